Context: an optimization exercise on an open-source flow, tuned for small area. The choices shown serve that exercise and are no tape-out recipe. At most, simulation tests tie the RTL to the original design; equivalence was not proved. The runs stand in the order in which they began. Some may have run side by side, so a run need not build on the results above it, and the first need not be the original design. The series may have gaps, and a smaller design here may also do less where the tests do not look. Function not checked in runs 2, 6, 14 and 19: the RTL went through the layout flow alone. Power and IR drop assume default switching activity.

==> flow/config.mk <==
export PLATFORM = sky130hd
export DESIGN_NAME = riscvCpu
export DESIGN_NICKNAME = riscvCpu
export VERILOG_FILES = /design/flow/design.v
export SDC_FILE = /design/flow/constraint.sdc
export NUM_CORES = 4
export LEC_CHECK = 0
export CAP_MARGIN = 20
export CORE_MARGIN = 2
export CORE_UTILIZATION = 40
export SLEW_MARGIN = 20
==> flow/constraint.sdc <==
create_clock -name core_clock -period 9.0 [get_ports {clk}]
set_input_delay 1.8000 -clock core_clock [delete_from_list [all_inputs] [get_ports {clk}]]
set_output_delay 1.8000 -clock core_clock [all_outputs]
set_load 0.01 [all_outputs]
==> flow/design.v <==
module IFU #(parameter PC_WIDTH = 32, INS_WIDTH = 32) (
  input resetn,
  input clk,
  input logic stall, w_stall,
  input logic doBranch,
  input logic [PC_WIDTH-1:0] branchAdr,
  input logic [INS_WIDTH-1:0] Instr,
  output logic [PC_WIDTH-1:0] PC, PC1CK,
  output logic InstrRd,
  output logic [INS_WIDTH-1:0] IR
);
  always @(posedge clk or negedge resetn) begin
    if(~resetn)
      PC1CK <= 0;
    else if (doBranch)
      PC1CK <= branchAdr;
    else if (w_stall)
      PC1CK <= PC1CK;
    else
      PC1CK <= PC1CK+(PC_WIDTH/8);
  end
  always @(posedge clk) PC <= PC1CK;
  always @(posedge clk) begin
    IR <= Instr;
    InstrRd <= ~stall;
  end
endmodule
module IDU  #(parameter REG_WIDTH = 32, INS_WIDTH = 32, IMMFULLWIDTH = 19, TOTAL_REGS=32, PC_WIDTH = 32)(
  input logic resetn,
  input logic clk,
  input logic [INS_WIDTH-1:0] IR,
  input logic [REG_WIDTH-1:0] rs1_data,
  input logic [REG_WIDTH-1:0] rs2_data,
  input logic [PC_WIDTH-1:0] PC,
  output logic [5-1:0] rs1_adr,
  output logic [5-1:0] rs2_adr,
  output logic [5-1:0] idu_rs1_adr,
  output logic [5-1:0] idu_rs2_adr,
  output logic [5-1:0] idu_rd_adr,
  output logic [REG_WIDTH-1:0] rs1,
  output logic [REG_WIDTH-1:0] rs2,
  output logic [2:0] funct3,
  output logic [6:0] funct7,
  output logic [6:0] opcode,
  output logic [31:0] immVal,
  output logic [PC_WIDTH-1:0] idu_PC
);
  wire [6:0] w_opcode = IR[6:0];
  assign rs1_adr = IR[19:15];
  assign rs2_adr = IR[24:20];
  always @(posedge clk or negedge resetn) begin
    if (~resetn) begin
      rs1 <= 0;
      rs2 <= 0;
      idu_rs1_adr <= 0;
      idu_rs2_adr <= 0;
      opcode <= 0;
      funct7 <= 0;
      funct3 <= 0;
      idu_rd_adr <= 0;
      idu_PC <= 0;
    end else begin
      rs1 <= rs1_data;
      rs2 <= rs2_data;  
      idu_rs1_adr <= rs1_adr;
      idu_rs2_adr <= rs2_adr;
      opcode <= w_opcode;
      funct7 <= IR[31:25];
      funct3 <= IR[14:12];
      idu_rd_adr <= IR[11:7];
      idu_PC <= PC;
    end
  end
  wire [31:0] imm_I = { {21{IR[31]}}, IR[30:25], IR[24:20] };
  wire [31:0] imm_S = { {21{IR[31]}}, IR[30:25], IR[11:8], IR[7] };
  wire [31:0] imm_B = { {20{IR[31]}}, IR[7],IR[30:25] ,IR[11:8], 1'b0 };
  wire [31:0] imm_U = { IR[31:12], 12'b0 };
  wire [31:0] imm_J = { {12{IR[31]}}, IR[19:12], IR[20], IR[30:25], IR[24:21], 1'b0 };
  wire [31:0] imm_C = { 27'b0, IR[19:15] };
  always @(posedge clk) begin
      case (w_opcode)
            7'h13 : immVal <= imm_I;
            7'h23 : immVal <= imm_S;
            7'h03 : immVal <= imm_I;
            7'h37 : immVal <= imm_U;
            7'h63 : immVal <= imm_B;
            7'h17 : immVal <= imm_U;
            7'h6F : immVal <= imm_J;
            7'h67 : immVal <= imm_I;
            7'h73 : immVal <= imm_C;
            default          : immVal <= 0;
        endcase
    end
endmodule
module EXU #( parameter REG_WIDTH = 32, PC_WIDTH = 32) (
  input logic resetn,
  input logic clk,
  input logic [5-1:0] idu_rd_adr,
  input logic [REG_WIDTH-1:0] opd1,
  input logic [REG_WIDTH-1:0] opd2,
  input logic [2:0] funct3,
  input logic [6:0] funct7,
  input logic [6:0] opcode,
  input logic [REG_WIDTH-1:0] immVal,
  input logic [PC_WIDTH-1:0] idu_PC,
  input logic [PC_WIDTH-1:0] lsu_PC,
  output logic [6:0] ex_opcode,
  output logic [REG_WIDTH-1:0] ex_rs1,
  output logic [REG_WIDTH-1:0] ex_rs2,
  output logic [REG_WIDTH-1:0] ex_immVal,
  output logic [REG_WIDTH-1:0] rslt,
  output logic [4:0] ex_rd_adr,
  output logic doBranch,
  output logic [PC_WIDTH-1:0] branchAdr,
  output logic [PC_WIDTH-1:0] mem_adr,
  output logic [REG_WIDTH-1:0] mem_wdata,
  output logic mem_we,
  output logic [PC_WIDTH-1:0] ex_PC
);
  wire [31:0] w_in2 = (opcode ==7'h13) ? immVal : (opcode == 7'h17) ? ex_PC + immVal: opd2;
  wire [31:0] w_in1 = opd1;
  wire signed [31:0] ws_in1 = w_in1;
  wire signed [31:0] ws_in2 = w_in2;
  wire [4:0] w_shamt = w_in2[4:0];
  logic branchTkn;
  logic [REG_WIDTH-1:0] w_rslt;
  always @(posedge clk or negedge resetn) begin
    if (~resetn) begin
      branchAdr <=0; 
      doBranch <= 0;
    end else begin
      branchAdr <= (opcode==7'h67) ? opd1 + immVal : (opcode == 7'h6F) ? lsu_PC   + immVal : ex_PC + immVal;
      doBranch  <= (opcode==7'h6F || opcode==7'h67) ? 1 :
      (opcode==7'h63) ? branchTkn : 0;
    end
  end
  always @(posedge clk or negedge resetn) begin
    if (!resetn)
      rslt<=0;
    else if ((opcode == 7'h33) || (opcode == 7'h13) || (opcode == 7'h17) || (opcode ==  7'h67) )
      rslt <= w_rslt;
    else if (opcode == 7'h37) 
      rslt <= immVal;
    else 
      rslt <=0;
  end
  always @(posedge clk or negedge resetn) begin
    if (!resetn) begin
      ex_opcode <= 0;
      ex_rs1 <= 0;
      ex_rs2 <= 0;
      ex_immVal <= 0;
      ex_rd_adr <= 0;
      ex_PC <= 0;
    end else begin
      ex_opcode <= opcode;
      ex_rs1 <= opd1;
      ex_rs2 <= opd2;
      ex_immVal <= immVal;
      ex_rd_adr <= idu_rd_adr;
      ex_PC <= idu_PC;
    end
  end
  always@(*) begin
    if (opcode == 7'h17) w_rslt = w_in1 + w_in2;
    else if (opcode == 7'h67) w_rslt = idu_PC;
    else
        case (funct3)
          3'h0 : w_rslt = (funct7 && (opcode == 7'h33)) ? w_in1 - w_in2 : w_in1 + w_in2;
            3'h1 : w_rslt = w_in1 << w_shamt;
            3'h2 : w_rslt = {31'b0, w_in1 < w_in2};
            3'h3 : w_rslt = {31'b0, w_in1 < w_in2};
            3'h4 : w_rslt = w_in1 ^ w_in2;
            3'h5 : begin
               if(funct7[5]) w_rslt = w_in1 >>> w_shamt;
               else          w_rslt = w_in1   >> w_shamt;
             end
            3'h6 : w_rslt = w_in1 | w_in2;
            3'h7 : w_rslt = w_in1 & w_in2;
            default        : begin
                w_rslt = 0;
            end
        endcase
  end
  always@(*) begin
        case(funct3)
            3'h0 : branchTkn = w_in1 == w_in2;
            3'h1 : branchTkn = w_in1 != w_in2;
            3'h4 : branchTkn = ws_in1 < ws_in2;
            3'h5 : branchTkn = ws_in1 >= ws_in2;
            3'h6 : branchTkn = w_in1 < w_in2;
            3'h7 : branchTkn = w_in1 >= w_in2;
            default        : branchTkn = 0;
        endcase
  end
  assign mem_we = (opcode == 7'h23);
  assign mem_wdata = (opcode == 7'h23)? opd2:0;
  assign mem_adr = (opcode == 7'h23 || opcode == 7'h03)? (opd1 + immVal):0;
endmodule
module LSU #(parameter REG_WIDTH = 32, PC_WIDTH = 32) (
  input logic clk,
  input logic resetn,
  input logic [REG_WIDTH-1:0] rslt,
  input logic [6:0] ex_opcode,
  input logic [REG_WIDTH-1:0] mem_rdata,
  input logic [REG_WIDTH-1:0] ex_rs1,
  input logic [REG_WIDTH-1:0] ex_immVal,
  input logic [REG_WIDTH-1:0] ex_rs2,
  input logic [4:0] ex_rd_adr,
  input logic [PC_WIDTH-1:0] ex_PC,
  output logic [REG_WIDTH-1:0] lsu_data,
  output logic [4:0] lsu_rd_adr,
  output logic [REG_WIDTH-1:0] lsu_rslt,
  output logic [6:0] lsu_opcode,
  output logic [PC_WIDTH-1:0] lsu_PC
);
  always @(posedge clk) lsu_data <= (ex_opcode == 7'h03)? mem_rdata: lsu_data;
  always @(posedge clk) lsu_rslt <= rslt;
  always @(posedge clk) lsu_opcode <= ex_opcode;
  always @(posedge clk) lsu_rd_adr <= ex_rd_adr;
  always @(posedge clk) lsu_PC <= ex_PC;
endmodule
module RUU #(parameter REG_WIDTH = 32, PC_WIDTH = 32) (
  input logic clk,
  input logic [REG_WIDTH-1:0] lsu_data,
  input logic [REG_WIDTH-1:0] lsu_rslt,
  input logic [6:0] lsu_opcode,
  input logic [PC_WIDTH-1:0] lsu_PC,
  output logic [REG_WIDTH-1:0] ruu_rdata,
  output logic ruu_rwe
);
  assign ruu_rdata = (lsu_opcode == 7'h03) ? lsu_data : ((lsu_opcode == 7'h6F) || (lsu_opcode == 7'h6F)) ? (lsu_PC + 4) : lsu_rslt;
  assign ruu_rwe = (lsu_opcode==7'h03) ? 1 :
    (lsu_opcode==7'h37) ? 1 :
    (lsu_opcode==7'h17) ? 1 :
    (lsu_opcode==7'h6F) ? 1 :
    (lsu_opcode==7'h67) ? 1 :
    (lsu_opcode==7'h33) ? 1 :
    (lsu_opcode==7'h13) ? 1 : 0;
endmodule
module riscvCpu #(parameter PC_WIDTH = 32, INS_WIDTH = 32, REG_WIDTH = 32, IMMFULLWIDTH = 19, REG_ADDR_WIDTH = 5, TOTAL_REGS = 32) (
  input logic resetn,
  input logic clk,
  input logic [REG_WIDTH-1:0] regRdData1,
  input logic [REG_WIDTH-1:0] regRdData2,
  input logic [REG_WIDTH-1:0] memrdData,
  input logic [INS_WIDTH-1:0] InstrData,
  output logic [REG_ADDR_WIDTH-1:0] regWrAdr,
  output logic [REG_ADDR_WIDTH-1:0] regRdAdr1,
  output logic [REG_ADDR_WIDTH-1:0] regRdAdr2,
  output logic regWE,
  output logic [REG_WIDTH-1:0] regWrData,
  output logic [PC_WIDTH-1:0] memAdr,
  output logic [REG_WIDTH-1:0] memwrData,
  output logic memWE,
  output logic [PC_WIDTH-1:0] InstrAdr
);
  logic [PC_WIDTH-1:0] branchAdr;
  logic [INS_WIDTH-1:0] Instr;
  logic stall;
  logic doBranch;
  logic [PC_WIDTH-1:0] PC, PC1CK;
  logic [INS_WIDTH-1:0] IR;
  logic InstrRd;
  logic [REG_WIDTH-1:0] rs1, rs2, rs1_data, rs2_data, opd1, opd2;
  logic [REG_ADDR_WIDTH-1:0] rs1_adr, rs2_adr, idu_rd_adr;
  logic [REG_ADDR_WIDTH-1:0] idu_rs1_adr, idu_rs2_adr;
  logic [2:0] funct3;
  logic [6:0] funct7;
  logic [6:0] opcode;
  logic [31:0] immVal;	
  logic [PC_WIDTH-1:0] idu_PC;
  logic [31:0] rslt;
  logic [PC_WIDTH-1:0] mem_adr;
  logic [REG_WIDTH-1:0] mem_wdata;
  logic [REG_WIDTH-1:0] mem_rdata;
  logic mem_we;
  logic [REG_WIDTH-1:0] lsu_data;
  logic [6:0] ex_opcode;
  logic [REG_WIDTH-1:0] ex_rs1;
  logic [REG_WIDTH-1:0] ex_rs2;
  logic [4:0] ex_rd_adr;
  logic [REG_WIDTH-1:0] ex_immVal;
  logic [PC_WIDTH-1:0] ex_PC;
  logic [REG_WIDTH-1:0] ruu_rdata;
  logic [REG_WIDTH-1:0] lsu_rslt;
  logic [4:0] lsu_rd_adr;
  logic [6:0] lsu_opcode;
  logic [PC_WIDTH-1:0] lsu_PC;
  logic ruu_rwe;
  logic w_stall;
  IFU ifu (.*);
  IDU idu (.*);
  EXU exu (.*);
  LSU lsu (.*);
  RUU ruu (.*);
  always @(*)
    w_stall = resetn && ( (Instr[6:0] == 7'h63) || (IR[6:0] == 7'h63) || (opcode == 7'h63) || (ex_opcode == 7'h63) 
                         || (Instr[6:0] == 7'h6F) || (IR[6:0] == 7'h6F) || (opcode == 7'h6F) || (ex_opcode == 7'h6F)
                         || (Instr[6:0] == 7'h67) || (IR[6:0] == 7'h67) || (opcode == 7'h67) || (ex_opcode == 7'h67) );
  always @(posedge clk) stall <= w_stall;
  assign InstrAdr = PC1CK;
  always @(posedge clk) begin
    if (~w_stall) Instr <= InstrData;
    else Instr <= 7'h13 ;
  end
  assign mem_rdata = memrdData;
  assign memwrData = mem_wdata;
  assign memWE = mem_we;
  assign memAdr = mem_adr;
  assign regWrData = ruu_rdata;
  assign regWE = ruu_rwe && (lsu_rd_adr != 0);
  assign regWrAdr = lsu_rd_adr;
  assign regRdAdr1 = rs1_adr;
  assign regRdAdr2 = rs2_adr;
  always @(*) rs1_data = ((lsu_rd_adr == rs1_adr) && (lsu_rd_adr !=0)) ? ruu_rdata: regRdData1;
  always @(*) if ( (ex_rd_adr == idu_rs1_adr)  && (ex_rd_adr != 0)) opd1 = rslt;
  else if ((lsu_rd_adr == idu_rs1_adr) && (lsu_rd_adr !=0)) opd1 = lsu_rslt;
  else opd1 = rs1;
  always @(*) rs2_data = ((lsu_rd_adr == rs2_adr) && (lsu_rd_adr !=0)) ? ruu_rdata: regRdData2;
  always @(*) if ( (ex_rd_adr == idu_rs2_adr)  && (ex_rd_adr != 0)) opd2 = rslt;
  else if ( (lsu_rd_adr == idu_rs2_adr) && (lsu_rd_adr != 0)) opd2 = lsu_rslt;
  else opd2 = rs2;
endmodule
==> flow/run.sh <==
#!/bin/bash
# synth_recipe.tcl (not shown) runs the flow's synth.tcl, then flattens the netlist and writes it again
# the make line also repeats each setting of config.mk as NAME=value (left out here)
make -C /OpenROAD-flow-scripts/flow DESIGN_CONFIG=/design/flow/config.mk WORK_HOME=/design/flow/orfs CLKGATE_MAP_FILE= SYNTH_SCRIPT=/design/flow/synth_recipe.tcl finish
==> impl_metrics.py, run 1 <==
metrics = {
    "status": {
        "status": "complete, no violations",
    },
    "pwr": {
        "internal_power_mw": 4.83,
        "pwr-share-clk": 0.313,
        "power_density_nw_per_um2": 200,
        "p_seq_frac": 0.365,
        "comb_power_share": 0.322,
        "p_switching_mw": 2.87,
        "swShare": 0.373,
        "vdd_drop_max_v": 0.000164,
        "p_leak_nw": 16.2,
    },
    "sta": {
        "slew_viol_final": 0,
        "period_needed_ps": 8670,
        "tns_ps": 0,
        "worstMarginPinSlew_ps": 1310,
        "min_period_over_period": 0.963,
        "rsz0062_at_grt": "false",
        "hold_viol": 0,
        "relSlewSlack": 0.118,
        "fin_skew_ps": 30.4,
        "setup_viol": 0,
        "timing.hold.ws_ps": 324,
        "fmax_mhz": 115,
        "setup_slack_ps": 334,
    },
    "clock_network": {
        "clk_path_buf_depth": 3,
        "htree_num_levels": 2,
        "post_cts_buffers": 0,
        "clk_latency_ps": 640,
        "clk_pin_slew_ps": 70,
        "cts_tree": "yes",
        "clock-sinks": 505,
        "cts_buffers": 54,
        "cts_root_buf": "clkbuf_16",
    },
    "synth": {
        "syn_area_per_cell_um2": 8.83,
        "synth_top_cell_by_area": "dfrtp_1",
        "yosysWarnings": 5,
        "synth_mux_area_frac": 0.0807,
        "synth_cell_types": 96,
        "synth_fa_ha_area_frac": 0.0770,
        "netlist_area_um2": 32500,
        "synthCells": 3680,
        "yosys.area_share.simple": 0.156,
        "synth_edf_count": 32,
        "synth_xor_area_frac": 0.0585,
        "ys_ff_latch": 505,
        "synth_top_area_share": 0.207,
        "synth_area_leaders": "dfrtp_1 21%, dfxtp_1 13%, ha_1 7.4%",
        "ys_async_sr_fraction": 0.533,
        "synth_common_cells": "301 x nand2_1, 301 x nor2_1, 269 x dfrtp_1, 263 x a21oi_1, 235 x o21ai_0",
        "ys.flop_type": "dfrtp_1",
        "synth_compound_area_frac": 0.221,
        "synth.yosys.seq_area_share": 0.362,
        "synth_top_family_by_area": "compound AO/OA/AOI/OAI gates",
        "synthesis.nets": 4007,
    },
    "floorplanning": {
        "dieArea_um2": 83500,
        "die_y_um": 289,
        "num_io_pins": 275,
        "core_area_um2": 80500,
        "rows": 104,
        "die-width_um": 289,
        "initial_core_util": 0.403,
    },
    "cells_and_area": {
        "layout-drive-gt1-share": 0.0931,
        "syn_to_final_growth_pct": 18.5,
        "finalNetCount": 4221,
    },
    "setup_path": {
        "r2r_slack_ps": 2130,
        "critPathKind": "flop to output port",
        "cp_max_fo": 13,
        "critPathCaptureType": "output port",
        "timing.critical_path.required_ps": 7200,
        "reg2reg_depth": 22,
        "startpoint_type": "flop",
        "worstReg2RegEnd": "exu.rslt[24]",
        "worstPathArrival_ps": 6870,
        "r2r-start": "idu.immVal[0]",
    },
    "placement": {
        "place_ws_ps": 1250,
        "gp_congestion": 1.05,
        "dpl.hpwl_mm": 122,
        "portBuffers": 274,
    },
    "global_route": {
        "grt_pass1_wl_mm": 218,
        "grt_pass1_vias": 29473,
        "grtUsageTotal": 0.362,
        "antenna_found_initial": 15,
        "grt_remaining_overflow": 0,
        "grt_start_max_net_pins": 150,
    },
    "routing": {
        "avgRoutedWirePerCell_um": 31.0,
        "drtIter0Drc": 4102,
        "drc_errors": 0,
        "finalWirelength_mm": 155,
        "vias": 31281,
        "drtPass1Iterations": 6,
        "vias_per_cell": 6.25,
        "ant_nets": 0,
    },
    "worst_hold_path": {
        "worst_hold_path.endpoint": "ifu.IR[24]",
        "hp-start": "Instr[24]",
        "min_path_cells": 0,
        "hold_class": "flop to flop",
    },
    "job": {
        "drv_cap": 0,
    },
}
==> per-stage QoR <==
| step | utilization | power, mW | cells | area, um2 |
|---|---|---|---|---|
| finish | 0.478 | 7.71 | 5001 | 38500 |
| global route | 0.478 | 7.96 | 5000 | 38500 |
| floorplan | - | 4.18 | 3680 | 32500 |
| global placement | 0.454 | 5.23 | 4896 | 36500 |
| detailed placement | 0.454 | 5.21 | 4896 | 36500 |
| CTS | 0.478 | 7.63 | 4998 | 38500 |
==> state kept, by name (all words and copies together), names as in the netlist, 32 cells and up <==
| name | cells |
|---|---|
| Instr | 32 |
| exu.branchAdr | 32 |
| exu.ex_PC | 32 |
| exu.rslt | 32 |
| idu.idu_PC | 32 |
| idu.immVal | 32 |
| idu.rs1 | 32 |
| idu.rs2 | 32 |
| ifu.IR | 32 |
| ifu.PC1CK | 32 |
| ifu.PC | 32 |
| lsu.lsu_PC | 32 |
| lsu.lsu_data | 32 |
| lsu.lsu_rslt | 32 |
==> worst max-delay path, stage by stage, from the launching register on <==
cell and delay [ps]:
dfrtp_1 450, xnor2_1 190, nand3_1 440, or2_2 610, a31oi_1 910, ha_1 470
a2111oi_0 590, a211oi_1 310, o2111a_1 320, o21ai_0 450, a31oi_1 150, o41ai_1 410
xor2_1 190, nor2_1 170, clkdlybuf4s50_1 560
==> what timing repair did <==
| item | 4_1_cts | 5_1_grt |
|---|---|---|
| gates resized for setup | 0 | 2 |
| setup endpoints to repair | 0 | 1 |
| hold buffers | 0 | 0 |
==> final cells by class <==
type                            instances  area, um2
Fill cell                            7763      42000
Multi-Input combinational cell       2820      19400
Sequential cell                       505      11800
Timing Repair Buffer                  367       3460
Clock buffer                           71       1520
Tap cell                             1060       1330
Inverter                              146        553
Clock inverter                         31        428
Antenna cell                            1       2.50
==> per-layer routing <==
metal,global-route usage,vias up,routed length [um]
li1,-,13783,-
met1,0.486,15261,63600
met2,0.556,1879,66800
met3,0.104,350,18300
met4,0.129,8,6410
met5,0,-,56
==> cell usage in the layout, fill, tap and decap left out, types with 57 or more instances in the layout <==
cell type,n
ha_1,192
dfxtp_1,204
nand2_1,301
clkbuf_16,57
a21oi_1,263
and2_1,69
clkdlybuf4s50_1,273
a21o_1,75
mux2_2,79
nand3_1,93
xnor2_1,149
xor2_1,68
buf_4,91
nor2_1,294
inv_1,138
nor3_1,64
o21ai_0,232
dfrtp_1,268
mux2i_1,147
==> power groups by stage <==
| stage | registers (mW) | logic [mW] | clock network (mW) |
|---|---|---|---|
| final | 2.81 | 2.48 | 2.41 |
| after global routing | 2.83 | 2.60 | 2.53 |
| after CTS | 2.80 | 2.39 | 2.44 |
| after detailed placement | 2.84 | 2.37 | 0 |
| after global placement | 2.84 | 2.38 | 0 |
| after floorplan | 2.69 | 1.49 | 0 |
==> how the worst max path moves through the flow <==
stage                           start         end  slack, ps
floorplan           lsu.lsu_rd_adr[2]  memAdr[30]       2490
global placement     exu.ex_rd_adr[1]  memAdr[30]       1290
detailed placement  lsu.lsu_rd_adr[2]  memAdr[30]       1250
CTS                 lsu.lsu_rd_adr[2]  memAdr[30]        390
global route         exu.ex_rd_adr[1]  memAdr[30]         50
finish               exu.ex_rd_adr[0]  memAdr[30]        330
==> cells by family (layout without fill, tap and decap cells) <==
| logic type | after synthesis | in the layout |
|---|---|---|
| DFF | 505 | 505 |
| and+or+nand+nor | 1070 | 1070 |
| buffers and inverters | 355 | 615 |
| muxes | 241 | 241 |
| other | 0 | 1 |
| AOI/OAI and AO/OA | 1095 | 1095 |
| xor gates and xnor gates | 217 | 217 |
| adders and majority gates | 197 | 197 |
==> run 2: changes to the inputs <==
==> flow/design.v (replaced) <==
module riscvCpu #(parameter PC_WIDTH = 32, INS_WIDTH = 32, REG_WIDTH = 32, IMMFULLWIDTH = 19, REG_ADDR_WIDTH = 5, TOTAL_REGS = 32) (
  input logic resetn,
  input logic clk,
  input logic [REG_WIDTH-1:0] regRdData1,
  input logic [REG_WIDTH-1:0] regRdData2,
  input logic [REG_WIDTH-1:0] memrdData,
  input logic [INS_WIDTH-1:0] InstrData,
  output logic [REG_ADDR_WIDTH-1:0] regWrAdr,
  output logic [REG_ADDR_WIDTH-1:0] regRdAdr1,
  output logic [REG_ADDR_WIDTH-1:0] regRdAdr2,
  output logic regWE,
  output logic [REG_WIDTH-1:0] regWrData,
  output logic [PC_WIDTH-1:0] memAdr,
  output logic [REG_WIDTH-1:0] memwrData,
  output logic memWE,
  output logic [PC_WIDTH-1:0] InstrAdr
);
  function automatic logic is_ctrl(input logic [6:0] op);
    is_ctrl = (op == 7'h63) || (op == 7'h6F) || (op == 7'h67);
  endfunction
  logic [31:0] pc;             
  logic [31:0] instr;          
  logic [31:0] ir;             
  logic [31:0] e_rs1, e_rs2;   
  logic [6:0]  e_op;
  logic [4:0]  e_rd, e_ra1, e_ra2;
  logic [2:0]  e_f3;
  logic [6:0]  e_f7;
  logic [31:0] m_res;          
  logic [31:0] badr;           
  logic        dobr;
  logic        m_ctrl, m_load, m_wr, m_fwd;
  logic [4:0]  m_rd;
  logic [31:0] w_val;          
  logic        w_wr, w_fwd;
  logic [4:0]  w_rd;
  logic        f0, f1, f2, f3;   
  logic        g1, g2, g3, g4;   
  logic w_stall;
  always_comb
    w_stall = resetn && (is_ctrl(instr[6:0]) || is_ctrl(ir[6:0]) || is_ctrl(e_op) || m_ctrl);
  logic [31:0] pc_inc;
  assign pc_inc = pc + 32'd4;
  assign InstrAdr = pc;
  always_ff @(posedge clk or negedge resetn)
    if (!resetn) pc <= 32'd0;
    else if (dobr) pc <= badr;
    else if (!w_stall) pc <= pc_inc;
  always_ff @(posedge clk) begin
    instr <= w_stall ? 32'h00000013 : InstrData;
    ir <= instr;
  end
  always_ff @(posedge clk or negedge resetn)
    if (!resetn) begin
      {f0, f1, f2, f3} <= 4'b0;
      {g1, g2, g3, g4} <= 4'b0;
    end else begin
      f0 <= !dobr && !w_stall;
      f1 <= f0;
      f2 <= f1;
      f3 <= f2;
      g1 <= dobr;
      g2 <= g1;
      g3 <= g2;
      g4 <= g3;
    end
  assign regRdAdr1 = ir[19:15];
  assign regRdAdr2 = ir[24:20];
  logic byp1, byp2;
  logic [31:0] rs1_data, rs2_data;
  assign byp1 = (w_rd == ir[19:15]) && (w_rd != 5'd0);
  assign byp2 = (w_rd == ir[24:20]) && (w_rd != 5'd0);
  assign rs1_data = byp1 ? (w_wr ? w_val : 32'd0) : regRdData1;
  assign rs2_data = byp2 ? (w_wr ? w_val : 32'd0) : regRdData2;
  always_ff @(posedge clk or negedge resetn)
    if (!resetn) begin
      e_op <= 7'd0;
      e_rd <= 5'd0;
    end else begin
      e_op <= ir[6:0];
      e_rd <= ir[11:7];
    end
  always_ff @(posedge clk) begin
    e_rs1 <= rs1_data;
    e_rs2 <= rs2_data;
    e_ra1 <= ir[19:15];
    e_ra2 <= ir[24:20];
    e_f3  <= ir[14:12];
    e_f7  <= ir[31:25];
  end
  logic is_op, is_opi, is_auipc, is_lui, is_jal, is_jalr, is_br, is_ld, is_st;
  assign is_op    = e_op == 7'h33;
  assign is_opi   = e_op == 7'h13;
  assign is_auipc = e_op == 7'h17;
  assign is_lui   = e_op == 7'h37;
  assign is_jal   = e_op == 7'h6F;
  assign is_jalr  = e_op == 7'h67;
  assign is_br    = e_op == 7'h63;
  assign is_ld    = e_op == 7'h03;
  assign is_st    = e_op == 7'h23;
  logic [31:0] imm;
  always_comb begin
    if (is_opi || is_ld || is_jalr) imm = {{21{e_f7[6]}}, e_f7[5:0], e_ra2};
    else if (is_st)                 imm = {{21{e_f7[6]}}, e_f7[5:0], e_rd};
    else if (is_br)                 imm = {{20{e_f7[6]}}, e_rd[0], e_f7[5:0], e_rd[4:1], 1'b0};
    else if (is_lui || is_auipc)    imm = {e_f7, e_ra2, e_ra1, e_f3, 12'b0};
    else if (is_jal)                imm = {{12{e_f7[6]}}, e_ra1, e_f3, e_ra2[0], e_f7[5:0], e_ra2[4:1], 1'b0};
    else                            imm = 32'd0;
  end
  logic mh1, mh2, wh1, wh2;
  logic [31:0] opd1, opd2;
  assign mh1 = (m_rd == e_ra1) && (m_rd != 5'd0);
  assign mh2 = (m_rd == e_ra2) && (m_rd != 5'd0);
  assign wh1 = (w_rd == e_ra1) && (w_rd != 5'd0);
  assign wh2 = (w_rd == e_ra2) && (w_rd != 5'd0);
  assign opd1 = mh1 ? (m_fwd ? m_res : 32'd0) : wh1 ? (w_fwd ? w_val : 32'd0) : e_rs1;
  assign opd2 = mh2 ? (m_fwd ? m_res : 32'd0) : wh2 ? (w_fwd ? w_val : 32'd0) : e_rs2;
  logic [2:0]  n_adv;
  logic [31:0] pc_back, base, tgt;
  assign n_adv   = {2'b0, f0} + {2'b0, f1} + {2'b0, f2} + {2'b0, is_jal & f3};
  assign pc_back = pc - {27'd0, n_adv, 2'b00};
  always_comb begin
    if (is_jalr || is_ld || is_st)             base = opd1;
    else if (is_auipc || is_br || (is_jal && !g4)) base = pc_back;
    else if (is_jal)                           base = badr;
    else                                       base = 32'd0;
  end
  assign tgt = base + imm;
  assign memWE     = is_st;
  assign memwrData = opd2;
  assign memAdr    = (is_ld || is_st) ? tgt : 32'd0;
  logic        sub;
  logic [31:0] ain, bin, bx, sum;
  logic        cout, ult, eq, slt_s, btkn;
  assign ain = opd1;
  assign bin = (is_op || is_br) ? opd2 : tgt;
  assign sub = is_br || ((is_op || is_opi) &&
               ((e_f3 == 3'd0) ? (is_op && (e_f7 != 7'd0)) : (e_f3 == 3'd2 || e_f3 == 3'd3)));
  assign bx  = bin ^ {32{sub}};
  assign {cout, sum} = {1'b0, ain} + {1'b0, bx} + {32'd0, sub};
  assign ult   = !cout;
  assign eq    = (ain == bin);
  assign slt_s = (ain[31] ^ bin[31]) ? ain[31] : ult;
  always_comb
    case (e_f3)
      3'd0: btkn = eq;
      3'd1: btkn = !eq;
      3'd4: btkn = slt_s;
      3'd5: btkn = !slt_s;
      3'd6: btkn = ult;
      3'd7: btkn = !ult;
      default: btkn = 1'b0;
    endcase
  logic        left;
  logic [31:0] shin, shout, shres;
  assign left = (e_f3 == 3'd1);
  always_comb
    for (int i = 0; i < 32; i++) shin[i] = left ? ain[31-i] : ain[i];
  assign shout = shin >> bin[4:0];
  always_comb
    for (int i = 0; i < 32; i++) shres[i] = left ? shout[31-i] : shout[i];
  logic [31:0] alu;
  always_comb
    case (e_f3)
      3'd0: alu = sum;
      3'd1: alu = shres;
      3'd2: alu = {31'd0, ult};
      3'd3: alu = {31'd0, ult};
      3'd4: alu = ain ^ bin;
      3'd5: alu = shres;
      3'd6: alu = ain | bin;
      default: alu = ain & bin;
    endcase
  logic [31:0] res;
  always_comb begin
    if (is_auipc)     res = sum;
    else if (is_jalr) res = pc;
    else if (is_jal)  res = pc_inc;
    else if (is_lui)  res = imm;
    else              res = alu;
  end
  logic fwd_next;
  assign fwd_next = is_op || is_opi || is_auipc || is_jalr || is_lui;
  always_ff @(posedge clk) begin
    m_res  <= res;
    m_fwd  <= fwd_next;
    m_load <= is_ld;
    m_wr   <= fwd_next || is_ld || is_jal;
    m_ctrl <= is_br || is_jal || is_jalr;
    m_rd   <= e_rd;
    dobr   <= is_jal || is_jalr || (is_br && btkn);
    if (is_br || is_jal || is_jalr) badr <= tgt;
    else if (dobr)                  badr <= pc;
  end
  always_ff @(posedge clk) begin
    w_val <= m_load ? memrdData : m_res;
    w_wr  <= m_wr;
    w_fwd <= m_fwd;
    w_rd  <= m_rd;
  end
  assign regWE     = w_wr && (w_rd != 5'd0);
  assign regWrAdr  = w_rd;
  assign regWrData = w_val;
endmodule
--- a/flow/config.mk
+++ b/flow/config.mk
@@ -5,6 +5,7 @@
 export SDC_FILE = /design/flow/constraint.sdc
 export NUM_CORES = 4
 export LEC_CHECK = 0
+export ABC_AREA = 1
 export CAP_MARGIN = 20
 export CORE_MARGIN = 2
 export CORE_UTILIZATION = 40
==> impl_metrics.py, run 2 <==
metrics = {
    "status": {
        "status": "complete, no violations",
    },
    "sta": {
        "rsz0062_at_grt": "true",
        "period_needed_ps": 8640,
        "timing.hold.ws_ps": 319,
        "setup_viol": 0,
        "slew_viol_final": 0,
        "worstMarginPinSlew_ps": 1170,
        "min_period_over_period": 0.960,
        "relSlewSlack": 0.210,
        "hold_viol": 0,
        "fin_skew_ps": 46.2,
        "fmax_mhz": 116,
    },
    "routing": {
        "ant_nets": 0,
        "vias_per_cell": 5.67,
        "drtPass1Iterations": 6,
        "drtIter0Drc": 3124,
        "avgRoutedWirePerCell_um": 26.0,
        "finalWirelength_mm": 126,
        "drc_errors": 0,
        "vias": 27387,
    },
    "synth": {
        "synthCells": 3795,
        "synth_common_cells": "1048 x nand2_1, 402 x nand3_1, 365 x inv_1, 324 x nor2_1, 241 x o21ai_0",
        "ys.flop_type": "dfxtp_1",
        "synth_area_leaders": "dfxtp_1 19%, nand2_1 16%, nand3_1 8.2%",
        "syn_area_per_cell_um2": 6.46,
        "synth_top_cell_by_area": "dfxtp_1",
        "ys_ff_latch": 313,
        "synth_edf_count": 32,
        "netlist_area_um2": 24500,
        "yosysWarnings": 1,
        "synthesis.nets": 4063,
        "synth_cell_types": 64,
        "ys_async_sr_fraction": 0.166,
        "synth.yosys.seq_area_share": 0.279,
        "yosysMostFrequentCell": "nand2_1",
        "synth_top_area_share": 0.187,
    },
    "pwr": {
        "vdd_drop_max_v": 0.000162,
        "p_leak_nw": 14.2,
        "finalPower_mw": 5.90,
        "power_density_nw_per_um2": 199,
    },
    "setup_path": {
        "critPathKind": "flop to output port",
        "startpoint_type": "flop",
        "r2r_slack_ps": 420,
        "path_common_cell": "inv_1",
        "cp_max_fo": 3,
        "reg2reg_depth": 45,
        "worstPathArrival_ps": 6840,
        "max_stage_delay_ps": 420,
        "timing.critical_path.required_ps": 7200,
        "critPathCaptureType": "output port",
        "crit_path_top_delay_cell": "fa_1",
        "worstReg2RegEnd": "m_res[13]",
        "r2r-start": "e_op[6]",
    },
    "cells_and_area": {
        "utilization": 0.489,
        "layout-drive-gt1-share": 0.0910,
        "final_cell_mix": "1041 x nand2_1, 396 x nand3_1, 362 x inv_1",
        "finalNetCount": 4281,
        "nFillCells": 6406,
        "syn_to_final_growth_pct": 20.6,
        "mostFrequentLayoutCell": "nand2_1",
    },
    "floorplanning": {
        "dieArea_um2": 63300,
        "die_y_um": 252,
        "die-width_um": 252,
        "core_area_um2": 60500,
        "num_io_pins": 275,
        "rows": 90,
        "initial_core_util": 0.406,
    },
    "placement": {
        "gp_congestion": 1.09,
        "dpl.hpwl_mm": 99.6,
        "portBuffers": 274,
    },
    "job": {
        "drv_cap": 0,
    },
    "worst_hold_path": {
        "min_path_cells": 0,
        "worst_hold_path.endpoint": "ir[22]",
        "hold_class": "flop to flop",
        "hp-start": "instr[22]",
    },
    "global_route": {
        "grt_remaining_overflow": 0,
        "grt_start_max_net_pins": 65,
        "antenna_found_initial": 5,
        "grtUsageTotal": 0.388,
        "grt_pass1_wl_mm": 179,
        "grt_pass1_vias": 25833,
    },
    "clock_network": {
        "htree_num_levels": 2,
        "holdBufCountCts": 0,
        "cts_tree": "yes",
        "cts_root_buf": "clkbuf_16",
        "cts_buffers": 38,
        "clock-sinks": 313,
        "clk_pin_slew_ps": 60,
        "clk_path_buf_depth": 3,
        "clk_latency_ps": 610,
    },
}
-- run 2: changes by cell type after synthesis, sizes merged, moves of 71 or more --
cell | before | now
inv | 142 | 391
dfrtp | 269 | 52
xnor2 | 149 | 38
a21o | 75 | 4
nand3 | 94 | 410
mux2i | 147 | 0
nand2 | 301 | 1067
-- run 2: area by class of cell --
class / count / area [um2] / share of cell area
Sequential cell: 313 / 6850 / 0.231
Clock inverter: 18 / 194 / 0.00655
Antenna cell: 3 / 7.51 / 0.000254
Timing Repair Buffer: 384 / 3560 / 0.120
Clock buffer: 52 / 1060 / 0.0360
Multi-Input combinational cell: 2878 / 15500 / 0.522
Tap cell: 782 / 978 / 0.0331
Inverter: 398 / 1490 / 0.0505
-- run 2: layer usage --
metal,global-route usage,wire [um],up-vias
met5,0,22,-
met4,0.228,8460,4
met3,0.0933,12000,291
met2,0.580,53300,1387
met1,0.509,51900,12820
li1,-,-,12885
-- run 2: what timing repair did --
| item | CTS | global route |
|---|---|---|
| gates resized for setup | 15 | 49 |
| pin swaps | 5 | 17 |
| setup endpoints to repair | 7 | 29 |
| buffers inserted | 2 | 7 |
-- run 2: metrics by stage --
step / area [um2] / TNS [ps] / setup slack, ps / cells
floorplan: 24500 / 0 / 959 / 3795
global placement: 28100 / 0 / 87.5 / 4746
detailed placement: 28100 / 0 / 32.9 / 4746
CTS: 29400 / 0 / 7.06 / 4818
global route: 29600 / -237 / -79.0 / 4825
finish: 29600 / 0 / 363 / 4828
-- run 2: logic make-up after synthesis --
family                     synth area share
muxes                                0.0147
buffers and inverters                 0.102
and+or+nand+nor                       0.341
xor gates and xnor gates             0.0468
AOI/OAI and AO/OA                     0.146
adders and majority gates            0.0716
DFF                                   0.279
-- run 2: how the worst max path moves through the flow --
| stage | to | startpoint | depth (start not counted) |
|---|---|---|---|
| floorplan | m_res[30] | e_op[5] | 57 |
| global placement | memAdr[30] | e_op[4] | 40 |
| detailed placement | memAdr[30] | e_op[4] | 40 |
| CTS | memAdr[31] | e_op[4] | 40 |
| global route | memAdr[28] | e_op[6] | 41 |
| finish | memAdr[28] | e_op[6] | 41 |
-- run 2: critical path, delay by kind of cell, from the launching register on --
family                   cells  cell delay [ps]
AO/OA/AOI/OAI                5              760
adder cells (fa/ha/maj)      5             1630
flip-flops                   1              370
buffers and inverters       10             1000
XOR/XNOR                     1              150
AND/OR/NAND/NOR             20             2320
-- run 2: where the power goes --
group	leakage [nW]	internal (mW)	switching, mW
registers	2.86	1.63	0.336
logic	10.7	0.842	1.50
clock network	0.603	0.879	0.709
==> run 3: changes to the inputs <==
--- a/flow/design.v
+++ b/flow/design.v
@@ -40,7 +40,15 @@
   always_comb
     w_stall = resetn && (is_ctrl(instr[6:0]) || is_ctrl(ir[6:0]) || is_ctrl(e_op) || m_ctrl);
   logic [31:0] pc_inc;
-  assign pc_inc = pc + 32'd4;
+  always_comb begin : inc
+    logic c;
+    c = 1'b1;
+    pc_inc[1:0] = pc[1:0];
+    for (int i = 2; i < 32; i++) begin
+      pc_inc[i] = pc[i] ^ c;
+      c = c & pc[i];
+    end
+  end
   assign InstrAdr = pc;
   always_ff @(posedge clk or negedge resetn)
     if (!resetn) pc <= 32'd0;
@@ -115,31 +123,33 @@
   assign wh2 = (w_rd == e_ra2) && (w_rd != 5'd0);
   assign opd1 = mh1 ? (m_fwd ? m_res : 32'd0) : wh1 ? (w_fwd ? w_val : 32'd0) : e_rs1;
   assign opd2 = mh2 ? (m_fwd ? m_res : 32'd0) : wh2 ? (w_fwd ? w_val : 32'd0) : e_rs2;
-  logic [2:0]  n_adv;
+  logic [1:0]  n_adv;
+  logic [29:0] pcb_hi;
   logic [31:0] pc_back, base, tgt;
-  assign n_adv   = {2'b0, f0} + {2'b0, f1} + {2'b0, f2} + {2'b0, is_jal & f3};
-  assign pc_back = pc - {27'd0, n_adv, 2'b00};
-  always_comb begin
-    if (is_jalr || is_ld || is_st)             base = opd1;
+  assign n_adv = is_jal ? ({1'b0, f2} + {1'b0, f3}) : ({1'b0, f0} + {1'b0, f1} + {1'b0, f2});
+  bk_add #(30) u_back (.a(pc[31:2]), .b({28'hfffffff, ~n_adv}), .cin(1'b1), .s(pcb_hi), .cout(), .p(), .g());
+  assign pc_back = {pcb_hi, pc[1:0]};
+  always_comb begin
+    if (is_jalr || is_ld || is_st)                 base = opd1;
     else if (is_auipc || is_br || (is_jal && !g4)) base = pc_back;
-    else if (is_jal)                           base = badr;
-    else                                       base = 32'd0;
-  end
-  assign tgt = base + imm;
+    else if (is_jal)                               base = badr;
+    else                                           base = 32'd0;
+  end
+  bk_add #(32) u_tgt (.a(base), .b(imm), .cin(1'b0), .s(tgt), .cout(), .p(), .g());
   assign memWE     = is_st;
   assign memwrData = opd2;
   assign memAdr    = (is_ld || is_st) ? tgt : 32'd0;
   logic        sub;
-  logic [31:0] ain, bin, bx, sum;
+  logic [31:0] ain, bin, bx, sum, ap, ag;
   logic        cout, ult, eq, slt_s, btkn;
   assign ain = opd1;
   assign bin = (is_op || is_br) ? opd2 : tgt;
   assign sub = is_br || ((is_op || is_opi) &&
                ((e_f3 == 3'd0) ? (is_op && (e_f7 != 7'd0)) : (e_f3 == 3'd2 || e_f3 == 3'd3)));
   assign bx  = bin ^ {32{sub}};
-  assign {cout, sum} = {1'b0, ain} + {1'b0, bx} + {32'd0, sub};
+  bk_add #(32) u_alu (.a(ain), .b(bx), .cin(sub), .s(sum), .cout(cout), .p(ap), .g(ag));
   assign ult   = !cout;
-  assign eq    = (ain == bin);
+  assign eq    = &ap;
   assign slt_s = (ain[31] ^ bin[31]) ? ain[31] : ult;
   always_comb
     case (e_f3)
@@ -152,11 +162,13 @@
       default: btkn = 1'b0;
     endcase
   logic        left;
+  logic [4:0]  shamt;
   logic [31:0] shin, shout, shres;
-  assign left = (e_f3 == 3'd1);
+  assign left  = (e_f3 == 3'd1);
+  assign shamt = is_op ? opd2[4:0] : e_ra2;
   always_comb
     for (int i = 0; i < 32; i++) shin[i] = left ? ain[31-i] : ain[i];
-  assign shout = shin >> bin[4:0];
+  assign shout = shin >> shamt;
   always_comb
     for (int i = 0; i < 32; i++) shres[i] = left ? shout[31-i] : shout[i];
   logic [31:0] alu;
@@ -166,10 +178,10 @@
       3'd1: alu = shres;
       3'd2: alu = {31'd0, ult};
       3'd3: alu = {31'd0, ult};
-      3'd4: alu = ain ^ bin;
+      3'd4: alu = ap;
       3'd5: alu = shres;
-      3'd6: alu = ain | bin;
-      default: alu = ain & bin;
+      3'd6: alu = ap | ag;
+      default: alu = ag;
     endcase
   logic [31:0] res;
   always_comb begin
@@ -202,3 +214,34 @@
   assign regWrAdr  = w_rd;
   assign regWrData = w_val;
 endmodule
+module bk_add #(parameter W = 32) (
+  input  logic [W-1:0] a,
+  input  logic [W-1:0] b,
+  input  logic         cin,
+  output logic [W-1:0] s,
+  output logic         cout,
+  output logic [W-1:0] p,
+  output logic [W-1:0] g
+);
+  logic [W-1:0] gg, pp;
+  assign p = a ^ b;
+  assign g = a & b;
+  always_comb begin
+    gg = g;
+    pp = p;
+    gg[0] = g[0] | (p[0] & cin);
+    for (int k = 0; (1 << k) < W; k++)
+      for (int i = (2 << k) - 1; i < W; i += (2 << k)) begin
+        gg[i] = gg[i] | (pp[i] & gg[i - (1 << k)]);
+        pp[i] = pp[i] & pp[i - (1 << k)];
+      end
+    for (int k = 4; k >= 0; k--)
+      if ((3 << k) - 1 < W)
+        for (int i = (3 << k) - 1; i < W; i += (2 << k)) begin
+          gg[i] = gg[i] | (pp[i] & gg[i - (1 << k)]);
+          pp[i] = pp[i] & pp[i - (1 << k)];
+        end
+  end
+  assign s = p ^ {gg[W-2:0], cin};
+  assign cout = gg[W-1];
+endmodule
--- a/flow/config.mk
+++ b/flow/config.mk
@@ -5,7 +5,6 @@
 export SDC_FILE = /design/flow/constraint.sdc
 export NUM_CORES = 4
 export LEC_CHECK = 0
-export ABC_AREA = 1
 export CAP_MARGIN = 20
 export CORE_MARGIN = 2
 export CORE_UTILIZATION = 40
==> impl_metrics.py, run 3 <==
metrics = {
    "status": {
        "status": "complete, no violations",
    },
    "synth": {
        "synthCells": 2820,
        "synth_common_cells": "364 x nand2_1, 256 x o21ai_0, 229 x dfxtp_1, 222 x a21oi_1, 195 x nor2_1",
        "synth_compound_area_frac": 0.236,
        "synth_top_family_by_area": "compound AO/OA/AOI/OAI gates",
        "ys_async_sr_fraction": 0.166,
        "yosys.area_share.simple": 0.178,
        "syn_area_per_cell_um2": 8.04,
        "synthesis.nets": 3121,
        "synth_edf_count": 32,
        "ys_ff_latch": 313,
        "synth_cell_types": 91,
        "yosysWarnings": 3,
        "synth_mux_area_frac": 0.0730,
        "yosysMostFrequentCell": "nand2_1",
        "ys.flop_type": "dfxtp_1",
        "synth_xor_area_frac": 0.0444,
        "synth_area_leaders": "dfxtp_1 20%, ha_1 7.6%, nand2_1 6.0%",
        "synth.yosys.seq_area_share": 0.302,
        "synth_top_area_share": 0.202,
        "synth_fa_ha_area_frac": 0.106,
        "netlist_area_um2": 22700,
        "synth_top_cell_by_area": "dfxtp_1",
    },
    "floorplanning": {
        "initial_core_util": 0.403,
        "die-width_um": 242,
        "dieArea_um2": 58600,
        "num_io_pins": 275,
        "rows": 87,
        "core_area_um2": 56300,
        "die_y_um": 242,
    },
    "setup_path": {
        "timing.critical_path.required_ps": 7200,
        "reg2reg_depth": 37,
        "r2r-start": "e_op[5]",
        "worstReg2RegEnd": "m_res[23]",
        "crit_path_top_delay_cell": "dfrtp_1",
        "max_stage_delay_ps": 370,
        "critPathCaptureType": "output port",
        "r2r_slack_ps": 260,
        "worstPathArrival_ps": 7060,
        "cp_max_fo": 3,
        "critPathKind": "flop to output port",
        "path_common_cell": "or3_4",
        "startpoint_type": "flop",
    },
    "global_route": {
        "grt_pass1_vias": 22370,
        "grt_pass1_wl_mm": 153,
        "grt_start_max_net_pins": 66,
        "grt_remaining_overflow": 0,
        "antenna_found_initial": 0,
        "grtUsageTotal": 0.347,
    },
    "worst_hold_path": {
        "min_path_cells": 0,
        "worst_hold_path.endpoint": "ir[27]",
        "hp-start": "instr[27]",
        "hold_class": "flop to flop",
    },
    "clock_network": {
        "clk_latency_ps": 560,
        "clk_path_buf_depth": 3,
        "cts_root_buf": "clkbuf_16",
        "holdBufCountCts": 0,
        "cts_tree": "yes",
        "htree_num_levels": 2,
        "clk_pin_slew_ps": 60,
        "cts_buffers": 38,
        "clock-sinks": 313,
    },
    "pwr": {
        "swShare": 0.368,
        "internal_power_mw": 3.36,
        "p_leak_nw": 11.9,
        "power_density_nw_per_um2": 189,
        "p_switching_mw": 1.96,
        "pwr-share-clk": 0.297,
        "vdd_drop_max_v": 0.000157,
        "p_seq_frac": 0.352,
        "comb_power_share": 0.351,
        "finalPower_mw": 5.32,
    },
    "cells_and_area": {
        "final_area_um2": 28200,
        "mostFrequentLayoutCell": "nand2_1",
        "final_cell_mix": "363 x nand2_1, 267 x clkdlybuf4s50_1, 250 x o21ai_0",
        "syn_to_final_growth_pct": 24.5,
        "nFillCells": 5507,
        "layout-drive-gt1-share": 0.116,
        "finalNetCount": 3393,
    },
    "sta": {
        "fin_skew_ps": 19.3,
        "relSlewSlack": 0.186,
        "fmax_mhz": 113,
        "timing.hold.ws_ps": 314,
        "period_needed_ps": 8860,
        "rsz0062_at_grt": "true",
        "tns_ps": 0,
        "setup_viol": 0,
        "hold_viol": 0,
        "slew_viol_final": 0,
        "min_period_over_period": 0.984,
        "worstMarginPinSlew_ps": 1220,
    },
    "routing": {
        "finalWirelength_mm": 105,
        "drtPass1Iterations": 7,
        "drc_errors": 0,
        "ant_nets": 0,
        "vias_per_cell": 6.05,
        "vias": 23465,
        "avgRoutedWirePerCell_um": 27.1,
        "drtIter0Drc": 2504,
    },
    "job": {
        "drv_cap": 0,
    },
    "placement": {
        "portBuffers": 274,
        "gp_congestion": 1.04,
        "place_area_um2": 26700,
        "dpl.hpwl_mm": 81.4,
    },
}
-- run 3: cell types whose count changed after synthesis, moves of 30 or more --
cell,before,now
a21o_1,4,55
and2_1,1,45
fa_1,4,34
inv_1,365,124
mux2i_1,0,108
nand2_1,1048,364
nand3_1,402,73
nand4_1,42,11
nor2_1,324,195
nor2b_1,0,40
nor3_1,22,59
or3_1,0,33
xnor2_1,38,78
xor2_1,93,37
-- run 3: how the worst max path moves through the flow --
stage | from | endpoint | depth (start not counted)
3_5_place_dp | f0 | memAdr[31] | 27
4_1_cts | f0 | memAdr[31] | 27
6_report | e_op[4] | memAdr[31] | 29
3_3_place_gp | f0 | memAdr[31] | 27
2_1_floorplan | e_op[4] | m_res[30] | 45
5_1_grt | e_op[4] | memAdr[31] | 29
-- run 3: metrics by stage --
step / setup WS (ps) / utilization / cells
4_1_cts: 31.5 / 0.499 / 3871
3_5_place_dp: -3.83 / 0.475 / 3801
3_3_place_gp: 60.5 / 0.475 / 3801
5_1_grt: -101 / 0.502 / 3876
2_1_floorplan: 45.0 / - / 2820
6_report: 145 / 0.502 / 3877
-- run 3: repair_timing --
action                     4_1_cts  5_1_grt
buffers inserted                 2        5
gates cloned                     0        0
setup endpoints to repair        5       17
resized for setup               14       40
pin swaps                        4       14
-- run 3: cells by family after synthesis --
group                    Yosys count
AND/OR/NAND/NOR                  886
multiplexers                     154
AO/OA/AOI/OAI                    844
flip-flops                       313
XOR/XNOR                         115
adder cells (fa/ha/maj)          171
buffers and inverters            337
-- run 3: final cells by class --
type                       instances  area [um2]  share of cell area
multi-input combinational       2170       14700               0.519
sequential                       313        6850               0.242
timing repair buffer             442        4020               0.142
clock buffer                      54        1130              0.0401
tap                              756         946              0.0335
inverter                         127         477              0.0169
clock inverter                    14         148             0.00523
antenna                            1        2.50           0.0000886
-- run 3: worst max-delay path, delay by kind of cell (launching register included) --
kind | cells | cell delay (ps)
DFF | 1 | 370
and+or+nand+nor | 16 | 3650
buffers and inverters | 2 | 320
adders and majority gates | 5 | 1270
AOI/OAI and AO/OA | 4 | 550
xor gates and xnor gates | 2 | 340
-- run 3: power groups by stage --
| stage | combinational, mW | sequential [mW] | clock (mW) |
|---|---|---|---|
| after floorplan | 0.965 | 1.83 | 0 |
| after global placement | 1.78 | 1.88 | 0 |
| final | 1.87 | 1.87 | 1.58 |
| after global routing | 2.00 | 1.89 | 1.67 |
| after detailed placement | 1.79 | 1.89 | 0 |
| after CTS | 1.82 | 1.86 | 1.61 |
-- run 3: per-layer routing --
layer,vias to the layer above,GRT usage,share of wire
li1,10611,-,-
met4,0,0.107,0.033
met3,164,0.0624,0.086
met1,11479,0.502,0.46
met2,1211,0.521,0.43
met5,-,0,0
==> run 4: changes to the inputs <==
==> flow/flow/run.sh (new file) <==
#!/bin/bash
# Own layout flow: the standard ORFS flow (standard.sh, standard synthesis
# unchanged) with two changes to how the layout is made:
#  * the input and output port buffers are the platform's smallest buffer
#    (sky130_fd_sc_hd__buf_1) instead of the delay buffer buffer_ports picks;
#  * clock tree synthesis inserts no dummy loads.
# Each tool's full output is kept in a log file in the folder this runs in.
set -euo pipefail
bash standard.sh \
  "BUFFER_PORTS_ARGS=-buffer_cell sky130_fd_sc_hd__buf_1" \
  "CTS_ARGS=-sink_clustering_enable -repair_clock_nets -dont_use_dummy_load" \
  finish > make_finish.log 2>&1
cp orfs/logs/sky130hd/riscvCpu/base/*.log . 2>/dev/null || true
==> flow/standard.sh (new file) <==
#!/bin/bash
# synth_recipe.tcl (not shown) runs the flow's synth.tcl, then flattens the netlist and writes it again
# the make line also repeats each setting of config.mk as NAME=value (left out here)
make -C /OpenROAD-flow-scripts/flow DESIGN_CONFIG=/design/flow/config.mk WORK_HOME=/design/flow/orfs CLKGATE_MAP_FILE= SYNTH_SCRIPT=/design/flow/synth_recipe.tcl "${@:-finish}"
removed: flow/run.sh
==> impl_metrics.py, run 4 <==
metrics = {
    "status": {
        "status": "complete, no violations",
    },
    "clock_network": {
        "clk_path_buf_depth": 3,
        "cts_root_buf": "clkbuf_16",
        "cts_tree": "yes",
        "cts_buffers": 36,
        "clk_pin_slew_ps": 60,
        "clk_latency_ps": 580,
        "holdBufCountCts": 0,
        "clock-sinks": 313,
        "htree_num_levels": 2,
    },
    "global_route": {
        "grt_pass1_vias": 22072,
        "antenna_found_initial": 4,
        "grtUsageTotal": 0.346,
        "grt_pass1_wl_mm": 152,
        "grt_remaining_overflow": 0,
        "grt_start_max_net_pins": 66,
    },
    "synth": {
        "synth_common_cells": "364 x nand2_1, 256 x o21ai_0, 229 x dfxtp_1, 222 x a21oi_1, 195 x nor2_1",
        "synth_cell_types": 91,
        "synth_top_area_share": 0.202,
        "synth_area_leaders": "dfxtp_1 20%, ha_1 7.6%, nand2_1 6.0%",
        "yosysMostFrequentCell": "nand2_1",
        "synthesis.nets": 3121,
        "yosysWarnings": 3,
        "syn_area_per_cell_um2": 8.04,
        "synthCells": 2820,
        "ys_ff_latch": 313,
        "synth.yosys.seq_area_share": 0.302,
        "synth_top_cell_by_area": "dfxtp_1",
        "ys_async_sr_fraction": 0.166,
        "ys.flop_type": "dfxtp_1",
        "synth_edf_count": 32,
        "netlist_area_um2": 22700,
    },
    "sta": {
        "min_period_over_period": 0.974,
        "period_needed_ps": 8770,
        "worstMarginPinSlew_ps": 1190,
        "fmax_mhz": 114,
        "setup_viol": 0,
        "relSlewSlack": 0.201,
        "hold_viol": 0,
        "fin_skew_ps": 57.6,
        "rsz0062_at_grt": "true",
        "slew_viol_final": 0,
        "setup_slack_ps": 234,
    },
    "setup_path": {
        "r2r_slack_ps": 350,
        "timing.critical_path.required_ps": 7200,
        "cp-startpoint": "f0",
        "critPathKind": "flop to output port",
        "cp_num_buf_inv": 2,
        "worstReg2RegEnd": "m_res[23]",
        "crit_path_top_delay_cell": "fa_1",
        "cp_max_fo": 3,
        "r2r-start": "e_ra1[2]",
        "path_common_cell": "or3_4",
        "max_stage_delay_ps": 540,
        "reg2reg_depth": 37,
        "startpoint_type": "flop",
        "crit_family": "simple AND/OR/NAND/NOR gates",
        "worstPathArrival_ps": 6970,
        "critPathCaptureType": "output port",
    },
    "cells_and_area": {
        "final_cell_mix": "362 x nand2_1, 272 x buf_1, 250 x o21ai_0",
        "utilization": 0.466,
        "final_area_um2": 26200,
        "finalNetCount": 3401,
        "syn_to_final_growth_pct": 15.7,
        "layout-drive-gt1-share": 0.111,
        "nFillCells": 5748,
        "mostFrequentLayoutCell": "nand2_1",
    },
    "routing": {
        "finalWirelength_mm": 105,
        "wl_met2_mm": 44.4,
        "drtIter0Drc": 2402,
        "vias": 23346,
        "wl_met1_mm": 47.4,
        "drtPass1Iterations": 8,
        "drc_errors": 0,
        "ant_nets": 0,
        "dr_wl_met3_mm": 8.94,
        "top_layer_used": "met5",
        "vias_per_cell": 6.06,
        "avgRoutedWirePerCell_um": 27.2,
    },
    "worst_hold_path": {
        "hp-start": "ir[7]",
        "hold_class": "flop to flop",
        "worst_hold_path.endpoint": "e_rd[0]",
        "min_path_cells": 0,
    },
    "placement": {
        "portBuffers": 274,
        "dpl.hpwl_mm": 81.7,
        "place_area_um2": 25100,
        "place_ws_ps": 59.9,
        "gp_congestion": 1.01,
    },
    "floorplanning": {
        "die_y_um": 242,
        "initial_core_util": 0.403,
        "die-width_um": 242,
        "dieArea_um2": 58600,
        "core_area_um2": 56300,
        "num_io_pins": 275,
        "rows": 87,
    },
    "job": {
        "drv_cap": 0,
    },
    "pwr": {
        "vdd_drop_max_v": 0.000145,
        "p_leak_nw": 11.0,
        "power_density_nw_per_um2": 184,
    },
}
## run 4: cell counts after synthesis
Identical to the previous run, type by type.
## run 4: logic make-up after synthesis
family                   share of synthesized area
AO/OA/AOI/OAI                                0.236
XOR/XNOR                                    0.0444
adder cells (fa/ha/maj)                      0.106
buffers and inverters                       0.0606
flip-flops                                   0.302
multiplexers                                0.0730
AND/OR/NAND/NOR                              0.178
## run 4: timing repair
| action | 4_1_cts | 5_1_grt |
|---|---|---|
| gates cloned | 0 | 0 |
| buffers inserted | 3 | 12 |
| hold endpoints to repair | 0 | 0 |
| resized for setup | 8 | 30 |
| setup endpoints to repair | 3 | 16 |
| pin swaps | 3 | 18 |
## run 4: worst register-to-register path, delay by kind of cell (launching register included)
kind | cells | cell delay (ps)
AO/OA/AOI/OAI | 21 | 3960
adder cells (fa/ha/maj) | 5 | 1920
AND/OR/NAND/NOR | 6 | 1280
XOR/XNOR | 4 | 780
flip-flops | 1 | 350
buffers and inverters | 1 | 190
## run 4: metal layers
layer / vias to the layer above / global-route usage
li1: 10584 / -
met1: 11363 / 0.505
met2: 1214 / 0.519
met3: 179 / 0.0506
met4: 6 / 0.121
met5: - / 0
## run 4: how the worst max path moves through the flow
| stage | depth (start not counted) | to | slack [ps] |
|---|---|---|---|
| after floorplan | 45 | m_res[30] | 50 |
| after global placement | 36 | m_res[23] | 170 |
| after detailed placement | 36 | m_res[23] | 60 |
| after CTS | 27 | memAdr[31] | 7 |
| after global routing | 29 | memAdr[31] | -40 |
| final | 27 | memAdr[31] | 230 |
## run 4: area by class of cell
| type | count | area [um2] | share of cell area |
|---|---|---|---|
| Clock buffer | 36 | 901 | 0.0343 |
| Sequential cell | 313 | 6850 | 0.261 |
| Antenna cell | 1 | 2.50 | 0.0000953 |
| Inverter | 127 | 477 | 0.0182 |
| Timing Repair Buffer | 452 | 2410 | 0.0919 |
| Tap cell | 756 | 946 | 0.0360 |
| Multi-Input combinational cell | 2170 | 14700 | 0.558 |
## run 4: metrics by stage
| step | setup TNS, ps | cells | total power [mW] | hold WS (ps) |
|---|---|---|---|---|
| after global placement | 0 | 3803 | 3.49 | 310 |
| after global routing | -70.8 | 3854 | 5.06 | 318 |
| after floorplan | 0 | 2820 | 2.79 | 310 |
| after detailed placement | 0 | 3803 | 3.50 | 312 |
| final | 0 | 3855 | 4.84 | 316 |
| after CTS | 0 | 3842 | 4.79 | 315 |
## run 4: power breakdown
| group | internal, mW | switching [mW] |
|---|---|---|
| combinational | 0.637 | 1.06 |
| clock | 0.701 | 0.568 |
| sequential | 1.62 | 0.256 |
==> run 5: changes to the inputs <==
==> flow/flow/run.sh (replaced) <==
#!/bin/bash
# Own layout flow: the standard ORFS flow (standard.sh, standard synthesis
# unchanged) with two changes to how the layout is made:
#  * the input and output port buffers are the platform's smallest buffer
#    (sky130_fd_sc_hd__buf_1) instead of the delay buffer buffer_ports picks;
#  * clock tree synthesis inserts no dummy loads and builds the tree from
#    sky130_fd_sc_hd__clkbuf_4 buffers.
# Each tool's full output is kept in a log file in the folder this runs in.
set -euo pipefail
bash standard.sh \
  "BUFFER_PORTS_ARGS=-buffer_cell sky130_fd_sc_hd__buf_1" \
  "CTS_ARGS=-sink_clustering_enable -repair_clock_nets -dont_use_dummy_load -buf_list sky130_fd_sc_hd__clkbuf_4" \
  finish > make_finish.log 2>&1
cp orfs/logs/sky130hd/riscvCpu/base/*.log . 2>/dev/null || true
==> impl_metrics.py, run 5 <==
metrics = {
    "global_route": {
        "grt_start_max_net_pins": 66,
        "antenna_found_initial": 1,
        "grt_pass1_vias": 22596,
        "grtUsageTotal": 0.350,
        "grt_pass1_wl_mm": 154,
        "grt_remaining_overflow": 0,
    },
    "setup_path": {
        "crit_family": "simple AND/OR/NAND/NOR gates",
        "critPathCaptureType": "output port",
        "startpoint_type": "flop",
        "critPathKind": "flop to output port",
        "cp_max_fo": 3,
        "worstPathArrival_ps": 7150,
        "r2r-start": "m_rd[1]",
        "r2r_slack_ps": 400,
        "timing.critical_path.required_ps": 7200,
        "path_common_cell": "or3_4",
        "max_stage_delay_ps": 550,
        "reg2reg_depth": 37,
        "cp_num_buf_inv": 3,
        "worstReg2RegEnd": "m_res[30]",
        "cp-startpoint": "f0",
        "crit_path_top_delay_cell": "fa_1",
    },
    "routing": {
        "ant_nets": 0,
        "drtIter0Drc": 2399,
        "vias_per_cell": 6.06,
        "vias": 23696,
        "finalWirelength_mm": 105,
        "avgRoutedWirePerCell_um": 26.9,
        "drc_errors": 0,
        "drtPass1Iterations": 6,
    },
    "cells_and_area": {
        "syn_to_final_growth_pct": 15.3,
        "final_cell_count_no_fill": 3912,
        "final_cell_mix": "363 x nand2_1, 269 x buf_1, 249 x o21ai_0",
        "finalNetCount": 3456,
        "final_area_um2": 26100,
        "layout-drive-gt1-share": 0.134,
        "nFillCells": 5810,
        "mostFrequentLayoutCell": "nand2_1",
    },
    "sta": {
        "fmax_mhz": 112,
        "period_needed_ps": 8950,
        "slew_viol_final": 0,
        "fin_skew_ps": 114,
        "min_period_over_period": 0.994,
        "timing.hold.ws_ps": 305,
        "tns_ps": 0,
        "setup_viol": 0,
        "worstMarginPinSlew_ps": 1200,
        "hold_viol": 0,
        "relSlewSlack": 0.190,
        "rsz0062_at_grt": "true",
    },
    "placement": {
        "place_area_um2": 25100,
        "gp_congestion": 1.01,
        "dpl.hpwl_mm": 81.7,
        "portBuffers": 274,
        "dp.cells": 3803,
    },
    "synth": {
        "synth_cell_types": 91,
        "ys_async_sr_fraction": 0.166,
        "synthCells": 2820,
        "yosysWarnings": 3,
        "ys_ff_latch": 313,
        "synth_common_cells": "364 x nand2_1, 256 x o21ai_0, 229 x dfxtp_1, 222 x a21oi_1, 195 x nor2_1",
        "synth_area_leaders": "dfxtp_1 20%, ha_1 7.6%, nand2_1 6.0%",
        "yosysMostFrequentCell": "nand2_1",
        "syn_area_per_cell_um2": 8.04,
        "synth.yosys.seq_area_share": 0.302,
        "synth_top_area_share": 0.202,
        "synthesis.nets": 3121,
        "synth_edf_count": 32,
        "netlist_area_um2": 22700,
        "ys.flop_type": "dfxtp_1",
        "synth_top_cell_by_area": "dfxtp_1",
    },
    "worst_hold_path": {
        "hold_class": "flop to flop",
        "min_path_cells": 0,
        "hp-start": "instr[16]",
        "worst_hold_path.endpoint": "ir[16]",
    },
    "floorplanning": {
        "die_y_um": 242,
        "dieArea_um2": 58600,
        "initial_core_util": 0.403,
        "rows": 87,
        "die-width_um": 242,
        "num_io_pins": 275,
        "core_area_um2": 56300,
    },
    "clock_network": {
        "cts_buffers": 88,
        "clk_path_buf_depth": 3,
        "clk_latency_ps": 860,
        "clock-sinks": 313,
        "holdBufCountCts": 0,
        "htree_num_levels": 3,
        "cts_tree": "yes",
        "clk_pin_slew_ps": 60,
        "cts_root_buf": "clkbuf_4",
    },
    "status": {
        "status": "complete, no violations",
    },
    "pwr": {
        "p_leak_nw": 11.0,
        "power_density_nw_per_um2": 175,
        "finalPower_mw": 4.58,
        "vdd_drop_max_v": 0.000118,
    },
    "job": {
        "drv_cap": 0,
    },
}
==> run 5: cells by family after synthesis <==
| kind of cell | count (synthesis) | synth area share |
|---|---|---|
| AND/OR/NAND/NOR | 886 | 0.178 |
| AO/OA/AOI/OAI | 844 | 0.236 |
| buffers and inverters | 337 | 0.0606 |
| flip-flops | 313 | 0.302 |
| adder cells (fa/ha/maj) | 171 | 0.106 |
| multiplexers | 154 | 0.0730 |
| XOR/XNOR | 115 | 0.0444 |
==> run 5: worst max-delay path by stage <==
stage	cells after the start	to	slack, ps
3_3_place_gp	36	m_res[23]	170
4_1_cts	26	memAdr[31]	-20
3_5_place_dp	36	m_res[23]	60
6_report	26	memAdr[29]	50
5_1_grt	26	memAdr[31]	-230
2_1_floorplan	45	m_res[30]	50
==> run 5: worst register-to-register path: cells and delay by family (launching register included) <==
| kind | cells | cell delay [ps] |
|---|---|---|
| flip-flops | 1 | 350 |
| buffers and inverters | 5 | 870 |
| AND/OR/NAND/NOR | 9 | 2100 |
| adder cells (fa/ha/maj) | 4 | 1660 |
| XOR/XNOR | 2 | 340 |
| AO/OA/AOI/OAI | 17 | 3200 |
==> run 5: stage by stage <==
| stage | utilization | setup WS, ps |
|---|---|---|
| finish | 0.465 | 50.1 |
| global route | 0.464 | -231 |
| global placement | 0.446 | 166 |
| CTS | 0.460 | -22.7 |
| floorplan | - | 45.0 |
| detailed placement | 0.446 | 59.9 |
==> run 5: area by class of cell <==
cell class / count / area [um2] / share of cell area
antenna: 3 / 7.51 / 0.000287
clock buffer: 88 / 661 / 0.0253
inverter: 127 / 477 / 0.0182
multi-input combinational: 2170 / 14800 / 0.564
sequential: 313 / 6850 / 0.262
tap: 756 / 946 / 0.0362
timing repair buffer: 455 / 2440 / 0.0935
==> run 5: metal layers <==
metal	vias up	share of wire	global-route usage
met5	-	0	0
met4	0	0.039	0.130
met3	202	0.084	0.0566
met2	1239	0.42	0.526
met1	11540	0.45	0.504
li1	10715	-	-
==> run 5: power by group <==
part | leakage (nW) | total (mW) | switching, mW | internal, mW
combinational | 7.72 | 1.70 | 1.06 | 0.643
clock | 0.405 | 1.00 | 0.560 | 0.440
sequential | 2.87 | 1.88 | 0.258 | 1.62
==> run 5: repair_timing <==
action | 4_1_cts | 5_1_grt
pin swaps | 14 | 23
resized for setup | 28 | 40
endpoints found under the setup margin | 5 | 18
setup buffers | 6 | 12
==> run 6: changes to the inputs <==
--- a/flow/design.v
+++ b/flow/design.v
@@ -32,10 +32,12 @@
   logic        m_ctrl, m_load, m_wr, m_fwd;
   logic [4:0]  m_rd;
   logic [31:0] w_val;          
-  logic        w_wr, w_fwd;
+  logic        w_wr;
   logic [4:0]  w_rd;
-  logic        f0, f1, f2, f3;   
-  logic        g1, g2, g3, g4;   
+  logic        f0, f1, f2;     
+  logic        d1, d2, d3;     
+  logic [1:0]  e_n;            
+  logic        e_j;            
   logic w_stall;
   always_comb
     w_stall = resetn && (is_ctrl(instr[6:0]) || is_ctrl(ir[6:0]) || is_ctrl(e_op) || m_ctrl);
@@ -58,28 +60,37 @@
     instr <= w_stall ? 32'h00000013 : InstrData;
     ir <= instr;
   end
-  always_ff @(posedge clk or negedge resetn)
-    if (!resetn) begin
-      {f0, f1, f2, f3} <= 4'b0;
-      {g1, g2, g3, g4} <= 4'b0;
-    end else begin
-      f0 <= !dobr && !w_stall;
-      f1 <= f0;
-      f2 <= f1;
-      f3 <= f2;
-      g1 <= dobr;
-      g2 <= g1;
-      g3 <= g2;
-      g4 <= g3;
-    end
+  logic inc_now, ir_jal;
+  assign inc_now = resetn && !dobr && !w_stall;
+  assign ir_jal  = ir[6:0] == 7'h6F;
+  always_ff @(posedge clk) begin
+    f0 <= inc_now;
+    f1 <= f0;
+    f2 <= f1;
+    d1 <= resetn && dobr;
+    d2 <= d1;
+    d3 <= d2;
+    e_n <= ir_jal ? ({1'b0, f1} + {1'b0, f2}) : ({1'b0, inc_now} + {1'b0, f0} + {1'b0, f1});
+    e_j <= d3;
+  end
   assign regRdAdr1 = ir[19:15];
   assign regRdAdr2 = ir[24:20];
-  logic byp1, byp2;
+  logic [31:0] res, res_fwd, m_fwdv, w_byp;
+  logic        fwd_next;
   logic [31:0] rs1_data, rs2_data;
-  assign byp1 = (w_rd == ir[19:15]) && (w_rd != 5'd0);
-  assign byp2 = (w_rd == ir[24:20]) && (w_rd != 5'd0);
-  assign rs1_data = byp1 ? (w_wr ? w_val : 32'd0) : regRdData1;
-  assign rs2_data = byp2 ? (w_wr ? w_val : 32'd0) : regRdData2;
+  assign res_fwd = fwd_next ? res : 32'd0;
+  assign m_fwdv  = m_fwd ? m_res : 32'd0;
+  assign w_byp   = w_wr ? w_val : 32'd0;
+  always_comb begin
+    if ((e_rd == ir[19:15]) && (e_rd != 5'd0))      rs1_data = res_fwd;
+    else if ((m_rd == ir[19:15]) && (m_rd != 5'd0)) rs1_data = m_fwdv;
+    else if ((w_rd == ir[19:15]) && (w_rd != 5'd0)) rs1_data = w_byp;
+    else                                            rs1_data = regRdData1;
+    if ((e_rd == ir[24:20]) && (e_rd != 5'd0))      rs2_data = res_fwd;
+    else if ((m_rd == ir[24:20]) && (m_rd != 5'd0)) rs2_data = m_fwdv;
+    else if ((w_rd == ir[24:20]) && (w_rd != 5'd0)) rs2_data = w_byp;
+    else                                            rs2_data = regRdData2;
+  end
   always_ff @(posedge clk or negedge resetn)
     if (!resetn) begin
       e_op <= 7'd0;
@@ -115,23 +126,16 @@
     else if (is_jal)                imm = {{12{e_f7[6]}}, e_ra1, e_f3, e_ra2[0], e_f7[5:0], e_ra2[4:1], 1'b0};
     else                            imm = 32'd0;
   end
-  logic mh1, mh2, wh1, wh2;
   logic [31:0] opd1, opd2;
-  assign mh1 = (m_rd == e_ra1) && (m_rd != 5'd0);
-  assign mh2 = (m_rd == e_ra2) && (m_rd != 5'd0);
-  assign wh1 = (w_rd == e_ra1) && (w_rd != 5'd0);
-  assign wh2 = (w_rd == e_ra2) && (w_rd != 5'd0);
-  assign opd1 = mh1 ? (m_fwd ? m_res : 32'd0) : wh1 ? (w_fwd ? w_val : 32'd0) : e_rs1;
-  assign opd2 = mh2 ? (m_fwd ? m_res : 32'd0) : wh2 ? (w_fwd ? w_val : 32'd0) : e_rs2;
-  logic [1:0]  n_adv;
+  assign opd1 = e_rs1;
+  assign opd2 = e_rs2;
   logic [29:0] pcb_hi;
   logic [31:0] pc_back, base, tgt;
-  assign n_adv = is_jal ? ({1'b0, f2} + {1'b0, f3}) : ({1'b0, f0} + {1'b0, f1} + {1'b0, f2});
-  bk_add #(30) u_back (.a(pc[31:2]), .b({28'hfffffff, ~n_adv}), .cin(1'b1), .s(pcb_hi), .cout(), .p(), .g());
+  bk_add #(30) u_back (.a(pc[31:2]), .b({28'hfffffff, ~e_n}), .cin(1'b1), .s(pcb_hi), .cout(), .p(), .g());
   assign pc_back = {pcb_hi, pc[1:0]};
   always_comb begin
     if (is_jalr || is_ld || is_st)                 base = opd1;
-    else if (is_auipc || is_br || (is_jal && !g4)) base = pc_back;
+    else if (is_auipc || is_br || (is_jal && !e_j)) base = pc_back;
     else if (is_jal)                               base = badr;
     else                                           base = 32'd0;
   end
@@ -183,7 +187,6 @@
       3'd6: alu = ap | ag;
       default: alu = ag;
     endcase
-  logic [31:0] res;
   always_comb begin
     if (is_auipc)     res = sum;
     else if (is_jalr) res = pc;
@@ -191,7 +194,6 @@
     else if (is_lui)  res = imm;
     else              res = alu;
   end
-  logic fwd_next;
   assign fwd_next = is_op || is_opi || is_auipc || is_jalr || is_lui;
   always_ff @(posedge clk) begin
     m_res  <= res;
@@ -207,7 +209,6 @@
   always_ff @(posedge clk) begin
     w_val <= m_load ? memrdData : m_res;
     w_wr  <= m_wr;
-    w_fwd <= m_fwd;
     w_rd  <= m_rd;
   end
   assign regWE     = w_wr && (w_rd != 5'd0);
--- a/flow/config.mk
+++ b/flow/config.mk
@@ -5,7 +5,7 @@
 export SDC_FILE = /design/flow/constraint.sdc
 export NUM_CORES = 4
 export LEC_CHECK = 0
-export CAP_MARGIN = 20
+export CAP_MARGIN = 0
 export CORE_MARGIN = 2
 export CORE_UTILIZATION = 40
-export SLEW_MARGIN = 20
+export SLEW_MARGIN = 0
==> impl_metrics.py, run 6 <==
metrics = {
    "sta": {
        "min_period_over_period": 0.949,
        "period_needed_ps": 8540,
        "slew_viol_final": 0,
        "fmax_mhz": 117,
        "fin_skew_ps": 130,
        "worstMarginPinSlew_ps": 1340,
        "setup_viol": 0,
        "hold_viol": 0,
        "tns_ps": 0,
        "relSlewSlack": 0.0995,
        "setup_slack_ps": 456,
        "rsz0062_at_grt": "false",
    },
    "routing": {
        "finalWirelength_mm": 112,
        "vias_per_cell": 6.21,
        "vias": 23742,
        "avgRoutedWirePerCell_um": 29.4,
        "ant_nets": 0,
        "drtPass1Iterations": 8,
        "drtIter0Drc": 2585,
        "drc_errors": 0,
    },
    "floorplanning": {
        "die_y_um": 241,
        "initial_core_util": 0.407,
        "dieArea_um2": 58100,
        "die-width_um": 241,
        "rows": 86,
        "num_io_pins": 275,
        "core_area_um2": 55300,
    },
    "job": {
        "drv_cap": 0,
    },
    "synth": {
        "ys.flop_type": "dfxtp_1",
        "syn_area_per_cell_um2": 8.19,
        "yosysWarnings": 3,
        "synth.yosys.seq_area_share": 0.303,
        "synth_common_cells": "255 x nand2_1, 245 x a21oi_1, 237 x dfxtp_1, 197 x nor2_1, 173 x o21ai_0",
        "ys_async_sr_fraction": 0.141,
        "synth_top_cell_by_area": "dfxtp_1",
        "ys_ff_latch": 313,
        "synth_top_area_share": 0.211,
        "synth_cell_types": 105,
        "synthesis.nets": 3046,
        "netlist_area_um2": 22500,
        "yosysMostFrequentCell": "nand2_1",
        "synth_edf_count": 32,
        "synthCells": 2745,
        "synth_area_leaders": "dfxtp_1 21%, ha_1 7.6%, a21oi_1 5.5%",
    },
    "setup_path": {
        "r2r_slack_ps": 460,
        "critPathCaptureType": "output port",
        "reg2reg_depth": 38,
        "worstPathArrival_ps": 6740,
        "startpoint_type": "flop",
        "cp_num_buf_inv": 6,
        "max_stage_delay_ps": 470,
        "critPathKind": "flop to output port",
        "crit_path_top_delay_cell": "xnor3_2",
        "path_common_cell": "or3_1",
        "r2r-start": "e_op[6]",
        "cp_max_fo": 4,
        "worstReg2RegEnd": "e_rs2[22]",
        "timing.critical_path.required_ps": 7200,
        "crit_family": "simple AND/OR/NAND/NOR gates",
    },
    "global_route": {
        "grt_pass1_vias": 22830,
        "grtUsageTotal": 0.381,
        "grt_use_met3": 0.0793,
        "top_usage_layer": "met2",
        "grt_remaining_overflow": 0,
        "use_met2": 0.576,
        "grt_start_max_net_pins": 65,
        "grtUsageMet1": 0.498,
        "antenna_found_initial": 5,
        "grt_pass1_wl_mm": 159,
    },
    "placement": {
        "place_ws_ps": 375,
        "gp_congestion": 1.09,
        "portBuffers": 274,
        "dp.cells": 3736,
        "dpl.hpwl_mm": 88.6,
        "place_area_um2": 25000,
    },
    "status": {
        "status": "complete, no violations",
    },
    "clock_network": {
        "clk_latency_ps": 840,
        "clk_path_buf_depth": 3,
        "holdBufCountCts": 0,
        "htree_num_levels": 3,
        "cts_tree": "yes",
        "cts_root_buf": "clkbuf_4",
        "clock-sinks": 313,
        "cts_buffers": 85,
        "clk_pin_slew_ps": 60,
    },
    "worst_hold_path": {
        "worst_hold_path.endpoint": "e_f7[5]",
        "hold_class": "flop to flop",
        "hp-start": "ir[30]",
        "min_path_cells": 0,
    },
    "cells_and_area": {
        "final_cell_mix": "273 x buf_1, 254 x nand2_1, 244 x a21oi_1",
        "mostFrequentLayoutCell": "buf_1",
        "finalNetCount": 3377,
        "final_area_um2": 25700,
        "layout-drive-gt1-share": 0.126,
        "syn_to_final_growth_pct": 14.2,
        "final_cell_count_no_fill": 3825,
    },
    "pwr": {
        "power_density_nw_per_um2": 181,
        "p_leak_nw": 10.7,
        "vdd_drop_max_v": 0.000134,
    },
}
==> run 6: cell count changes after synthesis, moves of 22 or more <==
cell,change
and2_1,+24
or3_1,-22
nand2_1,-109
nor3_1,-25
nor2b_1,-29
a21oi_1,+23
nand3_1,+96
o21ai_0,-83
==> run 6: worst max-delay path by stage <==
stage                  from          to  slack, ps  depth (start not counted)
floorplan           e_op[4]   e_rs1[30]        580                         43
global placement    e_op[6]   e_rs2[22]        390                         38
detailed placement    pc[2]   e_rs1[30]        380                         44
CTS                   pc[2]  memAdr[31]         80                         26
global route          pc[2]   e_rs1[30]         10                         44
finish                pc[2]  memAdr[31]        460                         26
==> run 6: cells by family after synthesis <==
kind of cell | after synthesis | share of synthesized area
adders and majority gates | 171 | 0.106
and+or+nand+nor | 854 | 0.183
buffers and inverters | 347 | 0.0635
DFF | 313 | 0.303
AOI/OAI and AO/OA | 802 | 0.230
xor gates and xnor gates | 111 | 0.0438
muxes | 147 | 0.0707
==> run 6: stage by stage <==
step           power (mW)  hold slack (ps)   util
2_1_floorplan        2.86              310      -
3_3_place_gp         3.64              310  0.451
3_5_place_dp         3.65              312  0.451
4_1_cts              4.63              302  0.463
5_1_grt              4.88              322  0.464
6_report             4.65              314  0.464
==> run 6: area by class of cell <==
class / instances / area (um2)
antenna: 3 / 7.51
clock buffer: 85 / 638
fill: 5617 / 29600
inverter: 141 / 529
multi-input combinational: 2085 / 14400
sequential: 313 / 6810
tap: 748 / 936
timing repair buffer: 450 / 2360
==> run 6: layer usage <==
layer | up-vias | share of wire | wire, um
met5 | - | 0.00012 | 13
li1 | 10504 | - | -
met3 | 285 | 0.091 | 10300
met2 | 1354 | 0.44 | 49300
met1 | 11597 | 0.40 | 45400
met4 | 2 | 0.066 | 7370
==> run 6: repair_timing <==
| action | 4_1_cts | 5_1_grt |
|---|---|---|
| gates resized for setup | 0 | 20 |
| buffers inserted | 0 | 1 |
| setup endpoints to repair | 0 | 22 |
==> run 6: worst reg2reg max path: cells and delay by family (launching register included) <==
kind,cells,cell delay [ps]
AOI/OAI and AO/OA,16,2700
DFF,1,450
and+or+nand+nor,7,1520
buffers and inverters,9,1500
xor gates and xnor gates,1,200
muxes,1,380
adders and majority gates,4,1680
==> run 6: power breakdown <==
group          switching [mW]  internal, mW
clock                   0.538         0.426
combinational            1.02         0.649
sequential              0.376          1.64
total                    1.93          2.72
==> run 7: changes to the inputs <==
--- a/flow/design.v
+++ b/flow/design.v
@@ -44,7 +44,7 @@
   logic [31:0] pc_inc;
   always_comb begin : inc
     logic c;
-    c = 1'b1;
+    c = !is_jalr;
     pc_inc[1:0] = pc[1:0];
     for (int i = 2; i < 32; i++) begin
       pc_inc[i] = pc[i] ^ c;
@@ -75,22 +75,24 @@
   end
   assign regRdAdr1 = ir[19:15];
   assign regRdAdr2 = ir[24:20];
-  logic [31:0] res, res_fwd, m_fwdv, w_byp;
+  logic [31:0] res;
   logic        fwd_next;
   logic [31:0] rs1_data, rs2_data;
-  assign res_fwd = fwd_next ? res : 32'd0;
-  assign m_fwdv  = m_fwd ? m_res : 32'd0;
-  assign w_byp   = w_wr ? w_val : 32'd0;
-  always_comb begin
-    if ((e_rd == ir[19:15]) && (e_rd != 5'd0))      rs1_data = res_fwd;
-    else if ((m_rd == ir[19:15]) && (m_rd != 5'd0)) rs1_data = m_fwdv;
-    else if ((w_rd == ir[19:15]) && (w_rd != 5'd0)) rs1_data = w_byp;
-    else                                            rs1_data = regRdData1;
-    if ((e_rd == ir[24:20]) && (e_rd != 5'd0))      rs2_data = res_fwd;
-    else if ((m_rd == ir[24:20]) && (m_rd != 5'd0)) rs2_data = m_fwdv;
-    else if ((w_rd == ir[24:20]) && (w_rd != 5'd0)) rs2_data = w_byp;
-    else                                            rs2_data = regRdData2;
-  end
+  logic hE1, hM1, hW1, hE2, hM2, hW2;
+  assign hE1 = (e_rd == ir[19:15]) && (e_rd != 5'd0);
+  assign hM1 = (m_rd == ir[19:15]) && (m_rd != 5'd0);
+  assign hW1 = (w_rd == ir[19:15]) && (w_rd != 5'd0);
+  assign hE2 = (e_rd == ir[24:20]) && (e_rd != 5'd0);
+  assign hM2 = (m_rd == ir[24:20]) && (m_rd != 5'd0);
+  assign hW2 = (w_rd == ir[24:20]) && (w_rd != 5'd0);
+  assign rs1_data = ({32{hE1 && fwd_next}} & res)
+                  | ({32{!hE1 && hM1 && m_fwd}} & m_res)
+                  | ({32{!hE1 && !hM1 && hW1 && w_wr}} & w_val)
+                  | ({32{!hE1 && !hM1 && !hW1}} & regRdData1);
+  assign rs2_data = ({32{hE2 && fwd_next}} & res)
+                  | ({32{!hE2 && hM2 && m_fwd}} & m_res)
+                  | ({32{!hE2 && !hM2 && hW2 && w_wr}} & w_val)
+                  | ({32{!hE2 && !hM2 && !hW2}} & regRdData2);
   always_ff @(posedge clk or negedge resetn)
     if (!resetn) begin
       e_op <= 7'd0;
@@ -118,14 +120,20 @@
   assign is_ld    = e_op == 7'h03;
   assign is_st    = e_op == 7'h23;
   logic [31:0] imm;
-  always_comb begin
-    if (is_opi || is_ld || is_jalr) imm = {{21{e_f7[6]}}, e_f7[5:0], e_ra2};
-    else if (is_st)                 imm = {{21{e_f7[6]}}, e_f7[5:0], e_rd};
-    else if (is_br)                 imm = {{20{e_f7[6]}}, e_rd[0], e_f7[5:0], e_rd[4:1], 1'b0};
-    else if (is_lui || is_auipc)    imm = {e_f7, e_ra2, e_ra1, e_f3, 12'b0};
-    else if (is_jal)                imm = {{12{e_f7[6]}}, e_ra1, e_f3, e_ra2[0], e_f7[5:0], e_ra2[4:1], 1'b0};
-    else                            imm = 32'd0;
-  end
+  logic        sS, sB, sU, sJ, sI, sgn;
+  assign sS  = is_st;
+  assign sB  = is_br;
+  assign sU  = is_lui || is_auipc;
+  assign sJ  = is_jal;
+  assign sI  = !(sS || sB || sU || sJ);
+  assign sgn = e_f7[6];
+  assign imm[0]     = (sI & e_ra2[0]) | (sS & e_rd[0]);
+  assign imm[4:1]   = ({4{sI || sJ}} & e_ra2[4:1]) | ({4{sS || sB}} & e_rd[4:1]);
+  assign imm[10:5]  = {6{!sU}} & e_f7[5:0];
+  assign imm[11]    = ((sI || sS) & sgn) | (sB & e_rd[0]) | (sJ & e_ra2[0]);
+  assign imm[19:12] = ({8{sU || sJ}} & {e_ra1, e_f3}) | ({8{!(sU || sJ)}} & {8{sgn}});
+  assign imm[30:20] = ({11{sU}} & {e_f7[5:0], e_ra2}) | ({11{!sU}} & {11{sgn}});
+  assign imm[31]    = sgn;
   logic [31:0] opd1, opd2;
   assign opd1 = e_rs1;
   assign opd2 = e_rs2;
@@ -133,12 +141,9 @@
   logic [31:0] pc_back, base, tgt;
   bk_add #(30) u_back (.a(pc[31:2]), .b({28'hfffffff, ~e_n}), .cin(1'b1), .s(pcb_hi), .cout(), .p(), .g());
   assign pc_back = {pcb_hi, pc[1:0]};
-  always_comb begin
-    if (is_jalr || is_ld || is_st)                 base = opd1;
-    else if (is_auipc || is_br || (is_jal && !e_j)) base = pc_back;
-    else if (is_jal)                               base = badr;
-    else                                           base = 32'd0;
-  end
+  assign base = ({32{is_jalr || is_ld || is_st}} & opd1)
+              | ({32{is_auipc || is_br || (is_jal && !e_j)}} & pc_back)
+              | ({32{is_jal && e_j}} & badr);
   bk_add #(32) u_tgt (.a(base), .b(imm), .cin(1'b0), .s(tgt), .cout(), .p(), .g());
   assign memWE     = is_st;
   assign memwrData = opd2;
@@ -147,7 +152,7 @@
   logic [31:0] ain, bin, bx, sum, ap, ag;
   logic        cout, ult, eq, slt_s, btkn;
   assign ain = opd1;
-  assign bin = (is_op || is_br) ? opd2 : tgt;
+  assign bin = ({32{is_op || is_br}} & opd2) | ({32{!(is_op || is_br)}} & tgt);
   assign sub = is_br || ((is_op || is_opi) &&
                ((e_f3 == 3'd0) ? (is_op && (e_f7 != 7'd0)) : (e_f3 == 3'd2 || e_f3 == 3'd3)));
   assign bx  = bin ^ {32{sub}};
@@ -174,25 +179,21 @@
     for (int i = 0; i < 32; i++) shin[i] = left ? ain[31-i] : ain[i];
   assign shout = shin >> shamt;
   always_comb
-    for (int i = 0; i < 32; i++) shres[i] = left ? shout[31-i] : shout[i];
-  logic [31:0] alu;
-  always_comb
-    case (e_f3)
-      3'd0: alu = sum;
-      3'd1: alu = shres;
-      3'd2: alu = {31'd0, ult};
-      3'd3: alu = {31'd0, ult};
-      3'd4: alu = ap;
-      3'd5: alu = shres;
-      3'd6: alu = ap | ag;
-      default: alu = ag;
-    endcase
+    for (int i = 0; i < 32; i++) shres[i] = shout[31-i];
+  logic        alu_op, sel_sum, sel_shl, sel_shr, sel_lt, sel_p, sel_g, sel_pc;
+  assign alu_op  = is_op || is_opi;
+  assign sel_sum = is_auipc || (alu_op && e_f3 == 3'd0);
+  assign sel_shl = alu_op && e_f3 == 3'd1;
+  assign sel_shr = alu_op && e_f3 == 3'd5;
+  assign sel_lt  = alu_op && (e_f3 == 3'd2 || e_f3 == 3'd3);
+  assign sel_p   = alu_op && (e_f3 == 3'd4 || e_f3 == 3'd6);
+  assign sel_g   = alu_op && (e_f3 == 3'd6 || e_f3 == 3'd7);
+  assign sel_pc  = is_jal || is_jalr;
   always_comb begin
-    if (is_auipc)     res = sum;
-    else if (is_jalr) res = pc;
-    else if (is_jal)  res = pc_inc;
-    else if (is_lui)  res = imm;
-    else              res = alu;
+    res = ({32{sel_sum}} & sum) | ({32{sel_shl}} & shres) | ({32{sel_shr}} & shout)
+        | ({32{sel_p}} & ap) | ({32{sel_g}} & ag) | ({32{sel_pc}} & pc_inc)
+        | ({32{is_lui}} & imm);
+    res[0] = res[0] | (sel_lt & ult);
   end
   assign fwd_next = is_op || is_opi || is_auipc || is_jalr || is_lui;
   always_ff @(posedge clk) begin
==> flow/flow/run.sh (replaced) <==
#!/bin/bash
# Own layout flow: the standard ORFS flow (standard.sh) with these changes
# to how the layout is made:
#  * synthesis is the standard synthesis script with an area-oriented ABC
#    mapping script (flow/synth.tcl, flow/abc_area.script); registers are
#    unchanged;
#  * the input and output port buffers are the platform's smallest buffer
#    (sky130_fd_sc_hd__buf_1) instead of the delay buffer buffer_ports picks;
#  * clock tree synthesis inserts no dummy loads and builds the tree from
#    sky130_fd_sc_hd__clkbuf_4 buffers.
# make's full output goes to make_finish.log here; each ORFS step's log is
# copied here too.
set -euo pipefail
export FLOW_WORK="$PWD"
export FLOW_ABC_SCRIPT="$PWD/flow/abc_area.script"
bash standard.sh \
  "SYNTH_SCRIPT=$PWD/flow/synth.tcl" \
  "BUFFER_PORTS_ARGS=-buffer_cell sky130_fd_sc_hd__buf_1" \
  "CTS_ARGS=-sink_clustering_enable -repair_clock_nets -dont_use_dummy_load -buf_list sky130_fd_sc_hd__clkbuf_4" \
  finish > make_finish.log 2>&1
cp orfs/logs/sky130hd/riscvCpu/base/*.log . 2>/dev/null || true
==> flow/flow/abc_area.script (new file) <==
strash
&get -n
&st
&syn2
&dch -f
&nf -a
&put
topo
dnsize -c
==> flow/flow/synth.tcl (new file) <==
# The standard synthesis (synth_recipe.tcl, sourced unchanged), with one
# change: Yosys's abc pass maps the combinational logic with the
# area-oriented ABC script in abc_area.script instead of ORFS's script.
# Flip-flops are mapped before abc runs, so the registers, their names and
# their cell types are exactly those of the standard synthesis.
proc abc {args} {
  set i [lsearch -exact $args -script]
  if { $i >= 0 } {
    set args [lreplace $args [expr {$i + 1}] [expr {$i + 1}] $::env(FLOW_ABC_SCRIPT)]
  }
  yosys abc {*}$args
}
source $::env(FLOW_WORK)/synth_recipe.tcl
==> impl_metrics.py, run 7 <==
metrics = {
    "sta": {
        "slew_viol_final": 0,
        "hold_viol": 0,
        "relSlewSlack": 0.248,
        "fin_skew_ps": 89.8,
        "tns_ps": 0,
        "worstMarginPinSlew_ps": 1130,
        "setup_viol": 0,
        "period_needed_ps": 8710,
        "fmax_mhz": 115,
        "min_period_over_period": 0.968,
        "timing.hold.ws_ps": 282,
    },
    "placement": {
        "dpl.hpwl_mm": 57.3,
        "dp.cells": 2915,
        "gp_congestion": 1.00,
        "portBuffers": 274,
    },
    "pwr": {
        "p_switching_mw": 1.57,
        "p_seq_frac": 0.450,
        "p_leak_nw": 8.42,
        "comb_power_share": 0.315,
        "internal_power_mw": 2.56,
        "swShare": 0.380,
        "vdd_drop_max_v": 0.000139,
        "pwr-share-clk": 0.235,
        "power_density_nw_per_um2": 193,
    },
    "worst_hold_path": {
        "hold_class": "flop to flop",
        "min_path_cells": 0,
        "worst_hold_path.endpoint": "ir[8]",
        "hp-start": "instr[8]",
    },
    "synth": {
        "yosysMostFrequentCell": "dfxtp_1",
        "synth_cell_types": 65,
        "synth.yosys.seq_area_share": 0.378,
        "ys_async_sr_fraction": 0.141,
        "synthCells": 1935,
        "synth_edf_count": 32,
        "yosysWarnings": 3,
        "synth_area_leaders": "dfxtp_1 26%, ha_1 7.4%, dfrtp_1 6.1%",
        "netlist_area_um2": 18000,
        "synth_common_cells": "237 x dfxtp_1, 201 x a21oi_1, 148 x nand2_1, 144 x o21ai_0, 139 x nor2_1",
        "ys.flop_type": "dfxtp_1",
        "synthesis.nets": 2205,
        "synth_top_cell_by_area": "dfxtp_1",
        "synth_top_area_share": 0.264,
        "syn_area_per_cell_um2": 9.30,
        "ys_ff_latch": 313,
    },
    "cells_and_area": {
        "finalNetCount": 2687,
        "utilization": 0.484,
        "mostFrequentLayoutCell": "buf_1",
        "layout-drive-gt1-share": 0.0998,
        "nFillCells": 4428,
        "final_cell_mix": "272 x buf_1, 236 x dfxtp_1, 199 x a21oi_1",
        "final_cell_count_no_fill": 3010,
        "syn_to_final_growth_pct": 19.2,
        "seqCellArea_um2": 6810,
        "multiInputGateArea_um2": 10900,
    },
    "routing": {
        "vias": 18293,
        "avgRoutedWirePerCell_um": 25.7,
        "drtPass1Iterations": 9,
        "vias_per_cell": 6.08,
        "finalWirelength_mm": 77.3,
        "drtIter0Drc": 2110,
        "ant_nets": 0,
        "drc_errors": 0,
    },
    "setup_path": {
        "cp_max_fo": 3,
        "max_stage_delay_ps": 440,
        "critPathCaptureType": "output port",
        "r2r_slack_ps": 570,
        "worstPathArrival_ps": 6910,
        "reg2reg_depth": 39,
        "startpoint_type": "flop",
        "crit_path_top_delay_cell": "fa_1",
        "worstReg2RegEnd": "e_rs2[29]",
        "critPathKind": "flop to output port",
        "timing.critical_path.required_ps": 7200,
        "r2r-start": "pc[2]",
    },
    "clock_network": {
        "htree_num_levels": 3,
        "clk_path_buf_depth": 3,
        "holdBufCountCts": 0,
        "clk_latency_ps": 850,
        "clk_pin_slew_ps": 60,
        "cts_tree": "yes",
        "clock-sinks": 313,
        "cts_buffers": 87,
        "cts_root_buf": "clkbuf_4",
    },
    "global_route": {
        "grt_pass1_vias": 18022,
        "grtUsageTotal": 0.327,
        "grt_start_max_net_pins": 66,
        "antenna_found_initial": 2,
        "grt_pass1_wl_mm": 114,
        "grt_remaining_overflow": 0,
    },
    "floorplanning": {
        "die_y_um": 216,
        "die-width_um": 216,
        "rows": 77,
        "initial_core_util": 0.406,
        "dieArea_um2": 46700,
        "num_io_pins": 275,
        "core_area_um2": 44300,
    },
    "job": {
        "drv_cap": 0,
    },
    "status": {
        "status": "complete, no violations",
    },
}
run 7: critical path: cells and delay by family, from the launching register on:
family / cells / cell delay [ps]
XOR/XNOR: 2 / 420
AO/OA/AOI/OAI: 8 / 1460
buffers and inverters: 7 / 810
AND/OR/NAND/NOR: 11 / 1640
adder cells (fa/ha/maj): 5 / 1390
flip-flops: 1 / 390
run 7: metal layers:
layer  track usage  wire length, um  part of all wire
met3        0.0682             6700             0.087
met5             0                0                 0
met4         0.158             3340             0.043
met2         0.504            34500              0.45
met1         0.436            32700              0.42
run 7: final cells by class:
class | count | area share
Antenna cell | 3 | 0.000350
Sequential cell | 313 | 0.317
Inverter | 100 | 0.0175
Tap cell | 592 | 0.0345
Timing Repair Buffer | 403 | 0.0932
Clock buffer | 87 | 0.0304
Multi-Input combinational cell | 1512 | 0.507
run 7: cell families (layout without fill, tap and decap cells):
| kind of cell | after synthesis | in the layout | share of synthesized area |
|---|---|---|---|
| buffers and inverters | 110 | 590 | 0.0250 |
| AOI/OAI and AO/OA | 611 | 611 | 0.225 |
| and+or+nand+nor | 545 | 545 | 0.144 |
| other | 0 | 3 | 0 |
| DFF | 313 | 313 | 0.378 |
| adders and majority gates | 141 | 141 | 0.112 |
| muxes | 107 | 107 | 0.0628 |
| xor gates and xnor gates | 108 | 108 | 0.0526 |
run 7: what timing repair did:
item	CTS	global route
gates resized for setup	6	6
pin swaps	3	5
buffers inserted	2	3
endpoints found under the setup margin	8	18
run 7: power groups by stage:
| stage | registers, mW | logic, mW | clock network (mW) |
|---|---|---|---|
| final | 1.86 | 1.30 | 0.971 |
| after global routing | 1.87 | 1.44 | 1.08 |
| after CTS | 1.85 | 1.28 | 1.01 |
| after detailed placement | 1.87 | 1.28 | 0 |
| after global placement | 1.87 | 1.26 | 0 |
| after floorplan | 1.81 | 0.752 | 0 |
run 7: how the worst max path moves through the flow:
stage | cells after the start | slack, ps | startpoint | endpoint
2_1_floorplan | 22 | 440 | e_op[5] | e_rs2[31]
3_3_place_gp | 39 | 270 | pc[2] | e_rs1[29]
3_5_place_dp | 39 | 60 | pc[2] | e_rs2[29]
4_1_cts | 33 | 10 | pc[2] | memAdr[31]
5_1_grt | 33 | -20 | pc[2] | memAdr[31]
6_report | 33 | 290 | pc[2] | memAdr[31]
run 7: through the flow:
stage	setup WS (ps)	cell area, um2	power (mW)
after floorplan	435	18000	2.56
after global placement	275	20700	3.13
after detailed placement	56.0	20700	3.15
after CTS	10.4	21400	4.14
after global routing	-19.7	21500	4.39
final	288	21500	4.13
==> run 8: changes to the inputs <==
--- a/flow/config.mk
+++ b/flow/config.mk
@@ -7,5 +7,5 @@
 export LEC_CHECK = 0
 export CAP_MARGIN = 0
 export CORE_MARGIN = 2
-export CORE_UTILIZATION = 40
+export CORE_UTILIZATION = 55
 export SLEW_MARGIN = 0
==> impl_metrics.py, run 8 <==
metrics = {
    "status": {
        "status": "complete, no violations",
    },
    "synth": {
        "ys_async_sr_fraction": 0.141,
        "synth_top_cell_by_area": "dfxtp_1",
        "synth_top_area_share": 0.264,
        "synth_common_cells": "237 x dfxtp_1, 201 x a21oi_1, 148 x nand2_1, 144 x o21ai_0, 139 x nor2_1",
        "synth_edf_count": 32,
        "yosysMostFrequentCell": "dfxtp_1",
        "synth.yosys.seq_area_share": 0.378,
        "synthesis.nets": 2205,
        "netlist_area_um2": 18000,
        "yosysWarnings": 3,
        "synth_cell_types": 65,
        "syn_area_per_cell_um2": 9.30,
        "ys.flop_type": "dfxtp_1",
        "ys_ff_latch": 313,
        "synth_area_leaders": "dfxtp_1 26%, ha_1 7.4%, dfrtp_1 6.1%",
        "synthCells": 1935,
    },
    "setup_path": {
        "worstPathArrival_ps": 7000,
        "critPathCaptureType": "output port",
        "path_common_cell": "clkinv_1",
        "critPathKind": "flop to output port",
        "startpoint_type": "flop",
        "cp_max_fo": 3,
        "timing.critical_path.required_ps": 7200,
        "max_stage_delay_ps": 430,
        "crit_path_top_delay_cell": "fa_1",
    },
    "floorplanning": {
        "die-width_um": 185,
        "num_io_pins": 275,
        "initial_core_util": 0.556,
        "rows": 66,
        "die_y_um": 185,
        "dieArea_um2": 34200,
        "core_area_um2": 32400,
    },
    "pwr": {
        "p_seq_frac": 0.460,
        "p_switching_mw": 1.54,
        "internal_power_mw": 2.51,
        "pwr-share-clk": 0.229,
        "comb_power_share": 0.311,
        "finalPower_mw": 4.04,
        "power_density_nw_per_um2": 193,
        "p_leak_nw": 8.22,
        "swShare": 0.380,
        "vdd_drop_max_v": 0.000173,
    },
    "clock_network": {
        "cts_buffers": 80,
        "cts_tree": "yes",
        "clk_pin_slew_ps": 60,
        "holdBufCountCts": 0,
        "cts_root_buf": "clkbuf_4",
        "htree_num_levels": 3,
        "clock-sinks": 313,
        "clk_path_buf_depth": 3,
        "clk_latency_ps": 820,
    },
    "routing": {
        "drc_errors": 0,
        "ant_nets": 0,
        "vias": 18381,
        "drtIter0Drc": 2556,
        "finalWirelength_mm": 72.0,
        "vias_per_cell": 6.52,
        "drtPass1Iterations": 7,
        "avgRoutedWirePerCell_um": 25.5,
    },
    "placement": {
        "dp.cells": 2728,
        "portBuffers": 274,
        "dpl.hpwl_mm": 51.9,
        "gp_congestion": 1.02,
        "place_ws_ps": 205,
        "place_area_um2": 20300,
    },
    "sta": {
        "fin_skew_ps": 109,
        "period_needed_ps": 8800,
        "setup_viol": 0,
        "relSlewSlack": 0.237,
        "fmax_mhz": 114,
        "slew_viol_final": 0,
        "tns_ps": 0,
        "setup_slack_ps": 204,
        "worstMarginPinSlew_ps": 1140,
        "min_period_over_period": 0.977,
        "hold_viol": 0,
    },
    "cells_and_area": {
        "syn_to_final_growth_pct": 16.6,
        "layout-drive-gt1-share": 0.0843,
        "finalNetCount": 2645,
        "nFillCells": 2817,
        "final_area_um2": 21000,
        "mostFrequentLayoutCell": "buf_1",
        "final_cell_mix": "273 x buf_1, 236 x dfxtp_1, 199 x a21oi_1",
        "final_cell_count_no_fill": 2819,
    },
    "global_route": {
        "antenna_found_initial": 3,
        "grtUsageTotal": 0.416,
        "grt_pass1_vias": 17314,
        "grt_pass1_wl_mm": 105,
        "grt_remaining_overflow": 0,
        "grt_start_max_net_pins": 59,
    },
    "worst_hold_path": {
        "hold_class": "flop to flop",
    },
    "job": {
        "drv_cap": 0,
    },
}
## run 8: worst max-delay path: cells and delay by family, from the launching register on
kind / cells / cell delay (ps)
simple gates: 11 / 1850
buf+inv: 6 / 660
xor+xnor: 2 / 430
flops: 1 / 400
fa+ha+maj: 5 / 1370
compound gates: 8 / 1530
## run 8: area by class of cell
| type | instances | area (um2) | area share |
|---|---|---|---|
| antenna | 4 | 10.0 | 0.000477 |
| timing repair buffer | 368 | 1740 | 0.0827 |
| inverter | 100 | 375 | 0.0179 |
| tap | 442 | 553 | 0.0263 |
| multi-input combinational | 1512 | 10900 | 0.520 |
| clock buffer | 80 | 601 | 0.0286 |
| sequential | 313 | 6810 | 0.324 |
## run 8: power groups by stage
stage	Combinational, mW	Sequential [mW]	Clock [mW]
2_1_floorplan	0.752	1.81	0
3_3_place_gp	1.18	1.86	0
3_5_place_dp	1.21	1.87	0
4_1_cts	1.22	1.84	0.936
5_1_grt	1.38	1.87	0.995
6_report	1.26	1.86	0.924
## run 8: worst paths after layout
path	startpoint	endpoint	slack, ps	cells after the start
max	pc[2]	memAdr[31]	200	32
min	instr[25]	ir[25]	260	0
max reg2reg	e_op[3]	e_rs1[31]	370	37
min reg2reg	instr[25]	ir[25]	260	0
max in group asynchronous	resetn	pc[3]	7250	2
min in group asynchronous	resetn	pc[18]	1130	2
## run 8: layer usage
layer	share of wire	GRT usage
met4	0.064	0.266
met5	0	0
met3	0.12	0.105
met2	0.43	0.622
met1	0.39	0.535
## run 8: through the flow
stage,util,hold WS [ps]
after floorplan,-,310
after global placement,0.626,310
after detailed placement,0.626,312
after CTS,0.645,249
after global routing,0.648,251
final,0.648,262
## run 8: cells by family after synthesis
kind of cell,count (synthesis),synth area share
AO/OA/AOI/OAI,611,0.225
AND/OR/NAND/NOR,545,0.144
flip-flops,313,0.378
adder cells (fa/ha/maj),141,0.112
buffers and inverters,110,0.0250
XOR/XNOR,108,0.0526
multiplexers,107,0.0628
## run 8: what timing repair did
item / CTS / global route
setup buffers: 1 / 6
resized for setup: 4 / 11
endpoints found under the hold margin: 0 / 0
endpoints found under the setup margin: 2 / 12
cloned: 0 / 0
pin swaps: 1 / 5
==> run 9: changes to the inputs <==
--- a/flow/config.mk
+++ b/flow/config.mk
@@ -7,5 +7,6 @@
 export LEC_CHECK = 0
 export CAP_MARGIN = 0
 export CORE_MARGIN = 2
-export CORE_UTILIZATION = 55
+export CORE_UTILIZATION = 40
+export GPL_TIMING_DRIVEN = 0
 export SLEW_MARGIN = 0
==> impl_metrics.py, run 9 <==
metrics = {
    "setup_path": {
        "critPathCaptureType": "output port",
        "timing.critical_path.required_ps": 7200,
        "cp_max_fo": 5,
        "critPathKind": "flop to output port",
        "worstPathArrival_ps": 6950,
        "crit_path_top_delay_cell": "dfrtp_2",
        "reg2reg_depth": 37,
        "startpoint_type": "flop",
        "max_stage_delay_ps": 440,
    },
    "routing": {
        "vias_per_cell": 6.14,
        "drtIter0Drc": 2201,
        "vias": 18106,
        "drc_errors": 0,
        "avgRoutedWirePerCell_um": 25.9,
        "ant_nets": 0,
        "finalWirelength_mm": 76.4,
        "drtPass1Iterations": 9,
    },
    "floorplanning": {
        "die-width_um": 216,
        "dieArea_um2": 46700,
        "die_y_um": 216,
        "core_area_um2": 44300,
        "num_io_pins": 275,
        "rows": 77,
        "initial_core_util": 0.406,
    },
    "cells_and_area": {
        "syn_to_final_growth_pct": 19.9,
        "final_cell_mix": "272 x buf_1, 235 x dfxtp_1, 196 x a21oi_1",
        "finalNetCount": 2626,
        "nFillCells": 4392,
        "layout-drive-gt1-share": 0.0960,
        "mostFrequentLayoutCell": "buf_1",
        "final_area_um2": 21600,
    },
    "synth": {
        "yosysWarnings": 3,
        "synth_top_cell_by_area": "dfxtp_1",
        "syn_area_per_cell_um2": 9.30,
        "ys_async_sr_fraction": 0.141,
        "synth.yosys.seq_area_share": 0.378,
        "synth_cell_types": 65,
        "synth_edf_count": 32,
        "netlist_area_um2": 18000,
        "synthesis.nets": 2205,
        "yosysMostFrequentCell": "dfxtp_1",
        "synth_top_area_share": 0.264,
        "ys.flop_type": "dfxtp_1",
        "synthCells": 1935,
        "synth_common_cells": "237 x dfxtp_1, 201 x a21oi_1, 148 x nand2_1, 144 x o21ai_0, 139 x nor2_1",
        "synth_area_leaders": "dfxtp_1 26%, ha_1 7.4%, dfrtp_1 6.1%",
        "ys_ff_latch": 313,
    },
    "worst_hold_path": {
        "hold_class": "flop to flop",
        "min_path_cells": 0,
    },
    "clock_network": {
        "cts_tree": "yes",
        "clk_pin_slew_ps": 60,
        "htree_num_levels": 3,
        "holdBufCountCts": 0,
        "cts_buffers": 86,
        "cts_root_buf": "clkbuf_4",
        "clk_path_buf_depth": 3,
        "clock-sinks": 313,
        "clk_latency_ps": 840,
    },
    "sta": {
        "fmax_mhz": 114,
        "worstMarginPinSlew_ps": 1390,
        "min_period_over_period": 0.973,
        "setup_viol": 0,
        "tns_ps": 0,
        "slew_viol_final": 0,
        "fin_skew_ps": 84.8,
        "relSlewSlack": 0.0688,
        "hold_viol": 0,
        "period_needed_ps": 8750,
    },
    "job": {
        "drv_cap": 0,
    },
    "placement": {
        "place_area_um2": 20400,
        "gp_congestion": 0.983,
        "portBuffers": 274,
        "dpl.hpwl_mm": 57.0,
    },
    "pwr": {
        "p_seq_frac": 0.454,
        "power_density_nw_per_um2": 190,
        "swShare": 0.382,
        "pwr-share-clk": 0.236,
        "vdd_drop_max_v": 0.000128,
        "comb_power_share": 0.310,
        "p_leak_nw": 8.30,
        "p_switching_mw": 1.57,
        "internal_power_mw": 2.53,
    },
    "global_route": {
        "antenna_found_initial": 1,
        "grt_remaining_overflow": 0,
        "grt_pass1_wl_mm": 112,
        "grt_start_max_net_pins": 40,
        "grt_pass1_vias": 17806,
        "grtUsageTotal": 0.321,
    },
    "status": {
        "status": "complete, no violations",
    },
}
run 9: cell counts after synthesis:
Identical to the previous run, type by type.
run 9: stage by stage:
| step | setup slack, ps | instances | hold slack [ps] | util | total power [mW] |
|---|---|---|---|---|---|
| 2_1_floorplan | 435 | 1935 | 310 | - | 2.56 |
| 3_3_place_gp | -3910 | 2801 | 311 | 0.446 | 3.03 |
| 3_5_place_dp | -2100 | 2833 | 312 | 0.461 | 3.08 |
| 5_1_grt | -51.5 | 2947 | 307 | 0.487 | 4.35 |
| 6_report | 246 | 2947 | 284 | 0.487 | 4.10 |
| 4_1_cts | 45.6 | 2927 | 298 | 0.481 | 4.09 |
run 9: worst paths after layout:
| path | start | end | slack, ps |
|---|---|---|---|
| worst min-delay path | instr[30] | ir[30] | 280 |
| max in group asynchronous | resetn | e_op[5] | 7300 |
| worst min register to register | instr[30] | ir[30] | 280 |
| min in group asynchronous | resetn | pc[18] | 1000 |
| worst max-delay path | pc[2] | memAdr[31] | 250 |
| worst max register to register | e_op[4] | e_rs2[30] | 330 |
run 9: kinds of logic (layout without fill, tap and decap cells):
| family | after synthesis | after routing | synth area share |
|---|---|---|---|
| AO/OA/AOI/OAI | 611 | 611 | 0.225 |
| AND/OR/NAND/NOR | 545 | 546 | 0.144 |
| flip-flops | 313 | 313 | 0.378 |
| adder cells (fa/ha/maj) | 141 | 141 | 0.112 |
| buffers and inverters | 110 | 528 | 0.0250 |
| XOR/XNOR | 108 | 108 | 0.0526 |
| multiplexers | 107 | 107 | 0.0628 |
| other | 0 | 1 | 0 |
run 9: repair_timing:
| item | CTS | global route |
|---|---|---|
| pin swaps | 7 | 10 |
| cloned | 1 | 0 |
| hold endpoints to repair | 0 | 0 |
| resized for setup | 43 | 24 |
| buffers inserted | 7 | 19 |
| endpoints found under the setup margin | 86 | 48 |
run 9: routing by layer:
metal  share of wire  GRT usage  vias up  wire length (um)
met5               0          0        -                 0
met4           0.046      0.155        0              3510
met3           0.091     0.0637      177              6920
met2            0.45      0.505      969             34300
met1            0.42      0.422     8834             31700
li1                -          -     8126                 -
run 9: critical path, delay by kind of cell, from the launching register on:
family / cells / cell delay (ps)
adder cells (fa/ha/maj): 5 / 1410
buffers and inverters: 4 / 370
flip-flops: 1 / 440
XOR/XNOR: 2 / 370
AO/OA/AOI/OAI: 8 / 1500
AND/OR/NAND/NOR: 11 / 2050
run 9: cell type report:
type / instances / area (um2) / share of cell area
Antenna cell: 1 / 2.50 / 0.000116
Inverter: 100 / 375 / 0.0174
Timing Repair Buffer: 332 / 1790 / 0.0829
Multi-Input combinational cell: 1513 / 11100 / 0.516
Buffer: 10 / 75.1 / 0.00348
Clock buffer: 86 / 646 / 0.0299
Sequential cell: 313 / 6820 / 0.316
Tap cell: 592 / 741 / 0.0343
run 9: power groups by stage:
stage	logic, mW	clock network (mW)	registers, mW
6_report	1.27	0.970	1.86
5_1_grt	1.40	1.07	1.88
2_1_floorplan	0.752	0	1.81
4_1_cts	1.23	1.00	1.85
3_5_place_dp	1.21	0	1.87
3_3_place_gp	1.16	0	1.87
==> run 10: changes to the inputs <==
--- a/flow/flow/run.sh
+++ b/flow/flow/run.sh
@@ -7,7 +7,7 @@
 #  * the input and output port buffers are the platform's smallest buffer
 #    (sky130_fd_sc_hd__buf_1) instead of the delay buffer buffer_ports picks;
 #  * clock tree synthesis inserts no dummy loads and builds the tree from
-#    sky130_fd_sc_hd__clkbuf_4 buffers.
+#    sky130_fd_sc_hd__clkbuf_8 buffers, in sink clusters of up to 20 within 60 um.
 # make's full output goes to make_finish.log here; each ORFS step's log is
 # copied here too.
 set -euo pipefail
@@ -16,6 +16,6 @@
 bash standard.sh \
   "SYNTH_SCRIPT=$PWD/flow/synth.tcl" \
   "BUFFER_PORTS_ARGS=-buffer_cell sky130_fd_sc_hd__buf_1" \
-  "CTS_ARGS=-sink_clustering_enable -repair_clock_nets -dont_use_dummy_load -buf_list sky130_fd_sc_hd__clkbuf_4" \
+  "CTS_ARGS=-sink_clustering_enable -repair_clock_nets -dont_use_dummy_load -buf_list sky130_fd_sc_hd__clkbuf_8 -sink_clustering_size 20 -sink_clustering_max_diameter 60" \
   finish > make_finish.log 2>&1
 cp orfs/logs/sky130hd/riscvCpu/base/*.log . 2>/dev/null || true
--- a/flow/config.mk
+++ b/flow/config.mk
@@ -7,6 +7,5 @@
 export LEC_CHECK = 0
 export CAP_MARGIN = 0
 export CORE_MARGIN = 2
-export CORE_UTILIZATION = 40
-export GPL_TIMING_DRIVEN = 0
+export CORE_UTILIZATION = 55
 export SLEW_MARGIN = 0
==> impl_metrics.py, run 10 <==
metrics = {
    "status": {
        "status": "complete, no violations",
    },
    "routing": {
        "vias_per_cell": 6.51,
        "ant_nets": 0,
        "drtPass1Iterations": 7,
        "drtIter0Drc": 2497,
        "vias": 17954,
        "avgRoutedWirePerCell_um": 25.7,
        "finalWirelength_mm": 70.9,
        "drc_errors": 0,
    },
    "setup_path": {
        "crit_family": "compound AO/OA/AOI/OAI gates",
        "path_common_cell": "o21ai_0",
        "startpoint_type": "flop",
        "cp_max_fo": 7,
        "timing.critical_path.required_ps": 9480,
        "crit_path_top_delay_cell": "a211oi_1",
        "crit_cells": 37,
        "critPathCaptureType": "flop",
        "cp_num_buf_inv": 5,
        "worstPathArrival_ps": 9130,
        "critPathKind": "flop to flop",
        "reg2reg_depth": 37,
        "max_stage_delay_ps": 520,
    },
    "floorplanning": {
        "num_io_pins": 275,
        "core_area_um2": 32400,
        "dieArea_um2": 34200,
        "die_y_um": 185,
        "initial_core_util": 0.556,
        "die-width_um": 185,
        "rows": 66,
    },
    "synth": {
        "synth_xor_area_frac": 0.0526,
        "synth_top_cell_by_area": "dfxtp_1",
        "synth_compound_area_frac": 0.225,
        "synthCells": 1935,
        "synth_mux_area_frac": 0.0628,
        "synth_edf_count": 32,
        "ys_async_sr_fraction": 0.141,
        "synthesis.nets": 2205,
        "synth_top_family_by_area": "compound AO/OA/AOI/OAI gates",
        "yosysWarnings": 3,
        "yosysMostFrequentCell": "dfxtp_1",
        "synth_common_cells": "237 x dfxtp_1, 201 x a21oi_1, 148 x nand2_1, 144 x o21ai_0, 139 x nor2_1",
        "ys_ff_latch": 313,
        "yosys.area_share.simple": 0.144,
        "synth_top_area_share": 0.264,
        "synth.yosys.seq_area_share": 0.378,
        "synth_area_leaders": "dfxtp_1 26%, ha_1 7.4%, dfrtp_1 6.1%",
        "synth_cell_types": 65,
        "ys.flop_type": "dfxtp_1",
        "synth_fa_ha_area_frac": 0.112,
        "netlist_area_um2": 18000,
        "syn_area_per_cell_um2": 9.30,
    },
    "global_route": {
        "antenna_found_initial": 3,
        "grtUsageTotal": 0.405,
        "grt_pass1_wl_mm": 103,
        "grt_start_max_net_pins": 59,
        "grt_remaining_overflow": 0,
        "grt_pass1_vias": 16785,
    },
    "placement": {
        "portBuffers": 274,
        "place_area_um2": 20300,
        "dpl.hpwl_mm": 51.9,
        "dp.cells": 2728,
        "gp_congestion": 1.02,
    },
    "sta": {
        "min_period_over_period": 0.960,
        "hold_viol": 0,
        "period_needed_ps": 8640,
        "tns_ps": 0,
        "setup_viol": 0,
        "fin_skew_ps": 65.5,
        "slew_viol_final": 0,
        "fmax_mhz": 116,
        "worstMarginPinSlew_ps": 1130,
        "timing.hold.ws_ps": 304,
        "relSlewSlack": 0.245,
    },
    "cells_and_area": {
        "finalNetCount": 2587,
        "n_antenna_cell": 0,
        "final_cell_count_no_fill": 2757,
        "layout-drive-gt1-share": 0.0605,
        "nFillCells": 2842,
        "final_area_um2": 20700,
        "final_cell_mix": "273 x buf_1, 236 x dfxtp_1, 199 x a21oi_1",
        "seqCellArea_um2": 6810,
        "mostFrequentLayoutCell": "buf_1",
        "syn_to_final_growth_pct": 14.9,
        "multiInputGateArea_um2": 10900,
    },
    "worst_hold_path": {
        "min_path_cells": 0,
        "hold_class": "flop to flop",
    },
    "clock_network": {
        "cts_root_buf": "clkbuf_8",
        "cts_buffers": 24,
        "clk_pin_slew_ps": 120,
        "clk_path_buf_depth": 3,
        "clk_latency_ps": 620,
        "htree_num_levels": 1,
        "clock-sinks": 313,
        "cts_tree": "yes",
    },
    "pwr": {
        "finalPower_mw": 3.79,
        "pwr-share-clk": 0.180,
        "swShare": 0.383,
        "internal_power_mw": 2.34,
        "comb_power_share": 0.330,
        "power_density_nw_per_um2": 183,
        "p_leak_nw": 8.02,
        "vdd_drop_max_v": 0.000173,
        "p_seq_frac": 0.490,
        "p_switching_mw": 1.45,
    },
    "job": {
        "drv_cap": 0,
    },
}
-- run 10: final cells by class --
cell class,instances,area share
flip-flops and latches,313,0.329
multi-input cells,1512,0.527
repair buffers,366,0.0832
well taps,442,0.0268
inverters,100,0.0182
clock buffers,24,0.0160
-- run 10: cell families after synthesis --
kind of cell             count (synthesis)
buffers and inverters                  110
XOR/XNOR                               108
multiplexers                           107
AO/OA/AOI/OAI                          611
AND/OR/NAND/NOR                        545
flip-flops                             313
adder cells (fa/ha/maj)                141
-- run 10: what timing repair did --
| item | in CTS | in global routing |
|---|---|---|
| resized for setup | 2 | 9 |
| hold buffers | 0 | 0 |
| setup buffers | 0 | 5 |
| setup endpoints to repair | 1 | 23 |
| pin swaps | 0 | 5 |
-- run 10: power groups by stage --
stage	registers (mW)	clock network (mW)	logic, mW
2_1_floorplan	1.81	0	0.752
3_3_place_gp	1.86	0	1.18
3_5_place_dp	1.87	0	1.21
4_1_cts	1.84	0.690	1.22
5_1_grt	1.87	0.733	1.38
6_report	1.85	0.682	1.25
-- run 10: path summary, 6_finish.rpt --
path	to	startpoint	slack (ps)
min	ir[19]	instr[19]	300
min reg2reg	ir[19]	instr[19]	300
max	e_rs1[31]	e_op[3]	360
max in group asynchronous	pc[3]	resetn	7150
min in group asynchronous	pc[21]	resetn	1340
max reg2reg	e_rs1[31]	e_op[3]	360
-- run 10: metal layers --
metal	up-vias	wire length [um]	GRT usage
li1	8024	-	-
met4	0	4610	0.233
met3	227	7850	0.0899
met1	8588	28300	0.535
met2	1115	30100	0.613
met5	-	0	0
-- run 10: stage by stage --
step | setup WS (ps) | utilization
5_1_grt | -28.6 | 0.639
3_3_place_gp | 359 | 0.626
4_1_cts | 63.0 | 0.636
2_1_floorplan | 435 | -
6_report | 357 | 0.639
3_5_place_dp | 205 | 0.626
==> run 11: changes to the inputs <==
==> flow/flow/abc_area.script (replaced) <==
strash
dch
amap
topo
dnsize -c
==> impl_metrics.py, run 11 <==
metrics = {
    "synth": {
        "synth_top_cell_by_area": "dfxtp_1",
        "synth_common_cells": "272 x clkinv_1, 237 x dfxtp_1, 211 x o22ai_1, 159 x nand2_1, 153 x o21ai_0",
        "synth_edf_count": 32,
        "synth.yosys.seq_area_share": 0.392,
        "syn_area_per_cell_um2": 8.87,
        "ys_ff_latch": 313,
        "synth_area_leaders": "dfxtp_1 27%, ha_1 7.6%, o22ai_1 7.6%",
        "synth_top_area_share": 0.273,
        "ys_async_sr_fraction": 0.141,
        "netlist_area_um2": 17400,
        "yosysMostFrequentCell": "clkinv_1",
        "synth_cell_types": 41,
        "yosysWarnings": 3,
        "ys.flop_type": "dfxtp_1",
        "synthCells": 1959,
        "synthesis.nets": 2229,
    },
    "sta": {
        "min_period_over_period": 0.958,
        "setup_slack_ps": 374,
        "period_needed_ps": 8630,
        "relSlewSlack": 0.206,
        "worstMarginPinSlew_ps": 1180,
        "fmax_mhz": 116,
        "slew_viol_final": 0,
        "hold_viol": 0,
        "setup_viol": 0,
        "fin_skew_ps": 78.7,
        "rsz0062_at_grt": "true",
    },
    "routing": {
        "drc_errors": 0,
        "ant_nets": 0,
        "vias": 18804,
        "drtPass1Iterations": 9,
        "avgRoutedWirePerCell_um": 25.3,
        "vias_per_cell": 6.65,
        "finalWirelength_mm": 71.6,
        "drtIter0Drc": 2598,
    },
    "setup_path": {
        "worstReg2RegEnd": "e_rs1[31]",
        "critPathKind": "flop to output port",
        "worstPathArrival_ps": 6830,
        "r2r-start": "e_op[1]",
        "cp-startpoint": "pc[2]",
        "reg2reg_depth": 45,
        "r2r_slack_ps": 470,
        "max_stage_delay_ps": 590,
        "startpoint_type": "flop",
        "timing.critical_path.required_ps": 7200,
        "critPathCaptureType": "output port",
        "cp_max_fo": 4,
        "crit_path_top_delay_cell": "fa_2",
    },
    "clock_network": {
        "cts_buffers": 25,
        "holdBufCountCts": 0,
        "cts_root_buf": "clkbuf_8",
        "cts_tree": "yes",
        "clk_latency_ps": 620,
        "clk_path_buf_depth": 3,
        "clock-sinks": 313,
        "clk_pin_slew_ps": 110,
        "htree_num_levels": 1,
    },
    "cells_and_area": {
        "multiInputGateArea_um2": 9780,
        "mostFrequentLayoutCell": "buf_1",
        "layout-drive-gt1-share": 0.109,
        "finalNetCount": 2696,
        "syn_to_final_growth_pct": 19.8,
        "n_antenna_cell": 0,
        "nFillCells": 2603,
        "final_cell_mix": "271 x buf_1, 269 x clkinv_1, 234 x dfxtp_1",
        "seqCellArea_um2": 6810,
        "final_cell_count_no_fill": 2826,
    },
    "floorplanning": {
        "rows": 65,
        "die-width_um": 182,
        "initial_core_util": 0.555,
        "die_y_um": 182,
        "num_io_pins": 275,
        "core_area_um2": 31300,
        "dieArea_um2": 33000,
    },
    "pwr": {
        "p_leak_nw": 7.91,
        "vdd_drop_max_v": 0.000154,
        "power_density_nw_per_um2": 187,
    },
    "global_route": {
        "grt_pass1_vias": 17607,
        "grtUsageTotal": 0.417,
        "antenna_found_initial": 1,
        "grt_start_max_net_pins": 65,
        "grt_pass1_wl_mm": 104,
        "grt_remaining_overflow": 0,
    },
    "worst_hold_path": {
        "min_path_cells": 0,
        "hold_class": "flop to flop",
        "worst_hold_path.endpoint": "ir[20]",
        "hp-start": "instr[20]",
    },
    "placement": {
        "place_ws_ps": -234,
        "portBuffers": 274,
        "dpl.hpwl_mm": 53.8,
        "dp.cells": 2796,
        "gp_congestion": 1.05,
    },
    "job": {
        "drv_cap": 0,
    },
    "status": {
        "status": "complete, no violations",
    },
}
[run 11: cell types whose count changed after synthesis, sizes merged, moves of 36 or more]
cell and delta:
xnor2 -72, and2 -49, mux2i -60, a222oi -51, o22a +75, mux2 -47, nand3 -59, xor2 -36
clkinv +172, o221ai +40, o22ai +209, a221o +48, a21oi -123
[run 11: routing by layer]
metal | wire length (um) | global-route usage
met2 | 29800 | 0.623
met3 | 9280 | 0.117
met5 | 13 | 0
met1 | 28300 | 0.557
met4 | 4130 | 0.203
[run 11: where the power goes]
part	total (mW)	internal, mW	leakage, nW	switching, mW
registers	1.77	1.58	2.81	0.190
clock network	0.694	0.247	0.180	0.447
logic	1.43	0.585	4.92	0.844
[run 11: repair_timing]
| action | CTS | global route |
|---|---|---|
| pin swaps | 2 | 18 |
| gates resized for setup | 6 | 48 |
| buffers inserted | 1 | 4 |
| setup endpoints to repair | 9 | 36 |
[run 11: final cells by class]
cell class	instances	share of cell area
sequential	313	0.327
inverter	272	0.0492
clock buffer	25	0.0165
multi-input combinational	1364	0.470
tap	402	0.0242
timing repair buffer	450	0.113
[run 11: worst max-delay path: cells and delay by family, from the launching register on]
family / cells / cell delay [ps]
DFF: 1 / 410
AOI/OAI and AO/OA: 7 / 1260
adders and majority gates: 5 / 1560
and+or+nand+nor: 12 / 2100
buffers and inverters: 8 / 900
[run 11: metrics by stage]
step           area [um2]  power [mW]  setup TNS, ps  utilization  hold WS (ps)
2_1_floorplan       17400        2.56              0            -           310
3_3_place_gp        20200        3.11          -3.43        0.646           310
3_5_place_dp        20200        3.14           -460        0.646           312
4_1_cts             20600        3.82              0        0.658           283
5_1_grt             20800        4.08          -62.7        0.665           289
6_report            20800        3.90              0        0.665           281
[run 11: cells by family (layout without fill, tap and decap cells)]
family                   count (synthesis)  in the layout  synth area share
AND/OR/NAND/NOR                        425            425             0.107
adder cells (fa/ha/maj)                140            140             0.116
AO/OA/AOI/OAI                          799            799             0.323
buffers and inverters                  282            747            0.0631
flip-flops                             313            313             0.392
[run 11: worst max path at each step]
stage          cells past startpoint          to
6_report                          32  memAdr[30]
5_1_grt                           45   e_rs1[29]
4_1_cts                           32  memAdr[31]
3_5_place_dp                      44    e_rs1[0]
3_3_place_gp                      43    e_rs1[0]
2_1_floorplan                     39   e_rs1[27]
==> run 12: changes to the inputs <==
--- a/flow/flow/run.sh
+++ b/flow/flow/run.sh
@@ -7,7 +7,7 @@
 #  * the input and output port buffers are the platform's smallest buffer
 #    (sky130_fd_sc_hd__buf_1) instead of the delay buffer buffer_ports picks;
 #  * clock tree synthesis inserts no dummy loads and builds the tree from
-#    sky130_fd_sc_hd__clkbuf_8 buffers, in sink clusters of up to 20 within 60 um.
+#    sky130_fd_sc_hd__clkbuf_8 buffers, in sink clusters of up to 16 within 50 um.
 # make's full output goes to make_finish.log here; each ORFS step's log is
 # copied here too.
 set -euo pipefail
@@ -16,6 +16,6 @@
 bash standard.sh \
   "SYNTH_SCRIPT=$PWD/flow/synth.tcl" \
   "BUFFER_PORTS_ARGS=-buffer_cell sky130_fd_sc_hd__buf_1" \
-  "CTS_ARGS=-sink_clustering_enable -repair_clock_nets -dont_use_dummy_load -buf_list sky130_fd_sc_hd__clkbuf_8 -sink_clustering_size 20 -sink_clustering_max_diameter 60" \
+  "CTS_ARGS=-sink_clustering_enable -repair_clock_nets -dont_use_dummy_load -buf_list sky130_fd_sc_hd__clkbuf_8 -sink_clustering_size 16 -sink_clustering_max_diameter 50" \
   finish > make_finish.log 2>&1
 cp orfs/logs/sky130hd/riscvCpu/base/*.log . 2>/dev/null || true
==> flow/flow/abc_area.script (replaced) <==
strash
&get -n
&st
&syn2
&dch -f
&nf -a
&put
topo
dnsize -c
==> impl_metrics.py, run 12 <==
metrics = {
    "sta": {
        "rsz0062_at_grt": "true",
        "fin_skew_ps": 57.4,
        "fmax_mhz": 115,
        "setup_viol": 0,
        "worstMarginPinSlew_ps": 1120,
        "setup_slack_ps": 274,
        "min_period_over_period": 0.970,
        "relSlewSlack": 0.249,
        "hold_viol": 0,
        "period_needed_ps": 8730,
        "timing.hold.ws_ps": 319,
        "slew_viol_final": 0,
    },
    "cells_and_area": {
        "finalNetCount": 2594,
        "final_cell_count_no_fill": 2767,
        "syn_to_final_growth_pct": 15.5,
        "utilization": 0.642,
        "nFillCells": 2837,
        "layout-drive-gt1-share": 0.0633,
        "mostFrequentLayoutCell": "buf_1",
        "final_cell_mix": "273 x buf_1, 236 x dfxtp_1, 199 x a21oi_1",
        "final_area_um2": 20800,
    },
    "status": {
        "status": "complete, no violations",
    },
    "clock_network": {
        "cts_buffers": 31,
        "cts_root_buf": "clkbuf_8",
        "clk_pin_slew_ps": 90,
        "clk_latency_ps": 640,
        "cts_tree": "yes",
        "clk_path_buf_depth": 3,
        "clock-sinks": 313,
        "holdBufCountCts": 0,
        "htree_num_levels": 1,
    },
    "floorplanning": {
        "core_area_um2": 32400,
        "initial_core_util": 0.556,
        "rows": 66,
        "die-width_um": 185,
        "die_y_um": 185,
        "num_io_pins": 275,
        "dieArea_um2": 34200,
    },
    "placement": {
        "dp.cells": 2728,
        "dpl.hpwl_mm": 51.9,
        "gp_congestion": 1.02,
        "place_ws_ps": 205,
        "portBuffers": 274,
        "place_area_um2": 20300,
    },
    "routing": {
        "drtIter0Drc": 2613,
        "vias": 18096,
        "vias_per_cell": 6.54,
        "ant_nets": 0,
        "avgRoutedWirePerCell_um": 25.8,
        "drc_errors": 0,
        "finalWirelength_mm": 71.3,
        "drtPass1Iterations": 7,
    },
    "global_route": {
        "grtUsageTotal": 0.407,
        "grt_start_max_net_pins": 59,
        "antenna_found_initial": 3,
        "grt_pass1_wl_mm": 104,
        "grt_remaining_overflow": 0,
        "grt_pass1_vias": 16877,
    },
    "synth": {
        "yosysWarnings": 3,
        "synth_edf_count": 32,
        "yosysMostFrequentCell": "dfxtp_1",
        "synthCells": 1935,
        "synth_cell_types": 65,
        "synth_top_area_share": 0.264,
        "synth_top_cell_by_area": "dfxtp_1",
        "synthesis.nets": 2205,
        "synth_area_leaders": "dfxtp_1 26%, ha_1 7.4%, dfrtp_1 6.1%",
        "synth_common_cells": "237 x dfxtp_1, 201 x a21oi_1, 148 x nand2_1, 144 x o21ai_0, 139 x nor2_1",
        "netlist_area_um2": 18000,
        "ys_ff_latch": 313,
        "syn_area_per_cell_um2": 9.30,
        "ys_async_sr_fraction": 0.141,
        "ys.flop_type": "dfxtp_1",
        "synth.yosys.seq_area_share": 0.378,
    },
    "setup_path": {
        "critPathCaptureType": "output port",
        "r2r-start": "e_op[3]",
        "worstPathArrival_ps": 6930,
        "cp_max_fo": 5,
        "critPathKind": "flop to output port",
        "crit_path_end": "memAdr[31]",
        "r2r_slack_ps": 300,
        "cp-startpoint": "pc[2]",
        "timing.critical_path.required_ps": 7200,
        "reg2reg_depth": 37,
        "max_stage_delay_ps": 430,
        "crit_path_top_delay_cell": "dfrtp_1",
        "startpoint_type": "flop",
        "worstReg2RegEnd": "e_rs1[31]",
    },
    "job": {
        "drv_cap": 0,
    },
    "pwr": {
        "power_density_nw_per_um2": 186,
        "p_leak_nw": 8.07,
        "vdd_drop_max_v": 0.000182,
    },
    "worst_hold_path": {
        "hp-start": "ir[11]",
        "hold_class": "flop to flop",
    },
}
==> run 12: power by group <==
part	switching (mW)	leakage [nW]	internal, mW
combinational	0.733	5.05	0.512
clock	0.459	0.223	0.303
sequential	0.273	2.80	1.58
total	1.46	8.07	2.40
==> run 12: per-layer routing <==
layer | wire length, um | vias up | track usage | share of wire
met4 | 4690 | 0 | 0.229 | 0.066
met3 | 8000 | 237 | 0.0895 | 0.11
met2 | 30500 | 1187 | 0.617 | 0.43
met5 | 0 | - | 0 | 0
li1 | - | 8040 | - | -
met1 | 28100 | 8632 | 0.539 | 0.39
==> run 12: worst min path at each step <==
stage          endpoint  slack [ps]  cells past startpoint
2_1_floorplan        d2         310                      0
3_3_place_gp     ir[24]         310                      0
3_5_place_dp        e_j         310                      0
4_1_cts         e_rd[4]         320                      0
5_1_grt         e_rd[4]         320                      0
6_report        e_rd[4]         320                      0
==> run 12: timing repair <==
item | 4_1_cts | 5_1_grt
buffers inserted | 0 | 5
setup endpoints to repair | 1 | 24
gates resized for setup | 2 | 10
pin swaps | 0 | 5
==> run 12: critical path: cells and delay by family, from the launching register on <==
kind / cells / cell delay [ps]
XOR/XNOR: 2 / 440
AO/OA/AOI/OAI: 8 / 1570
AND/OR/NAND/NOR: 11 / 1790
buffers and inverters: 6 / 670
adder cells (fa/ha/maj): 5 / 1410
flip-flops: 1 / 430
==> run 12: cell type report <==
cell class                 count  area, um2  share of cell area
multi-input combinational   1512      10900               0.524
timing repair buffer         366       1720              0.0828
sequential                   313       6810               0.328
inverter                     100        375              0.0181
clock buffer                  31        427              0.0205
tap                          442        553              0.0266
antenna                        3       7.51            0.000361
==> run 12: cell families (layout without fill, tap and decap cells) <==
| kind of cell | count (synthesis) | after routing | share of synthesized area |
|---|---|---|---|
| simple gates | 545 | 545 | 0.144 |
| compound gates | 611 | 611 | 0.225 |
| mux | 107 | 107 | 0.0628 |
| fa+ha+maj | 141 | 141 | 0.112 |
| other cells | 0 | 3 | 0 |
| buf+inv | 110 | 497 | 0.0250 |
| flops | 313 | 313 | 0.378 |
| xor+xnor | 108 | 108 | 0.0526 |
==> run 12: stage by stage <==
step	setup TNS (ps)	power, mW
after floorplan	0	2.56
after global placement	0	3.04
after detailed placement	0	3.08
after CTS	0	3.83
after global routing	-76.9	4.06
final	0	3.86
==> run 13: changes to the inputs <==
--- a/flow/config.mk
+++ b/flow/config.mk
@@ -7,5 +7,5 @@
 export LEC_CHECK = 0
 export CAP_MARGIN = 0
 export CORE_MARGIN = 2
-export CORE_UTILIZATION = 55
+export CORE_UTILIZATION = 65
 export SLEW_MARGIN = 0
==> impl_metrics.py, run 13 <==
metrics = {
    "sta": {
        "tns_ps": 0,
        "fmax_mhz": 114,
        "worstMarginPinSlew_ps": 1260,
        "setup_viol": 0,
        "hold_viol": 0,
        "setup_slack_ps": 262,
        "period_needed_ps": 8740,
        "relSlewSlack": 0.153,
        "fin_skew_ps": 106,
        "slew_viol_final": 0,
        "min_period_over_period": 0.971,
    },
    "clock_network": {
        "holdBufCountCts": 0,
        "clock-sinks": 313,
        "clk_path_buf_depth": 3,
        "cts_buffers": 29,
        "clk_pin_slew_ps": 100,
        "cts_tree": "yes",
        "cts_root_buf": "clkbuf_8",
        "htree_num_levels": 1,
        "clk_latency_ps": 650,
    },
    "cells_and_area": {
        "finalNetCount": 2563,
        "syn_to_final_growth_pct": 13.6,
        "final_area_um2": 20400,
        "layout-drive-gt1-share": 0.0528,
        "mostFrequentLayoutCell": "buf_1",
        "final_cell_mix": "273 x buf_1, 236 x dfxtp_1, 199 x a21oi_1",
        "utilization": 0.755,
        "nFillCells": 1845,
    },
    "setup_path": {
        "worstPathArrival_ps": 9200,
        "cp_max_fo": 8,
        "critPathCaptureType": "flop",
        "critPathKind": "flop to flop",
        "timing.critical_path.required_ps": 9460,
        "startpoint_type": "flop",
        "crit_path_top_delay_cell": "dfrtp_1",
        "path_common_cell": "ha_1",
        "max_stage_delay_ps": 500,
    },
    "pwr": {
        "power_density_nw_per_um2": 189,
        "finalPower_mw": 3.86,
        "vdd_drop_max_v": 0.000203,
        "p_leak_nw": 7.91,
    },
    "job": {
        "drv_cap": 0,
    },
    "synth": {
        "synth_common_cells": "237 x dfxtp_1, 201 x a21oi_1, 148 x nand2_1, 144 x o21ai_0, 139 x nor2_1",
        "synth_top_area_share": 0.264,
        "ys_async_sr_fraction": 0.141,
        "yosysWarnings": 3,
        "synth_top_cell_by_area": "dfxtp_1",
        "netlist_area_um2": 18000,
        "synth_edf_count": 32,
        "synthCells": 1935,
        "yosysMostFrequentCell": "dfxtp_1",
        "synth_cell_types": 65,
        "syn_area_per_cell_um2": 9.30,
        "ys.flop_type": "dfxtp_1",
        "synth.yosys.seq_area_share": 0.378,
        "synth_area_leaders": "dfxtp_1 26%, ha_1 7.4%, dfrtp_1 6.1%",
        "ys_ff_latch": 313,
        "synthesis.nets": 2205,
    },
    "global_route": {
        "grtUsageTotal": 0.497,
        "grt_remaining_overflow": 0,
        "grt_pass1_wl_mm": 109,
        "antenna_found_initial": 1,
        "grt_start_max_net_pins": 66,
        "grt_pass1_vias": 18346,
    },
    "worst_hold_path": {
        "hold_class": "flop to flop",
    },
    "routing": {
        "ant_nets": 0,
        "vias": 19093,
        "vias_per_cell": 7.17,
        "drc_errors": 0,
        "avgRoutedWirePerCell_um": 27.4,
        "finalWirelength_mm": 73.0,
        "drtIter0Drc": 3498,
        "drtPass1Iterations": 10,
    },
    "placement": {
        "place_ws_ps": 44.0,
        "dpl.hpwl_mm": 52.2,
        "place_area_um2": 20000,
        "gp_congestion": 1.08,
        "portBuffers": 274,
    },
    "floorplanning": {
        "core_area_um2": 27100,
        "rows": 60,
        "initial_core_util": 0.664,
        "num_io_pins": 275,
        "die-width_um": 170,
        "die_y_um": 170,
        "dieArea_um2": 29000,
    },
    "status": {
        "status": "complete, no violations",
    },
}
run 13: changes by cell type in the layout (fill, tap and decap cells not counted), sizes merged:
cell	change
buf	-29
clkbuf	-2
diode	-2
run 13: cells by family after synthesis:
| family | count (synthesis) | synth area share |
|---|---|---|
| AOI/OAI and AO/OA | 611 | 0.225 |
| xor gates and xnor gates | 108 | 0.0526 |
| adders and majority gates | 141 | 0.112 |
| buffers and inverters | 110 | 0.0250 |
| DFF | 313 | 0.378 |
| muxes | 107 | 0.0628 |
| and+or+nand+nor | 545 | 0.144 |
run 13: area by class of cell:
type,instances,area [um2],area share
multi-input cells,1512,10900,0.533
inverters,100,375,0.0184
well taps,372,465,0.0228
clock buffers,29,399,0.0195
diodes,1,2.50,0.000122
repair buffers,337,1500,0.0735
flip-flops and latches,313,6810,0.333
run 13: what timing repair did:
action,in CTS,in global routing
hold endpoints to repair,0,0
resized for setup,2,15
pin swaps,0,5
setup endpoints to repair,4,31
buffers inserted,0,4
run 13: critical path: cells and delay by family, from the launching register on:
family          cells  cell delay, ps
compound gates      5            1180
fa+ha+maj          29            5870
flops               1             500
simple gates        2             810
buf+inv             1             220
run 13: stage by stage:
step,hold slack [ps],cells
floorplan,310,1935
detailed placement,312,2630
global route,298,2663
global placement,309,2630
finish,281,2664
CTS,299,2659
run 13: final timing paths:
check | start | end | slack [ps] | cells after the start
worst max-delay path | e_op[4] | e_rs1[30] | 260 | 37
worst min-delay path | instr[8] | ir[8] | 280 | 0
worst max register to register | e_op[4] | e_rs1[30] | 260 | 37
worst min register to register | instr[8] | ir[8] | 280 | 0
max in group asynchronous | resetn | pc[1] | 7090 | 2
min in group asynchronous | resetn | pc[20] | 1310 | 2
run 13: metal layers:
| metal | vias to the layer above | wire (um) | GRT usage |
|---|---|---|---|
| li1 | 7976 | - | - |
| met1 | 8863 | 25300 | 0.625 |
| met2 | 1802 | 30400 | 0.738 |
| met5 | - | 0 | 0 |
| met3 | 452 | 11000 | 0.146 |
| met4 | 0 | 6360 | 0.339 |
run 13: power by group:
group / internal (mW) / total (mW) / switching (mW) / leakage, nW
registers: 1.58 / 1.86 / 0.276 / 2.80
logic: 0.499 / 1.26 / 0.765 / 4.91
clock network: 0.285 / 0.741 / 0.456 / 0.209
total: 2.37 / 3.86 / 1.50 / 7.91
==> run 14: changes to the inputs <==
--- a/flow/design.v
+++ b/flow/design.v
@@ -38,6 +38,7 @@
   logic        d1, d2, d3;     
   logic [1:0]  e_n;            
   logic        e_j;            
+  logic is_op, is_opi, is_auipc, is_lui, is_jal, is_jalr, is_br, is_ld, is_st;
   logic w_stall;
   always_comb
     w_stall = resetn && (is_ctrl(instr[6:0]) || is_ctrl(ir[6:0]) || is_ctrl(e_op) || m_ctrl);
@@ -109,7 +110,6 @@
     e_f3  <= ir[14:12];
     e_f7  <= ir[31:25];
   end
-  logic is_op, is_opi, is_auipc, is_lui, is_jal, is_jalr, is_br, is_ld, is_st;
   assign is_op    = e_op == 7'h33;
   assign is_opi   = e_op == 7'h13;
   assign is_auipc = e_op == 7'h17;
@@ -228,21 +228,23 @@
   logic [W-1:0] gg, pp;
   assign p = a ^ b;
   assign g = a & b;
+  localparam int LOG = $clog2(W);
   always_comb begin
     gg = g;
     pp = p;
     gg[0] = g[0] | (p[0] & cin);
-    for (int k = 0; (1 << k) < W; k++)
-      for (int i = (2 << k) - 1; i < W; i += (2 << k)) begin
-        gg[i] = gg[i] | (pp[i] & gg[i - (1 << k)]);
-        pp[i] = pp[i] & pp[i - (1 << k)];
-      end
-    for (int k = 4; k >= 0; k--)
-      if ((3 << k) - 1 < W)
-        for (int i = (3 << k) - 1; i < W; i += (2 << k)) begin
+    for (int k = 0; k < LOG; k++)
+      for (int i = 0; i < W; i++)
+        if ((i % (2 << k)) == (2 << k) - 1) begin
           gg[i] = gg[i] | (pp[i] & gg[i - (1 << k)]);
           pp[i] = pp[i] & pp[i - (1 << k)];
         end
+    for (int k = LOG - 2; k >= 0; k--)
+      for (int i = 0; i < W; i++)
+        if ((i >= (3 << k) - 1) && ((i - ((3 << k) - 1)) % (2 << k)) == 0) begin
+          gg[i] = gg[i] | (pp[i] & gg[i - (1 << k)]);
+          pp[i] = pp[i] & pp[i - (1 << k)];
+        end
   end
   assign s = p ^ {gg[W-2:0], cin};
   assign cout = gg[W-1];
--- a/flow/flow/run.sh
+++ b/flow/flow/run.sh
@@ -7,7 +7,8 @@
 #  * the input and output port buffers are the platform's smallest buffer
 #    (sky130_fd_sc_hd__buf_1) instead of the delay buffer buffer_ports picks;
 #  * clock tree synthesis inserts no dummy loads and builds the tree from
-#    sky130_fd_sc_hd__clkbuf_8 buffers, in sink clusters of up to 16 within 50 um.
+#    sky130_fd_sc_hd__clkbuf_4 and _8 buffers, in sink clusters of up to 16
+#    within 60 um.
 # make's full output goes to make_finish.log here; each ORFS step's log is
 # copied here too.
 set -euo pipefail
@@ -16,6 +17,6 @@
 bash standard.sh \
   "SYNTH_SCRIPT=$PWD/flow/synth.tcl" \
   "BUFFER_PORTS_ARGS=-buffer_cell sky130_fd_sc_hd__buf_1" \
-  "CTS_ARGS=-sink_clustering_enable -repair_clock_nets -dont_use_dummy_load -buf_list sky130_fd_sc_hd__clkbuf_8 -sink_clustering_size 16 -sink_clustering_max_diameter 50" \
+  "CTS_ARGS=-sink_clustering_enable -repair_clock_nets -dont_use_dummy_load -buf_list {sky130_fd_sc_hd__clkbuf_4 sky130_fd_sc_hd__clkbuf_8} -sink_clustering_size 16 -sink_clustering_max_diameter 60" \
   finish > make_finish.log 2>&1
 cp orfs/logs/sky130hd/riscvCpu/base/*.log . 2>/dev/null || true
==> flow/flow/abc_area.script (replaced) <==
strash
&get -n
&st
&syn2
&dch -f
&nf -a -R 1000
&put
topo
dnsize -c
--- a/flow/config.mk
+++ b/flow/config.mk
@@ -7,5 +7,5 @@
 export LEC_CHECK = 0
 export CAP_MARGIN = 0
 export CORE_MARGIN = 2
-export CORE_UTILIZATION = 65
+export CORE_UTILIZATION = 55
 export SLEW_MARGIN = 0
==> impl_metrics.py, run 14 <==
metrics = {
    "setup_path": {
        "max_stage_delay_ps": 430,
        "worstPathArrival_ps": 6760,
        "worstReg2RegEnd": "e_rs1[31]",
        "timing.critical_path.required_ps": 7200,
        "r2r_slack_ps": 560,
        "crit_path_top_delay_cell": "fa_1",
        "cp_max_fo": 4,
        "reg2reg_depth": 38,
        "startpoint_type": "flop",
        "r2r-start": "e_op[3]",
        "critPathCaptureType": "output port",
        "critPathKind": "flop to output port",
    },
    "synth": {
        "yosysMostFrequentCell": "dfxtp_1",
        "ys_async_sr_fraction": 0.141,
        "ys.flop_type": "dfxtp_1",
        "netlist_area_um2": 17800,
        "synth_fa_ha_area_frac": 0.114,
        "synth_common_cells": "237 x dfxtp_1, 189 x a21oi_1, 158 x nand2_1, 157 x o21ai_0, 150 x nor2_1",
        "synth_compound_area_frac": 0.214,
        "syn_area_per_cell_um2": 9.36,
        "synth_top_family_by_area": "compound AO/OA/AOI/OAI gates",
        "synthesis.nets": 2168,
        "synth_cell_types": 55,
        "synth_area_leaders": "dfxtp_1 27%, ha_1 7.5%, dfrtp_1 6.2%",
        "synth_edf_count": 32,
        "yosys.area_share.simple": 0.134,
        "synth_top_area_share": 0.267,
        "synthCells": 1898,
        "yosysWarnings": 3,
        "ys_ff_latch": 313,
        "synth_top_cell_by_area": "dfxtp_1",
        "synth_mux_area_frac": 0.0776,
        "synth.yosys.seq_area_share": 0.383,
        "synth_xor_area_frac": 0.0528,
    },
    "cells_and_area": {
        "finalNetCount": 2530,
        "n_antenna_cell": 0,
        "nFillCells": 2725,
        "syn_to_final_growth_pct": 14.2,
        "final_cell_mix": "272 x buf_1, 237 x dfxtp_1, 189 x a21oi_1",
        "final_area_um2": 20300,
        "utilization": 0.641,
        "mostFrequentLayoutCell": "buf_1",
        "layout-drive-gt1-share": 0.0562,
    },
    "sta": {
        "tns_ps": 0,
        "slew_viol_final": 0,
        "hold_viol": 0,
        "timing.hold.ws_ps": 315,
        "rsz0062_at_grt": "false",
        "min_period_over_period": 0.951,
        "period_needed_ps": 8560,
        "worstMarginPinSlew_ps": 1190,
        "relSlewSlack": 0.203,
        "fmax_mhz": 117,
        "fin_skew_ps": 80.2,
        "setup_viol": 0,
    },
    "clock_network": {
        "htree_num_levels": 1,
        "cts_root_buf": "clkbuf_8",
        "holdBufCountCts": 0,
        "clk_path_buf_depth": 3,
        "clk_latency_ps": 650,
        "cts_buffers": 28,
        "clock-sinks": 313,
        "clk_pin_slew_ps": 110,
        "cts_tree": "yes",
    },
    "routing": {
        "drc_errors": 0,
        "vias": 17111,
        "ant_nets": 0,
        "finalWirelength_mm": 66.1,
        "drtPass1Iterations": 10,
        "vias_per_cell": 6.43,
        "avgRoutedWirePerCell_um": 24.9,
        "drtIter0Drc": 2199,
    },
    "worst_hold_path": {
        "hold_class": "flop to flop",
        "worst_hold_path.endpoint": "e_f7[1]",
        "hp-start": "ir[26]",
        "min_path_cells": 0,
    },
    "global_route": {
        "grtUsageTotal": 0.384,
        "grt_pass1_wl_mm": 98.2,
        "grt_remaining_overflow": 0,
        "antenna_found_initial": 0,
        "grt_start_max_net_pins": 66,
        "grt_pass1_vias": 16117,
    },
    "pwr": {
        "power_density_nw_per_um2": 188,
        "vdd_drop_max_v": 0.000177,
        "finalPower_mw": 3.81,
        "p_leak_nw": 7.92,
    },
    "status": {
        "status": "complete, no violations",
    },
    "floorplanning": {
        "dieArea_um2": 33700,
        "die_y_um": 184,
        "initial_core_util": 0.561,
        "num_io_pins": 275,
        "core_area_um2": 31600,
        "rows": 65,
        "die-width_um": 184,
    },
    "placement": {
        "place_area_um2": 19800,
        "dpl.hpwl_mm": 50.0,
        "gp_congestion": 1.03,
        "portBuffers": 274,
    },
    "job": {
        "drv_cap": 0,
    },
}
==> run 14: cell families after synthesis <==
logic type                 Yosys count
DFF                                313
AOI/OAI and AO/OA                  586
and+or+nand+nor                    513
buffers and inverters              106
xor gates and xnor gates           107
muxes                              132
adders and majority gates          141
==> run 14: worst max-delay path by stage <==
stage	from	to	slack (ps)	cells past startpoint
3_3_place_gp	pc[2]	dobr	320	42
2_1_floorplan	e_op[5]	e_rs2[27]	230	39
4_1_cts	pc[2]	memAdr[31]	30	32
5_1_grt	e_op[3]	e_rs1[0]	5	40
3_5_place_dp	pc[2]	dobr	-30	42
6_report	pc[2]	memAdr[31]	440	32
==> run 14: critical path: cells and delay by family, from the launching register on <==
kind / cells / cell delay (ps)
buffers and inverters: 6 / 670
DFF: 1 / 420
AOI/OAI and AO/OA: 6 / 830
and+or+nand+nor: 13 / 2460
adders and majority gates: 5 / 1410
xor gates and xnor gates: 2 / 330
==> run 14: power breakdown <==
part / leakage, nW / switching (mW) / internal [mW]
logic: 4.92 / 0.739 / 0.494
registers: 2.80 / 0.270 / 1.58
clock network: 0.201 / 0.452 / 0.275
==> run 14: area by class of cell <==
type	instances	area, um2	share of cell area
inverter	96	360	0.0178
clock buffer	28	385	0.0190
multi-input combinational	1479	10700	0.527
timing repair buffer	342	1540	0.0760
tap	402	503	0.0248
sequential	313	6810	0.336
==> run 14: repair_timing <==
item,4_1_cts,5_1_grt
pin swaps,1,7
setup endpoints to repair,5,28
resized for setup,7,17
hold endpoints to repair,0,0
setup buffers,1,7
==> run 14: layer usage <==
layer,wire [um],GRT usage,vias to the layer above
met5,0,0,-
met4,3760,0.188,0
met3,6150,0.0584,190
met2,29500,0.606,1012
met1,26700,0.515,8135
li1,-,-,7774
==> run 14: stage by stage <==
stage,setup slack (ps),cells
3_3_place_gp,315,2624
5_1_grt,4.87,2660
4_1_cts,25.2,2653
3_5_place_dp,-31.7,2624
2_1_floorplan,231,1898
6_report,439,2660
==> run 15: changes to the inputs <==
--- a/flow/design.v
+++ b/flow/design.v
@@ -228,7 +228,7 @@
   logic [W-1:0] gg, pp;
   assign p = a ^ b;
   assign g = a & b;
-  localparam int LOG = $clog2(W);
+  localparam int LOG = (W > 16) ? 5 : (W > 8) ? 4 : (W > 4) ? 3 : (W > 2) ? 2 : 1;
   always_comb begin
     gg = g;
     pp = p;
==> impl_metrics.py, run 15 <==
metrics = {
    "global_route": {
        "grtUsageTotal": 0.384,
        "grt_remaining_overflow": 0,
        "grt_pass1_wl_mm": 98.2,
        "antenna_found_initial": 0,
        "grt_start_max_net_pins": 66,
        "grt_pass1_vias": 16117,
    },
    "synth": {
        "synth_edf_count": 32,
        "yosysMostFrequentCell": "dfxtp_1",
        "syn_area_per_cell_um2": 9.36,
        "ys_ff_latch": 313,
        "synth.yosys.seq_area_share": 0.383,
        "ys_async_sr_fraction": 0.141,
        "synthesis.nets": 2168,
        "yosysWarnings": 3,
        "synth_cell_types": 55,
        "synth_top_cell_by_area": "dfxtp_1",
        "netlist_area_um2": 17800,
        "synth_area_leaders": "dfxtp_1 27%, ha_1 7.5%, dfrtp_1 6.2%",
        "synth_common_cells": "237 x dfxtp_1, 189 x a21oi_1, 158 x nand2_1, 157 x o21ai_0, 150 x nor2_1",
        "synthCells": 1898,
        "ys.flop_type": "dfxtp_1",
        "synth_top_area_share": 0.267,
    },
    "placement": {
        "portBuffers": 274,
        "place_area_um2": 19800,
        "gp_congestion": 1.03,
        "dp.cells": 2624,
        "dpl.hpwl_mm": 50.0,
    },
    "sta": {
        "slew_viol_final": 0,
        "min_period_over_period": 0.951,
        "timing.hold.ws_ps": 315,
        "fmax_mhz": 117,
        "worstMarginPinSlew_ps": 1190,
        "rsz0062_at_grt": "false",
        "hold_viol": 0,
        "setup_viol": 0,
        "relSlewSlack": 0.203,
        "period_needed_ps": 8560,
        "fin_skew_ps": 80.2,
    },
    "routing": {
        "vias_per_cell": 6.43,
        "ant_nets": 0,
        "drc_errors": 0,
        "vias": 17111,
        "drtIter0Drc": 2199,
        "finalWirelength_mm": 66.1,
        "drtPass1Iterations": 10,
        "avgRoutedWirePerCell_um": 24.9,
    },
    "pwr": {
        "power_density_nw_per_um2": 188,
        "vdd_drop_max_v": 0.000177,
        "p_leak_nw": 7.92,
        "finalPower_mw": 3.81,
    },
    "clock_network": {
        "htree_num_levels": 1,
        "clk_latency_ps": 650,
        "holdBufCountCts": 0,
        "cts_root_buf": "clkbuf_8",
        "clk_pin_slew_ps": 110,
        "cts_tree": "yes",
        "clock-sinks": 313,
        "cts_buffers": 28,
        "clk_path_buf_depth": 3,
    },
    "cells_and_area": {
        "n_antenna_cell": 0,
        "layout-drive-gt1-share": 0.0562,
        "finalNetCount": 2530,
        "mostFrequentLayoutCell": "buf_1",
        "utilization": 0.641,
        "final_area_um2": 20300,
        "final_cell_count_no_fill": 2660,
        "final_cell_mix": "272 x buf_1, 237 x dfxtp_1, 189 x a21oi_1",
        "syn_to_final_growth_pct": 14.2,
    },
    "setup_path": {
        "crit_path_top_delay_cell": "fa_1",
        "crit_path_end": "memAdr[31]",
        "worstReg2RegEnd": "e_rs1[31]",
        "reg2reg_depth": 38,
        "timing.critical_path.required_ps": 7200,
        "critPathKind": "flop to output port",
        "r2r_slack_ps": 560,
        "r2r-start": "e_op[3]",
        "worstPathArrival_ps": 6760,
        "startpoint_type": "flop",
        "max_stage_delay_ps": 430,
        "cp-startpoint": "pc[2]",
        "cp_max_fo": 4,
        "critPathCaptureType": "output port",
    },
    "status": {
        "status": "complete, no violations",
    },
    "floorplanning": {
        "initial_core_util": 0.561,
        "num_io_pins": 275,
        "dieArea_um2": 33700,
        "rows": 65,
        "core_area_um2": 31600,
        "die-width_um": 184,
        "die_y_um": 184,
    },
    "worst_hold_path": {
        "hold_class": "flop to flop",
    },
    "job": {
        "drv_cap": 0,
    },
}
-- run 15: cell counts after synthesis --
No cell type changed its count.
-- run 15: power by group --
part / switching (mW) / total, mW / internal (mW)
registers: 0.270 / 1.85 / 1.58
logic: 0.739 / 1.23 / 0.494
clock network: 0.452 / 0.727 / 0.275
total: 1.46 / 3.81 / 2.35
-- run 15: metal layers --
metal,GRT usage,wire length [um],vias up
met4,0.188,3760,0
met1,0.515,26700,8135
met2,0.606,29500,1012
met5,0,0,-
met3,0.0584,6150,190
li1,-,-,7774
-- run 15: kinds of logic (layout without fill, tap and decap cells) --
group	after synthesis	after routing	share of synthesized area
adder cells (fa/ha/maj)	141	141	0.114
XOR/XNOR	107	107	0.0528
multiplexers	132	132	0.0776
AO/OA/AOI/OAI	586	586	0.214
buffers and inverters	106	466	0.0245
flip-flops	313	313	0.383
AND/OR/NAND/NOR	513	513	0.134
-- run 15: stage by stage --
| step | setup slack, ps | TNS (ps) |
|---|---|---|
| floorplan | 231 | 0 |
| global placement | 315 | 0 |
| detailed placement | -31.7 | -31.7 |
| CTS | 25.2 | 0 |
| global route | 4.87 | 0 |
| finish | 439 | 0 |
-- run 15: timing repair --
action                     in CTS  in global routing
setup endpoints to repair       5                 28
setup buffers                   1                  7
pin swaps                       1                  7
resized for setup               7                 17
-- run 15: cell type report --
class                      count  area (um2)
clock buffer                  28         385
timing repair buffer         342        1540
fill                        2725       11400
inverter                      96         360
multi-input combinational   1479       10700
sequential                   313        6810
tap                          402         503
-- run 15: how the worst min path moves through the flow --
stage | start | to | cells after the start
after detailed placement | ir[25] | e_f7[0] | 0
after global placement | ir[13] | e_f3[1] | 0
final | ir[26] | e_f7[1] | 0
after floorplan | d1 | d2 | 0
after global routing | ir[26] | e_f7[1] | 0
after CTS | ir[26] | e_f7[1] | 0
-- run 15: critical path, delay by kind of cell, from the launching register on --
kind	cells	cell delay [ps]
AND/OR/NAND/NOR	13	2460
adder cells (fa/ha/maj)	5	1410
AO/OA/AOI/OAI	6	830
buffers and inverters	6	670
flip-flops	1	420
XOR/XNOR	2	330
==> run 16: changes to the inputs <==
--- a/flow/config.mk
+++ b/flow/config.mk
@@ -8,4 +8,5 @@
 export CAP_MARGIN = 0
 export CORE_MARGIN = 2
 export CORE_UTILIZATION = 55
+export PLACE_DENSITY = 0.75
 export SLEW_MARGIN = 0
==> impl_metrics.py, run 16 <==
metrics = {
    "routing": {
        "drtIter0Drc": 2210,
        "drc_errors": 0,
        "drtPass1Iterations": 8,
        "finalWirelength_mm": 67.6,
        "vias": 17475,
        "vias_per_cell": 6.58,
        "ant_nets": 0,
        "avgRoutedWirePerCell_um": 25.4,
    },
    "synth": {
        "synth.yosys.seq_area_share": 0.383,
        "syn_area_per_cell_um2": 9.36,
        "synthCells": 1898,
        "synth_top_area_share": 0.267,
        "synth_common_cells": "237 x dfxtp_1, 189 x a21oi_1, 158 x nand2_1, 157 x o21ai_0, 150 x nor2_1",
        "ys_ff_latch": 313,
        "synth_edf_count": 32,
        "netlist_area_um2": 17800,
        "yosysMostFrequentCell": "dfxtp_1",
        "synth_cell_types": 55,
        "synth_top_cell_by_area": "dfxtp_1",
        "synthesis.nets": 2168,
        "ys.flop_type": "dfxtp_1",
        "synth_area_leaders": "dfxtp_1 27%, ha_1 7.5%, dfrtp_1 6.2%",
        "yosysWarnings": 3,
        "ys_async_sr_fraction": 0.141,
    },
    "worst_hold_path": {
        "worst_hold_path.endpoint": "d3",
        "hp-start": "d2",
        "hold_class": "flop to flop",
        "min_path_cells": 0,
    },
    "cells_and_area": {
        "final_area_um2": 20200,
        "n_antenna_cell": 0,
        "final_cell_mix": "273 x buf_1, 236 x dfxtp_1, 189 x a21oi_1",
        "nFillCells": 2739,
        "finalNetCount": 2527,
        "layout-drive-gt1-share": 0.0537,
        "syn_to_final_growth_pct": 13.9,
        "mostFrequentLayoutCell": "buf_1",
    },
    "setup_path": {
        "timing.critical_path.required_ps": 7200,
        "startpoint_type": "flop",
        "reg2reg_depth": 40,
        "r2r_slack_ps": 580,
        "critPathCaptureType": "output port",
        "cp_max_fo": 3,
        "critPathKind": "flop to output port",
        "max_stage_delay_ps": 440,
        "crit_path_top_delay_cell": "fa_1",
        "worstReg2RegEnd": "e_rs1[27]",
        "r2r-start": "e_op[3]",
        "worstPathArrival_ps": 6800,
    },
    "sta": {
        "min_period_over_period": 0.956,
        "setup_slack_ps": 398,
        "fin_skew_ps": 84.6,
        "relSlewSlack": 0.185,
        "tns_ps": 0,
        "slew_viol_final": 0,
        "setup_viol": 0,
        "worstMarginPinSlew_ps": 1220,
        "fmax_mhz": 116,
        "hold_viol": 0,
        "period_needed_ps": 8600,
    },
    "global_route": {
        "grt_pass1_vias": 16687,
        "grt_start_max_net_pins": 66,
        "top_usage_layer": "met2",
        "use_met2": 0.622,
        "grt_remaining_overflow": 0,
        "grtUsageMet1": 0.530,
        "antenna_found_initial": 0,
        "grt_use_met3": 0.0523,
        "grt_pass1_wl_mm": 100,
        "grtUsageTotal": 0.391,
    },
    "pwr": {
        "p_leak_nw": 7.89,
        "vdd_drop_max_v": 0.000178,
        "finalPower_mw": 3.79,
        "power_density_nw_per_um2": 188,
    },
    "floorplanning": {
        "rows": 65,
        "core_area_um2": 31600,
        "num_io_pins": 275,
        "dieArea_um2": 33700,
        "die_y_um": 184,
        "die-width_um": 184,
        "initial_core_util": 0.561,
    },
    "clock_network": {
        "clock-sinks": 313,
        "clk_latency_ps": 620,
        "cts_root_buf": "clkbuf_8",
        "cts_tree": "yes",
        "clk_pin_slew_ps": 90,
        "clk_path_buf_depth": 3,
        "htree_num_levels": 1,
        "cts_buffers": 27,
    },
    "placement": {
        "place_area_um2": 19800,
        "gp_congestion": 1.03,
        "place_ws_ps": 169,
        "portBuffers": 274,
        "dpl.hpwl_mm": 50.4,
    },
    "job": {
        "drv_cap": 0,
    },
    "status": {
        "status": "complete, no violations",
    },
}
-- run 16: cell counts after synthesis --
Identical to the previous run, type by type.
-- run 16: layer usage --
layer	vias up	wire length, um
met1	8363	27300
li1	7780	-
met5	-	0
met3	215	6350
met4	0	3710
met2	1117	30300
-- run 16: power breakdown --
group          internal [mW]  switching, mW  leakage (nW)
logic                  0.490          0.740          4.90
clock network          0.266          0.451         0.194
registers               1.58          0.266          2.80
total                   2.34           1.46          7.89
-- run 16: metrics by stage --
stage / instances / hold WS (ps) / utilization
after global routing: 2657 / 287 / 0.639
after floorplan: 1898 / 310 / -
after global placement: 2628 / 310 / 0.625
final: 2657 / 286 / 0.639
after detailed placement: 2628 / 312 / 0.625
after CTS: 2655 / 282 / 0.637
-- run 16: worst max-delay path, delay by kind of cell (launching register included) --
kind                     cells  cell delay [ps]
XOR/XNOR                     3              450
buffers and inverters        6              660
flip-flops                   1              370
adder cells (fa/ha/maj)      5             1470
AO/OA/AOI/OAI                6              920
AND/OR/NAND/NOR             14             2310
-- run 16: area by class of cell --
type | count | area [um2] | share of cell area
tap | 402 | 503 | 0.0249
multi-input combinational | 1479 | 10700 | 0.527
sequential | 313 | 6810 | 0.337
clock buffer | 27 | 372 | 0.0184
timing repair buffer | 340 | 1530 | 0.0754
inverter | 96 | 360 | 0.0178
-- run 16: kinds of logic after synthesis --
kind of cell    count (synthesis)  share of synthesized area
mux                           132                     0.0776
simple gates                  513                      0.134
xor+xnor                      107                     0.0528
compound gates                586                      0.214
flops                         313                      0.383
buf+inv                       106                     0.0245
fa+ha+maj                     141                      0.114
-- run 16: worst max-delay path by stage --
stage / from / endpoint / slack [ps] / cells after the start
after detailed placement: pc[2] / e_rs1[0] / 170 / 42
after floorplan: e_op[5] / e_rs2[27] / 230 / 39
after global placement: pc[2] / e_rs1[0] / 380 / 42
final: pc[2] / memAdr[31] / 400 / 34
after CTS: pc[2] / memAdr[31] / 60 / 32
after global routing: pc[2] / memAdr[31] / -70 / 34
-- run 16: timing repair --
item / 4_1_cts / 5_1_grt
buffers inserted: 0 / 2
cloned: 0 / 0
resized for setup: 4 / 14
hold buffers: 0 / 0
pin swaps: 0 / 6
endpoints found under the hold margin: 0 / 0
endpoints found under the setup margin: 2 / 26
==> run 17: changes to the inputs <==
--- a/flow/flow/run.sh
+++ b/flow/flow/run.sh
@@ -1,9 +1,9 @@
 #!/bin/bash
 # Own layout flow: the standard ORFS flow (standard.sh) with these changes
 # to how the layout is made:
-#  * synthesis is the standard synthesis script with an area-oriented ABC
-#    mapping script (flow/synth.tcl, flow/abc_area.script); registers are
-#    unchanged;
+#  * synthesis is the standard synthesis script, but adders are not
+#    extracted into adder cells and ABC maps with an area-oriented script
+#    (flow/synth.tcl, flow/abc_area.script); registers are unchanged;
 #  * the input and output port buffers are the platform's smallest buffer
 #    (sky130_fd_sc_hd__buf_1) instead of the delay buffer buffer_ports picks;
 #  * clock tree synthesis inserts no dummy loads and builds the tree from
==> flow/flow/synth.tcl (replaced) <==
# The standard synthesis (synth_recipe.tcl, sourced unchanged), with two
# changes to how the combinational logic is mapped: full and half adders are
# not extracted into the platform's adder cells (extract_fa does nothing), and
# Yosys's abc pass uses the area-oriented ABC script in abc_area.script instead
# of ORFS's script.
# Flip-flops are mapped before abc runs, so the registers, their names and
# their cell types are exactly those of the standard synthesis.
proc extract_fa {args} {
  puts "extract_fa: skipped, adders are mapped by abc"
}
proc abc {args} {
  set i [lsearch -exact $args -script]
  if { $i >= 0 } {
    set args [lreplace $args [expr {$i + 1}] [expr {$i + 1}] $::env(FLOW_ABC_SCRIPT)]
  }
  yosys abc {*}$args
}
source $::env(FLOW_WORK)/synth_recipe.tcl
--- a/flow/config.mk
+++ b/flow/config.mk
@@ -8,5 +8,4 @@
 export CAP_MARGIN = 0
 export CORE_MARGIN = 2
 export CORE_UTILIZATION = 55
-export PLACE_DENSITY = 0.75
 export SLEW_MARGIN = 0
==> impl_metrics.py, run 17 <==
metrics = {
    "status": {
        "status": "complete, no violations",
    },
    "global_route": {
        "grtUsageTotal": 0.432,
        "grt_pass1_vias": 17545,
        "antenna_found_initial": 0,
        "grt_remaining_overflow": 0,
        "grt_pass1_wl_mm": 107,
        "grt_start_max_net_pins": 66,
    },
    "job": {
        "drv_cap": 0,
    },
    "routing": {
        "vias_per_cell": 6.74,
        "drc_errors": 0,
        "avgRoutedWirePerCell_um": 26.6,
        "drtPass1Iterations": 10,
        "dr_wl_met3_mm": 8.80,
        "wl_met1_mm": 27.2,
        "vias": 18654,
        "finalWirelength_mm": 73.6,
        "drtIter0Drc": 3042,
        "ant_nets": 0,
        "wl_met2_mm": 31.8,
        "top_layer_used": "met4",
    },
    "placement": {
        "dpl.hpwl_mm": 53.9,
        "gp_congestion": 1.06,
        "dp.cells": 2739,
        "portBuffers": 274,
    },
    "setup_path": {
        "max_stage_delay_ps": 570,
        "critPathCaptureType": "output port",
        "cp_max_fo": 8,
        "startpoint_type": "flop",
        "worstPathArrival_ps": 6990,
        "path_common_cell": "buf_4",
        "r2r_slack_ps": 450,
        "timing.critical_path.required_ps": 7200,
        "crit_path_top_delay_cell": "xnor2_1",
        "critPathKind": "flop to output port",
    },
    "pwr": {
        "power_density_nw_per_um2": 186,
        "p_leak_nw": 7.50,
        "vdd_drop_max_v": 0.000214,
    },
    "sta": {
        "setup_viol": 0,
        "hold_viol": 0,
        "fmax_mhz": 114,
        "min_period_over_period": 0.977,
        "tns_ps": 0,
        "worstMarginPinSlew_ps": 1200,
        "slew_viol_final": 0,
        "period_needed_ps": 8790,
        "relSlewSlack": 0.197,
        "fin_skew_ps": 60.8,
        "timing.hold.ws_ps": 324,
    },
    "clock_network": {
        "clk_path_buf_depth": 3,
        "clock-sinks": 313,
        "cts_tree": "yes",
        "clk_pin_slew_ps": 100,
        "clk_latency_ps": 640,
        "cts_buffers": 25,
        "cts_root_buf": "clkbuf_8",
        "htree_num_levels": 1,
        "holdBufCountCts": 0,
    },
    "floorplanning": {
        "rows": 65,
        "initial_core_util": 0.555,
        "die_y_um": 182,
        "core_area_um2": 31300,
        "num_io_pins": 275,
        "dieArea_um2": 33000,
        "die-width_um": 182,
    },
    "synth": {
        "synth_common_cells": "265 x nor2_1, 237 x dfxtp_1, 222 x nand2_1, 177 x o21ai_0, 170 x a21oi_1",
        "synth_cell_types": 60,
        "ys_ff_latch": 313,
        "synthesis.nets": 2132,
        "synth.yosys.seq_area_share": 0.392,
        "synth_area_leaders": "dfxtp_1 27%, dfrtp_1 6.3%, nor2_1 5.7%",
        "synth_top_area_share": 0.273,
        "syn_area_per_cell_um2": 8.68,
        "yosysMostFrequentCell": "nor2_1",
        "netlist_area_um2": 17400,
        "synth_edf_count": 32,
        "yosysWarnings": 3,
        "ys_async_sr_fraction": 0.141,
        "ys.flop_type": "dfxtp_1",
        "synth_top_cell_by_area": "dfxtp_1",
        "synthCells": 2002,
    },
    "cells_and_area": {
        "finalNetCount": 2496,
        "nFillCells": 2698,
        "utilization": 0.637,
        "n_antenna_cell": 0,
        "syn_to_final_growth_pct": 14.7,
        "mostFrequentLayoutCell": "buf_1",
        "final_cell_count_no_fill": 2766,
        "final_cell_mix": "273 x buf_1, 261 x nor2_1, 236 x dfxtp_1",
        "layout-drive-gt1-share": 0.0698,
    },
    "worst_hold_path": {
        "hold_class": "flop to flop",
    },
}
run 17: cell types whose count changed after synthesis, moves of 18 or more:
| cell | previous run | this run |
|---|---|---|
| xor2_1 | 36 | 74 |
| clkinv_1 | 96 | 43 |
| mux4_2 | 0 | 24 |
| a31oi_1 | 5 | 23 |
| o21ai_0 | 157 | 177 |
| mux2i_1 | 86 | 34 |
| nor2_1 | 150 | 265 |
| ha_1 | 106 | 0 |
| a22oi_1 | 47 | 22 |
| a21oi_1 | 189 | 170 |
| nor2b_1 | 37 | 13 |
| fa_1 | 34 | 0 |
| nand2_1 | 158 | 222 |
| xnor2_1 | 71 | 112 |
run 17: area by class of cell:
class                           instances  area, um2  area share
Sequential cell                       313       6810       0.341
Clock buffer                           25        344      0.0173
Inverter                               43        161     0.00809
Tap cell                              402        503      0.0252
Multi-Input combinational cell       1636      10500       0.529
Timing Repair Buffer                  347       1580      0.0793
run 17: metrics by stage:
stage	total power [mW]	setup slack, ps	area, um2
after global placement	2.95	666	19500
after detailed placement	2.98	386	19500
after CTS	3.66	53.5	19800
after floorplan	2.52	260	17400
after global routing	3.86	-6.99	19900
final	3.72	211	19900
run 17: worst paths after layout:
check                      startpoint          to  cells after the start
setup / recovery                pc[3]  memAdr[30]                     27
hold / removal              instr[23]      ir[23]                      0
setup reg to reg                pc[3]    e_rs1[0]                     35
hold reg to reg             instr[23]      ir[23]                      0
max in group asynchronous      resetn      pc[26]                      2
min in group asynchronous      resetn       pc[6]                      2
run 17: layer usage:
metal	GRT usage	up-vias
met1	0.543	8701
met5	0	-
met4	0.286	0
met2	0.668	1434
li1	-	8193
met3	0.101	326
run 17: critical path: cells and delay by family (launching register included):
| kind | cells | cell delay (ps) |
|---|---|---|
| AND/OR/NAND/NOR | 9 | 1860 |
| adder cells (fa/ha/maj) | 1 | 370 |
| AO/OA/AOI/OAI | 11 | 2120 |
| flip-flops | 1 | 460 |
| buffers and inverters | 4 | 640 |
| XOR/XNOR | 2 | 900 |
run 17: report_power, final:
group / leakage (nW) / internal, mW / switching, mW
combinational: 4.53 / 0.457 / 0.706
sequential: 2.79 / 1.57 / 0.284
clock: 0.180 / 0.247 / 0.454
run 17: cells by family after synthesis:
family	Yosys count	share of synthesized area
compound gates	628	0.236
fa+ha+maj	12	0.00691
buf+inv	53	0.0136
mux	97	0.0759
simple gates	713	0.182
xor+xnor	186	0.0937
flops	313	0.392
run 17: what timing repair did:
| action | in CTS | in global routing |
|---|---|---|
| endpoints found under the setup margin | 1 | 23 |
| endpoints found under the hold margin | 0 | 0 |
| gates resized for setup | 8 | 29 |
| pin swaps | 0 | 7 |
| setup buffers | 0 | 2 |
==> run 18: changes to the inputs <==
==> flow/flow/abc_area.script (replaced) <==
strash
dch
amap
topo
dnsize -c
==> impl_metrics.py, run 18 <==
metrics = {
    "setup_path": {
        "r2r_slack_ps": -240,
        "max_stage_delay_ps": 400,
        "cp_num_buf_inv": 22,
        "critPathKind": "flop to output port",
        "reg2reg_depth": 64,
        "crit_path_top_delay_cell": "dfrtp_1",
        "path_common_cell": "buf_4",
        "worstReg2RegEnd": "dobr",
        "startpoint_type": "flop",
        "cp_max_fo": 4,
        "worstPathArrival_ps": 7550,
        "r2r-start": "pc[3]",
        "critPathCaptureType": "output port",
        "timing.critical_path.required_ps": 7200,
        "crit_family": "buffers and inverters",
    },
    "clock_network": {
        "clk_latency_ps": 580,
        "cts_root_buf": "clkbuf_8",
        "cts_buffers": 34,
        "clock-sinks": 313,
        "holdBufCountCts": 0,
        "clk_path_buf_depth": 3,
        "cts_tree": "yes",
        "htree_num_levels": 2,
        "clk_pin_slew_ps": 100,
    },
    "synth": {
        "syn_area_per_cell_um2": 7.83,
        "synth_common_cells": "354 x nor2_1, 237 x clkinv_1, 237 x dfxtp_1, 197 x o21ai_0, 179 x o22ai_1",
        "synth.yosys.seq_area_share": 0.406,
        "ys_ff_latch": 313,
        "synth_edf_count": 32,
        "yosysMostFrequentCell": "nor2_1",
        "ys.flop_type": "dfxtp_1",
        "synth_top_cell_by_area": "dfxtp_1",
        "synth_cell_types": 41,
        "synth_area_leaders": "dfxtp_1 28%, nor2_1 7.9%, o22ai_1 6.7%",
        "ys_async_sr_fraction": 0.141,
        "synth_top_area_share": 0.283,
        "netlist_area_um2": 16800,
        "yosysWarnings": 3,
        "synthCells": 2143,
        "synthesis.nets": 2273,
    },
    "global_route": {
        "grt_pass1_vias": 20356,
        "grtUsageTotal": 0.468,
        "grt_start_max_net_pins": 63,
        "antenna_found_initial": 1,
        "grt_remaining_overflow": 0,
        "grt_pass1_wl_mm": 114,
    },
    "routing": {
        "drtIter0Drc": 3241,
        "drc_errors": 0,
        "finalWirelength_mm": 80.4,
        "ant_nets": 0,
        "vias": 21870,
        "vias_per_cell": 6.83,
        "drtPass1Iterations": 9,
        "avgRoutedWirePerCell_um": 25.1,
    },
    "cells_and_area": {
        "n_antenna_cell": 0,
        "layout-drive-gt1-share": 0.227,
        "final_cell_mix": "359 x buf_4, 284 x nor2_1, 271 x buf_1",
        "syn_to_final_growth_pct": 35.3,
        "nFillCells": 2188,
        "seqCellArea_um2": 6810,
        "final_area_um2": 22700,
        "multiInputGateArea_um2": 10100,
        "utilization": 0.760,
        "mostFrequentLayoutCell": "buf_4",
        "finalNetCount": 2944,
    },
    "pwr": {
        "power_density_nw_per_um2": 185,
        "vdd_drop_max_v": 0.000197,
        "p_leak_nw": 8.47,
    },
    "status": {
        "status": "finished with violations",
        "so.violations": "max-capacitance violations, max-slew violations, negative setup slack",
    },
    "worst_hold_path": {
        "worst_hold_path.endpoint": "ir[24]",
        "hold_class": "flop to flop",
        "hp-start": "instr[24]",
        "min_path_cells": 0,
    },
    "sta": {
        "fmax_mhz": 107,
        "worstMarginPinSlew_ps": 1570,
        "setup_slack_ps": -351,
        "relSlewSlack": -0.0572,
        "hold_viol": 0,
        "setup_viol": 7,
        "tns_ps": -1210,
        "fin_skew_ps": 74.7,
        "slew_viol_final": 8,
        "rsz0062_at_grt": "true",
        "min_period_over_period": 1.04,
        "period_needed_ps": 9350,
    },
    "floorplanning": {
        "die_y_um": 179,
        "rows": 63,
        "core_area_um2": 29900,
        "num_io_pins": 275,
        "die-width_um": 179,
        "dieArea_um2": 31900,
        "initial_core_util": 0.562,
    },
    "job": {
        "drv_cap": 2,
    },
    "placement": {
        "portBuffers": 274,
        "place_area_um2": 20500,
        "gp_congestion": 1.02,
        "dpl.hpwl_mm": 52.9,
    },
}
run 18: changes by cell type in the layout (fill, tap and decap cells not counted), sizes merged, moves of 74 or more:
cell    delta
buf      +297
o22ai    +165
clkinv   +178
xnor2    -110
xor2      -74
a221o     +88
nor2      +89
o22a      +84
run 18: metrics by stage:
| step | power (mW) | setup WS [ps] | std cells | hold WS, ps |
|---|---|---|---|---|
| 4_1_cts | 3.97 | -75.2 | 3163 | 274 |
| 2_1_floorplan | 2.51 | 79.1 | 2143 | 310 |
| 6_report | 4.21 | -351 | 3202 | 274 |
| 3_3_place_gp | 3.09 | -843 | 3080 | 310 |
| 3_5_place_dp | 3.12 | -1070 | 3080 | 313 |
| 5_1_grt | 4.36 | -561 | 3202 | 277 |
run 18: per-layer routing:
layer / vias up / GRT usage / part of all wire
met2: 1870 / 0.711 / 0.42
li1: 9435 / - / -
met5: - / 0 / 0.00016
met3: 565 / 0.131 / 0.14
met1: 9998 / 0.570 / 0.35
met4: 2 / 0.336 / 0.085
run 18: cell families (layout without fill, tap and decap cells):
family | count (synthesis) | count (layout) | synth area share
buffers and inverters | 247 | 916 | 0.0575
AOI/OAI and AO/OA | 896 | 896 | 0.363
xor gates and xnor gates | 2 | 2 | 0.00104
and+or+nand+nor | 685 | 685 | 0.173
DFF | 313 | 313 | 0.406
run 18: worst register-to-register path, delay by kind of cell (launching register included):
kind | cells | cell delay (ps)
compound gates | 20 | 3620
flops | 1 | 400
buf+inv | 22 | 2820
simple gates | 22 | 2310
run 18: worst max path at each step:
stage	from	to	depth (start not counted)	slack, ps
3_3_place_gp	e_op[1]	e_rs1[31]	52	-840
4_1_cts	e_op[0]	memAdr[31]	45	-80
2_1_floorplan	e_op[3]	e_rs1[31]	46	80
3_5_place_dp	pc[3]	e_rs1[31]	56	-1070
5_1_grt	pc[3]	dobr	66	-560
6_report	pc[3]	memAdr[31]	54	-350
run 18: layout make-up:
class	instances	area share
flip-flops and latches	313	0.300
well taps	390	0.0215
clock buffers	34	0.0206
multi-input cells	1583	0.447
inverters	237	0.0402
repair buffers	645	0.171
run 18: report_power, final:
| group | leakage (nW) | switching, mW | internal, mW |
|---|---|---|---|
| Clock | 0.244 | 0.483 | 0.337 |
| Sequential | 2.80 | 0.233 | 1.58 |
| Combinational | 5.43 | 0.927 | 0.650 |
| Total | 8.47 | 1.64 | 2.57 |
run 18: repair_timing:
action / in CTS / in global routing
setup endpoints to repair: 26 / 52
setup buffers: 50 / 43
gates resized for setup: 119 / 181
pin swaps: 48 / 65
==> run 19: changes to the inputs <==
--- a/flow/design.v
+++ b/flow/design.v
@@ -58,7 +58,7 @@
     else if (dobr) pc <= badr;
     else if (!w_stall) pc <= pc_inc;
   always_ff @(posedge clk) begin
-    instr <= w_stall ? 32'h00000013 : InstrData;
+    instr <= InstrData & ~({32{w_stall}} & 32'h01ff8fff);
     ir <= instr;
   end
   logic inc_now, ir_jal;
@@ -139,7 +139,23 @@
   assign opd2 = e_rs2;
   logic [29:0] pcb_hi;
   logic [31:0] pc_back, base, tgt;
-  bk_add #(30) u_back (.a(pc[31:2]), .b({28'hfffffff, ~e_n}), .cin(1'b1), .s(pcb_hi), .cout(), .p(), .g());
+  always_comb begin : dec
+    logic [2:0] lo;
+    logic [6:0] gz;
+    logic       bk, bj;
+    lo = {1'b0, pc[3:2]} - {1'b0, e_n};
+    pcb_hi[1:0] = lo[1:0];
+    for (int k = 0; k < 7; k++) gz[k] = (pc[4*k+7 -: 4] == 4'd0);
+    for (int k = 0; k < 7; k++) begin
+      bk = lo[2];
+      for (int m = 0; m < k; m++) bk = bk & gz[m];
+      bj = bk;
+      for (int j = 0; j < 4; j++) begin
+        pcb_hi[4*k+2+j] = pc[4*k+4+j] ^ bj;
+        bj = bj & !pc[4*k+4+j];
+      end
+    end
+  end
   assign pc_back = {pcb_hi, pc[1:0]};
   assign base = ({32{is_jalr || is_ld || is_st}} & opd1)
               | ({32{is_auipc || is_br || (is_jal && !e_j)}} & pc_back)
==> flow/flow/abc_area.script (replaced) <==
strash
&get -n
&st
&syn2
&dch -f
&nf -a -R 1000
&put
topo
dnsize -c
--- a/flow/config.mk
+++ b/flow/config.mk
@@ -8,4 +8,5 @@
 export CAP_MARGIN = 0
 export CORE_MARGIN = 2
 export CORE_UTILIZATION = 55
+export PLACE_DENSITY = 0.75
 export SLEW_MARGIN = 0
==> impl_metrics.py, run 19 <==
metrics = {
    "status": {
        "status": "complete, no violations",
    },
    "pwr": {
        "p_leak_nw": 7.69,
        "power_density_nw_per_um2": 183,
        "vdd_drop_max_v": 0.000233,
    },
    "synth": {
        "synth_area_leaders": "dfxtp_1 27%, dfrtp_1 6.4%, nand2_1 6.0%",
        "synth_top_area_share": 0.274,
        "synth_top_cell_by_area": "dfxtp_1",
        "synth_common_cells": "277 x nand2_1, 237 x dfxtp_1, 210 x nor2_1, 191 x o21ai_0, 153 x a21oi_1",
        "synthesis.nets": 2111,
        "ys_ff_latch": 313,
        "yosys.area_share.simple": 0.176,
        "synth_fa_ha_area_frac": 0.00984,
        "synth_mux_area_frac": 0.0774,
        "synth_edf_count": 32,
        "synth_xor_area_frac": 0.102,
        "yosysWarnings": 2,
        "syn_area_per_cell_um2": 8.73,
        "synth_compound_area_frac": 0.228,
        "synthCells": 1981,
        "synth_cell_types": 54,
        "synth_top_family_by_area": "compound AO/OA/AOI/OAI gates",
        "yosysMostFrequentCell": "nand2_1",
        "netlist_area_um2": 17300,
        "ys.flop_type": "dfxtp_1",
        "synth.yosys.seq_area_share": 0.393,
        "ys_async_sr_fraction": 0.141,
    },
    "cells_and_area": {
        "finalNetCount": 2532,
        "final_cell_count_no_fill": 2797,
        "final_cell_mix": "275 x nand2_1, 273 x buf_1, 236 x dfxtp_1",
        "layout-drive-gt1-share": 0.0842,
        "utilization": 0.657,
        "syn_to_final_growth_pct": 16.8,
        "mostFrequentLayoutCell": "nand2_1",
    },
    "floorplanning": {
        "die_y_um": 181,
        "core_area_um2": 30700,
        "rows": 64,
        "die-width_um": 181,
        "initial_core_util": 0.563,
        "num_io_pins": 275,
        "dieArea_um2": 32900,
    },
    "sta": {
        "rsz0062_at_grt": "true",
        "worstMarginPinSlew_ps": 1210,
        "hold_viol": 0,
        "min_period_over_period": 0.976,
        "slew_viol_final": 0,
        "timing.hold.ws_ps": 313,
        "fmax_mhz": 114,
        "fin_skew_ps": 109,
        "tns_ps": 0,
        "setup_viol": 0,
        "relSlewSlack": 0.188,
        "period_needed_ps": 8780,
    },
    "placement": {
        "gp_congestion": 1.10,
        "portBuffers": 274,
        "dp.cells": 2767,
        "dpl.hpwl_mm": 54.4,
    },
    "clock_network": {
        "cts_tree": "yes",
        "cts_buffers": 26,
        "clk_path_buf_depth": 3,
        "htree_num_levels": 1,
        "clk_pin_slew_ps": 90,
        "clk_latency_ps": 650,
        "cts_root_buf": "clkbuf_8",
        "clock-sinks": 313,
    },
    "global_route": {
        "antenna_found_initial": 1,
        "grt_pass1_wl_mm": 107,
        "grt_pass1_vias": 17698,
        "grtUsageTotal": 0.433,
        "grt_start_max_net_pins": 66,
        "grt_remaining_overflow": 0,
    },
    "setup_path": {
        "crit_path_top_delay_cell": "or4_4",
        "critPathKind": "flop to output port",
        "worstPathArrival_ps": 6980,
        "max_stage_delay_ps": 500,
        "startpoint_type": "flop",
        "critPathCaptureType": "output port",
        "timing.critical_path.required_ps": 7200,
        "cp_max_fo": 5,
        "r2r_slack_ps": 580,
        "path_common_cell": "nand2b_1",
    },
    "routing": {
        "drc_errors": 0,
        "ant_nets": 0,
        "avgRoutedWirePerCell_um": 26.3,
        "finalWirelength_mm": 73.6,
        "vias_per_cell": 6.68,
        "vias": 18690,
        "drtIter0Drc": 2644,
        "drtPass1Iterations": 9,
    },
    "worst_hold_path": {
        "hold_class": "flop to flop",
    },
    "job": {
        "drv_cap": 0,
    },
}
[run 19: cell count changes in the layout (fill, tap and decap cells not counted), moves of 74 or more]
cell	before	now
o22a_1	88	6
buf_4	359	129
a222oi_1	5	79
nor2_1	284	207
xor2_1	0	87
xnor2_1	2	115
clkinv_1	209	39
a221o_1	94	6
o22ai_1	170	22
nand2_1	154	275
[run 19: timing repair]
action	in CTS	in global routing
endpoints found under the setup margin	3	8
buffers inserted	2	1
pin swaps	2	3
hold buffers	0	0
gates resized for setup	3	9
[run 19: stage by stage]
step | instance area, um2 | worst slack, ps | power, mW
final | 20200 | 218 | 3.69
after global routing | 20200 | -61.0 | 3.84
after global placement | 19800 | 477 | 2.93
after CTS | 20200 | 16.1 | 3.65
after floorplan | 17300 | 594 | 2.47
after detailed placement | 19800 | 237 | 2.96
[run 19: cells by family after synthesis]
group           after synthesis
simple gates                692
compound gates              608
flops                       313
xor+xnor                    202
mux                         100
buf+inv                      49
fa+ha+maj                    17
[run 19: power breakdown]
| part | internal (mW) | leakage, nW | switching (mW) |
|---|---|---|---|
| Sequential | 1.57 | 2.79 | 0.281 |
| Clock | 0.256 | 0.187 | 0.455 |
| Combinational | 0.475 | 4.71 | 0.660 |
[run 19: area by class of cell]
type | count | area (um2)
inverters | 39 | 146
flip-flops and latches | 313 | 6810
fillers | 2657 | 10600
clock buffers | 26 | 358
repair buffers | 403 | 2000
well taps | 396 | 495
multi-input cells | 1619 | 10400
diodes | 1 | 2.50
[run 19: critical path: cells and delay by family (launching register included)]
kind / cells / cell delay [ps]
buffers and inverters: 2 / 290
DFF: 1 / 380
and+or+nand+nor: 16 / 3240
AOI/OAI and AO/OA: 7 / 1290
xor gates and xnor gates: 1 / 370
adders and majority gates: 2 / 780
[run 19: routing by layer]
layer | up-vias | share of wire | GRT usage
li1 | 8208 | - | -
met3 | 319 | 0.11 | 0.0798
met2 | 1373 | 0.44 | 0.675
met5 | - | 0 | 0
met4 | 0 | 0.080 | 0.291
met1 | 8790 | 0.37 | 0.549
[run 19: path summary, 6_finish.rpt]
check	startpoint	depth (start not counted)	endpoint
hold / removal	ir[29]	0	e_f7[4]
setup reg to reg	pc[2]	38	dobr
min in group asynchronous	resetn	2	e_rd[2]
setup / recovery	pc[2]	28	memAdr[29]
hold reg to reg	ir[29]	0	e_f7[4]
max in group asynchronous	resetn	2	pc[18]
==> run 20: changes to the inputs <==
--- a/flow/design.v
+++ b/flow/design.v
@@ -139,23 +139,7 @@
   assign opd2 = e_rs2;
   logic [29:0] pcb_hi;
   logic [31:0] pc_back, base, tgt;
-  always_comb begin : dec
-    logic [2:0] lo;
-    logic [6:0] gz;
-    logic       bk, bj;
-    lo = {1'b0, pc[3:2]} - {1'b0, e_n};
-    pcb_hi[1:0] = lo[1:0];
-    for (int k = 0; k < 7; k++) gz[k] = (pc[4*k+7 -: 4] == 4'd0);
-    for (int k = 0; k < 7; k++) begin
-      bk = lo[2];
-      for (int m = 0; m < k; m++) bk = bk & gz[m];
-      bj = bk;
-      for (int j = 0; j < 4; j++) begin
-        pcb_hi[4*k+2+j] = pc[4*k+4+j] ^ bj;
-        bj = bj & !pc[4*k+4+j];
-      end
-    end
-  end
+  bk_add #(30) u_back (.a(pc[31:2]), .b({28'hfffffff, ~e_n}), .cin(1'b1), .s(pcb_hi), .cout(), .p(), .g());
   assign pc_back = {pcb_hi, pc[1:0]};
   assign base = ({32{is_jalr || is_ld || is_st}} & opd1)
               | ({32{is_auipc || is_br || (is_jal && !e_j)}} & pc_back)
==> impl_metrics.py, run 20 <==
metrics = {
    "global_route": {
        "grtUsageTotal": 0.437,
        "grt_pass1_vias": 17595,
        "grt_start_max_net_pins": 66,
        "grt_pass1_wl_mm": 108,
        "grt_remaining_overflow": 0,
        "antenna_found_initial": 3,
    },
    "synth": {
        "synth_edf_count": 32,
        "netlist_area_um2": 17400,
        "ys.flop_type": "dfxtp_1",
        "ys_ff_latch": 313,
        "synth_common_cells": "237 x dfxtp_1, 237 x nand2_1, 231 x nor2_1, 177 x a21oi_1, 173 x o21ai_0",
        "synth_top_cell_by_area": "dfxtp_1",
        "syn_area_per_cell_um2": 8.75,
        "ys_async_sr_fraction": 0.141,
        "synthesis.nets": 2114,
        "synth_top_area_share": 0.273,
        "synth.yosys.seq_area_share": 0.392,
        "synth_cell_types": 56,
        "synthCells": 1984,
        "yosysWarnings": 3,
        "synth_area_leaders": "dfxtp_1 27%, dfrtp_1 6.3%, xnor2_1 6.3%",
    },
    "routing": {
        "vias_per_cell": 6.77,
        "drtPass1Iterations": 8,
        "drc_errors": 0,
        "avgRoutedWirePerCell_um": 26.9,
        "ant_nets": 0,
        "vias": 18600,
        "finalWirelength_mm": 74.0,
        "drtIter0Drc": 2669,
    },
    "pwr": {
        "p_leak_nw": 7.44,
        "power_density_nw_per_um2": 183,
        "vdd_drop_max_v": 0.000157,
    },
    "placement": {
        "dpl.hpwl_mm": 54.6,
        "place_area_um2": 19400,
        "dp.cells": 2722,
        "portBuffers": 274,
        "gp_congestion": 1.07,
    },
    "floorplanning": {
        "num_io_pins": 275,
        "core_area_um2": 31300,
        "die_y_um": 182,
        "initial_core_util": 0.554,
        "die-width_um": 182,
        "dieArea_um2": 33000,
        "rows": 65,
    },
    "setup_path": {
        "max_stage_delay_ps": 510,
        "crit_path_top_delay_cell": "or4_1",
        "critPathCaptureType": "output port",
        "cp_num_buf_inv": 1,
        "cp_max_fo": 10,
        "startpoint_type": "flop",
        "critPathKind": "flop to output port",
        "cp_cell_sequence": "nand2b_1, maj3_1, or3_1, nor2_2, nand4_1, or4_1, or2_0, xnor2_1, a222oi_1, nand2_1, nor2b_1, and4_1, o21ai_0, nand2_1, a31oi_2, o31ai_2, a31oi_1, o21ai_1, a21o_1, maj3_1, xnor2_1, nor2_1, buf_1",
        "timing.critical_path.required_ps": 7200,
        "crit_family": "simple AND/OR/NAND/NOR gates",
        "worstPathArrival_ps": 6690,
    },
    "sta": {
        "slew_viol_final": 0,
        "worstMarginPinSlew_ps": 1330,
        "min_period_over_period": 0.944,
        "period_needed_ps": 8490,
        "relSlewSlack": 0.111,
        "setup_viol": 0,
        "fmax_mhz": 118,
        "fin_skew_ps": 74.8,
        "hold_viol": 0,
    },
    "clock_network": {
        "clk_latency_ps": 630,
        "cts_root_buf": "clkbuf_8",
        "cts_resized": 0,
        "post_cts_buffers": 0,
        "clock-sinks": 313,
        "cts_buffers": 26,
        "clk_pin_slew_ps": 100,
        "htree_num_levels": 1,
        "cts_tree": "yes",
        "clk_path_buf_depth": 3,
        "holdBufCountCts": 0,
    },
    "cells_and_area": {
        "n_antenna_cell": 0,
        "final_area_um2": 19800,
        "final_cell_count_no_fill": 2748,
        "mostFrequentLayoutCell": "buf_1",
        "final_cell_mix": "273 x buf_1, 236 x dfxtp_1, 235 x nand2_1",
        "layout-drive-gt1-share": 0.0622,
        "syn_to_final_growth_pct": 14.2,
        "finalNetCount": 2478,
    },
    "job": {
        "drv_cap": 0,
    },
    "worst_hold_path": {
        "hold_class": "flop to flop",
    },
    "status": {
        "status": "complete, no violations",
    },
}
## run 20: changes by cell type in the layout (fill, tap and decap cells not counted), sizes merged, moves of 9 or more
cell	previous run	this run
buf	402	345
nand2	277	237
a21oi	153	177
nor2	210	231
o21ai	191	173
xor2	87	71
clkinv	39	49
xnor2	115	124
## run 20: final cells by class
| type | instances | area (um2) |
|---|---|---|
| fill | 2747 | 11500 |
| multi-input combinational | 1612 | 10400 |
| sequential | 313 | 6810 |
| timing repair buffer | 346 | 1570 |
| tap | 402 | 503 |
| clock buffer | 26 | 358 |
| inverter | 49 | 184 |
## run 20: where the power goes
group | switching, mW | total (mW) | internal [mW]
logic | 0.637 | 1.07 | 0.435
registers | 0.281 | 1.84 | 1.56
clock network | 0.449 | 0.706 | 0.256
total | 1.37 | 3.62 | 2.25
## run 20: final timing paths
kind / from / end / slack (ps) / cells after the start
max: pc[2] / memAdr[31] / 510 / 23
min: ir[13] / e_f3[1] / 310 / 0
max reg2reg: e_op[3] / e_rs1[30] / 720 / 39
min reg2reg: ir[13] / e_f3[1] / 310 / 0
max in group asynchronous: resetn / pc[15] / 7170 / 2
min in group asynchronous: resetn / e_op[4] / 1280 / 2
## run 20: cells by family after synthesis
group | synth area share
AND/OR/NAND/NOR | 0.173
AO/OA/AOI/OAI | 0.232
flip-flops | 0.392
XOR/XNOR | 0.0984
multiplexers | 0.0790
buffers and inverters | 0.0149
adder cells (fa/ha/maj) | 0.00981
## run 20: metrics by stage
step | power (mW) | util | setup slack (ps) | TNS, ps | hold WS (ps)
after CTS | 3.59 | 0.631 | 162 | 0 | 310
after global routing | 3.78 | 0.633 | -20.4 | -33.4 | 331
after detailed placement | 2.90 | 0.620 | 616 | 0 | 312
after floorplan | 2.46 | - | 688 | 0 | 310
final | 3.62 | 0.633 | 508 | 0 | 311
after global placement | 2.88 | 0.620 | 843 | 0 | 310
## run 20: per-layer routing
layer  global-route usage  vias to the layer above  share of wire  wire, um
li1                     -                     8099              -         -
met1                0.561                     8775           0.37     27500
met2                0.673                     1415           0.43     32200
met3                0.104                      309           0.12      9200
met4                0.254                        2          0.069      5130
met5                    0                        -        0.00027        20
==> run 21: changes to the inputs <==
--- a/flow/config.mk
+++ b/flow/config.mk
@@ -7,6 +7,6 @@
 export LEC_CHECK = 0
 export CAP_MARGIN = 0
 export CORE_MARGIN = 2
-export CORE_UTILIZATION = 55
+export CORE_UTILIZATION = 60
 export PLACE_DENSITY = 0.75
 export SLEW_MARGIN = 0
==> impl_metrics.py, run 21 <==
metrics = {
    "cells_and_area": {
        "layout-drive-gt1-share": 0.0631,
        "final_area_um2": 19800,
        "nFillCells": 2281,
        "final_cell_mix": "273 x buf_1, 236 x nand2_1, 236 x dfxtp_1",
        "utilization": 0.691,
        "finalNetCount": 2479,
        "mostFrequentLayoutCell": "buf_1",
        "final_cell_count_no_fill": 2732,
        "syn_to_final_growth_pct": 14.1,
    },
    "clock_network": {
        "clk_latency_ps": 630,
        "cts_tree": "yes",
        "cts_buffers": 26,
        "holdBufCountCts": 0,
        "clk_pin_slew_ps": 100,
        "cts_root_buf": "clkbuf_8",
        "clock-sinks": 313,
        "htree_num_levels": 1,
        "clk_path_buf_depth": 3,
    },
    "routing": {
        "vias": 18990,
        "wl_met2_mm": 32.7,
        "drtIter0Drc": 2937,
        "avgRoutedWirePerCell_um": 27.3,
        "wl_met1_mm": 26.1,
        "dr_wl_met3_mm": 10.1,
        "top_layer_used": "met5",
        "ant_nets": 0,
        "drc_errors": 0,
        "drtPass1Iterations": 11,
        "vias_per_cell": 6.95,
        "finalWirelength_mm": 74.5,
    },
    "setup_path": {
        "crit_family": "simple AND/OR/NAND/NOR gates",
        "max_stage_delay_ps": 530,
        "critPathCaptureType": "output port",
        "cp_max_fo": 10,
        "cp_num_buf_inv": 1,
        "crit_path_top_delay_cell": "or4_1",
        "timing.critical_path.required_ps": 7200,
        "cp_cell_sequence": "nand2b_1, maj3_1, or3_1, nor2_2, nand4_1, or4_1, or2_0, xnor2_1, a222oi_1, nand2_1, nor2b_1, and4_1, o21ai_0, nand2_1, a31oi_1, o31ai_2, a31oi_1, o21ai_1, a21o_1, maj3_1, xnor2_1, nor2_1, buf_1",
        "critPathKind": "flop to output port",
        "worstPathArrival_ps": 6760,
        "startpoint_type": "flop",
    },
    "synth": {
        "synth_top_area_share": 0.273,
        "synth_common_cells": "237 x dfxtp_1, 237 x nand2_1, 231 x nor2_1, 177 x a21oi_1, 173 x o21ai_0",
        "synthesis.nets": 2114,
        "ys_async_sr_fraction": 0.141,
        "ys.flop_type": "dfxtp_1",
        "synthCells": 1984,
        "synth.yosys.seq_area_share": 0.392,
        "synth_edf_count": 32,
        "synth_top_cell_by_area": "dfxtp_1",
        "syn_area_per_cell_um2": 8.75,
        "yosysWarnings": 3,
        "synth_cell_types": 56,
        "synth_area_leaders": "dfxtp_1 27%, dfrtp_1 6.3%, xnor2_1 6.3%",
        "ys_ff_latch": 313,
        "netlist_area_um2": 17400,
    },
    "sta": {
        "period_needed_ps": 8560,
        "worstMarginPinSlew_ps": 1360,
        "min_period_over_period": 0.952,
        "setup_viol": 0,
        "relSlewSlack": 0.0943,
        "hold_viol": 0,
        "fin_skew_ps": 74.6,
        "fmax_mhz": 117,
        "slew_viol_final": 0,
        "setup_slack_ps": 435,
    },
    "pwr": {
        "vdd_drop_max_v": 0.000208,
        "p_leak_nw": 7.44,
        "p_seq_frac": 0.508,
        "p_switching_mw": 1.39,
        "internal_power_mw": 2.25,
        "pwr-share-clk": 0.195,
        "power_density_nw_per_um2": 184,
        "swShare": 0.382,
        "comb_power_share": 0.296,
    },
    "placement": {
        "gp_congestion": 1.06,
        "dpl.hpwl_mm": 54.5,
        "place_area_um2": 19400,
        "place_ws_ps": 534,
        "portBuffers": 274,
        "dp.cells": 2701,
    },
    "status": {
        "status": "complete, no violations",
    },
    "global_route": {
        "antenna_found_initial": 3,
        "grt_remaining_overflow": 0,
        "grt_start_max_net_pins": 67,
        "grt_pass1_wl_mm": 109,
        "grtUsageTotal": 0.475,
        "grt_pass1_vias": 18036,
    },
    "worst_hold_path": {
        "hold_class": "flop to flop",
    },
    "floorplanning": {
        "initial_core_util": 0.606,
        "core_area_um2": 28600,
        "die_y_um": 174,
        "num_io_pins": 275,
        "rows": 62,
        "die-width_um": 174,
        "dieArea_um2": 30300,
    },
    "job": {
        "drv_cap": 0,
    },
}
## run 21: cell counts after synthesis
Identical to the previous run, type by type.
## run 21: per-stage QoR
stage               hold slack [ps]  setup TNS (ps)  power [mW]
floorplan                       310               0        2.46
global placement                310               0        2.86
detailed placement              312               0        2.89
CTS                             321               0        3.57
global route                    316           -43.7        3.77
finish                          315               0        3.64
## run 21: path summary, 6_finish.rpt
check,endpoint,slack [ps],cells past startpoint,from
worst max-delay path,memAdr[31],440,23,pc[2]
worst min-delay path,d3,320,0,d2
worst max register to register,dobr,610,32,pc[2]
worst min register to register,d3,320,0,d2
max in group asynchronous,pc[13],7130,2,resetn
min in group asynchronous,pc[0],1310,2,resetn
## run 21: worst register-to-register path, delay by kind of cell, from the launching register on
kind	cells	cell delay [ps]
AOI/OAI and AO/OA	13	2480
xor gates and xnor gates	4	1000
adders and majority gates	3	1140
DFF	1	500
and+or+nand+nor	12	3030
## run 21: timing repair
item	in CTS	in global routing
setup buffers	0	4
setup endpoints to repair	0	16
gates resized for setup	0	12
## run 21: layer usage
metal / track usage / vias up
met5: 0 / -
met4: 0.290 / 4
met3: 0.124 / 380
met2: 0.742 / 1607
met1: 0.590 / 8882
li1: - / 8117
## run 21: cell families (layout without fill, tap and decap cells)
kind of cell	count (synthesis)	after routing	synth area share
AOI/OAI and AO/OA	621	621	0.232
xor gates and xnor gates	195	195	0.0984
adders and majority gates	17	17	0.00981
buffers and inverters	59	422	0.0149
DFF	313	313	0.392
muxes	102	102	0.0790
other	0	1	0
and+or+nand+nor	677	677	0.173
## run 21: area by class of cell
type	instances	area, um2	share of cell area
Antenna cell	1	2.50	0.000126
Clock buffer	26	358	0.0181
Inverter	49	184	0.00929
Multi-Input combinational cell	1612	10400	0.524
Sequential cell	313	6810	0.344
Tap cell	384	480	0.0243
Timing Repair Buffer	347	1580	0.0797
## run 21: power groups by stage
stage               combinational (mW)  sequential [mW]  clock (mW)
finish                            1.08             1.85       0.711
global route                      1.16             1.86       0.748
CTS                               1.04             1.83       0.703
detailed placement                1.03             1.86           0
global placement                  1.00             1.86           0
floorplan                        0.667             1.79           0
==> run 22: changes to the inputs <==
--- a/flow/config.mk
+++ b/flow/config.mk
@@ -7,6 +7,7 @@
 export LEC_CHECK = 0
 export CAP_MARGIN = 0
 export CORE_MARGIN = 2
-export CORE_UTILIZATION = 60
+export CORE_UTILIZATION = 55
+export GPL_ROUTABILITY_DRIVEN = 0
 export PLACE_DENSITY = 0.75
 export SLEW_MARGIN = 0
==> impl_metrics.py, run 22 <==
metrics = {
    "status": {
        "status": "complete, no violations",
    },
    "sta": {
        "setup_viol": 0,
        "fin_skew_ps": 62.0,
        "setup_slack_ps": 408,
        "hold_viol": 0,
        "min_period_over_period": 0.955,
        "relSlewSlack": 0.221,
        "worstMarginPinSlew_ps": 1170,
        "period_needed_ps": 8590,
        "slew_viol_final": 0,
        "timing.hold.ws_ps": 281,
        "tns_ps": 0,
        "fmax_mhz": 116,
        "rsz0062_at_grt": "false",
    },
    "global_route": {
        "grt_remaining_overflow": 0,
        "grtUsageTotal": 0.394,
        "grt_pass1_vias": 17232,
        "grt_start_max_net_pins": 67,
        "grt_pass1_wl_mm": 99.9,
        "antenna_found_initial": 1,
    },
    "synth": {
        "synth_common_cells": "237 x dfxtp_1, 237 x nand2_1, 231 x nor2_1, 177 x a21oi_1, 173 x o21ai_0",
        "synth_top_area_share": 0.273,
        "syn_area_per_cell_um2": 8.75,
        "synth.yosys.seq_area_share": 0.392,
        "ys.flop_type": "dfxtp_1",
        "yosysWarnings": 3,
        "netlist_area_um2": 17400,
        "synth_top_cell_by_area": "dfxtp_1",
        "synth_xor_area_frac": 0.0984,
        "synth_compound_area_frac": 0.232,
        "synthCells": 1984,
        "synth_edf_count": 32,
        "ys_ff_latch": 313,
        "synthesis.nets": 2114,
        "yosys.area_share.simple": 0.173,
        "ys_async_sr_fraction": 0.141,
        "synth_mux_area_frac": 0.0790,
        "synth_top_family_by_area": "compound AO/OA/AOI/OAI gates",
        "synth_fa_ha_area_frac": 0.00981,
        "synth_area_leaders": "dfxtp_1 27%, dfrtp_1 6.3%, xnor2_1 6.3%",
        "synth_cell_types": 56,
    },
    "pwr": {
        "pwr-share-clk": 0.202,
        "vdd_drop_max_v": 0.000177,
        "p_seq_frac": 0.509,
        "swShare": 0.375,
        "power_density_nw_per_um2": 183,
        "p_switching_mw": 1.36,
        "p_leak_nw": 7.42,
        "internal_power_mw": 2.26,
        "comb_power_share": 0.288,
    },
    "cells_and_area": {
        "final_cell_mix": "273 x buf_1, 236 x dfxtp_1, 234 x nand2_1",
        "layout-drive-gt1-share": 0.0582,
        "utilization": 0.631,
        "nFillCells": 2721,
        "syn_to_final_growth_pct": 13.8,
        "mostFrequentLayoutCell": "buf_1",
        "finalNetCount": 2467,
    },
    "routing": {
        "wl_met2_mm": 28.4,
        "drc_errors": 0,
        "ant_nets": 0,
        "dr_wl_met3_mm": 9.02,
        "wl_met1_mm": 24.5,
        "drtPass1Iterations": 10,
        "vias_per_cell": 6.69,
        "finalWirelength_mm": 66.9,
        "vias": 18318,
        "avgRoutedWirePerCell_um": 24.4,
        "top_layer_used": "met4",
        "drtIter0Drc": 3352,
    },
    "setup_path": {
        "r2r-start": "e_op[3]",
        "startpoint_type": "flop",
        "crit_path_end": "memAdr[31]",
        "worstPathArrival_ps": 6790,
        "cp-startpoint": "pc[2]",
        "timing.critical_path.required_ps": 7200,
        "reg2reg_depth": 37,
        "cp_max_fo": 10,
        "critPathKind": "flop to output port",
        "r2r_slack_ps": 640,
        "critPathCaptureType": "output port",
        "worstReg2RegEnd": "dobr",
    },
    "floorplanning": {
        "die_y_um": 182,
        "core_area_um2": 31300,
        "num_io_pins": 275,
        "rows": 65,
        "dieArea_um2": 33000,
        "initial_core_util": 0.554,
        "die-width_um": 182,
    },
    "worst_hold_path": {
        "hold_class": "flop to flop",
        "hp-start": "instr[29]",
    },
    "clock_network": {
        "clk_pin_slew_ps": 90,
        "clock-sinks": 313,
        "cts_root_buf": "clkbuf_8",
        "cts_tree": "yes",
        "htree_num_levels": 1,
        "clk_path_buf_depth": 3,
        "cts_buffers": 28,
        "clk_latency_ps": 630,
    },
    "placement": {
        "portBuffers": 274,
        "dpl.hpwl_mm": 48.6,
        "place_ws_ps": 600,
    },
    "job": {
        "drv_cap": 0,
    },
}
-- run 22: cell count changes in the layout (fill, tap and decap cells not counted), sizes merged --
cell	previous run	this run
buf	346	332
clkbuf	27	29
-- run 22: area by class of cell --
class,count,area [um2],share of cell area
flip-flops and latches,313,6810,0.345
repair buffers,333,1470,0.0746
inverters,49,184,0.00931
diodes,1,2.50,0.000127
clock buffers,28,385,0.0195
well taps,402,503,0.0255
multi-input cells,1612,10400,0.526
-- run 22: layer usage --
| metal | vias up | global-route usage |
|---|---|---|
| met1 | 8462 | 0.494 |
| met4 | 0 | 0.247 |
| met3 | 355 | 0.112 |
| met2 | 1413 | 0.598 |
| li1 | 8088 | - |
| met5 | - | 0 |
-- run 22: per-stage QoR --
step / cell area, um2 / total power [mW] / cells
6_report: 19800 / 3.62 / 2738
5_1_grt: 19700 / 3.77 / 2737
4_1_cts: 19700 / 3.56 / 2735
3_5_place_dp: 19300 / 2.86 / 2707
3_3_place_gp: 19300 / 2.83 / 2707
2_1_floorplan: 17400 / 2.46 / 1984
-- run 22: logic make-up (layout without fill, tap and decap cells) --
kind of cell    count (synthesis)  count (layout)
flops                         313             313
fa+ha+maj                      17              17
other cells                     0               1
simple gates                  677             677
compound gates                621             621
buf+inv                        59             410
mux                           102             102
xor+xnor                      195             195
-- run 22: worst max-delay path, cell delays in order (launching register included) --
cell	delay, ps
dfrtp_1	490
nand2b_1	240
maj3_1	410
or3_1	400
nor2_1	420
nand4_1	280
or4_1	500
or2_0	330
xnor2_1	170
a222oi_1	390
nand2_1	140
nor2b_1	200
and4_1	190
o21ai_0	70
nand2_1	70
a31oi_1	310
o31ai_2	110
a31oi_1	230
o21ai_1	150
a21o_1	200
maj3_1	340
xnor2_1	270
nor2_1	120
buf_1	170
-- run 22: how the worst min path moves through the flow --
stage / end / depth (start not counted)
after floorplan: d2 / 0
after global placement: ir[7] / 0
after detailed placement: e_f7[0] / 0
after CTS: ir[29] / 0
after global routing: ir[29] / 0
final: ir[29] / 0
-- run 22: power groups by stage --
stage | registers, mW | clock network [mW] | logic (mW)
after floorplan | 1.79 | 0 | 0.667
after global placement | 1.85 | 0 | 0.977
after detailed placement | 1.86 | 0 | 1.00
after CTS | 1.82 | 0.733 | 1.01
after global routing | 1.86 | 0.783 | 1.13
final | 1.84 | 0.732 | 1.04
-- run 22: repair_timing --
action | in CTS | in global routing
resized for setup | 0 | 17
hold buffers | 0 | 0
endpoints found under the setup margin | 0 | 24
setup buffers | 0 | 2
==> run 23: changes to the inputs <==
==> flow/flow/abc_area.script (replaced) <==
strash
&get -n
&st
&syn2
&dch -f
&nf -a -R 1000
&put
topo
upsize -c
dnsize -c
--- a/flow/config.mk
+++ b/flow/config.mk
@@ -8,6 +8,5 @@
 export CAP_MARGIN = 0
 export CORE_MARGIN = 2
 export CORE_UTILIZATION = 55
-export GPL_ROUTABILITY_DRIVEN = 0
 export PLACE_DENSITY = 0.75
 export SLEW_MARGIN = 0
==> impl_metrics.py, run 23 <==
metrics = {
    "pwr": {
        "vdd_drop_max_v": 0.000198,
        "swShare": 0.381,
        "power_density_nw_per_um2": 184,
        "pwr-share-clk": 0.200,
        "internal_power_mw": 2.25,
        "p_seq_frac": 0.511,
        "finalPower_mw": 3.63,
        "p_leak_nw": 7.34,
        "comb_power_share": 0.289,
        "p_switching_mw": 1.38,
    },
    "cells_and_area": {
        "finalNetCount": 2440,
        "final_cell_mix": "273 x buf_1, 236 x dfxtp_1, 230 x nand2_1",
        "nFillCells": 2775,
        "layout-drive-gt1-share": 0.0646,
        "final_area_um2": 19700,
        "n_antenna_cell": 0,
        "syn_to_final_growth_pct": 12.2,
        "utilization": 0.626,
        "mostFrequentLayoutCell": "buf_1",
    },
    "global_route": {
        "grt_start_max_net_pins": 66,
        "antenna_found_initial": 4,
        "grtUsageTotal": 0.427,
        "grt_pass1_wl_mm": 107,
        "grt_pass1_vias": 17298,
        "grt_remaining_overflow": 0,
    },
    "routing": {
        "ant_nets": 0,
        "drtIter0Drc": 2845,
        "drtPass1Iterations": 8,
        "avgRoutedWirePerCell_um": 27.1,
        "drc_errors": 0,
        "vias": 18418,
        "vias_per_cell": 6.80,
        "finalWirelength_mm": 73.5,
    },
    "clock_network": {
        "clock-sinks": 313,
        "cts_tree": "yes",
        "clk_path_buf_depth": 3,
        "holdBufCountCts": 0,
        "clk_pin_slew_ps": 100,
        "post_cts_buffers": 0,
        "htree_num_levels": 1,
        "cts_root_buf": "clkbuf_8",
        "clk_latency_ps": 660,
        "cts_buffers": 27,
        "cts_resized": 0,
    },
    "placement": {
        "gp_congestion": 1.08,
        "dpl.hpwl_mm": 54.2,
        "place_area_um2": 19300,
        "portBuffers": 274,
    },
    "worst_hold_path": {
        "hold_class": "flop to flop",
        "min_path_cells": 0,
    },
    "synth": {
        "synth_top_area_share": 0.270,
        "synth_area_leaders": "dfxtp_1 27%, dfrtp_1 6.3%, xnor2_1 6.1%",
        "ys.flop_type": "dfxtp_1",
        "yosysWarnings": 3,
        "synthesis.nets": 2114,
        "synth_cell_types": 80,
        "synth.yosys.seq_area_share": 0.387,
        "ys_ff_latch": 313,
        "syn_area_per_cell_um2": 8.86,
        "synth_edf_count": 32,
        "synth_top_cell_by_area": "dfxtp_1",
        "synthCells": 1984,
        "netlist_area_um2": 17600,
        "ys_async_sr_fraction": 0.141,
        "synth_common_cells": "237 x dfxtp_1, 231 x nand2_1, 227 x nor2_1, 173 x a21oi_1, 161 x o21ai_0",
        "yosysMostFrequentCell": "dfxtp_1",
    },
    "setup_path": {
        "cp_max_fo": 10,
        "timing.critical_path.required_ps": 7200,
        "worstPathArrival_ps": 6700,
        "reg2reg_depth": 31,
        "critPathKind": "flop to output port",
        "startpoint_type": "flop",
        "critPathCaptureType": "output port",
    },
    "floorplanning": {
        "rows": 65,
        "initial_core_util": 0.558,
        "die_y_um": 183,
        "dieArea_um2": 33400,
        "die-width_um": 183,
        "num_io_pins": 275,
        "core_area_um2": 31500,
    },
    "sta": {
        "relSlewSlack": 0.125,
        "min_period_over_period": 0.945,
        "fmax_mhz": 118,
        "fin_skew_ps": 109,
        "setup_viol": 0,
        "worstMarginPinSlew_ps": 1310,
        "slew_viol_final": 0,
        "tns_ps": 0,
        "period_needed_ps": 8500,
        "rsz0062_at_grt": "false",
        "hold_viol": 0,
        "timing.hold.ws_ps": 307,
    },
    "job": {
        "drv_cap": 0,
    },
    "status": {
        "status": "complete, no violations",
    },
}
-- run 23: changes by cell type in the layout (fill, tap and decap cells not counted), sizes merged --
cell,previous run,this run
buf,332,306
clkinv,49,43
inv,0,6
clkbuf,29,28
diode,1,0
-- run 23: kinds of logic (layout without fill, tap and decap cells) --
group | count (synthesis) | count (layout) | share of synthesized area
compound gates | 621 | 621 | 0.235
xor+xnor | 195 | 195 | 0.0976
fa+ha+maj | 17 | 17 | 0.00997
buf+inv | 59 | 383 | 0.0147
flops | 313 | 313 | 0.387
mux | 102 | 102 | 0.0780
simple gates | 677 | 677 | 0.177
-- run 23: worst paths after layout --
check	end	start	slack, ps
min in group asynchronous	pc[2]	resetn	1010
max in group asynchronous	pc[13]	resetn	7070
worst min-delay path	e_f3[1]	ir[13]	310
worst max-delay path	memAdr[31]	pc[2]	500
worst max register to register	dobr	pc[2]	640
worst min register to register	e_f3[1]	ir[13]	310
-- run 23: layout make-up --
type	instances	area, um2	share of cell area
Clock buffer	27	372	0.0188
Sequential cell	313	6810	0.345
Timing Repair Buffer	307	1280	0.0648
Inverter	49	184	0.00933
Tap cell	402	503	0.0255
Multi-Input combinational cell	1612	10600	0.536
-- run 23: power by group through the flow --
stage	Clock, mW	Combinational (mW)	Sequential, mW
after floorplan	0	0.687	1.79
after global placement	0	1.01	1.86
after detailed placement	0	1.02	1.87
after CTS	0.724	1.03	1.84
after global routing	0.774	1.14	1.87
final	0.725	1.05	1.85
-- run 23: per-layer routing --
metal	up-vias	GRT usage	wire length (um)
li1	8030	-	-
met1	8725	0.563	27900
met2	1381	0.662	32300
met3	276	0.0890	8760
met4	6	0.229	4440
met5	-	0	46
-- run 23: worst max-delay path, cell delays in order, from the launching register on --
cell and delay, ps:
dfrtp_1 500, nand2b_1 230, maj3_1 400, or3_1 420, nor2_1 140, buf_4 150, nand4_1 210, or4_1 520
or2_1 320, xnor2_1 150, a222oi_1 460, nand2_1 150, nor2b_1 220, and4_1 230, o21ai_0 80, nand2_1 100
a31oi_4 220, o31ai_4 120, a31oi_2 230, o21ai_2 110, a21o_1 180, maj3_1 340, xnor2_1 280, nor2_1 110
buf_1 160
-- run 23: stage by stage --
stage | instances | worst slack (ps)
final | 2710 | 496
after floorplan | 1984 | 1840
after global placement | 2683 | 1090
after global routing | 2710 | 154
after detailed placement | 2683 | 890
after CTS | 2710 | 587
==> run 24: changes to the inputs <==
==> flow/flow/abc_area.script (replaced) <==
strash
&get -n
&st
&syn2
&dch -f
&nf -a -R 1000
&put
topo
stime -c
upsize -c
dnsize -c
upsize -c
dnsize -c
==> impl_metrics.py, run 24 <==
metrics = {
    "clock_network": {
        "holdBufCountCts": 0,
        "clk_pin_slew_ps": 90,
        "clock-sinks": 313,
        "cts_tree": "yes",
        "cts_resized": 0,
        "cts_root_buf": "clkbuf_8",
        "clk_latency_ps": 640,
        "cts_buffers": 27,
        "post_cts_buffers": 0,
        "htree_num_levels": 1,
        "clk_path_buf_depth": 3,
    },
    "synth": {
        "syn_area_per_cell_um2": 8.83,
        "ys_ff_latch": 313,
        "synthesis.nets": 2114,
        "synth_top_area_share": 0.271,
        "synth_common_cells": "237 x dfxtp_1, 234 x nand2_1, 229 x nor2_1, 174 x a21oi_1, 161 x o21ai_0",
        "ys_async_sr_fraction": 0.141,
        "synthCells": 1984,
        "ys.flop_type": "dfxtp_1",
        "yosysWarnings": 3,
        "netlist_area_um2": 17500,
        "synth_edf_count": 32,
        "yosysMostFrequentCell": "dfxtp_1",
        "synth_top_cell_by_area": "dfxtp_1",
        "synth.yosys.seq_area_share": 0.388,
        "synth_area_leaders": "dfxtp_1 27%, dfrtp_1 6.3%, xnor2_1 6.1%",
        "synth_cell_types": 80,
    },
    "sta": {
        "period_needed_ps": 8480,
        "fin_skew_ps": 82.6,
        "rsz0062_at_grt": "false",
        "worstMarginPinSlew_ps": 1240,
        "tns_ps": 0,
        "min_period_over_period": 0.942,
        "setup_viol": 0,
        "slew_viol_final": 0,
        "hold_viol": 0,
        "fmax_mhz": 118,
        "setup_slack_ps": 521,
        "relSlewSlack": 0.175,
    },
    "setup_path": {
        "max_stage_delay_ps": 430,
        "critPathKind": "flop to output port",
        "path_common_cell": "nand2_1",
        "r2r-start": "e_op[3]",
        "reg2reg_depth": 38,
        "crit_path_top_delay_cell": "or3_4",
        "cp_max_fo": 14,
        "startpoint_type": "flop",
        "worstPathArrival_ps": 6680,
        "critPathCaptureType": "output port",
        "timing.critical_path.required_ps": 7200,
        "worstReg2RegEnd": "e_rs1[31]",
        "r2r_slack_ps": 640,
    },
    "placement": {
        "dpl.hpwl_mm": 55.0,
        "gp_congestion": 1.04,
        "place_ws_ps": 862,
        "dp.cells": 2690,
        "portBuffers": 274,
    },
    "pwr": {
        "vdd_drop_max_v": 0.000184,
        "power_density_nw_per_um2": 184,
        "p_leak_nw": 7.36,
    },
    "floorplanning": {
        "die-width_um": 183,
        "num_io_pins": 275,
        "die_y_um": 183,
        "initial_core_util": 0.557,
        "dieArea_um2": 33300,
        "core_area_um2": 31500,
        "rows": 65,
    },
    "worst_hold_path": {
        "worst_hold_path.endpoint": "e_j",
        "min_path_cells": 0,
        "hp-start": "d3",
        "hold_class": "flop to flop",
    },
    "cells_and_area": {
        "mostFrequentLayoutCell": "buf_1",
        "multiInputGateArea_um2": 10500,
        "syn_to_final_growth_pct": 12.5,
        "finalNetCount": 2447,
        "final_cell_count_no_fill": 2718,
        "nFillCells": 2776,
        "utilization": 0.626,
        "seqCellArea_um2": 6810,
        "final_cell_mix": "273 x buf_1, 236 x dfxtp_1, 233 x nand2_1",
        "layout-drive-gt1-share": 0.0631,
    },
    "routing": {
        "drtPass1Iterations": 9,
        "drtIter0Drc": 2463,
        "ant_nets": 0,
        "finalWirelength_mm": 74.5,
        "drc_errors": 0,
        "avgRoutedWirePerCell_um": 27.4,
        "vias": 18495,
        "vias_per_cell": 6.80,
    },
    "global_route": {
        "grt_pass1_wl_mm": 108,
        "grt_start_max_net_pins": 67,
        "grtUsageTotal": 0.435,
        "grt_remaining_overflow": 0,
        "grt_pass1_vias": 17114,
        "antenna_found_initial": 0,
    },
    "status": {
        "status": "complete, no violations",
    },
    "job": {
        "drv_cap": 0,
    },
}
run 24: report_power, final:
part | switching [mW] | internal, mW
Clock | 0.450 | 0.266
Combinational | 0.637 | 0.420
Sequential | 0.287 | 1.56
Total | 1.37 | 2.25
run 24: cell type report:
cell class / count / area share
Multi-Input combinational cell: 1612 / 0.533
Antenna cell: 1 / 0.000127
Tap cell: 402 / 0.0255
Inverter: 49 / 0.00933
Sequential cell: 313 / 0.345
Timing Repair Buffer: 314 / 0.0675
Clock buffer: 27 / 0.0188
run 24: cells by family after synthesis:
logic type,after synthesis,synth area share
AND/OR/NAND/NOR,677,0.176
AO/OA/AOI/OAI,621,0.235
flip-flops,313,0.388
XOR/XNOR,195,0.0979
multiplexers,102,0.0782
buffers and inverters,59,0.0148
adder cells (fa/ha/maj),17,0.00999
run 24: worst max path at each step:
stage	endpoint	start	slack, ps
after floorplan	dobr	pc[2]	1830
after global placement	e_rs2[31]	pc[2]	1000
after detailed placement	e_rs1[31]	pc[2]	860
after CTS	memAdr[31]	pc[2]	570
after global routing	dobr	e_op[1]	100
final	memAdr[31]	e_op[3]	520
run 24: through the flow:
| step | power (mW) | area (um2) | hold WS, ps |
|---|---|---|---|
| CTS | 3.59 | 19700 | 308 |
| detailed placement | 2.89 | 19300 | 312 |
| finish | 3.62 | 19700 | 307 |
| floorplan | 2.47 | 17500 | 310 |
| global placement | 2.87 | 19300 | 310 |
| global route | 3.77 | 19700 | 314 |
run 24: worst max-delay path: cells and delay by family (launching register included):
kind	cells	cell delay, ps
buffers and inverters	3	340
AO/OA/AOI/OAI	10	2100
AND/OR/NAND/NOR	12	2720
adder cells (fa/ha/maj)	2	400
XOR/XNOR	1	100
flip-flops	1	400
run 24: routing by layer:
| layer | vias up | wire length (um) | GRT usage |
|---|---|---|---|
| met5 | - | 0 | 0 |
| met4 | 0 | 4590 | 0.244 |
| met3 | 256 | 8960 | 0.0876 |
| met2 | 1341 | 33000 | 0.681 |
| met1 | 8842 | 27900 | 0.564 |
| li1 | 8056 | - | - |
==> run 25: changes to the inputs <==
==> flow/flow/abc_area.script (replaced) <==
strash
&get -n
&st
&syn2
&dch -f
&nf -a -R 1000
&put
topo
upsize -c
dnsize -c
--- a/flow/config.mk
+++ b/flow/config.mk
@@ -8,5 +8,6 @@
 export CAP_MARGIN = 0
 export CORE_MARGIN = 2
 export CORE_UTILIZATION = 55
+export GPL_ROUTABILITY_DRIVEN = 0
 export PLACE_DENSITY = 0.75
 export SLEW_MARGIN = 0
==> impl_metrics.py, run 25 <==
metrics = {
    "status": {
        "status": "complete, no violations",
    },
    "floorplanning": {
        "rows": 65,
        "die_y_um": 183,
        "initial_core_util": 0.558,
        "num_io_pins": 275,
        "die-width_um": 183,
        "core_area_um2": 31500,
        "dieArea_um2": 33400,
    },
    "synth": {
        "ys.flop_type": "dfxtp_1",
        "synthesis.nets": 2114,
        "synth_edf_count": 32,
        "synth_compound_area_frac": 0.235,
        "synth_xor_area_frac": 0.0976,
        "synth_common_cells": "237 x dfxtp_1, 231 x nand2_1, 227 x nor2_1, 173 x a21oi_1, 161 x o21ai_0",
        "synth_cell_types": 80,
        "synth.yosys.seq_area_share": 0.387,
        "synth_top_area_share": 0.270,
        "yosys.area_share.simple": 0.177,
        "synth_mux_area_frac": 0.0780,
        "synthCells": 1984,
        "yosysMostFrequentCell": "dfxtp_1",
        "ys_ff_latch": 313,
        "netlist_area_um2": 17600,
        "synth_top_cell_by_area": "dfxtp_1",
        "synth_area_leaders": "dfxtp_1 27%, dfrtp_1 6.3%, xnor2_1 6.1%",
        "syn_area_per_cell_um2": 8.86,
        "ys_async_sr_fraction": 0.141,
        "yosysWarnings": 3,
        "synth_fa_ha_area_frac": 0.00997,
        "synth_top_family_by_area": "compound AO/OA/AOI/OAI gates",
    },
    "clock_network": {
        "cts_root_buf": "clkbuf_8",
        "clk_pin_slew_ps": 90,
        "htree_num_levels": 1,
        "cts_buffers": 28,
        "clk_latency_ps": 620,
        "cts_resized": 0,
        "holdBufCountCts": 0,
        "post_cts_buffers": 0,
        "cts_tree": "yes",
        "clk_path_buf_depth": 3,
        "clock-sinks": 313,
    },
    "sta": {
        "relSlewSlack": 0.145,
        "period_needed_ps": 8620,
        "timing.hold.ws_ps": 330,
        "setup_slack_ps": 380,
        "fin_skew_ps": 89.3,
        "fmax_mhz": 116,
        "rsz0062_at_grt": "false",
        "slew_viol_final": 0,
        "hold_viol": 0,
        "tns_ps": 0,
        "min_period_over_period": 0.958,
        "setup_viol": 0,
        "worstMarginPinSlew_ps": 1270,
    },
    "setup_path": {
        "critPathCaptureType": "output port",
        "startpoint_type": "flop",
        "timing.critical_path.required_ps": 7200,
        "worstPathArrival_ps": 6820,
        "critPathKind": "flop to output port",
        "cp_max_fo": 10,
    },
    "global_route": {
        "grt_pass1_wl_mm": 97.8,
        "antenna_found_initial": 0,
        "grt_use_met3": 0.0959,
        "grt_remaining_overflow": 0,
        "top_usage_layer": "met2",
        "grtUsageTotal": 0.382,
        "use_met2": 0.589,
        "grtUsageMet1": 0.482,
        "grt_pass1_vias": 16998,
        "grt_start_max_net_pins": 66,
    },
    "pwr": {
        "pwr-share-clk": 0.202,
        "finalPower_mw": 3.59,
        "internal_power_mw": 2.26,
        "swShare": 0.372,
        "vdd_drop_max_v": 0.000184,
        "power_density_nw_per_um2": 183,
        "p_leak_nw": 7.33,
        "p_switching_mw": 1.34,
        "comb_power_share": 0.287,
        "p_seq_frac": 0.511,
    },
    "worst_hold_path": {
        "hold_class": "flop to flop",
    },
    "cells_and_area": {
        "utilization": 0.625,
        "final_cell_mix": "273 x buf_1, 236 x dfxtp_1, 230 x nand2_1",
        "finalNetCount": 2437,
        "layout-drive-gt1-share": 0.0616,
        "syn_to_final_growth_pct": 12.0,
        "mostFrequentLayoutCell": "buf_1",
        "n_antenna_cell": 0,
        "final_area_um2": 19700,
        "final_cell_count_no_fill": 2707,
        "nFillCells": 2795,
    },
    "placement": {
        "dpl.hpwl_mm": 48.2,
        "portBuffers": 274,
        "dp.cells": 2679,
        "place_ws_ps": 899,
        "place_area_um2": 19300,
    },
    "routing": {
        "avgRoutedWirePerCell_um": 24.4,
        "drtPass1Iterations": 12,
        "drtIter0Drc": 3154,
        "drc_errors": 0,
        "vias_per_cell": 6.71,
        "vias": 18151,
        "finalWirelength_mm": 66.1,
        "ant_nets": 0,
    },
    "job": {
        "drv_cap": 0,
    },
}
run 25: cell count changes after synthesis, moves of 2 or more:
cell,previous run,this run
and2_4,1,3
nand2_1,234,231
nand2_2,2,5
nor2_1,229,227
o21ai_1,7,5
run 25: area by class of cell:
class | instances | area (um2) | area share
clock buffer | 28 | 385 | 0.0196
inverter | 49 | 184 | 0.00934
multi-input combinational | 1612 | 10600 | 0.536
sequential | 313 | 6810 | 0.346
tap | 402 | 503 | 0.0256
timing repair buffer | 303 | 1250 | 0.0634
run 25: power by group through the flow:
stage	sequential, mW	combinational [mW]	clock, mW
6_report	1.84	1.03	0.726
4_1_cts	1.82	1.00	0.739
2_1_floorplan	1.79	0.687	0
3_5_place_dp	1.85	1.00	0
5_1_grt	1.85	1.12	0.789
3_3_place_gp	1.84	0.975	0
run 25: worst paths after layout:
check / start / endpoint / slack [ps] / cells past startpoint
worst min-delay path: ir[30] / e_f7[5] / 330 / 0
worst min register to register: ir[30] / e_f7[5] / 330 / 0
min in group asynchronous: resetn / e_rd[0] / 1290 / 2
worst max-delay path: pc[2] / memAdr[31] / 380 / 23
max in group asynchronous: resetn / pc[24] / 7160 / 2
worst max register to register: pc[2] / e_rs2[30] / 590 / 34
run 25: layer usage:
layer  vias up  share of wire
met5         -              0
met4         0          0.075
met3       298           0.13
met2      1347           0.43
met1      8494           0.36
li1       8012              -
run 25: logic make-up (layout without fill, tap and decap cells):
group | after synthesis | in the layout
adders and majority gates | 17 | 17
buffers and inverters | 59 | 380
xor gates and xnor gates | 195 | 195
and+or+nand+nor | 677 | 677
AOI/OAI and AO/OA | 621 | 621
DFF | 313 | 313
muxes | 102 | 102
run 25: worst max-delay path, cell delays in order, from the launching register on:
cell	delay (ps)
dfrtp_1	500
nand2b_1	240
maj3_1	400
or3_1	390
nor2_1	420
nand4_1	290
or4_1	510
or2_1	330
xnor2_1	160
a222oi_1	410
nand2_1	150
nor2b_1	210
and4_1	220
o21ai_0	90
nand2_1	110
a31oi_4	210
o31ai_4	120
a31oi_2	220
o21ai_2	110
a21o_1	180
maj3_1	340
xnor2_1	170
nor2_1	220
buf_1	180

## port drivers added, routing unchanged
The flow's constraints put no driver on any port. The routed layouts listed below were extracted and timed again, unchanged, in two steps. Step 1: set_driving_cell puts a clkbuf_16 on clk and a buf_2 on each other input, an assumption about the parent block. Step 2 moves the port delays by t, midway between the first and last clock arrival at a register: inputs arrive t later, outputs are due t later. That takes back most of the time a late clock gives input paths. a / b / c = ideal / step 1 / step 2; a / b = the first two.
run | t (ns) | slack for setup (ns) | slew at the worst register clock pin (ns)
run 1 | 0.687 | 0.334 / 0.267 / 0.954 | 0.07 / 0.07
run 2 | 0.658 | 0.363 / 0.296 / 0.416 | 0.08 / 0.08
run 3 | 0.617 | 0.145 / 0.082 / 0.262 | 0.07 / 0.07
run 4 | 0.606 | 0.234 / 0.174 / 0.353 | 0.06 / 0.06
run 5 | 0.856 | 0.050 / -0.004 / 0.401 | 0.07 / 0.07
run 6 | 0.835 | 0.456 / 0.395 / 0.462 | 0.07 / 0.07
run 7 | 0.860 | 0.288 / 0.230 / 0.569 | 0.07 / 0.07
run 8 | 0.819 | 0.204 / 0.152 / 0.374 | 0.07 / 0.07
run 9 | 0.859 | 0.246 / 0.189 / 0.330 | 0.07 / 0.07
run 10 | 0.639 | 0.357 / 0.327 / 0.357 | 0.12 / 0.12
run 11 | 0.637 | 0.374 / 0.321 / 0.467 | 0.12 / 0.12
run 12 | 0.664 | 0.274 / 0.222 / 0.297 | 0.10 / 0.10
run 13 | 0.649 | 0.262 / 0.230 / 0.262 | 0.10 / 0.10
run 14 | 0.667 | 0.439 / 0.385 / 0.564 | 0.11 / 0.11
run 15 | 0.667 | 0.439 / 0.385 / 0.564 | 0.11 / 0.11
run 16 | 0.631 | 0.398 / 0.349 / 0.576 | 0.10 / 0.10
run 17 | 0.657 | 0.211 / 0.159 / 0.449 | 0.11 / 0.11
run 18 | 0.595 | -0.351 / -0.404 / -0.238 | 0.10 / 0.10
run 19 | 0.647 | 0.218 / 0.164 / 0.583 | 0.11 / 0.11
run 20 | 0.641 | 0.508 / 0.457 / 0.716 | 0.10 / 0.10
run 21 | 0.642 | 0.435 / 0.383 / 0.614 | 0.11 / 0.11
run 22 | 0.651 | 0.408 / 0.357 / 0.636 | 0.10 / 0.10
run 23 | 0.654 | 0.496 / 0.444 / 0.645 | 0.11 / 0.11
run 24 | 0.646 | 0.521 / 0.470 / 0.644 | 0.10 / 0.10
run 25 | 0.629 | 0.380 / 0.331 / 0.591 | 0.10 / 0.10
